Source: an optimization exercise on an open RTL-to-GDS flow (aim: small area and a short achievable clock period). Production flows keep margins and buffers that such runs may drop.
RTL that was checked went through simulation tests only; none was proved equivalent to the original.
The runs stand in the order in which they began. Some may have run side by side, so a run need not build on the results above it, and the first need not be the original design.
The series may have gaps, and a smaller design here may also do less where the tests do not look.
The RTL of runs 3 to 6, 9 to 12, 20, 21 and 25 was laid out without a check of its function.
The flow treats the clock pin as an ideal source. Dropping or thinning the clock tree relies on that and would not hold on a real chip.

==> flow/run.sh <==
#!/bin/bash
# synth_recipe.tcl (not shown) runs the flow's synth.tcl, then flattens the netlist and writes it again
# the make line also repeats each setting of config.mk as NAME=value (left out here)
make -C /OpenROAD-flow-scripts/flow DESIGN_CONFIG=/design/flow/config.mk WORK_HOME=/design/flow/orfs CLKGATE_MAP_FILE= SYNTH_SCRIPT=/design/flow/synth_recipe.tcl finish
==> flow/config.mk <==
export PLATFORM = sky130hd
export DESIGN_NAME = Master
export DESIGN_NICKNAME = Master
export VERILOG_FILES = /design/flow/design.v
export SDC_FILE = /design/flow/constraint.sdc
export NUM_CORES = 4
export LEC_CHECK = 0
export CAP_MARGIN = 20
export CORE_MARGIN = 2
export CORE_UTILIZATION = 35
export PLACE_DENSITY = 0.6
export SETUP_SLACK_MARGIN = 0.2
export SLEW_MARGIN = 20
==> flow/constraint.sdc <==
create_clock -name core_clock -period 3.7 [get_ports {clk}]
set_input_delay 0.7400 -clock core_clock [delete_from_list [all_inputs] [get_ports {clk}]]
set_output_delay 0.7400 -clock core_clock [all_outputs]
set_load 0.01 [all_outputs]
==> flow/design.v <==
module SPI (clk,rst_n,MOSI,MISO,SS_n,rx_data,rx_valid,tx_data,tx_valid);
parameter IDLE=3'b000;
parameter CHK_CMD=3'b001;
parameter WRITE=3'b010;
parameter READ_ADDRESS=3'b011;
parameter READ_DATA=3'b100;
input MOSI,SS_n,clk,rst_n;
 output reg rx_valid;
output reg [9:0] rx_data;
input [7:0] tx_data;
input tx_valid;
reg  rd_address_first;
output reg MISO;
reg[3:0] count_1;
reg [3:0]count_2;
reg [3:0] count_3;
(* fsm_encoding = "gray" *)
reg [2:0] ns,cs;
always@(*)
begin
ns = cs;
case (cs)
    IDLE:begin
        if(!SS_n)
        ns=CHK_CMD;
        else
        ns= IDLE;
    end
    CHK_CMD:begin
        if(SS_n==0)
        begin
        if(MOSI==0)
        ns=WRITE;
        else
        if(rd_address_first==0)
        begin
        ns=READ_ADDRESS;
        end
        else
        begin
        ns=READ_DATA;
        end
        end
        else
        ns= IDLE;
    end
    WRITE:begin
        if(SS_n)
        ns= IDLE;
        else
        begin
        if(count_1 <10)
        ns= WRITE;
        end
    end
    READ_ADDRESS:begin
        if(SS_n)
        ns=IDLE;
        else
        begin
            if(count_2 < 10)
            ns=READ_ADDRESS;
    end 
    end
    READ_DATA: begin
         if(SS_n)
        ns=IDLE;
        else
        begin
            if(count_3 < 8)
            ns=READ_DATA;
    end 
    end
    default: ns= IDLE;
endcase    
end
always@(posedge clk,negedge rst_n)
begin
  if(!rst_n)
   cs<=IDLE; 
else
cs<= ns;
end
always@(posedge clk,negedge rst_n)
begin
if(!rst_n)
begin
  rx_data<=0;
  rx_valid<=0;
  count_1<=0;
   count_2<=0;
  rd_address_first<=0;
  count_3<=0;
MISO<=0;
end
else
case(cs)
IDLE:begin
  rx_valid<=0;
  count_1<=0;
 count_2<=0;
  count_3<=0;  
end
CHK_CMD:begin
    rx_valid<=0;
    count_1<=0;
   count_2<=0;
    count_3<=0;
end
WRITE: begin
    if(count_1<10)
    begin
        rx_data<={rx_data[8:0],MOSI};
        count_1<=count_1+1;
    end
        else
        rx_valid<=1;
    end
READ_ADDRESS: begin
 rd_address_first<=1;
    if(count_2<10)
    begin
        rx_data<={rx_data[8:0],MOSI };
       count_2<=count_2+1;
    end
        else
        rx_valid<=1;
    end
    READ_DATA: begin
    rd_address_first<=0;
    if(count_2<10)
    begin
        rx_data<={rx_data[8:0],MOSI };
       count_2<=count_2+1;
    end
        else
        begin
        rx_valid<=1;
        if(count_3 < 8 )
        begin
            if(tx_valid==1)
            begin
            MISO <= tx_data[7-count_3];
            count_3<=count_3+1;
            end
        end
        end    
    end
    default:begin
  rx_valid<=0;
  count_1<=0;
 count_2<=0;
  count_3<=7;  
end 
    endcase
end
endmodule
module RAM_pr2(clk,rst_n,din,rx_valid,dout,tx_valid);
parameter MEM_DEPTH = 256;
parameter ADDR_SIZE = 8;
input [9:0] din;
input rx_valid,clk,rst_n;
output reg[7:0] dout;
output reg tx_valid;
reg [ADDR_SIZE-1:0] wr_address;
reg [ADDR_SIZE-1:0] mem_1 [MEM_DEPTH-1:0];
always @(posedge clk,negedge rst_n) begin
    if(!rst_n)
    begin
    dout<=0;
    tx_valid<=0;
    end
    else
    begin
    if(rx_valid==1)
    begin
    case (din[9:8])
    2'b00: begin
      tx_valid<=0;  
    end
    2'b01: begin
        tx_valid<=0;
    end
    2'b10:begin
         tx_valid<=0;
    end
    2'b11: begin
        dout<= mem_1[wr_address];
        tx_valid<=1;
    end
    endcase
    end
end
end 
always @(posedge clk) begin
    if(rst_n && rx_valid==1)
    begin
    case (din[9:8])
    2'b00: wr_address<= din[7:0];
    2'b01: mem_1[wr_address]<= din[7:0];
    2'b10: wr_address<= din[7:0];
    default: ;
    endcase
    end
end
endmodule
module Master(SS_n,MOSI,MISO,clk,rst_n);
input MOSI,SS_n,clk,rst_n;
 output MISO;
 wire rx_valid;
wire [9:0] rx_data;
wire [7:0] tx_data;
wire tx_valid;
 SPI   s1 (clk,rst_n,MOSI,MISO,SS_n,rx_data,rx_valid,tx_data,tx_valid);
RAM_pr2  R1(clk,rst_n,rx_data,rx_valid,tx_data,tx_valid);
endmodule
==> impl_results.md, run 1 <==
- Share of layout cells above drive strength 1: 28.4%
- Setup crit end kind: register
- Top cells by count, synth: edfxtp_1 (2056), mux4_2 (451), nor2_1 (321)
- Synth Area per Inst: 20.4 um^2
- HP Class: primary input to async pin
- Area of the die: 238000 um^2
- Max-slew headroom: 30.7%
- Reg clk slew, reported paths: 70 ps
- Crit-path max FO: 21
- Sequential area share after synthesis: 76.5%
- GP Congestion: 0.877
- TritonCTS buffer count: 210
- Yosys top cell area share: 75.3%
- Adder-cell share of the synthesized area: 0.0458%
- Vias in the first global route: 42.4k
- GR met3 Demand/Resource: 3.42%
- Period utilization: 94.6%
- Die Y: 488 um
- Most frequent cell after synthesis: edfxtp_1
- Fraction of synthesized area in multiplexers: 15.2%
- Final TNS setup: 0 ps
- Initial DRC Count: 5506
- Primary FF master, synth: edfxtp_1
- Syn Nets: 4016
- Floorplan row count: 177
- Vias: 43.0k
- Synth top area cells: edfxtp_1 (75%), mux4_2 (12%), mux2i_1 (2.0%)
- Status: complete, no violations
- # nets final: 4511
- GR Overflow Total: 0
- Skew final: 67.3 ps
- Hold_buf cts: 0
- Compound-gate portion of the synthesized area: 3.04%
- Longest Clk Path Bufs: 3
- Avg WL per Cell: 28.6 um
- Initial core utilization: 35.2%
- Post-Syn Area: 81900 um^2
- Routed WL: 224000 um
- First-pass GRT wire length: 318000 um
- Gr usage total: 18.6%
- Die width: 488 um
- Yosys reg bits: 2093
- Post-Synth XOR/XNOR Area: 0.0321%
- Synth unique cells: 73
- Clk root buf: clkbuf_16
- Port bufs: 4
- CTS H-tree depth: 4
- Post-DP HPWL: 143000 um
- Global routing's busiest layer: met2
- P&R area growth vs syn: 17.1%
- Warnings, synthesis: 2
- Worst Path Arrival: 4240 ps
- Max Transition Viols Final: 0
- Post-Synth Simple-Gate Area: 3.42%
- Fin crit period: 3500 ps
- Via density: 5.51
- GR Util met2: 29.4%
- 1st-pass router iterations: 5
- Min Hold Slack: 119 ps
- Filler cells: 20.4k
- Final setup fails: 0
- CTS Sinks: 2093
- Number of flops mapped to enable cells by yosys: 2056
- Io pins: 5
- Post-synthesis instance total: 4009
- RSZ-0062 raised after global routing: false
- Max Freq: 286 MHz
- Area leader, netlist: edfxtp_1
- Startpoint types: register
- Clock latency on the worst-skew pair: 870 ps
- Synth async-reset ratio: 1.77%
- DRC viols: 0
- TritonCTS clock tree: done
- Grt met1 use: 26.4%
- Measured slew at the worst slew-check pin: 1040 ps
- Core Box Area: 233000 um^2
- Pin count of the biggest net entering global routing: 119
- Crit Path Class: register to register
- Req. time, crit path: 4440 ps
- # Max-Cap Violations: 0
- Final Hold Fails: 0
- Largest family of logic cells by synthesized area: multiplexers
- Initial antenna violation count: 10
- Remaining antenna violation count after routing: 0
[worst paths after layout]
check / startpoint / cells after the start / end / slack (ps)
min: rst_n / 2 / s1.rx_data[1] / 120
max in group asynchronous: rst_n / 2 / s1.rx_data[3] / 3100
max reg2reg: R1.wr_address[3] / 9 / R1.dout[0] / 200
min reg2reg: R1.tx_valid / 1 / R1.tx_valid / 490
min in group core_clock: R1.tx_valid / 1 / R1.tx_valid / 490
max: R1.wr_address[3] / 9 / R1.dout[0] / 200
[worst max-delay path, stage by stage (launching register included)]
cell and delay, ps:
edfxtp_1 460, buf_12 230, buf_4 230, nor2_2 650, a22o_1 250, nor4_1 50, a2111oi_1 720, o21ai_0 370
a31oi_1 280, o22ai_1 130
[sequential cells by signal, summed over array words and instances (netlist names)]
signal and flops:
s1.count_2 4, R1.dout 8, R1.wr_address 8, s1.rx_valid 1, s1.cs 3, s1.count_3 4, R1.mem_1 2048, R1.tx_valid 1
s1.MISO 1, s1.rx_data 10, s1.rd_address_first 1, s1.count_1 4
[layout by cell type (no fill, tap or decap), types with 6 or more instances in the layout]
master / Yosys / routed
nor2_1: 321 / 318
clkbuf_1: 85 / 52
mux4_2: 451 / 451
or4_1: 7 / 7
dfrtp_4: 0 / 8
bufinv_16: 0 / 19
a21oi_1: 54 / 54
buf_12: 2 / 49
mux4_1: 6 / 6
nor3_1: 21 / 21
nand2b_1: 10 / 10
nand4_1: 23 / 23
nor2b_1: 21 / 16
a2111oi_0: 7 / 6
a22o_1: 7 / 7
o221ai_1: 13 / 13
o32ai_1: 6 / 6
mux2i_1: 166 / 166
dfrtp_1: 37 / 29
mux2_2: 41 / 41
nand2_1: 163 / 163
a31oi_1: 10 / 10
a221oi_1: 21 / 21
a211oi_1: 20 / 19
buf_4: 47 / 469
and3_1: 7 / 7
edfxtp_1: 2056 / 2056
o21ai_0: 36 / 35
clkinv_1: 1 / 56
o22ai_1: 36 / 36
clkinv_16: 0 / 6
a32oi_1: 27 / 27
clkbuf_16: 0 / 212
a22oi_1: 68 / 68
clkinv_2: 0 / 30
nand3_1: 47 / 47
[metrics by stage]
step                utilization, %  cells  worst slack [ps]  cell area [um^2]
finish                        41.2   7818               201             95900
global placement              38.3   7421               137             89100
floorplan                        -   4009               817             81900
detailed placement            38.3   7421               141             89100
CTS                           41.2   7812               233             95900
global route                  41.2   7815               248             95900
[metal layers]
layer / routed length (um) / share of wire (%)
met3: 20000 / 8.9
met1: 92100 / 41
met5: 0 / 0
met4: 6440 / 2.9
met2: 105000 / 47
[layout make-up]
class | instances | area [um^2] | area share, %
Antenna cell | 3 | 7.51 | 0.00783
Clock buffer | 264 | 5490 | 5.72
Clock inverter | 127 | 1310 | 1.37
Inverter | 5 | 25.0 | 0.0261
Multi-Input combinational cell | 1668 | 17900 | 18.6
Sequential cell | 2093 | 62700 | 65.4
Tap cell | 3132 | 3920 | 4.09
Timing Repair Buffer | 526 | 4610 | 4.81
[cells by family (layout without fill, tap and decap cells)]
| kind of cell | Yosys count | count (layout) |
|---|---|---|
| fa+ha+maj | 3 | 3 |
| xor+xnor | 3 | 3 |
| flops | 2093 | 2093 |
| mux | 664 | 664 |
| other cells | 0 | 3 |
| compound gates | 349 | 349 |
| buf+inv | 248 | 922 |
| simple gates | 649 | 649 |
[what timing repair did]
item                                    CTS  global route
gates resized for setup                   2             4
endpoints found under the setup margin    2             2
gates cloned                              0             1
buffers inserted                          0             2
Power of run 1 is not shown: the default activity estimate is doubtful for this run.
==> inputs of run 2 (changes only) <==
--- a/flow/design.v
+++ b/flow/design.v
@@ -156,53 +156,56 @@
 end
 endmodule
 module RAM_pr2(clk,rst_n,din,rx_valid,dout,tx_valid);
-parameter MEM_DEPTH = 256;
-parameter ADDR_SIZE = 8;
 input [9:0] din;
 input rx_valid,clk,rst_n;
-output reg[7:0] dout;
+output [7:0] dout;
 output reg tx_valid;
-reg [ADDR_SIZE-1:0] wr_address;
-reg [ADDR_SIZE-1:0] mem_1 [MEM_DEPTH-1:0];
+reg [7:0] wr_address;
+reg [7:0] cw;
+reg valid;
+reg [2:0] ph;
+reg match_r;
+reg [2047:0] st;
+wire ld_addr = rx_valid & ~din[8];
+wire wr = rx_valid & ~din[9] & din[8];
+wire [7:0] addr_nx = ld_addr ? din[7:0] : wr_address;
+assign dout = cw;
 always @(posedge clk,negedge rst_n) begin
     if(!rst_n)
-    begin
-    dout<=0;
-    tx_valid<=0;
-    end
-    else
-    begin
-    if(rx_valid==1)
-    begin
-    case (din[9:8])
-    2'b00: begin
-      tx_valid<=0;  
-    end
-    2'b01: begin
         tx_valid<=0;
-    end
-    2'b10:begin
-         tx_valid<=0;
-    end
-    2'b11: begin
-        dout<= mem_1[wr_address];
-        tx_valid<=1;
-    end
-    endcase
-    end
-end
-end 
+    else if(rx_valid)
+        tx_valid<=din[9]&din[8];
+end
 always @(posedge clk) begin
-    if(rst_n && rx_valid==1)
-    begin
-    case (din[9:8])
-    2'b00: wr_address<= din[7:0];
-    2'b01: mem_1[wr_address]<= din[7:0];
-    2'b10: wr_address<= din[7:0];
-    default: ;
-    endcase
-    end
-end
+    ph <= ph + 3'd1;
+    match_r <= (ph + 3'd1) == addr_nx[2:0];
+    if(ld_addr)
+        wr_address <= din[7:0];
+end
+wire [7:0] rd = st[{wr_address[7:3],6'd56} +: 8];
+always @(posedge clk) begin
+    if(wr) begin
+        cw <= din[7:0];
+        valid <= 1'b1;
+    end else if(ld_addr)
+        valid <= 1'b0;
+    else if(match_r && !valid) begin
+        cw <= rd;
+        valid <= 1'b1;
+    end
+end
+genvar l, i;
+generate
+for (l = 0; l < 32; l = l + 1) begin : g_loop
+    wire sel = match_r & valid & (wr_address[7:3] == l);
+    always @(posedge clk)
+        st[l*64 +: 8] <= sel ? cw : st[l*64+56 +: 8];
+    for (i = 1; i < 8; i = i + 1) begin : g_word
+        always @(posedge clk)
+            st[l*64+i*8 +: 8] <= st[l*64+(i-1)*8 +: 8];
+    end
+end
+endgenerate
 endmodule
 module Master(SS_n,MOSI,MISO,clk,rst_n);
 input MOSI,SS_n,clk,rst_n;
==> run 2 against run 1 <==
- register-to-register slack gained 570 ps
- first-iteration DRC count shrank 81%
- fmax grew 19%
- setup slack gained 570 ps
- critical path depth shrank 3
- clock-buffer cell count grew 13
- sequential share of layout area grew 8.6 points
- final cell count shrank 38%
==> impl_results.md, run 2 <==
- Yosys reg bits: 2098
- Hold_sp: R1.st[1745]
- Synth Area per Inst: 17.6 um^2
- Gr usage total: 10.8%
- Final Hold Fails: 0
- Sequential area share after synthesis: 87.1%
- Port bufs: 4
- Crit Path Class: register to register
- Synth unique cells: 49
- Worst Path Arrival: 3430 ps
- Post-DP HPWL: 44600 um
- Area of the die: 142000 um^2
- TritonCTS clock tree: done
- Initial DRC Count: 1048
- Setup crit end kind: register
- Die Y: 376 um
- Initial antenna violation count: 3
- R2R cell count: 6
- Commonest non-fill, non-tap cell in the layout: dfxtp_1
- CTS resizes: 0
- First-pass GRT wire length: 115000 um
- RSZ-0062 raised after global routing: false
- Vias: 19.4k
- CTS Sinks: 2098
- Final TNS setup: 0 ps
- Floorplan row count: 136
- Register with the most flip-flops: R1.st
- Die width: 376 um
- Post-CTS Setup Inserts: 0
- Initial core utilization: 35.3%
- Flip-flop count of the largest register after layout: 2048
- Period utilization: 79.2%
- Skew final: 29.0 ps
- HP Class: register to register
- Clock latency on the worst-skew pair: 770 ps
- Reg2reg start: R1.wr_address[5]
- Avg WL per Cell: 15.5 um
- Yosys top cell area share: 84.8%
- Max Freq: 341 MHz
- 1st-pass router iterations: 5
- Longest Clk Path Bufs: 3
- Syn Nets: 2772
- Filler cells: 12.2k
- Post-Syn Area: 48500 um^2
- Routed WL: 75600 um
- CTS H-tree depth: 4
- GP Congestion: 0.752
- Synth top area cells: dfxtp_1 (85%), mux2_2 (6.3%), mux4_2 (1.9%)
- Hold_buf cts: 0
- Status: complete, no violations
- Final setup fails: 0
- Top cells by count, synth: dfxtp_1 (2056), mux2_2 (273), mux2i_1 (59)
- Startpoint types: register
- Max-slew headroom: 34.7%
- Number of flops mapped to enable cells by yosys: 13
- R2r setup slk: 770 ps
- Req. time, crit path: 4200 ps
- WHS Path Cells: 0
- Post-synthesis instance total: 2764
- GR Overflow Total: 0
- Via density: 3.98
- Measured slew at the worst slew-check pin: 979 ps
- # Max-Cap Violations: 0
- Synth async-reset ratio: 1.38%
- Top flop regs: R1.st (2048), s1.rx_data (10)
- DRC viols: 0
- Primary FF master, synth: dfxtp_1
- Most frequent cell after synthesis: dfxtp_1
- Area leader, netlist: dfxtp_1
- Warnings, synthesis: 2
- Vias in the first global route: 19.3k
- Pin count of the biggest net entering global routing: 45
- Area after DPL: 50700 um^2
- P&R area growth vs syn: 17.7%
- Clk root buf: clkbuf_16
- Max Transition Viols Final: 0
- Share of layout cells above drive strength 1: 21.7%
- Remaining antenna violation count after routing: 0
- TritonCTS buffer count: 187
- Core Box Area: 137000 um^2
- Fin crit period: 2930 ps
- Io pins: 5
- # nets final: 2928
- Hold EP: R1.st[1753]
- Crit-path max FO: 22
- Reg clk slew, reported paths: 60 ps
- Design Area, Final: 57100 um^2
- FF-to-FF End: R1.cw[0]
- Most frequent cells in the layout: dfxtp_1 (2056), mux2_2 (273), clkbuf_16 (190)
## run 2: cell types whose count changed after synthesis, sizes merged, moves of 28 or more
cell and change:
mux2i -107, mux4 -415, dfxtp +2056, mux2 +236
clkbuf -51, nor2 -262, nand3 -38, o21ai -28
buf -133, a22oi -65, nand2 -137, a21oi -36
edfxtp -2043
## run 2: metrics by stage
stage / hold slack [ps] / utilization [%] / instances / setup WS [ps]
floorplan: 310 / - / 2764 / 1720
global placement: 310 / 36.9 / 4525 / 755
CTS: 295 / 41.6 / 4867 / 765
finish: 304 / 41.6 / 4868 / 770
global route: 302 / 41.6 / 4867 / 711
detailed placement: 312 / 36.9 / 4525 / 772
## run 2: worst max-delay path: stages (launching register included)
cell      delay, ps
edfxtp_1        730
buf_12          290
mux4_2          570
mux2i_1         290
nor2_1           80
nor4_1          560
nor3_1          110
## run 2: logic make-up after synthesis
group	Yosys count	synth area share, %
simple gates	135	1.44
compound gates	78	1.03
mux	378	9.59
xor+xnor	6	0.108
fa+ha+maj	4	0.103
buf+inv	65	0.634
flops	2098	87.1
## run 2: area by class of cell
class,instances,area (um^2),share of cell area [%]
Antenna cell,1,2.50,0.00438
Inverter,6,22.5,0.0394
Tap cell,1794,2240,3.93
Clock inverter,65,852,1.49
Clock buffer,277,5560,9.73
Multi-Input combinational cell,601,5960,10.4
Sequential cell,2098,42300,74.0
Timing Repair Buffer,26,230,0.403
## run 2: layer usage
metal	global-route usage [%]	routed length, um	share of wire, %	vias up
met5	0	0	0	-
met3	2.67	3080	4.1	166
met2	15.4	31400	42	336
met4	4.71	2440	3.2	0
li1	-	-	-	9440
met1	15.4	38700	51	9414
## run 2: worst max-delay path by stage
stage | startpoint | to | slack (ps) | depth (start not counted)
5_1_grt | R1.wr_address[5] | R1.cw[0] | 710 | 6
2_1_floorplan | R1.wr_address[3] | R1.cw[0] | 1720 | 6
4_1_cts | R1.wr_address[5] | R1.cw[0] | 770 | 6
6_report | R1.wr_address[5] | R1.cw[0] | 770 | 6
3_3_place_gp | R1.wr_address[5] | R1.cw[0] | 760 | 6
3_5_place_dp | R1.wr_address[5] | R1.cw[0] | 770 | 6
Power of run 2 is not shown: the default activity estimate is doubtful for this run.
==> inputs of run 3 (changes only) <==
--- a/flow/design.v
+++ b/flow/design.v
@@ -165,10 +165,12 @@
 reg valid;
 reg [2:0] ph;
 reg match_r;
+reg [7:0] rd_r;
+reg rd_ok;
 reg [2047:0] st;
 wire ld_addr = rx_valid & ~din[8];
 wire wr = rx_valid & ~din[9] & din[8];
-wire [7:0] addr_nx = ld_addr ? din[7:0] : wr_address;
+wire [2:0] off_nx = ld_addr ? din[2:0] : wr_address[2:0];
 assign dout = cw;
 always @(posedge clk,negedge rst_n) begin
     if(!rst_n)
@@ -178,19 +180,22 @@
 end
 always @(posedge clk) begin
     ph <= ph + 3'd1;
-    match_r <= (ph + 3'd1) == addr_nx[2:0];
+    match_r <= (ph + 3'd1) == off_nx;
     if(ld_addr)
         wr_address <= din[7:0];
 end
-wire [7:0] rd = st[{wr_address[7:3],6'd56} +: 8];
+always @(posedge clk) begin
+    rd_r <= st[{wr_address[7:3],6'd56} +: 8];
+    rd_ok <= match_r & ~ld_addr;
+end
 always @(posedge clk) begin
     if(wr) begin
         cw <= din[7:0];
         valid <= 1'b1;
     end else if(ld_addr)
         valid <= 1'b0;
-    else if(match_r && !valid) begin
-        cw <= rd;
+    else if(rd_ok && !valid) begin
+        cw <= rd_r;
         valid <= 1'b1;
     end
 end
--- a/flow/config.mk
+++ b/flow/config.mk
@@ -8,6 +8,8 @@
 export CAP_MARGIN = 20
 export CORE_MARGIN = 2
 export CORE_UTILIZATION = 35
+export CTS_CLUSTER_DIAMETER = 100
+export CTS_CLUSTER_SIZE = 30
 export PLACE_DENSITY = 0.6
 export SETUP_SLACK_MARGIN = 0.2
 export SLEW_MARGIN = 20
==> run 3 against run 2 <==
- clock skew increased by 21 ps
- sequential cell count increased by 9
- register-to-register slack improved by 50 ps
- clock-buffer cell count decreased by 185
- fmax increased by 1.6%
- sequential share of layout area increased by 5.6 points
- highest routed layer unchanged
==> impl_results.md, run 3 <==
- P&R area growth vs syn: 9.28%
- HP Class: register to register
- Core Box Area: 139000 um^2
- Synth Area per Inst: 17.6 um^2
- Reg clk slew, reported paths: 110 ps
- Skew final: 49.6 ps
- Post-Synth XOR/XNOR Area: 0.126%
- CTS H-tree depth: 3
- Pin count of the biggest net entering global routing: 36
- Most frequent cell after synthesis: dfxtp_1
- Io pins: 5
- Max Transition Viols Final: 0
- CTS Sinks: 2107
- Crit-path max FO: 22
- CP max-delay cell: edfxtp_1
- Max Freq: 347 MHz
- Post-Syn Area: 48800 um^2
- CTS resizes: 0
- Primary FF master, synth: dfxtp_1
- # Max-Cap Violations: 0
- Commonest non-fill, non-tap cell in the layout: dfxtp_1
- Vias in the first global route: 18.0k
- Initial antenna violation count: 2
- Top delay family on crit path: simple AND/OR/NAND/NOR gates
- Clock latency on the worst-skew pair: 700 ps
- Die Y: 378 um
- Remaining antenna violation count after routing: 0
- Measured slew at the worst slew-check pin: 1040 ps
- # nets final: 2835
- Area of the die: 143000 um^2
- Die width: 378 um
- Clk root buf: clkbuf_16
- Port bufs: 4
- Yosys reg bits: 2107
- Worst Path Arrival: 3430 ps
- Gr usage total: 10.6%
- Critical path's largest stage delay: 1050 ps
- Period utilization: 77.9%
- Flip-flop count of the largest register after layout: 2048
- GR Overflow Total: 0
- Post-CTS Setup Inserts: 0
- Max-slew headroom: 30.4%
- Syn Nets: 2786
- Warnings, synthesis: 2
- Register with the most flip-flops: R1.st
- Final Hold Fails: 0
- 1st-pass router iterations: 4
- Hold_buf cts: 0
- Pre-CTS WS: 870 ps
- Avg WL per Cell: 15.9 um
- Final WS setup: 816 ps
- Crit-path cells: nand3_1 > nor2_2 > mux2_2
- Largest family of logic cells by synthesized area: multiplexers
- Fin crit period: 2880 ps
- Top cells by count, synth: dfxtp_1 (2062), mux2_2 (275), mux2i_1 (70)
- Design Area, Final: 53400 um^2
- Routed WL: 75100 um
- Reg2reg start: R1.wr_address[7]
- Non-Filler Instances: 4722
- Top flop regs: R1.st (2048), s1.rx_data (10)
- TritonCTS clock tree: done
- Synth unique cells: 47
- Area after DPL: 51100 um^2
- Post-synthesis instance total: 2778
- First-pass GRT wire length: 112000 um
- Hold_sp: R1.st[878]
- DP Cell Count: 4620
- Status: complete, no violations
- GP Congestion: 0.755
- Share of layout cells above drive strength 1: 16.2%
- Post-Synth Simple-Gate Area: 1.25%
- Adder-cell share of the synthesized area: 0.102%
- DRC viols: 0
- TritonCTS buffer count: 81
- Crit path launch: R1.wr_address[7]
- Vias: 18.5k
- Yosys top cell area share: 84.5%
- Setup crit end kind: register
- Most frequent cells in the layout: dfxtp_1 (2062), mux2_2 (275), clkbuf_16 (83)
- Synth async-reset ratio: 1.38%
- Startpoint types: register
- Final setup fails: 0
- Crit path buffers/inverters: 0
- Synth top area cells: dfxtp_1 (85%), mux2_2 (6.3%), mux4_2 (1.8%)
- Compound-gate portion of the synthesized area: 1.24%
- Via density: 3.93
- Longest Clk Path Bufs: 3
- Crit Path Class: register to register
- Req. time, crit path: 4250 ps
- Area leader, netlist: dfxtp_1
- RSZ-0062 raised after global routing: false
- Floorplan row count: 137
- Initial core utilization: 35.1%
- Initial DRC Count: 1038
- Fraction of synthesized area in multiplexers: 9.67%
- Final TNS setup: 0 ps
- Post-DP HPWL: 46600 um
- Number of flops mapped to enable cells by yosys: 16
- Sequential area share after synthesis: 87.0%
run 3: changes by cell type after synthesis, sizes merged, moves of 5 or more:
cell	previous run	this run
nor2	59	39
o21a	1	6
a21oi	18	24
o221ai	0	5
dfxtp	2056	2062
a211o	7	0
o22ai	23	18
nor4	9	0
mux2i	59	70
a221oi	0	5
run 3: routing by layer:
layer / GRT usage [%] / vias up / share of wire, %
met5: 0 / - / 0
met4: 3.49 / 0 / 3.1
met3: 2.03 / 118 / 3.2
met2: 15.5 / 197 / 42
met1: 15.5 / 9084 / 52
li1: - / 9141 / -
run 3: path summary, 6_finish.rpt:
path / cells after the start / slack (ps) / endpoint
max: 3 / 820 / R1.st[1410]
min: 0 / 300 / R1.st[886]
max reg2reg: 3 / 820 / R1.st[1410]
min reg2reg: 0 / 300 / R1.st[886]
max in group asynchronous: 2 / 2910 / s1.count_1[0]
min in group asynchronous: 2 / 430 / s1.rx_data[4]
run 3: per-stage QoR:
stage / utilization, % / hold slack (ps)
after floorplan: - / 310
after global placement: 36.8 / 310
after detailed placement: 36.8 / 312
after CTS: 38.4 / 295
after global routing: 38.4 / 309
final: 38.4 / 298
run 3: logic make-up (layout without fill, tap and decap cells):
group	after synthesis	in the layout
AO/OA/AOI/OAI	93	93
XOR/XNOR	7	7
adder cells (fa/ha/maj)	4	4
buffers and inverters	68	135
flip-flops	2107	2107
multiplexers	387	387
other	0	1
AND/OR/NAND/NOR	112	112
run 3: final cells by class:
cell class | count | area, um^2
clock inverters | 9 | 138
multi-input cells | 603 | 6050
inverters | 7 | 26.3
repair buffers | 27 | 213
fillers | 12700 | 85600
clock buffers | 92 | 2110
diodes | 1 | 2.50
flip-flops and latches | 2107 | 42500
well taps | 1876 | 2350
Power of run 3 is not shown: the default activity estimate is doubtful for this run.
==> inputs of run 4 (changes only) <==
--- a/flow/config.mk
+++ b/flow/config.mk
@@ -8,8 +8,8 @@
 export CAP_MARGIN = 20
 export CORE_MARGIN = 2
 export CORE_UTILIZATION = 35
-export CTS_CLUSTER_DIAMETER = 100
-export CTS_CLUSTER_SIZE = 30
+export CTS_CLUSTER_DIAMETER = 50
+export CTS_CLUSTER_SIZE = 40
 export PLACE_DENSITY = 0.6
 export SETUP_SLACK_MARGIN = 0.2
 export SLEW_MARGIN = 20
==> run 4 against run 3 <==
- wire length increased by 1.8%
- first-iteration DRC count decreased by 7.7%
- utilization increased by 1.5 points
- via count increased by 2.2%
- sequential cell count unchanged
- register-to-register slack about the same
- critical path depth unchanged
- sequential share of layout area decreased by 3.0 points
- area after synthesis unchanged
- non-clock buffer count unchanged
- final cell count increased by 2.6%
- critical endpoint unchanged
- highest routed layer unchanged
==> impl_results.md, run 4 <==
- Remaining antenna violation count after routing: 0
- Die width: 378 um
- Most frequent cells in the layout: dfxtp_1 (2062), mux2_2 (275), clkbuf_16 (117)
- Design Area, Final: 55500 um^2
- DRC viols: 0
- Initial antenna violation count: 2
- Yosys top cell area share: 84.5%
- CTS resizes: 0
- Max Transition Viols Final: 0
- Number of flops mapped to enable cells by yosys: 16
- Crit-path max FO: 22
- GP Congestion: 0.755
- Skew final: 37.2 ps
- Post-DP HPWL: 46600 um
- Share of layout cells above drive strength 1: 19.8%
- Startpoint types: register
- Warnings, synthesis: 2
- Longest Clk Path Bufs: 3
- Yosys reg bits: 2107
- GR Overflow Total: 0
- Top cells by count, synth: dfxtp_1 (2062), mux2_2 (275), mux2i_1 (70)
- Commonest non-fill, non-tap cell in the layout: dfxtp_1
- Final Hold Fails: 0
- P&R area growth vs syn: 13.6%
- Area leader, netlist: dfxtp_1
- Clk root buf: clkbuf_16
- # nets final: 2871
- Routed WL: 76400 um
- Core Box Area: 139000 um^2
- Measured slew at the worst slew-check pin: 1050 ps
- Synth unique cells: 47
- Die Y: 378 um
- Clock latency on the worst-skew pair: 740 ps
- Max-slew headroom: 29.8%
- HP Class: register to register
- Pin count of the biggest net entering global routing: 36
- Sequential area share after synthesis: 87.0%
- Post-Syn Area: 48800 um^2
- Synth Area per Inst: 17.6 um^2
- Final setup fails: 0
- Gr usage total: 10.8%
- Status: complete, no violations
- Io pins: 5
- First-pass GRT wire length: 115000 um
- Fin crit period: 2870 ps
- Floorplan row count: 137
- Area after DPL: 51100 um^2
- Initial DRC Count: 958
- CTS Sinks: 2107
- Most frequent cell after synthesis: dfxtp_1
- Flip-flop count of the largest register after layout: 2048
- TritonCTS clock tree: done
- Setup crit end kind: register
- RSZ-0062 raised after global routing: false
- Synth async-reset ratio: 1.38%
- Top flop regs: R1.st (2048), s1.rx_data (10)
- Crit Path Class: register to register
- Syn Nets: 2786
- CTS H-tree depth: 3
- Hold_buf cts: 0
- Avg WL per Cell: 15.8 um
- Req. time, crit path: 4310 ps
- Initial core utilization: 35.1%
- Port bufs: 4
- Primary FF master, synth: dfxtp_1
- # Max-Cap Violations: 0
- Post-CTS Setup Inserts: 0
- Vias: 18.9k
- Worst Path Arrival: 3480 ps
- TritonCTS buffer count: 117
- Reg clk slew, reported paths: 90 ps
- Max Freq: 348 MHz
- Period utilization: 77.6%
- 1st-pass router iterations: 5
- Synth top area cells: dfxtp_1 (85%), mux2_2 (6.3%), mux4_2 (1.8%)
- Via density: 3.91
- Vias in the first global route: 18.6k
- Register with the most flip-flops: R1.st
- Final TNS setup: 0 ps
- Post-synthesis instance total: 2778
- Area of the die: 143000 um^2
==> run 4: cell counts after synthesis <==
Identical to the previous run, type by type.
==> run 4: cell families (layout without fill, tap and decap cells) <==
logic type,after synthesis,in the layout,synth area share [%]
DFF,2107,2107,87.0
muxes,387,387,9.67
and+or+nand+nor,112,112,1.25
AOI/OAI and AO/OA,93,93,1.24
buffers and inverters,68,256,0.623
xor gates and xnor gates,7,7,0.126
adders and majority gates,4,4,0.102
other,0,1,0
==> run 4: cell type report <==
class / instances / area, um^2
fillers: 12500 / 83500
flip-flops and latches: 2107 / 42500
multi-input cells: 603 / 6050
clock buffers: 126 / 3010
well taps: 1876 / 2350
clock inverters: 96 / 1350
repair buffers: 27 / 213
inverters: 7 / 26.3
diodes: 1 / 2.50
==> run 4: path summary, 6_finish.rpt <==
path	cells past startpoint	endpoint	startpoint	slack [ps]
worst max-delay path	3	R1.st[1410]	R1.wr_address[7]	830
worst min-delay path	0	R1.st[955]	R1.st[947]	300
worst max register to register	3	R1.st[1410]	R1.wr_address[7]	830
worst min register to register	0	R1.st[955]	R1.st[947]	300
max in group asynchronous	2	s1.count_1[0]	rst_n	2920
min in group asynchronous	2	s1.rx_data[6]	rst_n	410
==> run 4: worst max-delay path, stage by stage (launching register included) <==
cell and delay [ps]:
edfxtp_1 1050, nand3_1 550, nor2_2 700, mux2_2 420
==> run 4: routing by layer <==
layer / wire length [um] / vias to the layer above / global-route usage, %
met5: 0 / - / 0
met4: 1900 / 0 / 3.33
met3: 2570 / 128 / 1.97
met2: 32600 / 248 / 16.1
met1: 39400 / 9247 / 15.7
li1: - / 9324 / -
==> run 4: stage by stage <==
stage	hold WS [ps]	utilization (%)	std cells	setup slack, ps
floorplan	310	-	2778	1800
global placement	310	36.8	4620	927
detailed placement	312	36.8	4620	870
CTS	307	39.9	4842	816
global route	304	39.9	4842	759
finish	303	39.9	4843	828
Power of run 4 is not shown: the default activity estimate is doubtful for this run.
==> inputs of run 5 (changes only) <==
--- a/flow/config.mk
+++ b/flow/config.mk
@@ -8,8 +8,8 @@
 export CAP_MARGIN = 20
 export CORE_MARGIN = 2
 export CORE_UTILIZATION = 35
-export CTS_CLUSTER_DIAMETER = 50
-export CTS_CLUSTER_SIZE = 40
+export CTS_CLUSTER_DIAMETER = 100
+export CTS_CLUSTER_SIZE = 30
 export PLACE_DENSITY = 0.6
-export SETUP_SLACK_MARGIN = 0.2
+export SETUP_SLACK_MARGIN = 2.0
 export SLEW_MARGIN = 20
==> run 5 against run 4 <==
- critical endpoint is now R1.st[196]
- register-to-register slack better by 700 ps
- setup slack improved by 700 ps
- still clean on timing, DRC and antenna
- area after synthesis unchanged
- first-iteration DRC count down 7.0%
- utilization up 0.55 points
- sequential share of layout area is 1.0 points lower
==> impl_results.md, run 5 <==
- Worst Path Arrival: 2720 ps
- Routed WL: 79000 um
- 1st-pass router iterations: 4
- GR met3 Demand/Resource: 2.11%
- Max Transition Viols Final: 0
- Vias in the first global route: 18.3k
- P&R area growth vs syn: 15.2%
- DRC viols: 0
- GP Congestion: 0.727
- Clock latency on the worst-skew pair: 680 ps
- Grt met1 use: 16.3%
- Reg clk slew, reported paths: 110 ps
- GR Overflow Total: 0
- Synth async-reset ratio: 1.38%
- Initial DRC Count: 891
- Pin count of the biggest net entering global routing: 33
- TritonCTS buffer count: 80
- Startpoint types: register
- Yosys reg bits: 2107
- Top cells by count, synth: dfxtp_1 (2062), mux2_2 (275), mux2i_1 (70)
- Area of the die: 143000 um^2
- Final setup fails: 0
- Commonest non-fill, non-tap cell in the layout: dfxtp_1
- Skew final: 45.6 ps
- HP Class: register to register
- Clk root buf: clkbuf_16
- Avg WL per Cell: 16.3 um
- Top flop regs: R1.st (2048), s1.rx_data (10)
- Most frequent cell after synthesis: dfxtp_1
- GR Util met2: 15.5%
- CTS Sinks: 2107
- Initial antenna violation count: 0
- Max Freq: 461 MHz
- Share of layout cells above drive strength 1: 22.3%
- Period utilization: 58.7%
- Sequential area share after synthesis: 87.0%
- Synth top area cells: dfxtp_1 (85%), mux2_2 (6.3%), mux4_2 (1.8%)
- Crit-path max FO: 8
- Synth unique cells: 47
- Measured slew at the worst slew-check pin: 652 ps
- Setup crit end kind: register
- CTS H-tree depth: 3
- Die Y: 378 um
- Crit Path Class: register to register
- Io pins: 5
- Core Box Area: 139000 um^2
- Remaining antenna violation count after routing: 0
- Final Hold Fails: 0
- Die width: 378 um
- Vias: 19.1k
- Fin crit period: 2170 ps
- Yosys top cell area share: 84.5%
- Max-slew headroom: 56.5%
- FF-to-FF End: R1.st[196]
- Number of flops mapped to enable cells by yosys: 16
- Warnings, synthesis: 2
- Floorplan row count: 137
- Reg2reg start: R1.wr_address[5]
- Post-synthesis instance total: 2778
- Port bufs: 4
- Post-DP HPWL: 45900 um
- Initial core utilization: 35.1%
- RSZ-0062 raised after global routing: true
- Via density: 3.95
- TritonCTS clock tree: done
- Hold EP: R1.st[1597]
- Gr usage total: 10.9%
- Area leader, netlist: dfxtp_1
- WHS Path Cells: 0
- Hold_sp: R1.st[1589]
- R2r setup slk: 1530 ps
- Status: complete, no violations
- Antenna Cells: 0
- Req. time, crit path: 4250 ps
- Global routing's busiest layer: met1
- Longest Clk Path Bufs: 3
- Final TNS setup: 0 ps
- Register with the most flip-flops: R1.st
- Post-Syn Area: 48800 um^2
- R2R cell count: 6
- Flip-flop count of the largest register after layout: 2048
- # Max-Cap Violations: 0
- Primary FF master, synth: dfxtp_1
- Filler cells: 12.4k
- First-pass GRT wire length: 116000 um
- Most frequent cells in the layout: dfxtp_1 (2061), mux2_4 (161), mux2_2 (116)
- Synth Area per Inst: 17.6 um^2
- Syn Nets: 2786
- # nets final: 2956
## run 5: logic make-up after synthesis
family / synth area share, %
DFF: 87.0
muxes: 9.67
and+or+nand+nor: 1.25
AOI/OAI and AO/OA: 1.24
buffers and inverters: 0.623
xor gates and xnor gates: 0.126
adders and majority gates: 0.102
## run 5: critical path, cell delays in order, from the launching register on
cell and delay [ps]:
edfxtp_1 540, buf_12 200, or3b_4 400, nor3b_4 220, buf_12 160, nand3_4 170, mux2_4 340
## run 5: area by class of cell
class,count,area (um^2),share of cell area [%]
Timing Repair Buffer,148,1880,3.34
Clock inverter,4,56.3,0.100
Tap cell,1876,2350,4.17
Multi-Input combinational cell,604,7320,13.0
Clock buffer,93,2110,3.76
Sequential cell,2107,42500,75.5
Inverter,7,37.5,0.0667
## run 5: layer usage
layer | vias up | part of all wire, %
met5 | - | 0
met4 | 0 | 3.3
met3 | 139 | 3.3
met2 | 245 | 41
met1 | 9322 | 52
li1 | 9394 | -
## run 5: worst max path at each step
| stage | from | to | slack [ps] | cells after the start |
|---|---|---|---|---|
| 3_5_place_dp | R1.wr_address[6] | R1.st[1734] | 670 | 4 |
| 4_1_cts | R1.wr_address[5] | R1.st[196] | 1550 | 6 |
| 6_report | R1.wr_address[5] | R1.st[196] | 1530 | 6 |
| 3_3_place_gp | R1.wr_address[6] | R1.st[1734] | 670 | 4 |
| 2_1_floorplan | R1.wr_address[6] | R1.st[0] | 1850 | 5 |
| 5_1_grt | R1.wr_address[4] | R1.rd_r[4] | 1470 | 8 |
## run 5: what timing repair did
action / in CTS / in global routing
buffers inserted: 76 / 35
gates resized for setup: 182 / 142
hold buffers: 0 / 0
setup endpoints to repair: 288 / 293
cloned: 6 / 3
pin swaps: 30 / 33
## run 5: stage by stage
step	cells	hold WS, ps	utilization (%)	setup WS (ps)	area (um^2)
2_1_floorplan	2778	310	-	1850	49100
3_3_place_gp	4620	309	36.9	668	51400
3_5_place_dp	4622	312	37.0	669	51400
4_1_cts	4801	319	39.8	1550	55300
5_1_grt	4839	315	40.5	1470	56300
6_report	4839	316	40.5	1530	56300
Power of run 5 is not shown: the default activity estimate is doubtful for this run.
==> inputs of run 6 (changes only) <==
--- a/flow/config.mk
+++ b/flow/config.mk
@@ -11,5 +11,5 @@
 export CTS_CLUSTER_DIAMETER = 100
 export CTS_CLUSTER_SIZE = 30
 export PLACE_DENSITY = 0.6
-export SETUP_SLACK_MARGIN = 2.0
+export SETUP_SLACK_MARGIN = 1.5
 export SLEW_MARGIN = 20
==> run 6 against run 5 <==
- highest routed layer unchanged
- die area unchanged
- largest cell class unchanged
- setup slack got worse by 79 ps
- critical path depth is 1 higher
- worst hold slack lost 17 ps
- via count shrank 1.8%
- still clean
- utilization down 1.5 points
- clock skew increased by 2.5 ps
- non-clock buffer count decreased by 83
- area after synthesis unchanged
- final cell count decreased by 1.6%
==> impl_results.md, run 6 <==
- Final WS setup: 1450 ps
- Initial antenna violation count: 2
- TritonCTS clock tree: done
- Synth async-reset ratio: 1.38%
- Initial core utilization: 35.1%
- Hold_buf cts: 0
- Min Hold Slack: 299 ps
- Syn Nets: 2786
- Commonest non-fill, non-tap cell in the layout: dfxtp_1
- Floorplan row count: 137
- Period utilization: 60.8%
- Die Y: 378 um
- Vias in the first global route: 18.3k
- Sequential area share after synthesis: 87.0%
- Max Freq: 444 MHz
- Req. time, crit path: 4260 ps
- Clock latency on the worst-skew pair: 700 ps
- Filler cells: 12.6k
- DRC viols: 0
- Core Box Area: 139000 um^2
- Gr usage total: 10.7%
- Vias: 18.8k
- # Max-Cap Violations: 0
- Final TNS setup: 0 ps
- Post-Syn Area: 48800 um^2
- Primary FF master, synth: dfxtp_1
- Pin count of the biggest net entering global routing: 36
- Worst Path Arrival: 2810 ps
- Max-slew headroom: 42.1%
- Post-synthesis instance total: 2778
- Setup crit end kind: register
- Initial DRC Count: 1027
- Top cells by count, synth: dfxtp_1 (2062), mux2_2 (275), mux2i_1 (70)
- Avg WL per Cell: 16.0 um
- Register with the most flip-flops: R1.st
- Longest Clk Path Bufs: 3
- Post-DP HPWL: 46600 um
- Die width: 378 um
- Share of layout cells above drive strength 1: 18.7%
- GP Congestion: 0.755
- Yosys top cell area share: 84.5%
- Startpoint types: register
- Io pins: 5
- Synth top area cells: dfxtp_1 (85%), mux2_2 (6.3%), mux4_2 (1.8%)
- RSZ-0062 raised after global routing: true
- Top flop regs: R1.st (2048), s1.rx_data (10)
- Remaining antenna violation count after routing: 0
- Reg clk slew, reported paths: 110 ps
- Crit Path Class: register to register
- Measured slew at the worst slew-check pin: 868 ps
- TritonCTS buffer count: 81
- Via density: 3.94
- Status: complete, no violations
- CTS Sinks: 2107
- Max Transition Viols Final: 0
- Area of the die: 143000 um^2
- Clk root buf: clkbuf_16
- Yosys reg bits: 2107
- Most frequent cells in the layout: dfxtp_1 (2060), mux2_2 (274), clkbuf_16 (84)
- GR Overflow Total: 0
- Pre-CTS WS: 870 ps
- Number of flops mapped to enable cells by yosys: 16
- Final Hold Fails: 0
- # nets final: 2873
- CTS H-tree depth: 3
- Port bufs: 4
- Flip-flop count of the largest register after layout: 2048
- Synth Area per Inst: 17.6 um^2
- First-pass GRT wire length: 114000 um
- Most frequent cell after synthesis: dfxtp_1
- P&R area growth vs syn: 10.9%
- Area leader, netlist: dfxtp_1
- Fin crit period: 2250 ps
- 1st-pass router iterations: 5
- Skew final: 48.2 ps
- Crit-path max FO: 8
- Routed WL: 76300 um
- HP Class: register to register
- Warnings, synthesis: 2
- Synth unique cells: 47
- Final setup fails: 0
-- run 6: cell counts after synthesis --
Identical to the previous run, type by type.
-- run 6: cells by family after synthesis --
logic type                 Yosys count  share of synthesized area, %
AOI/OAI and AO/OA                   93                          1.24
xor gates and xnor gates             7                         0.126
adders and majority gates            4                         0.102
buffers and inverters               68                         0.623
DFF                               2107                          87.0
muxes                              387                          9.67
and+or+nand+nor                    112                          1.25
-- run 6: cell type report --
class | instances | area, um^2 | share of cell area (%)
inverters | 7 | 26.3 | 0.0485
multi-input cells | 603 | 6360 | 11.7
flip-flops and latches | 2107 | 42500 | 78.4
clock inverters | 9 | 138 | 0.254
repair buffers | 65 | 703 | 1.30
diodes | 1 | 2.50 | 0.00462
clock buffers | 92 | 2110 | 3.90
well taps | 1876 | 2350 | 4.33
-- run 6: repair_timing --
action | in CTS | in global routing
gates cloned | 1 | 1
setup endpoints to repair | 265 | 137
gates resized for setup | 74 | 21
pin swaps | 9 | 4
setup buffers | 30 | 6
-- run 6: worst paths after layout --
path	depth (start not counted)	startpoint	to	slack, ps
worst min-delay path	0	R1.st[980]	R1.st[988]	300
worst min register to register	0	R1.st[980]	R1.st[988]	300
worst max-delay path	7	R1.wr_address[5]	R1.st[196]	1450
max in group asynchronous	2	rst_n	s1.count_1[0]	2910
min in group asynchronous	2	rst_n	s1.rx_data[3]	430
worst max register to register	7	R1.wr_address[5]	R1.st[196]	1450
-- run 6: worst max-delay path, stage by stage (launching register included) --
cell      delay (ps)
edfxtp_1         450
buf_6            170
buf_12           150
or3b_4           410
nor3b_4          220
buf_12           170
nand3_4          170
mux2_4           360
-- run 6: per-layer routing --
metal,vias up,wire length (um),global-route usage (%)
li1,9223,-,-
met1,9195,39500,15.6
met2,215,32100,15.8
met3,120,2480,2.08
met4,0,2310,3.55
met5,-,0,0
-- run 6: through the flow --
step | area, um^2 | instances | util (%)
after floorplan | 48800 | 2778 | -
after global placement | 51100 | 4620 | 36.8
after detailed placement | 51100 | 4620 | 36.8
after CTS | 54000 | 4752 | 38.8
after global routing | 54200 | 4760 | 39.0
final | 54200 | 4760 | 39.0
Power of run 6 is not shown: the default activity estimate is doubtful for this run.
==> inputs of run 7 (changes only) <==
==> flow/design.v (replaced) <==
module SPI (clk,rst_n,MOSI,MISO,SS_n,rx_data,rx_valid,tx_data,tx_valid);
input MOSI,SS_n,clk,rst_n;
output reg rx_valid;
output reg [9:0] rx_data;
input [7:0] tx_data;
input tx_valid;
output reg MISO;
reg chk, act, sh;
reg is_ra, is_rd;
reg rd_address_first;
reg [3:0] cnt;
reg [3:0] count_3;
wire send = act & is_rd & ~sh & tx_valid & ~count_3[3];
always @(posedge clk,negedge rst_n)
begin
    if(!rst_n) begin
        chk <= 1'b0;
        act <= 1'b0;
        sh <= 1'b0;
        rx_valid <= 1'b0;
        rd_address_first <= 1'b0;
        MISO <= 1'b0;
    end else begin
        chk <= ~SS_n & ~chk & ~act;
        act <= ~SS_n & (chk | act);
        sh <= ~SS_n & (chk | (sh & (cnt != 4'd9)));
        rx_valid <= act & ~sh;
        if(act & is_ra)
            rd_address_first <= 1'b1;
        else if(act & is_rd)
            rd_address_first <= 1'b0;
        if(send)
            MISO <= tx_data[~count_3[2:0]];
    end
end
always @(posedge clk)
begin
    if(chk) begin
        is_ra <= MOSI & ~rd_address_first;
        is_rd <= MOSI & rd_address_first;
    end
    if(!act)
        cnt <= 4'd0;
    else if(sh)
        cnt <= cnt + 4'd1;
    if(!act)
        count_3 <= 4'd0;
    else if(send)
        count_3 <= count_3 + 4'd1;
    if(sh)
        rx_data <= {rx_data[8:0],MOSI};
end
endmodule
module RAM_pr2(clk,rst_n,din,rx_valid,dout,tx_valid);
input [9:0] din;
input rx_valid,clk,rst_n;
output [7:0] dout;
output reg tx_valid;
reg [7:0] wr_address;
reg [7:0] cw;
reg valid;
reg [2:0] ph;
reg match_r;
reg [7:0] hi_oh;      
reg [3:0] lo_wb;      
reg [7:0] rd_r;
reg rd_ok;
reg [2047:0] st;
wire ld_addr = rx_valid & ~din[8];
wire wr = rx_valid & ~din[9] & din[8];
wire [7:0] addr_nx = ld_addr ? din[7:0] : wr_address;
wire match_nx = (ph + 3'd1) == addr_nx[2:0];
wire fetch = rd_ok & ~valid;
wire valid_nx = wr | (~ld_addr & (valid | fetch));
assign dout = cw;
always @(posedge clk,negedge rst_n) begin
    if(!rst_n)
        tx_valid<=0;
    else if(rx_valid)
        tx_valid<=din[9]&din[8];
end
integer k;
always @(posedge clk) begin
    ph <= ph + 3'd1;
    wr_address <= addr_nx;
    match_r <= match_nx;
    valid <= valid_nx;
    for (k = 0; k < 8; k = k + 1)
        hi_oh[k] <= addr_nx[7:5] == k;
    for (k = 0; k < 4; k = k + 1)
        lo_wb[k] <= (addr_nx[4:3] == k) & match_nx & valid_nx;
    if(wr)
        cw <= din[7:0];
    else if(fetch)
        cw <= rd_r;
end
reg [7:0] rd;
integer g;
always @(*) begin
    rd = 8'd0;
    for (g = 0; g < 8; g = g + 1)
        rd = rd | ({8{hi_oh[g]}} & st[{g[2:0],wr_address[4:3],6'd56} +: 8]);
end
always @(posedge clk) begin
    rd_r <= rd;
    rd_ok <= match_r & ~ld_addr;
end
genvar l, i;
generate
for (l = 0; l < 32; l = l + 1) begin : g_loop
    wire sel = hi_oh[l/4] & lo_wb[l%4];
    always @(posedge clk)
        st[l*64 +: 8] <= sel ? cw : st[l*64+56 +: 8];
    for (i = 1; i < 8; i = i + 1) begin : g_word
        always @(posedge clk)
            st[l*64+i*8 +: 8] <= st[l*64+(i-1)*8 +: 8];
    end
end
endgenerate
endmodule
module Master(SS_n,MOSI,MISO,clk,rst_n);
input MOSI,SS_n,clk,rst_n;
 output MISO;
 wire rx_valid;
wire [9:0] rx_data;
wire [7:0] tx_data;
wire tx_valid;
 SPI   s1 (clk,rst_n,MOSI,MISO,SS_n,rx_data,rx_valid,tx_data,tx_valid);
RAM_pr2  R1(clk,rst_n,rx_data,rx_valid,tx_data,tx_valid);
endmodule
--- a/flow/config.mk
+++ b/flow/config.mk
@@ -11,5 +11,5 @@
 export CTS_CLUSTER_DIAMETER = 100
 export CTS_CLUSTER_SIZE = 30
 export PLACE_DENSITY = 0.6
-export SETUP_SLACK_MARGIN = 1.5
+export SETUP_SLACK_MARGIN = 2.3
 export SLEW_MARGIN = 20
==> run 7 against run 6 <==
- sequential cell count grew 10
- area after synthesis fell by 0.81%
- register-to-register slack improved by 370 ps
- first-iteration DRC count increased by 4.2%
- utilization up 0.49 points
- setup slack improved by 260 ps
- die area shrank 0.81%
- global-route usage up 0.19 points
- non-clock buffer count rose by 9
- worst hold slack gained 12 ps
- fmax is 13% higher
- critical path depth decreased by 6
- critical endpoint is now MISO
==> impl_results.md, run 7 <==
- # nets final: 2875
- Final Hold Fails: 0
- FF-to-FF End: R1.rd_r[2]
- P&R area growth vs syn: 12.0%
- RSZ-0062 raised after global routing: true
- Fraction of synthesized area in multiplexers: 9.17%
- Initial antenna violation count: 2
- Remaining antenna violation count after routing: 0
- GP Congestion: 0.768
- Req. time, crit path: 2960 ps
- Vias in the first global route: 18.1k
- Initial core utilization: 35.2%
- GR Overflow Total: 0
- WHS Path Cells: 0
- Avg WL per Cell: 16.5 um
- Max-slew headroom: 56.2%
- Clk root buf: clkbuf_16
- R2r setup slk: 1820 ps
- Crit path buffers/inverters: 1
- Routed WL: 77200 um
- Flip-flop count of the largest register after layout: 2048
- Filler cells: 12.4k
- Initial DRC Count: 1070
- Period utilization: 53.7%
- First-pass GRT wire length: 115000 um
- Largest family of logic cells by synthesized area: multiplexers
- Clock latency on the worst-skew pair: 690 ps
- CP max-delay cell: dfrtp_1
- Post-DP HPWL: 47000 um
- Primary FF master, synth: dfxtp_1
- Status: complete, no violations
- Die Y: 376 um
- Vias: 18.7k
- Io pins: 5
- Hold_buf cts: 0
- Warnings, synthesis: 2
- CTS Sinks: 2117
- Top flop regs: R1.st (2048), s1.rx_data (10)
- Floorplan row count: 136
- Synth unique cells: 35
- Post-Synth Simple-Gate Area: 1.11%
- Reg2reg start: R1.wr_address[3]
- HP Class: register to register
- Top cells by count, synth: dfxtp_1 (2090), mux2_2 (264), mux2i_1 (107)
- Post-synthesis instance total: 2770
- Synth Area per Inst: 17.5 um^2
- Most frequent cells in the layout: dfxtp_1 (2080), mux2_2 (264), mux2i_1 (84)
- Adder-cell share of the synthesized area: 0.103%
- Final TNS setup: 0 ps
- Area of the die: 141000 um^2
- Port bufs: 4
- 1st-pass router iterations: 4
- Hold EP: R1.st[1316]
- Sequential area share after synthesis: 88.0%
- # Max-Cap Violations: 0
- Fin crit period: 1990 ps
- Critical path's largest stage delay: 430 ps
- Reg clk slew, reported paths: 110 ps
- Post-Syn Area: 48400 um^2
- Register with the most flip-flops: R1.st
- Most frequent cell after synthesis: dfxtp_1
- TritonCTS clock tree: done
- Syn Nets: 2778
- Core Box Area: 137000 um^2
- Die width: 376 um
- Max Transition Viols Final: 0
- Via density: 3.99
- Startpoint types: register
- CTS H-tree depth: 3
- Skew final: 38.1 ps
- Area leader, netlist: dfxtp_1
- Synth top area cells: dfxtp_1 (86%), mux2_2 (6.1%), mux2i_1 (2.2%)
- Crit-path cells: buf_2
- Pin count of the biggest net entering global routing: 33
- Max Freq: 504 MHz
- Compound-gate portion of the synthesized area: 0.863%
- Share of layout cells above drive strength 1: 19.6%
- Synth async-reset ratio: 0.331%
- TritonCTS buffer count: 81
- Setup crit end kind: output pin
- Antenna Cells: 0
- Top delay family on crit path: flip-flops
- Crit Path Class: register to output pin
- Final setup fails: 0
- Yosys reg bits: 2117
- Hold_sp: R1.st[1308]
- Post-Synth XOR/XNOR Area: 0.163%
- R2R cell count: 5
- Yosys top cell area share: 86.4%
- Longest Clk Path Bufs: 3
- Commonest non-fill, non-tap cell in the layout: dfxtp_1
- DRC viols: 0
- Measured slew at the worst slew-check pin: 658 ps
- Crit-path max FO: 2
- Number of flops mapped to enable cells by yosys: 20
- Gr usage total: 10.9%
- Worst Path Arrival: 1250 ps
[run 7: changes by cell type in the layout (fill, tap and decap cells not counted), moves of 21 or more]
cell,change
nor2_4,-21
mux2i_1,+25
dfrtp_1,-25
o22ai_1,+25
mux4_2,-23
nand2_2,+36
[run 7: what timing repair did]
action                                  in CTS  in global routing
setup buffers                               30                 20
endpoints found under the hold margin        0                  0
gates cloned                                 8                  1
endpoints found under the setup margin     303                156
gates resized for setup                    137                 45
pin swaps                                   25                 18
[run 7: cell families after synthesis]
logic type / Yosys count
xor gates and xnor gates: 9
DFF: 2117
buffers and inverters: 74
and+or+nand+nor: 113
muxes: 389
AOI/OAI and AO/OA: 64
adders and majority gates: 4
[run 7: stage by stage]
step           utilization, %  cells  hold WS, ps  area (um^2)  setup slack [ps]
5_1_grt                  39.5   4677          308        54300              1630
6_report                 39.5   4677          311        54300              1710
4_1_cts                  39.2   4656          312        53900              1660
3_3_place_gp             36.8   4519          310        50600              1340
3_5_place_dp             36.8   4519          312        50600              1390
2_1_floorplan               -   2770          310        48600              1980
[run 7: worst max-delay path by stage]
stage	start	cells after the start	slack, ps	end
floorplan	s1.rx_data[8]	6	1980	R1.lo_wb[1]
finish	s1.MISO	1	1710	MISO
detailed placement	R1.wr_address[3]	4	1390	R1.rd_r[1]
global placement	R1.wr_address[4]	5	1340	R1.rd_r[7]
global route	s1.MISO	1	1630	MISO
CTS	s1.MISO	1	1660	MISO
[run 7: layout make-up]
cell class / count / area [um^2] / share of cell area, %
Clock buffer: 90 / 2080 / 3.84
Clock inverter: 9 / 120 / 0.221
Inverter: 13 / 48.8 / 0.0899
Multi-Input combinational cell: 580 / 6170 / 11.4
Sequential cell: 2117 / 42700 / 78.6
Tap cell: 1794 / 2240 / 4.14
Timing Repair Buffer: 74 / 941 / 1.73
[run 7: metal layers]
layer | up-vias | track usage, % | part of all wire (%)
met2 | 226 | 16.3 | 42
li1 | 9163 | - | -
met3 | 129 | 2.18 | 3.5
met1 | 9151 | 15.6 | 51
met4 | 0 | 3.93 | 3.5
met5 | - | 0 | 0
Power of run 7 is not shown: the default activity estimate is doubtful for this run.
==> inputs of run 8 (changes only) <==
--- a/flow/config.mk
+++ b/flow/config.mk
@@ -11,5 +11,5 @@
 export CTS_CLUSTER_DIAMETER = 100
 export CTS_CLUSTER_SIZE = 30
 export PLACE_DENSITY = 0.6
-export SETUP_SLACK_MARGIN = 2.3
+export SETUP_SLACK_MARGIN = 2.0
 export SLEW_MARGIN = 20
==> run 8 against run 7 <==
- die area did not move
- via count fell by 0.12%
- first-iteration DRC count fell by 2.6%
- area after synthesis did not move
- final area fell by 0.55%
- clock skew fell by 8.9 ps
- still clean
- critical endpoint unchanged
==> impl_results.md, run 8 <==
- Synth unique cells: 35
- Critical path's largest stage delay: 400 ps
- CTS H-tree depth: 3
- Max-slew headroom: 56.1%
- Floorplan row count: 136
- Crit-path cells: buf_2
- Flip-flop count of the largest register after layout: 2048
- R2R cell count: 7
- Primary FF master, synth: dfxtp_1
- Critical path depth: 1
- Clk root buf: clkbuf_16
- Warnings, synthesis: 2
- GR Overflow Total: 0
- CP max-delay cell: dfrtp_1
- Initial core utilization: 35.2%
- Crit Path Class: register to output pin
- Initial antenna violation count: 2
- Pre-CTS WS: 1090 ps
- Startpoint types: register
- Io pins: 5
- Final Hold Fails: 0
- Area of the die: 141000 um^2
- Commonest non-fill, non-tap cell in the layout: dfxtp_1
- Fin crit period: 1960 ps
- Via density: 4.00
- Top flop regs: R1.st (2048), s1.rx_data (10)
- Top cells by count, synth: dfxtp_1 (2090), mux2_2 (264), mux2i_1 (107)
- Vias: 18.6k
- Max Transition Viols Final: 0
- Crit path launch: s1.MISO
- # nets final: 2866
- TritonCTS clock tree: done
- Post-synthesis instance total: 2770
- Non-Filler Instances: 4667
- Remaining antenna violation count after routing: 0
- Reg clk slew, reported paths: 100 ps
- TritonCTS buffer count: 81
- Core Box Area: 137000 um^2
- Measured slew at the worst slew-check pin: 659 ps
- Syn Nets: 2778
- Routed WL: 80500 um
- Yosys reg bits: 2117
- Status: complete, no violations
- Avg WL per Cell: 17.2 um
- Synth Area per Inst: 17.5 um^2
- Most frequent cell after synthesis: dfxtp_1
- Post-DP HPWL: 51700 um
- Reg2reg start: R1.wr_address[3]
- Port bufs: 4
- Max Freq: 510 MHz
- Final TNS setup: 0 ps
- Top delay family on crit path: flip-flops
- Gr usage total: 11.3%
- Most frequent cells in the layout: dfxtp_1 (2084), mux2_2 (264), mux2i_1 (88)
- Area leader, netlist: dfxtp_1
- DP Cell Count: 4520
- Pin count of the biggest net entering global routing: 34
- Sequential area share after synthesis: 88.0%
- Req. time, crit path: 2960 ps
- Setup crit end kind: output pin
- Vias in the first global route: 18.1k
- Period utilization: 53.0%
- DRC viols: 0
- Share of layout cells above drive strength 1: 18.1%
- Crit-path max FO: 2
- Synth async-reset ratio: 0.331%
- Crit path buffers/inverters: 1
- # Max-Cap Violations: 0
- Post-Syn Area: 48400 um^2
- CTS Sinks: 2117
- Die Y: 376 um
- RSZ-0062 raised after global routing: true
- First-pass GRT wire length: 118000 um
- Final setup fails: 0
- Final WS setup: 1740 ps
- Die width: 376 um
- GP Congestion: 0.785
- Yosys top cell area share: 86.4%
- Skew final: 29.2 ps
- Clock latency on the worst-skew pair: 680 ps
- Hold_buf cts: 0
- Worst Path Arrival: 1220 ps
- Initial DRC Count: 1042
- 1st-pass router iterations: 5
- HP Class: primary input to async pin
- Synth top area cells: dfxtp_1 (86%), mux2_2 (6.1%), mux2i_1 (2.2%)
- Number of flops mapped to enable cells by yosys: 20
- Longest Clk Path Bufs: 3
- P&R area growth vs syn: 11.4%
- Register with the most flip-flops: R1.st
## run 8: cell counts after synthesis
No cell type changed its count.
## run 8: cell families (layout without fill, tap and decap cells)
logic type | after synthesis | in the layout | share of synthesized area [%]
DFF | 2117 | 2117 | 88.0
muxes | 389 | 389 | 9.17
and+or+nand+nor | 113 | 113 | 1.11
buffers and inverters | 74 | 175 | 0.620
AOI/OAI and AO/OA | 64 | 64 | 0.863
xor gates and xnor gates | 9 | 9 | 0.163
adders and majority gates | 4 | 4 | 0.103
other | 0 | 2 | 0
## run 8: worst paths after layout
check / endpoint / slack, ps
min in group core_clock: R1.st[948] / 320
worst min-delay path: s1.chk / 310
max in group asynchronous: s1.sh / 3130
worst max register to register: R1.rd_r[5] / 1790
worst max-delay path: MISO / 1740
worst min register to register: R1.st[948] / 320
## run 8: repair_timing
item                       CTS  global route
gates resized for setup     67            64
cloned                       8             1
hold endpoints to repair     0             0
pin swaps                   17            19
setup endpoints to repair  102           146
buffers inserted            29            11
## run 8: routing by layer
metal | global-route usage [%] | vias up | share of wire (%)
li1 | - | 9144 | -
met1 | 15.5 | 9170 | 49
met2 | 18.3 | 203 | 45
met3 | 1.87 | 129 | 2.9
met4 | 3.71 | 0 | 3.1
met5 | 0 | - | 0
## run 8: area by class of cell
type | count | area (um^2)
inverter | 13 | 48.8
sequential | 2117 | 42600
fill | 12400 | 83500
multi-input combinational | 579 | 6010
clock buffer | 89 | 2100
timing repair buffer | 66 | 847
antenna | 2 | 5.00
clock inverter | 7 | 76.3
tap | 1794 | 2240
## run 8: per-stage QoR
step | instance area, um^2 | utilization [%] | hold slack (ps)
2_1_floorplan | 48500 | - | 310
3_3_place_gp | 50600 | 36.8 | 310
3_5_place_dp | 50600 | 36.8 | 312
4_1_cts | 53600 | 38.9 | 263
5_1_grt | 54000 | 39.2 | 288
6_report | 54000 | 39.2 | 309
Power of run 8 is not shown: the default activity estimate is doubtful for this run.
==> inputs of run 9 (changes only) <==
--- a/flow/design.v
+++ b/flow/design.v
@@ -56,20 +56,44 @@
 input rx_valid,clk,rst_n;
 output [7:0] dout;
 output reg tx_valid;
-reg [7:0] wr_address;
+reg [5:0] hi_oh;
+reg [1:0] lo;
+reg [1:0] part;
+reg [1:0] a10;
+reg is21;
 reg [7:0] cw;
 reg valid;
-reg [2:0] ph;
+reg [1:0] p3;         
+reg [1:0] p4;         
 reg match_r;
-reg [7:0] hi_oh;      
 reg [3:0] lo_wb;      
 reg [7:0] rd_r;
 reg rd_ok;
-reg [2047:0] st;
 wire ld_addr = rx_valid & ~din[8];
 wire wr = rx_valid & ~din[9] & din[8];
-wire [7:0] addr_nx = ld_addr ? din[7:0] : wr_address;
-wire match_nx = (ph + 3'd1) == addr_nx[2:0];
+wire [5:0] h = din[7:2];
+reg [2:0] d_hi;
+reg [1:0] d_lo, d_part;
+reg d_is21;
+always @(*) begin
+    d_is21 = 1'b0;
+    if (h[1:0] != 2'd3) begin
+        d_hi = {1'b0, h[5:4]}; d_lo = h[3:2]; d_part = h[1:0];
+    end else if (h[3:2] != 2'd3) begin
+        d_hi = 3'd4; d_lo = h[5:4]; d_part = h[3:2];
+    end else if (h[5:4] != 2'd3) begin
+        d_hi = 3'd5; d_lo = 2'd0; d_part = h[5:4];
+    end else begin
+        d_hi = 3'd5; d_lo = 2'd1; d_part = 2'd0; d_is21 = 1'b1;
+    end
+end
+wire [1:0] lo_nx = ld_addr ? d_lo : lo;
+wire [1:0] part_nx = ld_addr ? d_part : part;
+wire [1:0] a10_nx = ld_addr ? din[1:0] : a10;
+wire is21_nx = ld_addr ? d_is21 : is21;
+wire [1:0] p4_nx = p4 + 2'd1;
+wire [1:0] p3_nx = (p4 == 2'd3) ? ((p3 == 2'd2) ? 2'd0 : p3 + 2'd1) : p3;
+wire match_nx = (p4_nx == a10_nx) & (is21_nx | (p3_nx == part_nx));
 wire fetch = rd_ok & ~valid;
 wire valid_nx = wr | (~ld_addr & (valid | fetch));
 assign dout = cw;
@@ -81,40 +105,48 @@
 end
 integer k;
 always @(posedge clk) begin
-    ph <= ph + 3'd1;
-    wr_address <= addr_nx;
+    p4 <= p4_nx;
+    p3 <= p3_nx;
+    if(ld_addr) begin
+        for (k = 0; k < 6; k = k + 1)
+            hi_oh[k] <= d_hi == k;
+        lo <= d_lo;
+        part <= d_part;
+        a10 <= din[1:0];
+        is21 <= d_is21;
+    end
     match_r <= match_nx;
     valid <= valid_nx;
-    for (k = 0; k < 8; k = k + 1)
-        hi_oh[k] <= addr_nx[7:5] == k;
     for (k = 0; k < 4; k = k + 1)
-        lo_wb[k] <= (addr_nx[4:3] == k) & match_nx & valid_nx;
+        lo_wb[k] <= (lo_nx == k) & match_nx & valid_nx;
     if(wr)
         cw <= din[7:0];
     else if(fetch)
         cw <= rd_r;
 end
+wire [7:0] last [0:23];
+assign last[22] = 8'd0;
+assign last[23] = 8'd0;
 reg [7:0] rd;
 integer g;
 always @(*) begin
     rd = 8'd0;
-    for (g = 0; g < 8; g = g + 1)
-        rd = rd | ({8{hi_oh[g]}} & st[{g[2:0],wr_address[4:3],6'd56} +: 8]);
+    for (g = 0; g < 6; g = g + 1)
+        rd = rd | ({8{hi_oh[g]}} & last[{g[2:0],lo}]);
 end
 always @(posedge clk) begin
     rd_r <= rd;
     rd_ok <= match_r & ~ld_addr;
 end
-genvar l, i;
+genvar l;
 generate
-for (l = 0; l < 32; l = l + 1) begin : g_loop
+for (l = 0; l < 22; l = l + 1) begin : g_loop
+    localparam N = (l == 21) ? 4 : 12;
+    reg [8*N-1:0] w;
     wire sel = hi_oh[l/4] & lo_wb[l%4];
+    assign last[l] = w[8*N-8 +: 8];
     always @(posedge clk)
-        st[l*64 +: 8] <= sel ? cw : st[l*64+56 +: 8];
-    for (i = 1; i < 8; i = i + 1) begin : g_word
-        always @(posedge clk)
-            st[l*64+i*8 +: 8] <= st[l*64+(i-1)*8 +: 8];
-    end
+        w <= {w[8*N-9:0], sel ? cw : w[8*N-8 +: 8]};
 end
 endgenerate
 endmodule
==> run 9 against run 8 <==
- wire length shrank 14%
- fmax increased by 0.71%
- setup slack better by 14 ps
- area after synthesis is 3.2% lower
- synthesized cell count decreased by 6.5%
- worst hold slack improved by 5.2 ps
- sequential cell count fell by 2
- register-to-register slack improved by 60 ps
- final area is 3.4% lower
- first-iteration DRC count up 6.9%
- critical path type unchanged
- largest cell class unchanged
==> impl_results.md, run 9 <==
- Most frequent cells in the layout: dfxtp_1 (2080), mux2_2 (183), clkbuf_16 (81)
- DRC viols: 0
- Share of layout cells above drive strength 1: 16.2%
- Final TNS setup: 0 ps
- Critical Path End: MISO
- Floorplan row count: 134
- Max-slew headroom: 51.5%
- Number of flops mapped to enable cells by yosys: 26
- Req. time, crit path: 2960 ps
- Final setup fails: 0
- Design Area, Final: 52100 um^2
- Measured slew at the worst slew-check pin: 727 ps
- Yosys top cell area share: 88.9%
- Clock latency on the worst-skew pair: 680 ps
- Initial DRC Count: 1114
- Avg WL per Cell: 15.5 um
- TritonCTS clock tree: done
- Initial core utilization: 35.2%
- Top delay family on crit path: flip-flops
- Skew final: 25.7 ps
- Synth top area cells: dfxtp_1 (89%), mux2_2 (4.4%), edfxtp_1 (1.7%)
- Hold_buf cts: 0
- Commonest non-fill, non-tap cell in the layout: dfxtp_1
- Crit Path Class: register to output pin
- GR Overflow Total: 0
- Reg2reg start: s1.rx_data[8]
- Vias: 17.2k
- 1st-pass router iterations: 5
- Port bufs: 4
- R2R cell count: 5
- Longest Clk Path Bufs: 3
- Final WS setup: 1750 ps
- Max Freq: 513 MHz
- Setup crit end kind: output pin
- Flip-flop count of the largest register after layout: 2048
- Filler cells: 12.1k
- Synth unique cells: 43
- Crit path buffers/inverters: 1
- Synth async-reset ratio: 0.331%
- TritonCTS buffer count: 80
- Area after DPL: 49100 um^2
- Pin count of the biggest net entering global routing: 32
- Reg area: 42600 um^2
- Die Y: 370 um
- Post-DP HPWL: 44500 um
- Sequential area share after synthesis: 90.9%
- # nets final: 2705
- Syn Nets: 2597
- Pre-CTS WS: 1340 ps
- FF-to-FF End: R1.lo_wb[2]
- Startpoint types: register
- Top cells by count, synth: dfxtp_1 (2082), mux2_2 (184), nand2_1 (54)
- Crit-path cells: buf_6
- First-pass GRT wire length: 102000 um
- Fin crit period: 1950 ps
- Post-synthesis instance total: 2589
- # Max-Cap Violations: 0
- R2r setup slk: 1850 ps
- Top flop regs: R1.g_loop.w (2048), s1.rx_data (10)
- CTS Sinks: 2115
- Most frequent cell after synthesis: dfxtp_1
- Critical path depth: 1
- Register with the most flip-flops: R1.g_loop.w
- Yosys reg bits: 2115
- Multi-input gate area: 4420 um^2
- Area of the die: 137000 um^2
- Clk root buf: clkbuf_16
- HP Class: register to register
- P&R area growth vs syn: 11.1%
- Routed WL: 69500 um
- Period utilization: 52.6%
- Warnings, synthesis: 2
- Reg clk slew, reported paths: 100 ps
- Final Hold Fails: 0
- Area leader, netlist: dfxtp_1
- Crit-path max FO: 2
- Max Transition Viols Final: 0
- CTS H-tree depth: 3
- Via density: 3.83
- Gr usage total: 10.1%
- Post-Syn Area: 46900 um^2
- GP Congestion: 0.814
- RSZ-0062 raised after global routing: true
- Worst Path Arrival: 1210 ps
- Initial antenna violation count: 2
- Vias in the first global route: 16.1k
- Status: complete, no violations
- Critical path's largest stage delay: 410 ps
- Die width: 370 um
- Core Box Area: 133000 um^2
- Primary FF master, synth: dfxtp_1
- Synth Area per Inst: 18.1 um^2
- Crit path launch: s1.MISO
- Remaining antenna violation count after routing: 0
- Io pins: 5
- WHS Path Cells: 0
- CP max-delay cell: dfrtp_1
-- run 9: cell types whose count changed in the layout (fill, tap and decap cells not counted), sizes merged, moves of 15 or more --
| cell | previous run | this run |
|---|---|---|
| mux2 | 264 | 185 |
| mux2i | 108 | 11 |
| o22ai | 48 | 0 |
| mux4 | 17 | 34 |
| a221oi | 0 | 17 |
| o21ai | 2 | 17 |
| nor2 | 8 | 32 |
-- run 9: kinds of logic (layout without fill, tap and decap cells) --
group | Yosys count | after routing | share of synthesized area, %
flip-flops | 2115 | 2115 | 90.9
multiplexers | 230 | 230 | 6.32
AND/OR/NAND/NOR | 121 | 121 | 1.19
AO/OA/AOI/OAI | 60 | 60 | 0.883
buffers and inverters | 51 | 173 | 0.432
XOR/XNOR | 8 | 8 | 0.149
adder cells (fa/ha/maj) | 4 | 4 | 0.107
other | 0 | 2 | 0
-- run 9: how the worst min path moves through the flow --
stage                             start             endpoint  slack [ps]
floorplan             R1.g_loop[0].w[2]   R1.g_loop[0].w[10]         310
global route                      rst_n              s1.MISO         330
detailed placement   R1.g_loop[0].w[86]   R1.g_loop[0].w[94]         310
finish              R1.g_loop[13].w[57]  R1.g_loop[13].w[65]         310
CTS                               rst_n                s1.sh         310
global placement    R1.g_loop[18].w[26]  R1.g_loop[18].w[34]         310
-- run 9: routing by layer --
layer | global-route usage [%] | part of all wire, % | vias up
li1 | - | - | 8479
met1 | 14.9 | 52 | 8404
met2 | 15.1 | 43 | 212
met3 | 1.70 | 3.5 | 84
met4 | 3.14 | 2.0 | 0
met5 | 0 | 0 | -
-- run 9: layout make-up --
cell class	instances	share of cell area, %
clock buffers	91	3.98
clock inverters	5	0.0984
well taps	1768	4.25
flip-flops and latches	2115	81.8
diodes	2	0.00960
repair buffers	68	1.26
inverters	9	0.0792
multi-input cells	423	8.49
-- run 9: timing repair --
item                       4_1_cts  5_1_grt
setup endpoints to repair      122      118
pin swaps                        7       10
cloned                           1        0
gates resized for setup         71       39
setup buffers                   31       22
-- run 9: worst register-to-register path: cells and delay by family, from the launching register on --
family | cells | cell delay [ps]
mux | 1 | 330
flops | 1 | 410
xor+xnor | 1 | 140
simple gates | 3 | 900
-- run 9: through the flow --
step                util [%]  hold slack [ps]  cells
global placement        36.8              309   4329
CTS                     38.8              305   4457
global route            39.1              325   4479
detailed placement      36.8              312   4329
finish                  39.1              314   4481
floorplan                  -              310   2589
Power of run 9 is not shown: the default activity estimate is doubtful for this run.
==> inputs of run 10 (changes only) <==
--- a/flow/config.mk
+++ b/flow/config.mk
@@ -7,9 +7,9 @@
 export LEC_CHECK = 0
 export CAP_MARGIN = 20
 export CORE_MARGIN = 2
-export CORE_UTILIZATION = 35
+export CORE_UTILIZATION = 60
 export CTS_CLUSTER_DIAMETER = 100
 export CTS_CLUSTER_SIZE = 30
-export PLACE_DENSITY = 0.6
+export PLACE_DENSITY = 0.7
 export SETUP_SLACK_MARGIN = 2.0
 export SLEW_MARGIN = 20
==> run 10 against run 9 <==
- still clean
- critical path depth stayed put
- global-route usage is 7.4 points higher
- register-to-register slack worse by 50 ps
- synthesized cell count stayed put
- clock skew is 0.78 ps lower
- clock-buffer cell count is 2 lower
- final cell count is 17% lower
- wire length is 0.27% higher
==> impl_results.md, run 10 <==
- Status: complete, no violations
- First-pass GRT wire length: 105000 um
- Share of layout cells above drive strength 1: 15.4%
- Final setup fails: 0
- Top flop regs: R1.g_loop.w (2048), s1.rx_data (10)
- Pin count of the biggest net entering global routing: 32
- Io pins: 5
- Max Freq: 518 MHz
- Startpoint types: register
- Area of the die: 80400 um^2
- P&R area growth vs syn: 8.77%
- Initial antenna violation count: 0
- Vias: 17.4k
- HP Class: register to register
- GR Overflow Total: 0
- Max-slew headroom: 55.8%
- Fin crit period: 1930 ps
- GP Congestion: 0.810
- WHS Path Cells: 0
- Filler cells: 5193
- Measured slew at the worst slew-check pin: 663 ps
- Final Hold Fails: 0
- # nets final: 2689
- Number of flops mapped to enable cells by yosys: 26
- # Max-Cap Violations: 0
- Most frequent cells in the layout: dfxtp_1 (2080), mux2_2 (183), clkbuf_16 (83)
- Remaining antenna violation count after routing: 0
- Routed WL: 69700 um
- Hold_sp: R1.g_loop[14].w[82]
- Setup crit end kind: output pin
- Via density: 4.65
- Clock latency on the worst-skew pair: 660 ps
- Register with the most flip-flops: R1.g_loop.w
- Initial DRC Count: 1020
- CP max-delay cell: dfrtp_1
- Syn Nets: 2597
- TritonCTS clock tree: done
- DRC viols: 0
- Vias in the first global route: 17.3k
- Initial core utilization: 60.5%
- Crit-path cells: buf_6
- Final TNS setup: 0 ps
- Yosys top cell area share: 88.9%
- Max Transition Viols Final: 0
- Most frequent cell after synthesis: dfxtp_1
- R2R cell count: 5
- Post-Syn Area: 46900 um^2
- Min Hold Slack: 313 ps
- Core Box Area: 77500 um^2
- Area leader, netlist: dfxtp_1
- Warnings, synthesis: 2
- Reg clk slew, reported paths: 100 ps
- Crit path buffers/inverters: 1
- Avg WL per Cell: 18.7 um
- CTS Sinks: 2115
- TritonCTS buffer count: 80
- Sequential area share after synthesis: 90.9%
- RSZ-0062 raised after global routing: true
- Crit path launch: s1.MISO
- Port bufs: 4
- Skew final: 25.0 ps
- Commonest non-fill, non-tap cell in the layout: dfxtp_1
- Worst Path Arrival: 1190 ps
- Top delay family on crit path: flip-flops
- Period utilization: 52.2%
- CTS H-tree depth: 3
- Crit-path max FO: 2
- Synth Area per Inst: 18.1 um^2
- Multi-input gate area: 4320 um^2
- Floorplan row count: 102
- Reg area: 42600 um^2
- Post-DP HPWL: 43800 um
- Crit Path Class: register to output pin
- Clk root buf: clkbuf_16
- Die Y: 284 um
- Yosys reg bits: 2115
- Synth top area cells: dfxtp_1 (89%), mux2_2 (4.4%), edfxtp_1 (1.7%)
- Primary FF master, synth: dfxtp_1
- Flip-flop count of the largest register after layout: 2048
- Req. time, crit path: 2960 ps
- Hold_buf cts: 0
- 1st-pass router iterations: 5
- Top cells by count, synth: dfxtp_1 (2082), mux2_2 (184), nand2_1 (54)
- Post-synthesis instance total: 2589
- Reg2reg start: s1.rx_data[8]
- Critical path depth: 1
- Die width: 284 um
- Synth async-reset ratio: 0.331%
- Gr usage total: 17.5%
- Critical path's largest stage delay: 420 ps
- Synth unique cells: 43
- Longest Clk Path Bufs: 3
-- run 10: cell count changes in the layout (fill, tap and decap cells not counted), sizes merged --
cell / previous run / this run
clkinv: 1 / 2
bufbuf: 0 / 1
diode: 2 / 1
clkbuf: 91 / 89
inv: 13 / 11
buf: 65 / 48
-- run 10: layer usage --
metal / global-route usage (%) / vias up / share of wire (%)
met4: 6.69 / 0 / 3.5
met2: 26.6 / 285 / 44
met5: 0 / - / 0
met3: 3.25 / 130 / 4.3
met1: 25.1 / 8505 / 49
li1: - / 8454 / -
-- run 10: layout make-up --
class	count	share of cell area (%)
Sequential cell	2115	83.6
Multi-Input combinational cell	423	8.47
Clock buffer	89	4.12
Tap cell	1040	2.55
Timing Repair Buffer	52	1.07
Clock inverter	4	0.0981
Inverter	9	0.0809
Antenna cell	1	0.00491
-- run 10: metrics by stage --
step | setup slack [ps] | area, um^2 | instances | util [%]
after detailed placement | 1370 | 48200 | 3603 | 62.3
after floorplan | 1940 | 46900 | 2589 | -
after global routing | 1720 | 51000 | 3732 | 65.8
final | 1770 | 51000 | 3733 | 65.8
after global placement | 1440 | 48200 | 3599 | 62.2
after CTS | 1720 | 50800 | 3722 | 65.6
-- run 10: cell families after synthesis --
| group | count (synthesis) | share of synthesized area [%] |
|---|---|---|
| flip-flops | 2115 | 90.9 |
| multiplexers | 230 | 6.32 |
| AND/OR/NAND/NOR | 121 | 1.19 |
| AO/OA/AOI/OAI | 60 | 0.883 |
| buffers and inverters | 51 | 0.432 |
| XOR/XNOR | 8 | 0.149 |
| adder cells (fa/ha/maj) | 4 | 0.107 |
-- run 10: worst paths after layout --
kind / to / slack [ps]
min: R1.g_loop[14].w[90] / 310
max: MISO / 1770
max reg2reg: R1.lo_wb[2] / 1800
min reg2reg: R1.g_loop[14].w[90] / 310
min in group asynchronous: s1.rx_valid / 360
max in group asynchronous: s1.act / 3050
-- run 10: repair_timing --
action / 4_1_cts / 5_1_grt
gates resized for setup: 52 / 28
endpoints found under the setup margin: 105 / 103
setup buffers: 24 / 10
pin swaps: 6 / 3
gates cloned: 2 / 0
Power of run 10 is not shown: the default activity estimate is doubtful for this run.
==> inputs of run 11 (changes only) <==
--- a/flow/design.v
+++ b/flow/design.v
@@ -87,13 +87,11 @@
         d_hi = 3'd5; d_lo = 2'd1; d_part = 2'd0; d_is21 = 1'b1;
     end
 end
-wire [1:0] lo_nx = ld_addr ? d_lo : lo;
-wire [1:0] part_nx = ld_addr ? d_part : part;
-wire [1:0] a10_nx = ld_addr ? din[1:0] : a10;
-wire is21_nx = ld_addr ? d_is21 : is21;
 wire [1:0] p4_nx = p4 + 2'd1;
 wire [1:0] p3_nx = (p4 == 2'd3) ? ((p3 == 2'd2) ? 2'd0 : p3 + 2'd1) : p3;
-wire match_nx = (p4_nx == a10_nx) & (is21_nx | (p3_nx == part_nx));
+wire match_old = (p4_nx == a10) & (is21 | (p3_nx == part));
+wire match_new = (p4_nx == din[1:0]) & (d_is21 | (p3_nx == d_part));
+wire match_nx = ld_addr ? match_new : match_old;
 wire fetch = rd_ok & ~valid;
 wire valid_nx = wr | (~ld_addr & (valid | fetch));
 assign dout = cw;
@@ -118,7 +116,7 @@
     match_r <= match_nx;
     valid <= valid_nx;
     for (k = 0; k < 4; k = k + 1)
-        lo_wb[k] <= (lo_nx == k) & match_nx & valid_nx;
+        lo_wb[k] <= (lo == k) & match_old & valid_nx;
     if(wr)
         cw <= din[7:0];
     else if(fetch)
==> run 11 against run 10 <==
- die area grew 0.66%
- final cell count up 0.64%
- synthesized cell count up 0.46%
- utilization increased by 0.26 points
- sequential cell count unchanged
- worst hold slack got worse by 5.0 ps
- register-to-register slack about the same
==> impl_results.md, run 11 <==
- Commonest non-fill, non-tap cell in the layout: dfxtp_1
- Post-Syn Area: 47200 um^2
- Antenna Cells: 0
- 1st-pass router iterations: 5
- Number of flops mapped to enable cells by yosys: 33
- Share of layout cells above drive strength 1: 15.9%
- Final TNS setup: 0 ps
- GP Congestion: 0.866
- HP Class: register to register
- Skew final: 42.5 ps
- Avg WL per Cell: 19.2 um
- RSZ-0062 raised after global routing: true
- Final setup fails: 0
- Yosys top cell area share: 88.0%
- Final WS setup: 1760 ps
- Most frequent cell after synthesis: dfxtp_1
- Grt met1 use: 26.0%
- Period utilization: 52.4%
- Clk root buf: clkbuf_16
- Die width: 285 um
- CP max-delay cell: dfrtp_1
- Initial DRC Count: 1067
- Req. time, crit path: 2960 ps
- Initial antenna violation count: 3
- Reg clk slew, reported paths: 110 ps
- Hold_sp: R1.g_loop[3].w[70]
- CTS H-tree depth: 3
- WHS Path Cells: 0
- Flip-flop count of the largest register after layout: 2048
- First-pass GRT wire length: 108000 um
- Max Transition Viols Final: 0
- # nets final: 2713
- Min Hold Slack: 308 ps
- Area leader, netlist: dfxtp_1
- Top cells by count, synth: dfxtp_1 (2075), mux2_2 (195), nand2_1 (46)
- TritonCTS clock tree: done
- Max-slew headroom: 26.6%
- Startpoint types: register
- R2r setup slk: 1790 ps
- Primary FF master, synth: dfxtp_1
- Post-synthesis instance total: 2601
- Filler cells: 5125
- # Max-Cap Violations: 0
- Critical path's largest stage delay: 410 ps
- GR met3 Demand/Resource: 3.17%
- Pin count of the biggest net entering global routing: 32
- Most frequent cells in the layout: dfxtp_1 (2074), mux2_2 (192), clkbuf_16 (83)
- Synth unique cells: 49
- TritonCTS buffer count: 80
- Global routing's busiest layer: met2
- Crit path buffers/inverters: 1
- Register with the most flip-flops: R1.g_loop.w
- Clock latency on the worst-skew pair: 670 ps
- Measured slew at the worst slew-check pin: 1100 ps
- Yosys reg bits: 2115
- Vias in the first global route: 17.4k
- GR Util met2: 28.7%
- Fin crit period: 1940 ps
- Status: complete, no violations
- Sequential area share after synthesis: 90.5%
- Routed WL: 72300 um
- Port bufs: 4
- Remaining antenna violation count after routing: 0
- Io pins: 5
- Warnings, synthesis: 2
- Pre-CTS WS: 1250 ps
- Syn Nets: 2609
- GR Overflow Total: 0
- Die Y: 285 um
- Top delay family on crit path: flip-flops
- Initial core utilization: 60.7%
- FF-to-FF End: R1.rd_r[7]
- Via density: 4.67
- Worst Path Arrival: 1200 ps
- Synth Area per Inst: 18.2 um^2
- Floorplan row count: 102
- Synth async-reset ratio: 0.331%
- Crit Path Class: register to output pin
- Crit-path max FO: 2
- Setup crit end kind: output pin
- Reg2reg start: R1.lo[0]
- Core Box Area: 77700 um^2
- Gr usage total: 18.0%
- Critical path depth: 1
- R2R cell count: 7
- P&R area growth vs syn: 8.82%
- DRC viols: 0
- Longest Clk Path Bufs: 3
- CTS Sinks: 2115
- Final Hold Fails: 0
- Post-DP HPWL: 46600 um
- Area of the die: 80900 um^2
- Max Freq: 516 MHz
- Hold EP: R1.g_loop[3].w[78]
- Synth top area cells: dfxtp_1 (88%), mux2_2 (4.7%), edfxtp_1 (2.1%)
- Crit-path cells: buf_6
- Vias: 17.5k
- Top flop regs: R1.g_loop.w (2048), s1.rx_data (10)
run 11: cell count changes after synthesis, sizes merged, moves of 6 or more:
cell	before	now
mux2	185	206
nor2	32	18
a21oi	11	20
a221oi	17	8
a22oi	8	0
mux2i	11	19
mux4	34	26
nand2	54	46
o2111ai	0	8
dfxtp	2082	2075
edfxtp	26	33
o21ai	17	23
run 11: kinds of logic (layout without fill, tap and decap cells):
logic type	Yosys count	count (layout)	share of synthesized area [%]
flip-flops	2115	2115	90.5
multiplexers	251	251	6.61
AND/OR/NAND/NOR	100	100	1.04
AO/OA/AOI/OAI	68	68	1.03
buffers and inverters	50	166	0.511
XOR/XNOR	13	13	0.241
adder cells (fa/ha/maj)	4	4	0.106
run 11: worst max-delay path by stage:
| stage | from | endpoint | slack, ps |
|---|---|---|---|
| finish | s1.MISO | MISO | 1760 |
| CTS | s1.MISO | MISO | 1720 |
| floorplan | R1.lo[0] | R1.rd_r[5] | 2060 |
| global route | s1.MISO | MISO | 1700 |
| global placement | R1.lo[0] | R1.rd_r[2] | 1350 |
| detailed placement | R1.lo[0] | R1.rd_r[4] | 1250 |
run 11: final cells by class:
class	instances	area (um^2)	area share, %
Sequential cell	2115	42700	83.1
Multi-Input combinational cell	436	4460	8.69
Clock buffer	87	2050	3.99
Tap cell	1040	1300	2.53
Timing Repair Buffer	65	724	1.41
Clock inverter	7	98.8	0.192
Inverter	7	26.3	0.0511
run 11: layer usage:
layer | vias to the layer above | part of all wire (%) | wire length (um)
li1 | 8531 | - | -
met4 | 0 | 2.1 | 1490
met3 | 88 | 3.8 | 2740
met5 | - | 0 | 0
met2 | 313 | 45 | 32900
met1 | 8605 | 49 | 35200
run 11: timing repair:
item,4_1_cts,5_1_grt
cloned,4,2
resized for setup,66,24
endpoints found under the setup margin,67,79
pin swaps,20,8
hold endpoints to repair,0,0
hold buffers,0,0
buffers inserted,28,13
run 11: metrics by stage:
stage / area (um^2) / instances / utilization (%)
floorplan: 47200 / 2601 / -
global placement: 48500 / 3616 / 62.3
detailed placement: 48500 / 3616 / 62.3
CTS: 51100 / 3742 / 65.8
global route: 51400 / 3757 / 66.1
finish: 51400 / 3757 / 66.1
Power of run 11 is not shown: the default activity estimate is doubtful for this run.
==> inputs of run 12 (changes only) <==
--- a/flow/config.mk
+++ b/flow/config.mk
@@ -7,9 +7,9 @@
 export LEC_CHECK = 0
 export CAP_MARGIN = 20
 export CORE_MARGIN = 2
-export CORE_UTILIZATION = 60
+export CORE_UTILIZATION = 70
 export CTS_CLUSTER_DIAMETER = 100
 export CTS_CLUSTER_SIZE = 30
-export PLACE_DENSITY = 0.7
+export PLACE_DENSITY = 0.8
 export SETUP_SLACK_MARGIN = 2.0
 export SLEW_MARGIN = 20
==> run 12 against run 11 <==
- critical path depth stayed put
- via count is 2.4% higher
- first-iteration DRC count is 15% higher
- non-clock buffer count is 13 lower
- die area is 14% lower
- final area is 0.81% lower
- sequential share of layout area is 0.68 points higher
- worst hold slack better by 14 ps
- critical path type unchanged
- highest routed layer is now met5
==> impl_results.md, run 12 <==
- Status: complete, no violations
- Top delay family on crit path: flip-flops
- Final Hold Fails: 0
- Most frequent cells in the layout: dfxtp_1 (2074), mux2_2 (197), clkbuf_16 (82)
- Top cells by count, synth: dfxtp_1 (2075), mux2_2 (195), nand2_1 (46)
- Initial core utilization: 70.5%
- Via density: 5.02
- P&R area growth vs syn: 7.94%
- CTS H-tree depth: 3
- Share of layout cells above drive strength 1: 15.4%
- Warnings, synthesis: 2
- R2r setup slk: 1790 ps
- Worst Path Arrival: 1210 ps
- Initial DRC Count: 1230
- Adder-cell share of the synthesized area: 0.106%
- Crit-path max FO: 2
- CP max-delay cell: dfrtp_1
- Register with the most flip-flops: R1.g_loop.w
- Antenna Cells: 0
- Flip-flop count of the largest register after layout: 2048
- Non-Filler Instances: 3578
- Post-DP HPWL: 46300 um
- GR Overflow Total: 0
- FF-to-FF End: R1.rd_r[5]
- GP Congestion: 0.865
- First-pass GRT wire length: 118000 um
- Reg clk slew, reported paths: 110 ps
- Clk root buf: clkbuf_16
- Die width: 264 um
- Startpoint types: register
- Crit-path cells: buf_6
- Max Freq: 513 MHz
- Fraction of synthesized area in multiplexers: 6.61%
- Initial antenna violation count: 1
- Sequential area share after synthesis: 90.5%
- Io pins: 5
- Clock latency on the worst-skew pair: 680 ps
- Commonest non-fill, non-tap cell in the layout: dfxtp_1
- Port bufs: 4
- Most frequent cell after synthesis: dfxtp_1
- Top flop regs: R1.g_loop.w (2048), s1.rx_data (10)
- Pin count of the biggest net entering global routing: 32
- Final TNS setup: 0 ps
- Measured slew at the worst slew-check pin: 766 ps
- Syn Nets: 2609
- Synth async-reset ratio: 0.331%
- Floorplan row count: 95
- Remaining antenna violation count after routing: 0
- Fin crit period: 1950 ps
- TritonCTS buffer count: 80
- Area leader, netlist: dfxtp_1
- Longest Clk Path Bufs: 3
- Largest family of logic cells by synthesized area: multiplexers
- R2R cell count: 7
- Yosys top cell area share: 88.0%
- Gr usage total: 23.3%
- Reg2reg start: R1.lo[0]
- Max Transition Viols Final: 0
- Post-Synth Simple-Gate Area: 1.04%
- 1st-pass router iterations: 8
- Synth top area cells: dfxtp_1 (88%), mux2_2 (4.7%), edfxtp_1 (2.1%)
- Routed WL: 80000 um
- Compound-gate portion of the synthesized area: 1.03%
- Req. time, crit path: 2960 ps
- TritonCTS clock tree: done
- Period utilization: 52.7%
- CTS Sinks: 2115
- Synth unique cells: 49
- Primary FF master, synth: dfxtp_1
- Area of the die: 69500 um^2
- Critical path's largest stage delay: 410 ps
- # nets final: 2700
- Critical Path End: MISO
- Critical path depth: 1
- Avg WL per Cell: 22.3 um
- Number of flops mapped to enable cells by yosys: 33
- Final setup fails: 0
- Setup crit end kind: output pin
- DRC viols: 0
- Core Box Area: 66900 um^2
- Post-synthesis instance total: 2601
- Crit Path Class: register to output pin
- Post-Syn Area: 47200 um^2
- Max-slew headroom: 48.8%
- Vias in the first global route: 18.9k
- HP Class: register to register
- Crit path buffers/inverters: 1
- Die Y: 264 um
- Crit path launch: s1.MISO
- RSZ-0062 raised after global routing: true
- # Max-Cap Violations: 0
- Yosys reg bits: 2115
- Post-Synth XOR/XNOR Area: 0.241%
- Skew final: 34.1 ps
- Synth Area per Inst: 18.2 um^2
- Vias: 18.0k
- DP Cell Count: 3444
==> run 12: cell counts after synthesis <==
No cell type changed its count.
==> run 12: metrics by stage <==
step / hold slack, ps / cell area, um^2 / utilization, % / setup WS (ps)
after global routing: 323 / 51000 / 76.2 / 1690
after floorplan: 310 / 47200 / - / 2060
final: 322 / 51000 / 76.2 / 1750
after global placement: 310 / 48200 / 72.0 / 1590
after CTS: 318 / 50800 / 75.9 / 1730
after detailed placement: 312 / 48200 / 72.0 / 1500
==> run 12: what timing repair did <==
action / CTS / global route
setup buffers: 21 / 12
setup endpoints to repair: 97 / 91
pin swaps: 14 / 4
hold buffers: 0 / 0
cloned: 6 / 0
gates resized for setup: 55 / 19
==> run 12: worst min path at each step <==
stage | start | to | depth (start not counted)
floorplan | R1.g_loop[0].w[2] | R1.g_loop[0].w[10] | 0
global placement | R1.g_loop[15].w[68] | R1.g_loop[15].w[76] | 0
detailed placement | R1.g_loop[12].w[77] | R1.g_loop[12].w[85] | 0
CTS | rst_n | s1.MISO | 1
global route | R1.g_loop[14].w[46] | R1.g_loop[14].w[54] | 0
finish | R1.g_loop[14].w[46] | R1.g_loop[14].w[54] | 0
==> run 12: kinds of logic after synthesis <==
group                      count (synthesis)
AOI/OAI and AO/OA                         68
xor gates and xnor gates                  13
adders and majority gates                  4
buffers and inverters                     50
DFF                                     2115
muxes                                    251
and+or+nand+nor                          100
==> run 12: routing by layer <==
layer  vias to the layer above  routed length (um)  global-route usage (%)
li1                       8508                   -                       -
met1                      8866               34600                    30.8
met2                       414               38600                    38.6
met3                       167                3590                    3.80
met4                         2                3110                    9.95
met5                         -                   7                       0
==> run 12: final cells by class <==
class / count / area [um^2]
Tap cell: 873 / 1090
Inverter: 7 / 26.3
Clock buffer: 90 / 2080
Clock inverter: 5 / 51.3
Multi-Input combinational cell: 436 / 4430
Timing Repair Buffer: 52 / 571
Sequential cell: 2115 / 42700
Fill cell: 3374 / 16000
==> run 12: worst reg2reg max path, stage by stage (launching register included) <==
cell and delay (ps):
edfxtp_1 440, buf_6 200, buf_12 150, mux2_2 380, o21ai_4 190, a21oi_2 90, a221oi_2 200, o2111ai_1 130
Power of run 12 is not shown: the default activity estimate is doubtful for this run.
==> inputs of run 13 (changes only) <==
--- a/flow/design.v
+++ b/flow/design.v
@@ -9,8 +9,8 @@
 reg is_ra, is_rd;
 reg rd_address_first;
 reg [3:0] cnt;
-reg [3:0] count_3;
-wire send = act & is_rd & ~sh & tx_valid & ~count_3[3];
+wire send = act & is_rd & ~sh & tx_valid & ~cnt[3];
+wire last_bit = cnt == 4'd9;
 always @(posedge clk,negedge rst_n)
 begin
     if(!rst_n) begin
@@ -23,14 +23,14 @@
     end else begin
         chk <= ~SS_n & ~chk & ~act;
         act <= ~SS_n & (chk | act);
-        sh <= ~SS_n & (chk | (sh & (cnt != 4'd9)));
+        sh <= ~SS_n & (chk | (sh & ~last_bit));
         rx_valid <= act & ~sh;
         if(act & is_ra)
             rd_address_first <= 1'b1;
         else if(act & is_rd)
             rd_address_first <= 1'b0;
         if(send)
-            MISO <= tx_data[~count_3[2:0]];
+            MISO <= tx_data[~cnt[2:0]];
     end
 end
 always @(posedge clk)
@@ -39,14 +39,10 @@
         is_ra <= MOSI & ~rd_address_first;
         is_rd <= MOSI & rd_address_first;
     end
-    if(!act)
+    if(!act || (sh && last_bit))
         cnt <= 4'd0;
-    else if(sh)
+    else if(sh || send)
         cnt <= cnt + 4'd1;
-    if(!act)
-        count_3 <= 4'd0;
-    else if(send)
-        count_3 <= count_3 + 4'd1;
     if(sh)
         rx_data <= {rx_data[8:0],MOSI};
 end
--- a/flow/config.mk
+++ b/flow/config.mk
@@ -7,9 +7,9 @@
 export LEC_CHECK = 0
 export CAP_MARGIN = 20
 export CORE_MARGIN = 2
-export CORE_UTILIZATION = 70
+export CORE_UTILIZATION = 60
 export CTS_CLUSTER_DIAMETER = 100
 export CTS_CLUSTER_SIZE = 30
-export PLACE_DENSITY = 0.8
+export PLACE_DENSITY = 0.7
 export SETUP_SLACK_MARGIN = 2.0
 export SLEW_MARGIN = 20
==> run 13 against run 12 <==
- clock-buffer cell count decreased by 3
- global-route usage fell by 5.1 points
- area after synthesis is 0.37% lower
- wire length shrank 9.5%
- critical path depth did not move
- fmax shrank 1.6%
- clock skew decreased by 7.7 ps
==> impl_results.md, run 13 <==
- Req. time, crit path: 2960 ps
- Area after DPL: 48300 um^2
- Design Area, Final: 50900 um^2
- Worst Path Arrival: 1240 ps
- Avg WL per Cell: 19.4 um
- Final Hold Fails: 0
- Hold_sp: R1.g_loop[15].w[84]
- DRC viols: 0
- Top cells by count, synth: dfxtp_1 (2071), mux2_2 (195), nand2_1 (45)
- Floorplan row count: 102
- Share of layout cells above drive strength 1: 15.0%
- CTS H-tree depth: 3
- Sequential area share after synthesis: 90.6%
- Most frequent cells in the layout: dfxtp_1 (2071), mux2_2 (195), clkbuf_16 (81)
- Die Y: 284 um
- Reg clk slew, reported paths: 110 ps
- GP Congestion: 0.873
- Vias: 17.5k
- FF-to-FF End: R1.rd_r[4]
- R2R cell count: 8
- Warnings, synthesis: 2
- Gr usage total: 18.2%
- Flip-flop count of the largest register after layout: 2048
- Period utilization: 53.6%
- Area of the die: 80600 um^2
- Measured slew at the worst slew-check pin: 660 ps
- Synth top area cells: dfxtp_1 (88%), mux2_2 (4.7%), edfxtp_1 (2.1%)
- Reg2reg start: R1.lo[0]
- Vias in the first global route: 17.4k
- Filler cells: 5253
- Synth async-reset ratio: 0.332%
- Syn Nets: 2596
- RSZ-0062 raised after global routing: true
- Post-layout util: 65.6%
- Max Transition Viols Final: 0
- Via density: 4.68
- Final setup fails: 0
- Post-DP HPWL: 46300 um
- Hold EP: R1.g_loop[15].w[92]
- Synth Area per Inst: 18.2 um^2
- Status: complete, no violations
- TritonCTS clock tree: done
- Clock latency on the worst-skew pair: 660 ps
- Top delay family on crit path: flip-flops
- # Max-Cap Violations: 0
- # nets final: 2688
- Area leader, netlist: dfxtp_1
- Remaining antenna violation count after routing: 0
- CP max-delay cell: dfrtp_1
- First-pass GRT wire length: 108000 um
- Initial core utilization: 60.6%
- Pin count of the biggest net entering global routing: 32
- Skew final: 26.5 ps
- Max Freq: 505 MHz
- Primary FF master, synth: dfxtp_1
- HP Class: register to register
- Top flop regs: R1.g_loop.w (2048), s1.rx_data (10)
- DP Cell Count: 3606
- Final TNS setup: 0 ps
- GR Overflow Total: 0
- TritonCTS buffer count: 80
- Fin crit period: 1980 ps
- Non-Filler Instances: 3734
- Yosys reg bits: 2111
- Yosys top cell area share: 88.1%
- Routed WL: 72400 um
- Io pins: 5
- Synth unique cells: 48
- Crit-path cells: buf_2
- Die width: 284 um
- Longest Clk Path Bufs: 3
- Crit-path max FO: 2
- Initial DRC Count: 923
- Post-Syn Area: 47000 um^2
- Crit path buffers/inverters: 1
- Commonest non-fill, non-tap cell in the layout: dfxtp_1
- Clk root buf: clkbuf_16
- Port bufs: 4
- Most frequent cell after synthesis: dfxtp_1
- Startpoint types: register
- R2r setup slk: 1780 ps
- Number of flops mapped to enable cells by yosys: 33
- CTS Sinks: 2111
- Register with the most flip-flops: R1.g_loop.w
- Core Box Area: 77600 um^2
- Critical path's largest stage delay: 430 ps
- 1st-pass router iterations: 5
- Initial antenna violation count: 2
- Post-synthesis instance total: 2589
- P&R area growth vs syn: 8.26%
- Max-slew headroom: 55.9%
- Setup crit end kind: output pin
- Crit Path Class: register to output pin
- WHS Path Cells: 0
## run 13: changes by cell type after synthesis, sizes merged, moves of 2 or more
cell	before	now
clkbuf	31	29
nor2b	10	8
dfxtp	2075	2071
xnor2	7	5
nor2	18	23
and2	6	1
## run 13: worst max-delay path by stage
stage / startpoint / end / slack, ps / cells after the start
final: s1.MISO / MISO / 1720 / 1
after global routing: s1.MISO / MISO / 1680 / 1
after CTS: s1.MISO / MISO / 1680 / 1
after detailed placement: R1.lo[0] / R1.rd_r[2] / 1160 / 4
after global placement: R1.lo[0] / R1.rd_r[1] / 1300 / 4
after floorplan: R1.lo[0] / R1.rd_r[5] / 2060 / 5
## run 13: layout make-up
cell class,count,area (um^2),area share (%)
inverters,8,30.0,0.0590
diodes,1,2.50,0.00491
clock inverters,7,101,0.199
flip-flops and latches,2111,42600,83.7
well taps,1040,1300,2.56
repair buffers,51,497,0.976
multi-input cells,429,4310,8.47
clock buffers,87,2050,4.02
## run 13: layer usage
| metal | GRT usage [%] | up-vias | part of all wire (%) |
|---|---|---|---|
| li1 | - | 8455 | - |
| met1 | 25.4 | 8585 | 48 |
| met2 | 29.1 | 294 | 45 |
| met3 | 2.78 | 127 | 3.4 |
| met4 | 6.55 | 0 | 3.4 |
| met5 | 0 | - | 0 |
## run 13: cell families (layout without fill, tap and decap cells)
logic type,Yosys count,count (layout),share of synthesized area (%)
AO/OA/AOI/OAI,68,68,1.02
XOR/XNOR,11,11,0.205
adder cells (fa/ha/maj),3,3,0.0798
buffers and inverters,49,153,0.505
flip-flops,2111,2111,90.6
multiplexers,250,250,6.61
other,0,1,0
AND/OR/NAND/NOR,97,97,0.958
## run 13: through the flow
stage	worst slack, ps	hold WS, ps
finish	1720	317
global route	1680	316
CTS	1680	305
detailed placement	1160	312
global placement	1300	310
floorplan	2060	310
## run 13: timing repair
action	in CTS	in global routing
endpoints found under the setup margin	100	90
hold buffers	0	0
pin swaps	18	7
cloned	2	0
buffers inserted	15	16
resized for setup	47	13
hold endpoints to repair	0	0
Power of run 13 is not shown: the default activity estimate is doubtful for this run.
==> inputs of run 14 (changes only) <==
--- a/flow/design.v
+++ b/flow/design.v
@@ -53,7 +53,7 @@
 output [7:0] dout;
 output reg tx_valid;
 reg [5:0] hi_oh;
-reg [1:0] lo;
+reg [3:0] lo_oh;
 reg [1:0] part;
 reg [1:0] a10;
 reg is21;
@@ -104,7 +104,8 @@
     if(ld_addr) begin
         for (k = 0; k < 6; k = k + 1)
             hi_oh[k] <= d_hi == k;
-        lo <= d_lo;
+        for (k = 0; k < 4; k = k + 1)
+            lo_oh[k] <= d_lo == k;
         part <= d_part;
         a10 <= din[1:0];
         is21 <= d_is21;
@@ -112,21 +113,19 @@
     match_r <= match_nx;
     valid <= valid_nx;
     for (k = 0; k < 4; k = k + 1)
-        lo_wb[k] <= (lo == k) & match_old & valid_nx;
+        lo_wb[k] <= lo_oh[k] & match_old & valid_nx;
     if(wr)
         cw <= din[7:0];
     else if(fetch)
         cw <= rd_r;
 end
-wire [7:0] last [0:23];
-assign last[22] = 8'd0;
-assign last[23] = 8'd0;
+wire [7:0] last [0:21];
 reg [7:0] rd;
 integer g;
 always @(*) begin
     rd = 8'd0;
-    for (g = 0; g < 6; g = g + 1)
-        rd = rd | ({8{hi_oh[g]}} & last[{g[2:0],lo}]);
+    for (g = 0; g < 22; g = g + 1)
+        rd = rd | ({8{hi_oh[g/4] & lo_oh[g%4]}} & last[g]);
 end
 always @(posedge clk) begin
     rd_r <= rd;
==> flow/flow/run.sh (new file) <==
#!/bin/bash
# The standard layout, with the clock tree's top rebuilt after CTS
# (flow/post_cts.tcl, run by ORFS's POST_CTS_TCL hook). The ORFS run's
# output goes to standard_flow.log, its logs to orfs/logs.
set -euo pipefail
here=$(pwd)
export POST_CTS_TCL="$here/flow/post_cts.tcl"
bash standard.sh finish > "$here/standard_flow.log" 2>&1
==> flow/flow/post_cts.tcl (new file) <==
# POST_CTS_TCL hook of the ORFS cts step: rebuild the clock tree's top, then
# legalise and repair timing again as the cts step does.
source [file join [file dirname [info script]] retree.tcl]
retree_top
detailed_placement
estimate_parasitics -placement
repair_timing_helper
detailed_placement
check_placement -verbose
estimate_parasitics -placement
report_clock_latency
==> flow/flow/retree.tcl (new file) <==
# Rebuild the top of the clock tree that CTS made: the root buffer and the
# branch buffers under it are replaced by four buffers that the clock port
# drives directly, each driving the leaf buffers (the ones that drive the
# flip-flops) of one quarter of the die. The leaf level is kept as CTS made
# it, so every flip-flop still gets its clock through two buffers, with the
# same latency for all of them. Returns without change unless the tree is
# made of non-inverting clock buffers only.
proc drives_nothing {inst} {
  foreach it [$inst getITerms] {
    if {[$it isOutputSignal] && [$it getNet] ne "NULL"} {
      foreach s [[$it getNet] getITerms] { if {[$s isInputSignal]} { return 0 } }
    }
  }
  return 1
}

proc retree_top {} {
  set block [ord::get_db_block]
  set clk [$block findNet clk]
  set roots {}
  foreach it [$clk getITerms] { lappend roots [$it getInst] }
  if {[llength $roots] != 1} { puts "retree: clk drives [llength $roots] cells, not changed"; return }
  # walk the tree: inner buffers, leaf buffers, dummy loads
  set inner {}; set leaves {}; set dummies {}
  set todo $roots
  while {[llength $todo]} {
    set c [lindex $todo 0]; set todo [lrange $todo 1 end]
    set m [[$c getMaster] getName]
    set out {}
    foreach it [$c getITerms] { if {[$it isOutputSignal]} { set out [$it getNet] } }
    set sinks {}
    if {$out ne "" && $out ne "NULL"} {
      foreach it [$out getITerms] { if {[$it isInputSignal]} { lappend sinks $it } }
    }
    if {![string match "sky130_fd_sc_hd__clkbuf_*" $m]} { puts "retree: $m [$c getName] in the tree, not changed"; return }
    set kids {}; set regs 0
    foreach it $sinks {
      set i [$it getInst]
      if {[drives_nothing $i]} {
        lappend dummies $i
      } elseif {[string match "sky130_fd_sc_hd__clkbuf_*" [[$i getMaster] getName]] && [[$it getMTerm] getName] eq "A"} {
        lappend kids $i
      } else { incr regs }
    }
    if {$regs && [llength $kids]} { puts "retree: [$c getName] drives buffers and flip-flops, not changed"; return }
    if {$regs} { lappend leaves $c } else { lappend inner $c; foreach k $kids { lappend todo $k } }
  }
  if {[llength $leaves] < 8 || ![llength $inner]} { puts "retree: [llength $leaves] leaves, not changed"; return }
  puts "retree: [llength $inner] inner buffers, [llength $leaves] leaf buffers, [llength $dummies] dummy loads"
  # remove the old top
  foreach l $leaves { [$l findITerm A] disconnect }
  set dummies [lsort -unique $dummies]
  foreach d $dummies { foreach it [$d getITerms] { if {[$it getNet] ne "NULL"} { $it disconnect } }; odb::dbInst_destroy $d }
  foreach c $inner {
    set out [[$c findITerm X] getNet]
    foreach it [$c getITerms] { if {[$it getNet] ne "NULL"} { $it disconnect } }
    odb::dbInst_destroy $c
    if {[llength [$out getITerms]] == 0 && [llength [$out getBTerms]] == 0} { odb::dbNet_destroy $out }
  }
  # four groups of leaves: halves by x, then halves by y
  set pts {}
  foreach l $leaves {
    set b [$l getBBox]
    lappend pts [list $l [expr {([$b xMin] + [$b xMax]) / 2}] [expr {([$b yMin] + [$b yMax]) / 2}]]
  }
  set pts [lsort -integer -index 1 $pts]
  set h [expr {[llength $pts] / 2}]
  set groups {}
  foreach half [list [lrange $pts 0 [expr {$h - 1}]] [lrange $pts $h end]] {
    set half [lsort -integer -index 2 $half]
    set q [expr {[llength $half] / 2}]
    lappend groups [lrange $half 0 [expr {$q - 1}]] [lrange $half $q end]
  }
  set master [[ord::get_db] findMaster sky130_fd_sc_hd__clkbuf_16]
  set i 0
  foreach g $groups {
    set sx 0; set sy 0
    foreach p $g { set sx [expr {$sx + [lindex $p 1]}]; set sy [expr {$sy + [lindex $p 2]}] }
    set b [odb::dbInst_create $block $master "clkbuf_top_$i"]
    $b setLocation [expr {$sx / [llength $g]}] [expr {$sy / [llength $g]}]
    $b setPlacementStatus PLACED
    $b setSourceType TIMING
    set n [odb::dbNet_create $block "clknet_top_$i"]
    $n setSigType CLOCK
    [$b findITerm A] connect $clk
    [$b findITerm X] connect $n
    foreach p $g { [[lindex $p 0] findITerm A] connect $n }
    puts "retree: clkbuf_top_$i drives [llength $g] leaf buffers"
    incr i
  }
}
==> flow/standard.sh (new file) <==
#!/bin/bash
# synth_recipe.tcl (not shown) runs the flow's synth.tcl, then flattens the netlist and writes it again
# the make line also repeats each setting of config.mk as NAME=value (left out here)
make -C /OpenROAD-flow-scripts/flow DESIGN_CONFIG=/design/flow/config.mk WORK_HOME=/design/flow/orfs CLKGATE_MAP_FILE= SYNTH_SCRIPT=/design/flow/synth_recipe.tcl "${@:-finish}"
removed: flow/run.sh
==> run 14 against run 13 <==
- final area is 0.57% lower
- still clean on timing, DRC and antenna
- critical path type is now register to register
- area after synthesis is 0.53% lower
- global-route usage is 0.43 points higher
- register-to-register slack better by 30 ps
- first-iteration DRC count is 40% higher
==> impl_results.md, run 14 <==
- CP max-delay cell: or4_1
- Final Hold Fails: 0
- Io pins: 5
- Req. time, crit path: 4110 ps
- Post-synthesis instance total: 2619
- Port bufs: 4
- Period utilization: 51.1%
- Initial DRC Count: 1293
- FF-to-FF End: R1.rd_r[4]
- Synth Area per Inst: 17.9 um^2
- Initial core utilization: 60.5%
- Reg2reg start: R1.hi_oh[1]
- DP Cell Count: 3626
- Area of the die: 80200 um^2
- # nets final: 2736
- DRC viols: 0
- Startpoint types: register
- Grt met1 use: 27.8%
- Worst Path Arrival: 2300 ps
- Measured slew at the worst slew-check pin: 607 ps
- Most frequent cell after synthesis: dfxtp_1
- Core Box Area: 77300 um^2
- Reg area: 42700 um^2
- Floorplan row count: 102
- Gr usage total: 18.6%
- Critical path's largest stage delay: 540 ps
- Most frequent cells in the layout: dfxtp_1 (2070), mux2_2 (182), clkbuf_16 (75)
- Die width: 283 um
- Pin count of the biggest net entering global routing: 31
- Fin crit period: 1890 ps
- Post-DP HPWL: 45800 um
- Crit Path Class: register to register
- Multi-input gate area: 3930 um^2
- Synth async-reset ratio: 0.331%
- Avg WL per Cell: 19.9 um
- P&R area growth vs syn: 8.22%
- Yosys reg bits: 2113
- Register with the most flip-flops: R1.g_loop.w
- Hold EP: R1.g_loop[17].w[78]
- Vias in the first global route: 17.8k
- GP Congestion: 0.891
- Status: complete, no violations
- Remaining antenna violation count after routing: 0
- Crit-path max FO: 20
- WHS Path Cells: 0
- HP Class: register to register
- R2R cell count: 4
- Routed WL: 74800 um
- Synth top area cells: dfxtp_1 (89%), mux2_2 (4.4%), edfxtp_1 (2.2%)
- Setup crit end kind: register
- Synth unique cells: 52
- Die Y: 283 um
- Filler cells: 5244
- Final setup fails: 0
- R2r setup slk: 1810 ps
- Vias: 17.9k
- Top flop regs: R1.g_loop.w (2048), s1.rx_data (10)
- First-pass GRT wire length: 112000 um
- GR Util met2: 28.7%
- Initial antenna violation count: 3
- Hold_sp: R1.g_loop[17].w[70]
- Top cells by count, synth: dfxtp_1 (2071), mux2_2 (182), a22oi_1 (37)
- Commonest non-fill, non-tap cell in the layout: dfxtp_1
- Global routing's busiest layer: met2
- Pre-CTS WS: 1370 ps
- Post-Syn Area: 46800 um^2
- GR Overflow Total: 0
- Area leader, netlist: dfxtp_1
- Final TNS setup: 0 ps
- Skew final: 50.8 ps
- Flip-flop count of the largest register after layout: 2048
- Max Transition Viols Final: 0
- Crit-path cells: buf_4 > a222oi_1 > o211ai_1 > or4_1
- Share of layout cells above drive strength 1: 13.6%
- Clock latency on the worst-skew pair: 520 ps
- Yosys top cell area share: 88.6%
- RSZ-0062 raised after global routing: true
- Final WS setup: 1810 ps
- Max-slew headroom: 59.4%
- Non-Filler Instances: 3767
- Primary FF master, synth: dfxtp_1
- Syn Nets: 2626
- 1st-pass router iterations: 6
- Via density: 4.75
- # Max-Cap Violations: 0
- CTS Sinks: 2113
- Reg clk slew, reported paths: 110 ps
- Max Freq: 529 MHz
- GR met3 Demand/Resource: 2.93%
- Warnings, synthesis: 2
- Number of flops mapped to enable cells by yosys: 35
- Sequential area share after synthesis: 91.2%
==> run 14: changes by cell type after synthesis, moves of 7 or more <==
cell / previous run / this run
o2111ai_1: 8 / 1
a22oi_1: 0 / 37
nand3_1: 2 / 10
buf_2: 6 / 15
a221oi_2: 8 / 0
inv_1: 8 / 15
mux4_2: 25 / 2
mux2i_1: 18 / 3
a22o_1: 2 / 13
nand2_1: 45 / 36
a222oi_1: 0 / 25
mux2_2: 195 / 182
==> run 14: stage by stage <==
stage / hold slack (ps) / instance area (um^2) / util [%]
2_1_floorplan: 310 / 46800 / -
5_1_grt: 313 / 50600 / 65.5
3_3_place_gp: 310 / 48000 / 62.0
6_report: 307 / 50600 / 65.5
3_5_place_dp: 312 / 48000 / 62.0
==> run 14: worst max-delay path: cells and delay by family (launching register included) <==
kind | cells | cell delay [ps]
AND/OR/NAND/NOR | 1 | 540
AO/OA/AOI/OAI | 2 | 530
flip-flops | 1 | 450
buffers and inverters | 1 | 250
==> run 14: cell families after synthesis <==
kind of cell	count (synthesis)	synth area share [%]
compound gates	134	2.18
xor+xnor	11	0.206
fa+ha+maj	4	0.102
buf+inv	66	0.666
flops	2113	91.2
mux	187	4.54
simple gates	104	1.07
==> run 14: routing by layer <==
layer	wire length (um)	vias up	part of all wire, %
li1	-	8633	-
met1	36800	8812	49
met2	33200	339	44
met3	3040	108	4.1
met4	1760	0	2.4
met5	0	-	0
==> run 14: worst max path at each step <==
stage | start | endpoint | cells past startpoint
after floorplan | R1.hi_oh[2] | R1.rd_r[4] | 5
after global placement | R1.hi_oh[2] | R1.rd_r[4] | 5
after detailed placement | R1.hi_oh[2] | R1.rd_r[4] | 5
after global routing | R1.hi_oh[1] | R1.rd_r[4] | 4
final | R1.hi_oh[1] | R1.rd_r[4] | 4
==> run 14: area by class of cell, clock buffers not listed <==
class	instances	area share, %
well taps	1040	2.57
diodes	1	0.00494
inverters	17	0.141
multi-input cells	440	7.75
flip-flops and latches	2113	84.3
repair buffers	81	1.51
Power of run 14 is not shown: the default activity estimate is doubtful for this run.
==> inputs of run 15 (changes only) <==
--- a/flow/design.v
+++ b/flow/design.v
@@ -52,8 +52,7 @@
 input rx_valid,clk,rst_n;
 output [7:0] dout;
 output reg tx_valid;
-reg [5:0] hi_oh;
-reg [3:0] lo_oh;
+reg [21:0] rs;
 reg [1:0] part;
 reg [1:0] a10;
 reg is21;
@@ -62,7 +61,7 @@
 reg [1:0] p3;         
 reg [1:0] p4;         
 reg match_r;
-reg [3:0] lo_wb;      
+reg wbe;              
 reg [7:0] rd_r;
 reg rd_ok;
 wire ld_addr = rx_valid & ~din[8];
@@ -102,18 +101,15 @@
     p4 <= p4_nx;
     p3 <= p3_nx;
     if(ld_addr) begin
-        for (k = 0; k < 6; k = k + 1)
-            hi_oh[k] <= d_hi == k;
-        for (k = 0; k < 4; k = k + 1)
-            lo_oh[k] <= d_lo == k;
+        for (k = 0; k < 22; k = k + 1)
+            rs[k] <= {d_hi, d_lo} == k;
         part <= d_part;
         a10 <= din[1:0];
         is21 <= d_is21;
     end
     match_r <= match_nx;
     valid <= valid_nx;
-    for (k = 0; k < 4; k = k + 1)
-        lo_wb[k] <= lo_oh[k] & match_old & valid_nx;
+    wbe <= match_old & valid_nx;
     if(wr)
         cw <= din[7:0];
     else if(fetch)
@@ -125,7 +121,7 @@
 always @(*) begin
     rd = 8'd0;
     for (g = 0; g < 22; g = g + 1)
-        rd = rd | ({8{hi_oh[g/4] & lo_oh[g%4]}} & last[g]);
+        rd = rd | ({8{rs[g]}} & last[g]);
 end
 always @(posedge clk) begin
     rd_r <= rd;
@@ -136,7 +132,7 @@
 for (l = 0; l < 22; l = l + 1) begin : g_loop
     localparam N = (l == 21) ? 4 : 12;
     reg [8*N-1:0] w;
-    wire sel = hi_oh[l/4] & lo_wb[l%4];
+    wire sel = rs[l] & wbe;
     assign last[l] = w[8*N-8 +: 8];
     always @(posedge clk)
         w <= {w[8*N-9:0], sel ? cw : w[8*N-8 +: 8]};
--- a/flow/config.mk
+++ b/flow/config.mk
@@ -11,5 +11,5 @@
 export CTS_CLUSTER_DIAMETER = 100
 export CTS_CLUSTER_SIZE = 30
 export PLACE_DENSITY = 0.7
-export SETUP_SLACK_MARGIN = 2.0
+export SETUP_SLACK_MARGIN = 1.9
 export SLEW_MARGIN = 20
==> run 15 against run 14 <==
- final cell count fell by 1.2%
- clock skew fell by 8.4 ps
- register-to-register slack improved by 160 ps
- utilization fell by 0.51 points
- die area rose by 0.44%
- fmax rose by 5.8%
- global-route usage barely moved
- area after synthesis rose by 0.45%
- critical path depth fell by 3
- critical path type is now register to output pin
- critical endpoint is now MISO
- highest routed layer is now met5
==> impl_results.md, run 15 <==
- Vias in the first global route: 17.4k
- Crit-path cells: buf_2
- Routed WL: 74700 um
- Setup crit end kind: output pin
- Fin crit period: 1790 ps
- Status: complete, no violations
- # Max-Cap Violations: 0
- Max Freq: 559 MHz
- Top delay family on crit path: flip-flops
- Measured slew at the worst slew-check pin: 630 ps
- Initial DRC Count: 1233
- Floorplan row count: 102
- Top cells by count, synth: dfxtp_1 (2068), mux2_2 (182), a22oi_1 (56)
- Register with the most flip-flops: R1.g_loop.w
- First-pass GRT wire length: 111000 um
- Synth async-reset ratio: 0.330%
- DRC viols: 0
- Warnings, synthesis: 2
- Share of layout cells above drive strength 1: 12.3%
- Die Y: 284 um
- Post-DP HPWL: 47600 um
- Yosys reg bits: 2122
- Max-slew headroom: 58.0%
- WHS Path Cells: 0
- Initial core utilization: 60.7%
- Critical path's largest stage delay: 410 ps
- GR Overflow Total: 0
- Worst Path Arrival: 1050 ps
- Crit-path max FO: 2
- Port bufs: 4
- Die width: 284 um
- P&R area growth vs syn: 7.08%
- Startpoint types: register
- Top flop regs: R1.g_loop.w (2048), R1.rs (22), s1.rx_data (10)
- Yosys top cell area share: 88.1%
- Commonest non-fill, non-tap cell in the layout: dfxtp_1
- Final TNS setup: 0 ps
- R2r setup slk: 1970 ps
- Syn Nets: 2612
- Pre-CTS WS: 1760 ps
- Remaining antenna violation count after routing: 0
- Final setup fails: 0
- Sequential area share after synthesis: 91.5%
- Non-Filler Instances: 3721
- Post-synthesis instance total: 2605
- Most frequent cell after synthesis: dfxtp_1
- Io pins: 5
- Period utilization: 48.3%
- Crit Path Class: register to output pin
- Synth unique cells: 38
- R2R cell count: 6
- Crit path buffers/inverters: 1
- HP Class: register to register
- Reg clk slew, reported paths: 100 ps
- Number of flops mapped to enable cells by yosys: 47
- Post-Syn Area: 47000 um^2
- Final WS setup: 1910 ps
- Critical path depth: 1
- Pin count of the biggest net entering global routing: 32
- Synth Area per Inst: 18.0 um^2
- Vias: 17.6k
- CP max-delay cell: dfrtp_1
- DP Cell Count: 3610
- GP Congestion: 0.861
- Area leader, netlist: dfxtp_1
- Filler cells: 5222
- Area of the die: 80600 um^2
- Initial antenna violation count: 6
- Flip-flop count of the largest register after layout: 2048
- Max Transition Viols Final: 0
- Skew final: 42.4 ps
- Core Box Area: 77500 um^2
- Via density: 4.73
- Req. time, crit path: 2960 ps
- Clock latency on the worst-skew pair: 510 ps
- 1st-pass router iterations: 7
- Most frequent cells in the layout: dfxtp_1 (2068), mux2_2 (182), clkbuf_16 (75)
- Synth top area cells: dfxtp_1 (88%), mux2_2 (4.4%), edfxtp_1 (3.0%)
- # nets final: 2687
- Gr usage total: 18.6%
- Final Hold Fails: 0
- Primary FF master, synth: dfxtp_1
- Avg WL per Cell: 20.1 um
- RSZ-0062 raised after global routing: true
- CTS Sinks: 2122
==> run 15: path summary, 6_finish.rpt <==
kind	end	startpoint
max	MISO	s1.MISO
min	R1.g_loop[20].w[68]	R1.g_loop[20].w[60]
max reg2reg	R1.rd_r[7]	R1.rs[5]
min reg2reg	R1.g_loop[20].w[68]	R1.g_loop[20].w[60]
max in group asynchronous	s1.rd_address_first	rst_n
min in group asynchronous	s1.act	rst_n
==> run 15: cell type report, clock buffers not listed <==
class	instances	area [um^2]	area share, %
well taps	1040	1300	2.59
multi-input cells	429	3760	7.47
diodes	4	10.0	0.0199
flip-flops and latches	2122	43000	85.4
inverters	8	30.0	0.0597
repair buffers	43	359	0.714
==> run 15: cell families after synthesis <==
kind of cell | Yosys count | synth area share [%]
and+or+nand+nor | 125 | 1.38
muxes | 187 | 4.55
AOI/OAI and AO/OA | 104 | 1.76
xor gates and xnor gates | 10 | 0.186
adders and majority gates | 3 | 0.0799
DFF | 2122 | 91.5
buffers and inverters | 54 | 0.572
==> run 15: routing by layer <==
layer / global-route usage [%] / vias to the layer above / part of all wire, %
met5: 0 / - / 0.017
met4: 6.35 / 2 / 3.2
met3: 3.34 / 148 / 5.0
met2: 28.8 / 365 / 44
met1: 26.8 / 8586 / 47
li1: - / 8491 / -
==> run 15: metrics by stage <==
step / instance area [um^2] / util, % / hold slack (ps)
after floorplan: 47000 / - / 310
after global placement: 48100 / 62.2 / 309
after detailed placement: 48100 / 62.2 / 312
after global routing: 50300 / 64.9 / 318
final: 50300 / 65.0 / 309
Power of run 15 is not shown: the default activity estimate is doubtful for this run.
==> inputs of run 16 (changes only) <==
--- a/flow/config.mk
+++ b/flow/config.mk
@@ -8,8 +8,8 @@
 export CAP_MARGIN = 20
 export CORE_MARGIN = 2
 export CORE_UTILIZATION = 60
-export CTS_CLUSTER_DIAMETER = 100
-export CTS_CLUSTER_SIZE = 30
+export CTS_CLUSTER_DIAMETER = 80
+export CTS_CLUSTER_SIZE = 36
 export PLACE_DENSITY = 0.7
-export SETUP_SLACK_MARGIN = 1.9
+export SETUP_SLACK_MARGIN = 2.0
 export SLEW_MARGIN = 20
==> run 16 against run 15 <==
- still clean
- register-to-register slack got worse by 40 ps
- fmax fell by 0.79%
- via count shrank 0.11%
- critical path type unchanged
- highest routed layer is now met4
==> impl_results.md, run 16 <==
- CTS Sinks: 2122
- Status: complete, no violations
- Remaining antenna violation count after routing: 0
- Synth Area per Inst: 18.0 um^2
- Die Y: 284 um
- Yosys top cell area share: 88.1%
- Vias: 17.6k
- Synth top area cells: dfxtp_1 (88%), mux2_2 (4.4%), edfxtp_1 (3.0%)
- Crit-path max FO: 2
- Avg WL per Cell: 20.3 um
- Die width: 284 um
- Period utilization: 48.7%
- Top delay family on crit path: flip-flops
- Most frequent cell after synthesis: dfxtp_1
- RSZ-0062 raised after global routing: true
- Skew final: 50.9 ps
- Most frequent cells in the layout: dfxtp_1 (2067), mux2_2 (182), clkbuf_16 (65)
- Syn Nets: 2612
- Crit-path cells: buf_2
- Clock latency on the worst-skew pair: 490 ps
- Post-Syn Area: 47000 um^2
- Crit Path Class: register to output pin
- First-pass GRT wire length: 112000 um
- Initial antenna violation count: 1
- CP max-delay cell: dfrtp_1
- Post-DP HPWL: 48400 um
- Yosys reg bits: 2122
- Final TNS setup: 0 ps
- Final Hold Fails: 0
- Primary FF master, synth: dfxtp_1
- Crit path buffers/inverters: 1
- # Max-Cap Violations: 0
- Register with the most flip-flops: R1.g_loop.w
- Post-synthesis instance total: 2605
- Top flop regs: R1.g_loop.w (2048), R1.rs (22), s1.rx_data (10)
- WHS Path Cells: 0
- # nets final: 2705
- Gr usage total: 18.8%
- Share of layout cells above drive strength 1: 14.2%
- R2R cell count: 6
- Routed WL: 75800 um
- Number of flops mapped to enable cells by yosys: 47
- Core Box Area: 77500 um^2
- Synth unique cells: 38
- Reg clk slew, reported paths: 120 ps
- Final WS setup: 1900 ps
- Worst Path Arrival: 1060 ps
- DRC viols: 0
- GR Overflow Total: 0
- P&R area growth vs syn: 7.61%
- Pre-CTS WS: 1570 ps
- Initial DRC Count: 1037
- Multi-input gate area: 4010 um^2
- Critical path depth: 1
- Vias in the first global route: 17.7k
- Filler cells: 5231
- Startpoint types: register
- Flip-flop count of the largest register after layout: 2048
- Critical path's largest stage delay: 420 ps
- Port bufs: 4
- Area of the die: 80600 um^2
- 1st-pass router iterations: 5
- HP Class: register to register
- Synth async-reset ratio: 0.330%
- Setup crit end kind: output pin
- Req. time, crit path: 2960 ps
- Area leader, netlist: dfxtp_1
- Fin crit period: 1800 ps
- Warnings, synthesis: 2
- Reg area: 43000 um^2
- Io pins: 5
- Max Freq: 555 MHz
- Pin count of the biggest net entering global routing: 37
- Top cells by count, synth: dfxtp_1 (2068), mux2_2 (182), a22oi_1 (56)
- Floorplan row count: 102
- Measured slew at the worst slew-check pin: 711 ps
- Max Transition Viols Final: 0
- Final setup fails: 0
- Via density: 4.70
- Antenna Cells: 0
- Commonest non-fill, non-tap cell in the layout: dfxtp_1
- Initial core utilization: 60.7%
- GP Congestion: 0.806
- Max-slew headroom: 52.6%
- Sequential area share after synthesis: 91.5%
-- run 16: cell counts after synthesis --
Identical to the previous run, type by type.
-- run 16: layout make-up, clock buffers not listed --
cell class	instances	area share [%]
inverter	8	0.0594
multi-input combinational	430	7.93
sequential	2122	85.0
tap	1040	2.57
timing repair buffer	70	1.21
-- run 16: path summary, 6_finish.rpt --
path                                          start                   to  slack [ps]
max in group asynchronous                     rst_n                s1.sh        2950
worst max register to register             R1.rs[2]           R1.rd_r[6]        1930
worst min register to register  R1.g_loop[13].w[12]  R1.g_loop[13].w[20]         270
min in group asynchronous                     rst_n               s1.chk         500
worst min-delay path            R1.g_loop[13].w[12]  R1.g_loop[13].w[20]         270
worst max-delay path                        s1.MISO                 MISO        1900
-- run 16: per-layer routing --
metal  routed length [um]  GRT usage, %  vias up
met3                 2700          2.27      119
met4                 1970          5.15        0
li1                     -             -     8528
met5                    0             0        -
met1                37100          27.6     8665
met2                34000          29.9      261
-- run 16: logic make-up (layout without fill, tap and decap cells) --
kind of cell | after synthesis | in the layout | share of synthesized area [%]
flip-flops | 2122 | 2122 | 91.5
multiplexers | 187 | 187 | 4.55
AND/OR/NAND/NOR | 125 | 126 | 1.38
AO/OA/AOI/OAI | 104 | 104 | 1.76
buffers and inverters | 54 | 143 | 0.572
XOR/XNOR | 10 | 10 | 0.186
adder cells (fa/ha/maj) | 3 | 3 | 0.0799
-- run 16: metrics by stage --
| step | area, um^2 | instances | hold WS, ps | util, % |
|---|---|---|---|---|
| finish | 50600 | 3735 | 272 | 65.3 |
| global route | 50600 | 3735 | 275 | 65.3 |
| detailed placement | 48200 | 3613 | 312 | 62.2 |
| global placement | 48200 | 3612 | 310 | 62.2 |
| floorplan | 47000 | 2605 | 310 | - |
-- run 16: worst register-to-register path, stage by stage (launching register included) --
cell	delay [ps]
edfxtp_1	450
buf_4	160
a22o_1	260
a221oi_2	260
nand3_1	180
nor2_2	190
nand4_1	110
Power of run 16 is not shown: the default activity estimate is doubtful for this run.
==> inputs of run 17 (changes only) <==
--- a/flow/config.mk
+++ b/flow/config.mk
@@ -8,8 +8,8 @@
 export CAP_MARGIN = 20
 export CORE_MARGIN = 2
 export CORE_UTILIZATION = 60
-export CTS_CLUSTER_DIAMETER = 80
-export CTS_CLUSTER_SIZE = 36
+export CTS_CLUSTER_DIAMETER = 100
+export CTS_CLUSTER_SIZE = 30
 export PLACE_DENSITY = 0.7
 export SETUP_SLACK_MARGIN = 2.0
 export SLEW_MARGIN = 20
==> run 17 against run 16 <==
- synthesized cell count did not move
- clock skew fell by 23 ps
- area after synthesis is the same
- worst hold slack gained 34 ps
- critical path depth is the same
- critical path type unchanged
- critical endpoint unchanged
- largest cell class unchanged
==> impl_results.md, run 17 <==
- 1st-pass router iterations: 4
- Die width: 284 um
- Worst Path Arrival: 1070 ps
- Io pins: 5
- Commonest non-fill, non-tap cell in the layout: dfxtp_1
- Port bufs: 4
- Avg WL per Cell: 20.4 um
- Pin count of the biggest net entering global routing: 31
- Max-slew headroom: 53.1%
- Status: complete, no violations
- CP max-delay cell: dfrtp_1
- Max layer used: met4
- Vias: 17.6k
- RSZ-0062 raised after global routing: true
- Core Box Area: 77500 um^2
- GP Congestion: 0.806
- Post-DP HPWL: 48400 um
- Req. time, crit path: 2960 ps
- Critical path's largest stage delay: 420 ps
- Primary FF master, synth: dfxtp_1
- Final setup fails: 0
- Post-synthesis instance total: 2605
- P&R area growth vs syn: 8.05%
- Period utilization: 48.9%
- Synth Area per Inst: 18.0 um^2
- Skew final: 28.2 ps
- Crit-path max FO: 2
- Top cells by count, synth: dfxtp_1 (2068), mux2_2 (182), a22oi_1 (56)
- Metal3 WL: 2930 um
- Synth unique cells: 38
- Initial core utilization: 60.7%
- Setup crit end kind: output pin
- HP Class: register to register
- Share of layout cells above drive strength 1: 14.4%
- Max Transition Viols Final: 0
- Top flop regs: R1.g_loop.w (2048), R1.rs (22), s1.rx_data (10)
- Syn Nets: 2612
- Post-Syn Area: 47000 um^2
- Area leader, netlist: dfxtp_1
- Vias in the first global route: 17.7k
- Crit Path Class: register to output pin
- CTS Sinks: 2122
- # Max-Cap Violations: 0
- # nets final: 2709
- M1 WL: 36700 um
- Yosys top cell area share: 88.1%
- Non-Filler Instances: 3740
- Flip-flop count of the largest register after layout: 2048
- Gr usage total: 18.9%
- DRC viols: 0
- Most frequent cells in the layout: dfxtp_1 (2067), mux2_2 (182), clkbuf_16 (75)
- Final TNS setup: 0 ps
- Measured slew at the worst slew-check pin: 703 ps
- Reg clk slew, reported paths: 110 ps
- Routed WL: 76200 um
- GR Overflow Total: 0
- Initial antenna violation count: 4
- Crit-path cells: buf_2
- Register with the most flip-flops: R1.g_loop.w
- DP Cell Count: 3613
- Initial DRC Count: 929
- Startpoint types: register
- Synth top area cells: dfxtp_1 (88%), mux2_2 (4.4%), edfxtp_1 (3.0%)
- Top delay family on crit path: flip-flops
- Max Freq: 553 MHz
- Sequential area share after synthesis: 91.5%
- Yosys reg bits: 2122
- Synth async-reset ratio: 0.330%
- Number of flops mapped to enable cells by yosys: 47
- Most frequent cell after synthesis: dfxtp_1
- Clock latency on the worst-skew pair: 500 ps
- Remaining antenna violation count after routing: 0
- Via density: 4.70
- Final Hold Fails: 0
- Warnings, synthesis: 2
- First-pass GRT wire length: 112000 um
- Crit path buffers/inverters: 1
- Routed met2 length: 34900 um
- Area of the die: 80600 um^2
- Fin crit period: 1810 ps
- Die Y: 284 um
- Floorplan row count: 102
-- run 17: changes by cell type in the layout (fill, tap and decap cells not counted), sizes merged --
cell / previous run / this run
diode: 0 / 1
clkbuf: 65 / 75
buf: 67 / 61
-- run 17: cell families after synthesis --
group	count (synthesis)	synth area share, %
flops	2122	91.5
buf+inv	54	0.572
simple gates	125	1.38
compound gates	104	1.76
fa+ha+maj	3	0.0799
mux	187	4.55
xor+xnor	10	0.186
-- run 17: worst paths after layout --
check / start / depth (start not counted) / to / slack [ps]
worst max register to register: R1.rs[5] / 5 / R1.rd_r[1] / 2020
max in group asynchronous: rst_n / 1 / s1.act / 2960
worst min register to register: R1.g_loop[3].w[48] / 0 / R1.g_loop[3].w[56] / 310
worst max-delay path: s1.MISO / 1 / MISO / 1890
worst min-delay path: R1.g_loop[3].w[48] / 0 / R1.g_loop[3].w[56] / 310
min in group asynchronous: rst_n / 1 / R1.tx_valid / 490
-- run 17: cell type report, clock buffers not listed --
cell class | instances | area (um^2)
tap | 1040 | 1300
antenna | 1 | 2.50
sequential | 2122 | 43000
inverter | 8 | 30.0
fill | 5190 | 26700
multi-input combinational | 430 | 4030
timing repair buffer | 64 | 547
-- run 17: routing by layer --
metal,track usage [%],vias to the layer above
met5,0,-
met4,4.92,0
met3,2.28,117
met2,30.5,299
met1,27.5,8628
li1,-,8539
-- run 17: metrics by stage --
| step | cell area, um^2 | setup slack, ps | utilization [%] | hold slack (ps) |
|---|---|---|---|---|
| global placement | 48200 | 1230 | 62.2 | 310 |
| finish | 50800 | 1890 | 65.5 | 306 |
| global route | 50800 | 1850 | 65.5 | 307 |
| floorplan | 47000 | 2270 | - | 310 |
| detailed placement | 48200 | 1570 | 62.2 | 312 |
Power of run 17 is not shown: the default activity estimate is doubtful for this run.
==> inputs of run 18 (changes only) <==
--- a/flow/config.mk
+++ b/flow/config.mk
@@ -5,6 +5,7 @@
 export SDC_FILE = /design/flow/constraint.sdc
 export NUM_CORES = 4
 export LEC_CHECK = 0
+export ABC_AREA = 1
 export CAP_MARGIN = 20
 export CORE_MARGIN = 2
 export CORE_UTILIZATION = 60
==> run 18 against run 17 <==
- sequential cell count is the same
- first-iteration DRC count grew 45%
- still clean on timing, DRC and antenna
- critical path type unchanged
- final cell count grew 8.3%
==> impl_results.md, run 18 <==
- Status: complete, no violations
- Gr usage total: 18.9%
- Top cells by count, synth: dfxtp_1 (2068), nand2_1 (372), o21ai_0 (193)
- Worst Path Arrival: 1050 ps
- Reg clk slew, reported paths: 110 ps
- Vias in the first global route: 18.7k
- Pin count of the biggest net entering global routing: 31
- Post-DP HPWL: 49900 um
- Initial antenna violation count: 2
- Commonest non-fill, non-tap cell in the layout: dfxtp_1
- Max-slew headroom: 59.2%
- Max Freq: 560 MHz
- FF-to-FF End: R1.g_loop[10].w[6]
- 1st-pass router iterations: 6
- P&R area growth vs syn: 7.01%
- Crit-path cells: buf_2
- Yosys top cell area share: 88.4%
- Final TNS setup: 0 ps
- CP max-delay cell: dfrtp_1
- Avg WL per Cell: 18.8 um
- Core Box Area: 77300 um^2
- Setup crit end kind: output pin
- Primary FF master, synth: dfxtp_1
- CTS Sinks: 2122
- HP Class: register to register
- Filler cells: 5362
- Startpoint types: register
- Fin crit period: 1790 ps
- Post-Syn Area: 46800 um^2
- Flip-flop count of the largest register after layout: 2048
- Yosys reg bits: 2122
- First-pass GRT wire length: 114000 um
- Most frequent cells in the layout: dfxtp_1 (2068), nand2_1 (364), o21ai_0 (167)
- Synth async-reset ratio: 0.330%
- Area of the die: 80300 um^2
- Hold EP: R1.g_loop[5].w[54]
- Crit-path max FO: 2
- Antenna Cells: 0
- Remaining antenna violation count after routing: 0
- Share of layout cells above drive strength 1: 4.82%
- DRC viols: 0
- Reg area: 43000 um^2
- Post-synthesis instance total: 2960
- Initial DRC Count: 1347
- Syn Nets: 2967
- Synth unique cells: 33
- Period utilization: 48.3%
- Top flop regs: R1.g_loop.w (2048), R1.rs (22), s1.rx_data (10)
- Synth top area cells: dfxtp_1 (88%), edfxtp_1 (3.0%), nand2_1 (3.0%)
- Skew final: 41.7 ps
- # nets final: 3021
- Reg2reg start: R1.wbe
- Most frequent cell after synthesis: dfxtp_1
- Area leader, netlist: dfxtp_1
- Floorplan row count: 102
- GR Overflow Total: 0
- Synth Area per Inst: 15.8 um^2
- Die Y: 283 um
- Clock latency on the worst-skew pair: 510 ps
- Number of flops mapped to enable cells by yosys: 47
- Crit path buffers/inverters: 1
- Final Hold Fails: 0
- Port bufs: 4
- Critical path depth: 1
- Max Transition Viols Final: 0
- # Max-Cap Violations: 0
- Vias: 19.2k
- Crit Path Class: register to output pin
- Via density: 4.75
- Top delay family on crit path: flip-flops
- Initial core utilization: 60.5%
- Io pins: 5
- Die width: 283 um
- GP Congestion: 0.977
- Final setup fails: 0
- R2R cell count: 3
- Design Area, Final: 50100 um^2
- RSZ-0062 raised after global routing: true
- Area after DPL: 48100 um^2
- Measured slew at the worst slew-check pin: 611 ps
- Sequential area share after synthesis: 91.8%
- DP Cell Count: 3958
- Warnings, synthesis: 2
- Critical path's largest stage delay: 400 ps
- R2r setup slk: 1980 ps
- Hold_sp: R1.g_loop[5].w[46]
- Non-Filler Instances: 4051
- Routed WL: 76200 um
- Req. time, crit path: 2960 ps
- WHS Path Cells: 0
- Register with the most flip-flops: R1.g_loop.w
- Multi-input gate area: 3440 um^2
==> run 18: cell count changes after synthesis, moves of 13 or more <==
cell	change
a22oi_1	-56
buf_2	-13
clkbuf_1	+38
inv_1	+37
mux2_2	-181
nand2_1	+357
nand2_2	-18
nand4_1	+20
o21ai_0	+187
==> run 18: worst max-delay path by stage <==
stage,from,end,slack (ps)
6_report,s1.MISO,MISO,1910
5_1_grt,s1.MISO,MISO,1860
3_5_place_dp,s1.rx_data[8],R1.match_r,1800
3_3_place_gp,s1.rx_data[8],R1.match_r,1790
2_1_floorplan,s1.rx_data[8],R1.match_r,2150
==> run 18: layout make-up, clock buffers not listed <==
cell class,instances,area share [%]
well taps,1040,2.60
repair inverters,1,0.0150
flip-flops and latches,2122,85.8
multi-input cells,724,6.86
repair buffers,39,0.594
inverters,50,0.402
==> run 18: cells by family (layout without fill, tap and decap cells) <==
group                      count (synthesis)  count (layout)  share of synthesized area, %
xor gates and xnor gates                   6               6                         0.112
AOI/OAI and AO/OA                        240             240                          2.90
adders and majority gates                  3               3                        0.0802
and+or+nand+nor                          474             474                          4.14
buffers and inverters                    114             165                         0.941
muxes                                      1               1                        0.0240
DFF                                     2122            2122                          91.8
==> run 18: layer usage <==
metal | up-vias | part of all wire, % | global-route usage (%)
met2 | 496 | 43 | 28.5
met4 | 0 | 4.0 | 7.61
met5 | - | 0 | 0
met3 | 174 | 4.9 | 2.70
met1 | 9187 | 48 | 27.8
li1 | 9377 | - | -
==> run 18: stage by stage <==
stage | hold WS, ps | setup slack [ps] | util, %
6_report | 308 | 1910 | 64.8
5_1_grt | 321 | 1860 | 64.8
3_5_place_dp | 312 | 1800 | 62.1
3_3_place_gp | 310 | 1790 | 62.1
2_1_floorplan | 310 | 2150 | -
Power of run 18 is not shown: the default activity estimate is doubtful for this run.
==> inputs of run 19 (changes only) <==
--- a/flow/config.mk
+++ b/flow/config.mk
@@ -5,12 +5,11 @@
 export SDC_FILE = /design/flow/constraint.sdc
 export NUM_CORES = 4
 export LEC_CHECK = 0
-export ABC_AREA = 1
 export CAP_MARGIN = 20
 export CORE_MARGIN = 2
 export CORE_UTILIZATION = 60
 export CTS_CLUSTER_DIAMETER = 100
 export CTS_CLUSTER_SIZE = 30
 export PLACE_DENSITY = 0.7
-export SETUP_SLACK_MARGIN = 2.0
+export SETUP_SLACK_MARGIN = 1.8
 export SLEW_MARGIN = 20
==> run 19 against run 18 <==
- largest cell class unchanged
- critical path depth grew 2
- via count shrank 8.9%
- final cell count shrank 8.7%
- global-route usage shrank 0.32 points
- setup slack lost 27 ps
- clock skew shrank 2.3 ps
- sequential share of layout area is essentially flat
- still clean on timing, DRC and antenna
- die area grew 0.36%
- critical endpoint is now s1.MISO
- worst hold slack gained 0.81 ps
- sequential cell count is the same
- synthesized cell count shrank 12%
==> impl_results.md, run 19 <==
- Post-Syn Area: 47000 um^2
- Top delay family on crit path: multiplexers
- Vias: 17.5k
- Initial core utilization: 60.7%
- Startpoint types: register
- Io pins: 5
- 1st-pass router iterations: 5
- Routed WL: 74400 um
- Yosys top cell area share: 88.1%
- Synth async-reset ratio: 0.330%
- Avg WL per Cell: 20.1 um
- First-pass GRT wire length: 110000 um
- Top flop regs: R1.g_loop.w (2048), R1.rs (22), s1.rx_data (10)
- Final WS setup: 1890 ps
- # nets final: 2665
- P&R area growth vs syn: 6.67%
- Worst Path Arrival: 2210 ps
- Most frequent cells in the layout: dfxtp_1 (2068), mux2_2 (182), clkbuf_16 (75)
- Reg area: 43000 um^2
- Post-Synth Simple-Gate Area: 1.38%
- Syn Nets: 2612
- Synth top area cells: dfxtp_1 (88%), mux2_2 (4.4%), edfxtp_1 (3.0%)
- Die width: 284 um
- Crit-path max FO: 13
- Remaining antenna violation count after routing: 0
- Measured slew at the worst slew-check pin: 879 ps
- Non-Filler Instances: 3699
- Fraction of synthesized area in multiplexers: 4.55%
- Largest family of logic cells by synthesized area: multiplexers
- Area after DPL: 48100 um^2
- Crit Path Class: register to register
- Share of layout cells above drive strength 1: 11.5%
- Initial DRC Count: 1196
- Final setup fails: 0
- Core Box Area: 77500 um^2
- # Max-Cap Violations: 0
- Warnings, synthesis: 2
- Most frequent cell after synthesis: dfxtp_1
- Vias in the first global route: 17.5k
- Die Y: 284 um
- Multi-input gate area: 3740 um^2
- HP Class: register to register
- Max-slew headroom: 41.4%
- Area of the die: 80600 um^2
- Period utilization: 49.0%
- Filler cells: 5238
- Max Freq: 552 MHz
- Yosys reg bits: 2122
- DRC viols: 0
- Post-synthesis instance total: 2605
- DP Cell Count: 3610
- Initial antenna violation count: 5
- Number of flops mapped to enable cells by yosys: 47
- GR Overflow Total: 0
- Crit-path cells: mux4_2 > mux2i_1 > a21oi_1
- Design Area, Final: 50100 um^2
- Register with the most flip-flops: R1.g_loop.w
- Top cells by count, synth: dfxtp_1 (2068), mux2_2 (182), a22oi_1 (56)
- Setup crit end kind: register
- Reg clk slew, reported paths: 120 ps
- Hold_sp: R1.g_loop[20].w[60]
- Critical path's largest stage delay: 770 ps
- Final TNS setup: 0 ps
- Skew final: 39.4 ps
- CTS Sinks: 2122
- Req. time, crit path: 4090 ps
- RSZ-0062 raised after global routing: false
- Primary FF master, synth: dfxtp_1
- Via density: 4.74
- Floorplan row count: 102
- Port bufs: 4
- CP max-delay cell: edfxtp_1
- Flip-flop count of the largest register after layout: 2048
- Compound-gate portion of the synthesized area: 1.76%
- Max Transition Viols Final: 0
- GP Congestion: 0.861
- Synth unique cells: 38
- Synth Area per Inst: 18.0 um^2
- Commonest non-fill, non-tap cell in the layout: dfxtp_1
- Post-Synth XOR/XNOR Area: 0.186%
- Crit path buffers/inverters: 0
- Pre-CTS WS: 1760 ps
- Crit path launch: R1.cw[3]
- Reg2reg start: R1.cw[3]
- Clock latency on the worst-skew pair: 520 ps
- Pin count of the biggest net entering global routing: 32
- Adder-cell share of the synthesized area: 0.0799%
- Post-DP HPWL: 47600 um
- Sequential area share after synthesis: 91.5%
- Status: complete, no violations
- Gr usage total: 18.6%
- Fin crit period: 1810 ps
- Final Hold Fails: 0
- Area leader, netlist: dfxtp_1
## run 19: kinds of logic after synthesis
family	count (synthesis)
XOR/XNOR	10
adder cells (fa/ha/maj)	3
buffers and inverters	54
flip-flops	2122
AND/OR/NAND/NOR	125
AO/OA/AOI/OAI	104
multiplexers	187
## run 19: cell type report, clock buffers not listed
| cell class | instances | share of cell area [%] |
|---|---|---|
| Antenna cell | 4 | 0.0200 |
| Tap cell | 1040 | 2.60 |
| Timing Repair Buffer | 21 | 0.362 |
| Sequential cell | 2122 | 85.8 |
| Multi-Input combinational cell | 429 | 7.46 |
| Inverter | 8 | 0.0599 |
## run 19: per-layer routing
metal | GRT usage, % | share of wire, % | vias to the layer above
met5 | 0 | 0.017 | -
met4 | 6.98 | 3.6 | 2
met3 | 3.53 | 5.1 | 157
met2 | 28.4 | 44 | 344
met1 | 26.6 | 48 | 8571
li1 | - | - | 8444
## run 19: stage by stage
step / util (%) / hold WS (ps)
floorplan: - / 310
global placement: 62.2 / 309
detailed placement: 62.2 / 312
global route: 64.7 / 318
finish: 64.7 / 308
## run 19: final timing paths
check | end | slack, ps | cells past startpoint
max reg2reg | s1.MISO | 1890 | 3
min | R1.g_loop[20].w[68] | 310 | 0
min in group asynchronous | R1.tx_valid | 490 | 1
max in group asynchronous | s1.rd_address_first | 2960 | 1
max | s1.MISO | 1890 | 3
min reg2reg | R1.g_loop[20].w[68] | 310 | 0
Power of run 19 is not shown: the default activity estimate is doubtful for this run.
==> inputs of run 20 (changes only) <==
--- a/flow/design.v
+++ b/flow/design.v
@@ -62,6 +62,7 @@
 reg [1:0] p4;         
 reg match_r;
 reg wbe;              
+reg wbe_n;            
 reg [7:0] rd_r;
 reg rd_ok;
 wire ld_addr = rx_valid & ~din[8];
@@ -110,6 +111,7 @@
     match_r <= match_nx;
     valid <= valid_nx;
     wbe <= match_old & valid_nx;
+    wbe_n <= ~(match_old & valid_nx);
     if(wr)
         cw <= din[7:0];
     else if(fetch)
@@ -133,9 +135,10 @@
     localparam N = (l == 21) ? 4 : 12;
     reg [8*N-1:0] w;
     wire sel = rs[l] & wbe;
+    wire keep = ~rs[l] | wbe_n;
     assign last[l] = w[8*N-8 +: 8];
     always @(posedge clk)
-        w <= {w[8*N-9:0], sel ? cw : w[8*N-8 +: 8]};
+        w <= {w[8*N-9:0], ({8{sel}} & cw) | ({8{keep}} & w[8*N-8 +: 8])};
 end
 endgenerate
 endmodule
--- a/flow/config.mk
+++ b/flow/config.mk
@@ -5,11 +5,12 @@
 export SDC_FILE = /design/flow/constraint.sdc
 export NUM_CORES = 4
 export LEC_CHECK = 0
+export ABC_AREA = 1
 export CAP_MARGIN = 20
 export CORE_MARGIN = 2
 export CORE_UTILIZATION = 60
 export CTS_CLUSTER_DIAMETER = 100
 export CTS_CLUSTER_SIZE = 30
 export PLACE_DENSITY = 0.7
-export SETUP_SLACK_MARGIN = 1.8
+export SETUP_SLACK_MARGIN = 2.0
 export SLEW_MARGIN = 20
==> run 20 against run 19 <==
- still clean
- wire length rose by 1.3%
- via count rose by 14%
- critical endpoint is now MISO
- largest cell class unchanged
- first-iteration DRC count rose by 45%
- critical path depth fell by 2
- sequential share of layout area fell by 0.66 points
- fmax fell by 1.0%
- critical path type is now register to output pin
==> impl_results.md, run 20 <==
- Vias in the first global route: 19.3k
- Reg clk slew, reported paths: 110 ps
- Routed WL: 75300 um
- FF-to-FF End: R1.rd_r[1]
- Io pins: 5
- Port bufs: 4
- Crit-path cells: buf_6
- GP Congestion: 0.894
- Synth Area per Inst: 15.7 um^2
- Pin count of the biggest net entering global routing: 64
- Most frequent cell after synthesis: dfxtp_1
- Area after DPL: 48400 um^2
- DP Cell Count: 4007
- Final setup fails: 0
- Yosys reg bits: 2123
- RSZ-0062 raised after global routing: true
- Design Area, Final: 50500 um^2
- Req. time, crit path: 2960 ps
- R2R cell count: 6
- Most frequent cells in the layout: dfxtp_1 (2067), o21ai_0 (285), nand2_1 (205)
- DRC viols: 0
- Post-Syn Area: 47200 um^2
- HP Class: register to register
- Top delay family on crit path: flip-flops
- Reg2reg start: R1.rs[9]
- Area of the die: 80900 um^2
- Remaining antenna violation count after routing: 0
- Period utilization: 49.5%
- Core Box Area: 77600 um^2
- Area leader, netlist: dfxtp_1
- Synth async-reset ratio: 0.330%
- Crit-path max FO: 2
- Hold EP: R1.g_loop[11].w[94]
- Synth top area cells: dfxtp_1 (88%), o21ai_0 (3.1%), edfxtp_1 (3.0%)
- Floorplan row count: 102
- Post-DP HPWL: 47400 um
- Syn Nets: 3013
- Non-Filler Instances: 4104
- First-pass GRT wire length: 113000 um
- Critical path's largest stage delay: 440 ps
- Number of flops mapped to enable cells by yosys: 47
- Initial DRC Count: 1736
- Worst Path Arrival: 1090 ps
- CTS Sinks: 2123
- Max Freq: 546 MHz
- Commonest non-fill, non-tap cell in the layout: dfxtp_1
- Via density: 4.89
- Clock latency on the worst-skew pair: 530 ps
- Avg WL per Cell: 18.3 um
- Post-synthesis instance total: 3006
- Register with the most flip-flops: R1.g_loop.w
- Share of layout cells above drive strength 1: 4.64%
- Max-slew headroom: 54.0%
- Flip-flop count of the largest register after layout: 2048
- Initial core utilization: 60.8%
- # nets final: 3069
- Yosys top cell area share: 87.8%
- Top flop regs: R1.g_loop.w (2048), R1.rs (22), s1.rx_data (10)
- Gr usage total: 18.5%
- Vias: 20.1k
- Die Y: 284 um
- Measured slew at the worst slew-check pin: 689 ps
- Final Hold Fails: 0
- # Max-Cap Violations: 0
- Primary FF master, synth: dfxtp_1
- R2r setup slk: 2050 ps
- Sequential area share after synthesis: 91.2%
- 1st-pass router iterations: 8
- Initial antenna violation count: 1
- Startpoint types: register
- WHS Path Cells: 0
- Crit path buffers/inverters: 1
- Die width: 284 um
- Skew final: 50.2 ps
- P&R area growth vs syn: 7.14%
- Final TNS setup: 0 ps
- Status: complete, no violations
- Synth unique cells: 38
- CP max-delay cell: dfrtp_1
- Warnings, synthesis: 2
- Hold_sp: R1.g_loop[11].w[86]
- GR Overflow Total: 0
- Max Transition Viols Final: 0
- Fin crit period: 1830 ps
- Crit Path Class: register to output pin
- Top cells by count, synth: dfxtp_1 (2069), o21ai_0 (294), nand2_1 (206)
- Setup crit end kind: output pin
## run 20: changes by cell type in the layout (fill, tap and decap cells not counted), sizes merged, moves of 23 or more
| cell | before | now |
|---|---|---|
| a22oi | 56 | 1 |
| inv | 8 | 110 |
| mux2 | 182 | 1 |
| nand2 | 35 | 208 |
| nor2 | 34 | 57 |
| o21ai | 7 | 296 |
| o22ai | 1 | 51 |
## run 20: kinds of logic after synthesis
group | after synthesis | share of synthesized area [%]
DFF | 2123 | 91.2
buffers and inverters | 171 | 1.38
and+or+nand+nor | 311 | 2.69
xor gates and xnor gates | 6 | 0.111
AOI/OAI and AO/OA | 391 | 4.56
adders and majority gates | 3 | 0.0796
muxes | 1 | 0.0239
## run 20: worst max-delay path by stage
stage                     slack [ps]  depth (start not counted)                  to     startpoint
after floorplan                 2150                          6          R1.match_r  s1.rx_data[8]
after global placement          1810                          3  R1.g_loop[11].w[5]         R1.wbe
after detailed placement        1790                          3  R1.g_loop[11].w[5]         R1.wbe
after global routing            1820                          1                MISO        s1.MISO
final                           1870                          1                MISO        s1.MISO
## run 20: metal layers
layer  part of all wire [%]  GRT usage (%)
met5                      0              0
met4                    4.9           7.99
met3                    6.8           3.45
met2                     41           26.8
met1                     47           27.3
## run 20: metrics by stage
stage	hold slack (ps)	setup WS, ps	util [%]
2_1_floorplan	310	2150	-
3_3_place_gp	309	1810	62.4
3_5_place_dp	312	1790	62.4
5_1_grt	308	1820	65.1
6_report	304	1870	65.1
## run 20: area by class of cell, clock buffers not listed
type | instances | area (um^2)
flip-flops and latches | 2123 | 43000
fillers | 5373 | 27000
multi-input cells | 712 | 3570
well taps | 1040 | 1300
inverters | 117 | 462
repair buffers | 31 | 302
diodes | 5 | 12.5
repair inverters | 1 | 7.51
Power of run 20 is not shown: the default activity estimate is doubtful for this run.
==> inputs of run 21 (changes only) <==
--- a/flow/config.mk
+++ b/flow/config.mk
@@ -12,5 +12,5 @@
 export CTS_CLUSTER_DIAMETER = 100
 export CTS_CLUSTER_SIZE = 30
 export PLACE_DENSITY = 0.7
-export SETUP_SLACK_MARGIN = 2.0
+export SETUP_SLACK_MARGIN = 1.9
 export SLEW_MARGIN = 20
==> run 21 against run 20 <==
- sequential share of layout area is 0.24 points higher
- first-iteration DRC count fell by 1.8%
- critical path depth unchanged
- register-to-register slack got worse by 110 ps
- final area decreased by 0.28%
- global-route usage down 0.059 points
- wire length down 0.94%
- sequential cell count is the same
- area after synthesis unchanged
- worst hold slack worse by 8.2 ps
==> impl_results.md, run 21 <==
- GR Overflow Total: 0
- Vias: 19.9k
- Reg2reg start: R1.cw[2]
- Primary FF master, synth: dfxtp_1
- Min Hold Slack: 296 ps
- Final setup fails: 0
- WHS Path Cells: 0
- Yosys top cell area share: 87.8%
- Floorplan row count: 102
- Number of flops mapped to enable cells by yosys: 47
- # Max-Cap Violations: 0
- Post-Syn Area: 47200 um^2
- Reg clk slew, reported paths: 110 ps
- Register with the most flip-flops: R1.g_loop.w
- Area of the die: 80900 um^2
- Most frequent cells in the layout: dfxtp_1 (2067), o21ai_0 (290), nand2_1 (206)
- Warnings, synthesis: 2
- Crit-path cells: buf_6
- Vias in the first global route: 19.3k
- Period utilization: 49.7%
- Synth Area per Inst: 15.7 um^2
- Gr usage total: 18.4%
- Max Freq: 544 MHz
- Commonest non-fill, non-tap cell in the layout: dfxtp_1
- Final TNS setup: 0 ps
- Post-synthesis instance total: 3006
- Share of layout cells above drive strength 1: 3.97%
- Avg WL per Cell: 18.2 um
- Startpoint types: register
- Crit path buffers/inverters: 1
- Yosys reg bits: 2123
- Synth top area cells: dfxtp_1 (88%), o21ai_0 (3.1%), edfxtp_1 (3.0%)
- RSZ-0062 raised after global routing: true
- Area leader, netlist: dfxtp_1
- R2R cell count: 3
- Initial antenna violation count: 1
- FF-to-FF End: R1.g_loop[5].w[2]
- Synth async-reset ratio: 0.330%
- R2r setup slk: 1940 ps
- Die width: 284 um
- Critical path's largest stage delay: 440 ps
- Synth unique cells: 38
- Remaining antenna violation count after routing: 0
- Final Hold Fails: 0
- Routed WL: 74600 um
- Max-slew headroom: 37.3%
- Top flop regs: R1.g_loop.w (2048), R1.rs (22), s1.rx_data (10)
- Sequential area share after synthesis: 91.2%
- HP Class: register to register
- Worst Path Arrival: 1100 ps
- Req. time, crit path: 2960 ps
- Initial core utilization: 60.8%
- Crit-path max FO: 2
- Crit Path Class: register to output pin
- Flip-flop count of the largest register after layout: 2048
- CP max-delay cell: dfrtp_1
- DRC viols: 0
- Measured slew at the worst slew-check pin: 939 ps
- Setup crit end kind: output pin
- Initial DRC Count: 1705
- First-pass GRT wire length: 113000 um
- Pin count of the biggest net entering global routing: 64
- Core Box Area: 77600 um^2
- Skew final: 54.6 ps
- Via density: 4.86
- Top delay family on crit path: flip-flops
- Syn Nets: 3013
- 1st-pass router iterations: 7
- P&R area growth vs syn: 6.83%
- Hold EP: R1.g_loop[11].w[90]
- Max Transition Viols Final: 0
- GP Congestion: 0.894
- Top cells by count, synth: dfxtp_1 (2069), o21ai_0 (294), nand2_1 (206)
- Die Y: 284 um
- CTS Sinks: 2123
- Most frequent cell after synthesis: dfxtp_1
- Clock latency on the worst-skew pair: 530 ps
- # nets final: 3061
- Io pins: 5
- Hold_sp: R1.g_loop[11].w[82]
- Post-DP HPWL: 47400 um
- Status: complete, no violations
- Port bufs: 4
- Fin crit period: 1840 ps
[run 21: cell counts after synthesis]
No cell type changed its count.
[run 21: how the worst max path moves through the flow]
stage,startpoint,end,depth (start not counted)
2_1_floorplan,s1.rx_data[8],R1.match_r,6
5_1_grt,s1.MISO,MISO,1
3_5_place_dp,R1.wbe,R1.g_loop[11].w[5],3
3_3_place_gp,R1.wbe,R1.g_loop[11].w[5],3
6_report,s1.MISO,MISO,1
[run 21: layout make-up, clock buffers not listed]
cell class | instances | area [um^2]
repair inverters | 1 | 7.51
fillers | 5382 | 27200
flip-flops and latches | 2123 | 43000
inverters | 117 | 450
multi-input cells | 712 | 3540
diodes | 4 | 10.0
repair buffers | 23 | 204
well taps | 1040 | 1300
[run 21: per-stage QoR]
step           worst slack [ps]  cells  area (um^2)  utilization (%)
2_1_floorplan              2150   3006        47200                -
3_3_place_gp               1810   4007        48400             62.4
3_5_place_dp               1790   4007        48400             62.4
5_1_grt                    1820   4091        50400             64.9
6_report                   1860   4095        50400             65.0
[run 21: cells by family after synthesis]
family / synth area share (%)
DFF: 91.2
adders and majority gates: 0.0796
AOI/OAI and AO/OA: 4.56
and+or+nand+nor: 2.69
xor gates and xnor gates: 0.111
muxes: 0.0239
buffers and inverters: 1.38
[run 21: per-layer routing]
metal  track usage (%)  vias up  part of all wire [%]
met2              26.5      613                    41
met5                 0        -                     0
met3              3.53      199                   6.3
met1              27.1     9473                    48
met4              8.51        0                   4.9
li1                  -     9598                     -
Power of run 21 is not shown: the default activity estimate is doubtful for this run.
==> inputs of run 22 (changes only) <==
--- a/flow/design.v
+++ b/flow/design.v
@@ -62,7 +62,6 @@
 reg [1:0] p4;         
 reg match_r;
 reg wbe;              
-reg wbe_n;            
 reg [7:0] rd_r;
 reg rd_ok;
 wire ld_addr = rx_valid & ~din[8];
@@ -111,7 +110,6 @@
     match_r <= match_nx;
     valid <= valid_nx;
     wbe <= match_old & valid_nx;
-    wbe_n <= ~(match_old & valid_nx);
     if(wr)
         cw <= din[7:0];
     else if(fetch)
@@ -135,10 +133,9 @@
     localparam N = (l == 21) ? 4 : 12;
     reg [8*N-1:0] w;
     wire sel = rs[l] & wbe;
-    wire keep = ~rs[l] | wbe_n;
     assign last[l] = w[8*N-8 +: 8];
     always @(posedge clk)
-        w <= {w[8*N-9:0], ({8{sel}} & cw) | ({8{keep}} & w[8*N-8 +: 8])};
+        w <= {w[8*N-9:0], sel ? cw : w[8*N-8 +: 8]};
 end
 endgenerate
 endmodule
--- a/flow/config.mk
+++ b/flow/config.mk
@@ -8,9 +8,9 @@
 export ABC_AREA = 1
 export CAP_MARGIN = 20
 export CORE_MARGIN = 2
-export CORE_UTILIZATION = 60
+export CORE_UTILIZATION = 70
 export CTS_CLUSTER_DIAMETER = 100
 export CTS_CLUSTER_SIZE = 30
-export PLACE_DENSITY = 0.7
-export SETUP_SLACK_MARGIN = 1.9
+export PLACE_DENSITY = 0.8
+export SETUP_SLACK_MARGIN = 2.0
 export SLEW_MARGIN = 20
==> run 22 against run 21 <==
- sequential share of layout area is 0.86 points higher
- final area is 1.1% lower
- fmax increased by 2.8%
- still clean
- critical path depth unchanged
- synthesized cell count down 1.5%
- final cell count fell by 5.6%
- highest routed layer is now met5
- first-iteration DRC count up 21%
- critical path type unchanged
- via count is 0.76% higher
- largest cell class unchanged
- utilization up 11 points
- wire length up 16%
==> impl_results.md, run 22 <==
- Status: complete, no violations
- Port bufs: 4
- Measured slew at the worst slew-check pin: 637 ps
- Flip-flop count of the largest register after layout: 2048
- Register with the most flip-flops: R1.g_loop.w
- Vias: 20.0k
- Final setup fails: 0
- Yosys top cell area share: 88.4%
- Largest family of logic cells by synthesized area: simple AND/OR/NAND/NOR gates
- CTS Sinks: 2122
- Skew final: 52.7 ps
- Compound-gate portion of the synthesized area: 2.90%
- GP Congestion: 0.992
- Top flop regs: R1.g_loop.w (2048), R1.rs (22), s1.rx_data (10)
- Primary FF master, synth: dfxtp_1
- Post-Synth Simple-Gate Area: 4.14%
- Antenna Cells: 0
- Max-slew headroom: 57.5%
- Die width: 263 um
- CP max-delay cell: dfrtp_1
- Synth async-reset ratio: 0.330%
- Startpoint types: register
- Most frequent cells in the layout: dfxtp_1 (2068), nand2_1 (357), o21ai_0 (157)
- Critical path's largest stage delay: 400 ps
- Final TNS setup: 0 ps
- Most frequent cell after synthesis: dfxtp_1
- Avg WL per Cell: 22.3 um
- Post-synthesis instance total: 2960
- Post-Synth XOR/XNOR Area: 0.112%
- GR Overflow Total: 0
- # nets final: 3010
- Hold_sp: R1.g_loop[19].w[4]
- Yosys reg bits: 2122
- Setup crit end kind: output pin
- Initial antenna violation count: 2
- Max Transition Viols Final: 0
- Clock latency on the worst-skew pair: 500 ps
- Gr usage total: 25.1%
- Initial DRC Count: 2064
- Remaining antenna violation count after routing: 0
- Syn Nets: 2967
- Adder-cell share of the synthesized area: 0.0802%
- Pin count of the biggest net entering global routing: 31
- Core Box Area: 66000 um^2
- # Max-Cap Violations: 0
- Share of layout cells above drive strength 1: 4.73%
- 1st-pass router iterations: 9
- Req. time, crit path: 2960 ps
- Reg clk slew, reported paths: 110 ps
- Number of flops mapped to enable cells by yosys: 47
- Synth Area per Inst: 15.8 um^2
- Max Freq: 559 MHz
- Top cells by count, synth: dfxtp_1 (2068), nand2_1 (372), o21ai_0 (193)
- Commonest non-fill, non-tap cell in the layout: dfxtp_1
- DRC viols: 0
- Sequential area share after synthesis: 91.8%
- Synth unique cells: 33
- Area leader, netlist: dfxtp_1
- Crit path launch: s1.MISO
- Top delay family on crit path: flip-flops
- HP Class: register to register
- Via density: 5.18
- P&R area growth vs syn: 6.51%
- Vias in the first global route: 20.3k
- Io pins: 5
- R2r setup slk: 1980 ps
- Period utilization: 48.3%
- Fin crit period: 1790 ps
- Synth top area cells: dfxtp_1 (88%), edfxtp_1 (3.0%), nand2_1 (3.0%)
- Area of the die: 69000 um^2
- Post-Syn Area: 46800 um^2
- Routed WL: 86200 um
- Reg2reg start: R1.wbe
- Crit path buffers/inverters: 1
- First-pass GRT wire length: 127000 um
- Fraction of synthesized area in multiplexers: 0.0240%
- RSZ-0062 raised after global routing: true
- Crit-path max FO: 2
- Crit-path cells: buf_2
- Die Y: 263 um
- Initial core utilization: 71.0%
- Final Hold Fails: 0
- Floorplan row count: 94
- Post-DP HPWL: 54100 um
- Worst Path Arrival: 1050 ps
- Warnings, synthesis: 2
- Crit Path Class: register to output pin
==> run 22: logic make-up after synthesis <==
logic type / after synthesis
flip-flops: 2122
AND/OR/NAND/NOR: 474
AO/OA/AOI/OAI: 240
buffers and inverters: 114
XOR/XNOR: 6
adder cells (fa/ha/maj): 3
multiplexers: 1
==> run 22: per-stage QoR <==
stage	setup slack [ps]	hold slack, ps	instance area (um^2)	util, %	instances
final	1910	269	49900	75.6	3864
after global routing	1870	268	49900	75.6	3864
after detailed placement	1840	312	47800	72.4	3775
after global placement	1800	309	47800	72.4	3775
after floorplan	2150	310	46800	-	2960
==> run 22: final timing paths <==
path                                  endpoint  cells past startpoint
setup reg to reg             R1.g_loop[8].w[3]                      4
max in group asynchronous                s1.sh                      1
hold reg to reg            R1.g_loop[19].w[12]                      0
setup / recovery                          MISO                      1
min in group asynchronous              s1.MISO                      1
hold / removal             R1.g_loop[19].w[12]                      0
==> run 22: layout make-up, clock buffers not listed <==
| class | count | area (um^2) |
|---|---|---|
| Fill cell | 3500 | 16100 |
| Inverter | 50 | 203 |
| Multi-Input combinational cell | 724 | 3460 |
| Sequential cell | 2122 | 43000 |
| Tap cell | 864 | 1080 |
| Timing Repair Buffer | 27 | 233 |
| Timing Repair inverter | 1 | 7.51 |
==> run 22: layer usage <==
metal  GRT usage, %  vias to the layer above  share of wire [%]
li1               -                     9340                  -
met2           41.4                      768                 47
met3           4.47                      275                6.4
met4           9.60                        2                4.6
met5              0                        -              0.015
met1           33.7                     9649                 42
Power of run 22 is not shown: the default activity estimate is doubtful for this run.
==> inputs of run 23 (changes only) <==
--- a/flow/config.mk
+++ b/flow/config.mk
@@ -8,9 +8,10 @@
 export ABC_AREA = 1
 export CAP_MARGIN = 20
 export CORE_MARGIN = 2
-export CORE_UTILIZATION = 70
-export CTS_CLUSTER_DIAMETER = 100
-export CTS_CLUSTER_SIZE = 30
-export PLACE_DENSITY = 0.8
+export CORE_UTILIZATION = 60
+export CTS_BUF_LIST = sky130_fd_sc_hd__clkbuf_8
+export CTS_CLUSTER_DIAMETER = 60
+export CTS_CLUSTER_SIZE = 20
+export PLACE_DENSITY = 0.7
 export SETUP_SLACK_MARGIN = 2.0
 export SLEW_MARGIN = 20
==> run 23 against run 22 <==
- still clean
- fmax grew 0.44%
- die area grew 16%
- final cell count grew 5.9%
- final area is essentially flat
- wire length shrank 13%
- critical path depth is the same
- critical path type unchanged
- highest routed layer is now met4
==> impl_results.md, run 23 <==
- Area after DPL: 48100 um^2
- Final setup fails: 0
- CP max-delay cell: dfrtp_1
- Final TNS setup: 0 ps
- Design Area, Final: 49800 um^2
- Commonest non-fill, non-tap cell in the layout: dfxtp_1
- Period utilization: 48.1%
- Initial DRC Count: 1447
- FF-to-FF End: R1.g_loop[10].w[6]
- Avg WL per Cell: 18.3 um
- DRC viols: 0
- Crit-path cells: buf_2
- Top cells by count, synth: dfxtp_1 (2068), nand2_1 (372), o21ai_0 (193)
- Crit-path max FO: 2
- Reg clk slew, reported paths: 110 ps
- Top delay family on crit path: flip-flops
- Top flop regs: R1.g_loop.w (2048), R1.rs (22), s1.rx_data (10)
- Io pins: 5
- Primary FF master, synth: dfxtp_1
- Grt met1 use: 27.5%
- Number of flops mapped to enable cells by yosys: 47
- Final Hold Fails: 0
- Yosys top cell area share: 88.4%
- Synth top area cells: dfxtp_1 (88%), edfxtp_1 (3.0%), nand2_1 (3.0%)
- GR met3 Demand/Resource: 2.76%
- CTS Sinks: 2122
- Setup crit end kind: output pin
- Initial antenna violation count: 3
- 1st-pass router iterations: 7
- Post-layout util: 64.5%
- Hold_sp: R1.g_loop[19].w[75]
- Most frequent cell after synthesis: dfxtp_1
- Share of layout cells above drive strength 1: 6.03%
- Port bufs: 4
- P&R area growth vs syn: 6.46%
- Warnings, synthesis: 2
- Vias: 19.3k
- Most frequent cells in the layout: dfxtp_1 (2068), nand2_1 (363), o21ai_0 (169)
- Global routing's busiest layer: met2
- Clock latency on the worst-skew pair: 500 ps
- Area of the die: 80300 um^2
- Crit path buffers/inverters: 1
- Reg2reg start: R1.wbe
- Syn Nets: 2967
- RSZ-0062 raised after global routing: true
- Post-Syn Area: 46800 um^2
- Yosys reg bits: 2122
- First-pass GRT wire length: 112000 um
- Vias in the first global route: 18.8k
- WHS Path Cells: 0
- Gr usage total: 18.6%
- Pin count of the biggest net entering global routing: 28
- Worst Path Arrival: 1040 ps
- Synth Area per Inst: 15.8 um^2
- Sequential area share after synthesis: 91.8%
- Routed WL: 74900 um
- Startpoint types: register
- GR Util met2: 27.8%
- Status: complete, no violations
- Max Freq: 562 MHz
- Synth unique cells: 33
- Req. time, crit path: 2960 ps
- Measured slew at the worst slew-check pin: 603 ps
- Max-slew headroom: 59.7%
- # Max-Cap Violations: 0
- Synth async-reset ratio: 0.330%
- R2R cell count: 3
- HP Class: register to register
- Die Y: 283 um
- Crit Path Class: register to output pin
- # nets final: 3059
- Post-DP HPWL: 49900 um
- GP Congestion: 0.977
- Critical path's largest stage delay: 400 ps
- Post-synthesis instance total: 2960
- Area leader, netlist: dfxtp_1
- Skew final: 38.4 ps
- Floorplan row count: 102
- Register with the most flip-flops: R1.g_loop.w
- Hold EP: R1.g_loop[19].w[83]
- Fin crit period: 1780 ps
- Via density: 4.73
- Die width: 283 um
- Core Box Area: 77300 um^2
- Remaining antenna violation count after routing: 0
- GR Overflow Total: 0
- R2r setup slk: 2010 ps
- Flip-flop count of the largest register after layout: 2048
- Max Transition Viols Final: 0
- Initial core utilization: 60.5%
run 23: cell count changes in the layout (fill, tap and decap cells not counted), sizes merged:
cell      previous run  this run
buf                 24        37
clkbuf              76       112
clkinv               0         3
clkinvlp             5         4
diode                0         3
inv                 46        44
run 23: worst max-delay path by stage:
stage / slack (ps) / cells after the start / end / start
after floorplan: 2150 / 6 / R1.match_r / s1.rx_data[8]
after global routing: 1870 / 1 / MISO / s1.MISO
after detailed placement: 1800 / 6 / R1.match_r / s1.rx_data[8]
after global placement: 1790 / 6 / R1.match_r / s1.rx_data[8]
final: 1920 / 1 / MISO / s1.MISO
run 23: cell families (layout without fill, tap and decap cells):
family / Yosys count / count (layout) / synth area share, %
other: 0 / 3 / 0
AO/OA/AOI/OAI: 240 / 240 / 2.90
AND/OR/NAND/NOR: 474 / 474 / 4.14
buffers and inverters: 114 / 203 / 0.941
flip-flops: 2122 / 2122 / 91.8
multiplexers: 1 / 1 / 0.0240
XOR/XNOR: 6 / 6 / 0.112
adder cells (fa/ha/maj): 3 / 3 / 0.0802
run 23: layout make-up, clock buffers not listed:
class	instances	area, um^2
multi-input combinational	724	3440
tap	1040	1300
fill	5414	27500
timing repair inverter	1	7.51
sequential	2122	43000
timing repair buffer	40	318
antenna	3	7.51
inverter	50	201
run 23: per-layer routing:
layer / share of wire, % / up-vias / routed length (um)
li1: - / 9426 / -
met1: 49 / 9201 / 36300
met2: 42 / 534 / 31800
met3: 5.3 / 174 / 3970
met4: 3.7 / 0 / 2800
met5: 0 / - / 0
run 23: through the flow:
stage / worst slack [ps] / std cells / hold slack (ps)
after global placement: 1790 / 3958 / 310
after floorplan: 2150 / 2960 / 310
final: 1920 / 4092 / 308
after detailed placement: 1800 / 3958 / 312
after global routing: 1870 / 4089 / 308
Power of run 23 is not shown: the default activity estimate is doubtful for this run.
==> inputs of run 24 (changes only) <==
--- a/flow/config.mk
+++ b/flow/config.mk
@@ -13,5 +13,5 @@
 export CTS_CLUSTER_DIAMETER = 60
 export CTS_CLUSTER_SIZE = 20
 export PLACE_DENSITY = 0.7
-export SETUP_SLACK_MARGIN = 2.0
+export SETUP_SLACK_MARGIN = 1.95
 export SLEW_MARGIN = 20
==> run 24 against run 23 <==
- still clean
- worst hold slack better by 0.82 ps
- register-to-register slack worse by 70 ps
- utilization down 0.13 points
- fmax about the same
- sequential share of layout area up 0.17 points
- final area down 0.20%
- critical path depth unchanged
- wire length down 0.35%
- die area unchanged
- via count down 0.40%
- clock skew down 2.6 ps
- critical path type unchanged
- largest cell class unchanged
==> impl_results.md, run 24 <==
- Sequential area share after synthesis: 91.8%
- Setup crit end kind: output pin
- Crit path buffers/inverters: 1
- Critical path depth: 1
- 1st-pass router iterations: 5
- Initial DRC Count: 1349
- Synth unique cells: 33
- Crit Path Class: register to output pin
- CP max-delay cell: dfrtp_1
- Port bufs: 4
- Period utilization: 48.1%
- Core Box Area: 77300 um^2
- Post-DP HPWL: 49900 um
- RSZ-0062 raised after global routing: true
- Die width: 283 um
- Synth async-reset ratio: 0.330%
- Worst Path Arrival: 1040 ps
- Pin count of the biggest net entering global routing: 28
- Final setup fails: 0
- Share of layout cells above drive strength 1: 5.46%
- Final TNS setup: 0 ps
- HP Class: register to register
- Gr usage total: 18.6%
- Flip-flop count of the largest register after layout: 2048
- R2R cell count: 3
- Final Hold Fails: 0
- Die Y: 283 um
- Clock latency on the worst-skew pair: 500 ps
- Hold_sp: R1.g_loop[19].w[8]
- Via density: 4.72
- Crit-path max FO: 2
- Primary FF master, synth: dfxtp_1
- Initial antenna violation count: 3
- Yosys top cell area share: 88.4%
- GP Congestion: 0.977
- Floorplan row count: 102
- Max Freq: 562 MHz
- Reg clk slew, reported paths: 110 ps
- Skew final: 35.8 ps
- GR Overflow Total: 0
- Synth Area per Inst: 15.8 um^2
- Synth top area cells: dfxtp_1 (88%), edfxtp_1 (3.0%), nand2_1 (3.0%)
- Register with the most flip-flops: R1.g_loop.w
- Yosys reg bits: 2122
- Warnings, synthesis: 2
- Crit-path cells: buf_2
- Area leader, netlist: dfxtp_1
- Routed WL: 74600 um
- Area of the die: 80300 um^2
- Top cells by count, synth: dfxtp_1 (2068), nand2_1 (372), o21ai_0 (193)
- Io pins: 5
- CTS Sinks: 2122
- # nets final: 3049
- Reg2reg start: R1.wbe
- Number of flops mapped to enable cells by yosys: 47
- Critical path's largest stage delay: 400 ps
- Area after DPL: 48100 um^2
- Measured slew at the worst slew-check pin: 891 ps
- Status: complete, no violations
- Req. time, crit path: 2960 ps
- Post-synthesis instance total: 2960
- # Max-Cap Violations: 0
- Top flop regs: R1.g_loop.w (2048), R1.rs (22), s1.rx_data (10)
- First-pass GRT wire length: 112000 um
- Most frequent cells in the layout: dfxtp_1 (2068), nand2_1 (368), o21ai_0 (174)
- WHS Path Cells: 0
- Initial core utilization: 60.5%
- Max-slew headroom: 40.5%
- Syn Nets: 2967
- Vias in the first global route: 18.8k
- Fin crit period: 1780 ps
- Avg WL per Cell: 18.3 um
- Startpoint types: register
- Crit path launch: s1.MISO
- Most frequent cell after synthesis: dfxtp_1
- Remaining antenna violation count after routing: 0
- Post-Syn Area: 46800 um^2
- DRC viols: 0
- Post-layout util: 64.3%
- Design Area, Final: 49700 um^2
- Top delay family on crit path: flip-flops
- Commonest non-fill, non-tap cell in the layout: dfxtp_1
- Vias: 19.3k
- Max Transition Viols Final: 0
- P&R area growth vs syn: 6.25%
[run 24: cell counts after synthesis]
No cell type changed its count.
[run 24: path summary, 6_finish.rpt]
path	to	slack (ps)
max in group asynchronous	s1.rx_valid	2950
worst max register to register	R1.g_loop[6].w[7]	1940
worst min register to register	R1.g_loop[19].w[16]	310
worst min-delay path	R1.g_loop[19].w[16]	310
worst max-delay path	MISO	1920
min in group asynchronous	s1.MISO	500
[run 24: final cells by class, clock buffers not listed]
| class | instances | area (um^2) |
|---|---|---|
| Sequential cell | 2122 | 43000 |
| Fill cell | 5422 | 27600 |
| Multi-Input combinational cell | 724 | 3430 |
| Tap cell | 1040 | 1300 |
| Timing Repair Buffer | 30 | 243 |
| Inverter | 50 | 193 |
| Timing Repair inverter | 1 | 7.51 |
| Antenna cell | 2 | 5.00 |
[run 24: cell families after synthesis]
logic type      after synthesis  share of synthesized area (%)
fa+ha+maj                     3                         0.0802
compound gates              240                           2.90
flops                      2122                           91.8
mux                           1                         0.0240
buf+inv                     114                          0.941
simple gates                474                           4.14
xor+xnor                      6                          0.112
[run 24: through the flow]
step | hold slack, ps | setup WS (ps) | instances
global placement | 310 | 1790 | 3958
detailed placement | 312 | 1800 | 3958
floorplan | 310 | 2150 | 2960
global route | 308 | 1870 | 4079
finish | 308 | 1920 | 4081
[run 24: routing by layer]
| metal | part of all wire (%) | vias to the layer above | wire [um] | track usage, % |
|---|---|---|---|---|
| li1 | - | 9405 | - | - |
| met1 | 49 | 9197 | 36600 | 27.6 |
| met2 | 42 | 485 | 31600 | 27.8 |
| met3 | 4.8 | 170 | 3590 | 2.65 |
| met4 | 3.8 | 0 | 2860 | 7.28 |
| met5 | 0 | - | 0 | 0 |
Power of run 24 is not shown: the default activity estimate is doubtful for this run.
==> inputs of run 25 (changes only) <==
--- a/flow/design.v
+++ b/flow/design.v
@@ -62,8 +62,6 @@
 reg [1:0] p4;         
 reg match_r;
 reg wbe;              
-reg [7:0] rd_r;
-reg rd_ok;
 wire ld_addr = rx_valid & ~din[8];
 wire wr = rx_valid & ~din[9] & din[8];
 wire [5:0] h = din[7:2];
@@ -87,8 +85,16 @@
 wire match_old = (p4_nx == a10) & (is21 | (p3_nx == part));
 wire match_new = (p4_nx == din[1:0]) & (d_is21 | (p3_nx == d_part));
 wire match_nx = ld_addr ? match_new : match_old;
-wire fetch = rd_ok & ~valid;
+wire fetch = match_r & ~valid & ~ld_addr;
 wire valid_nx = wr | (~ld_addr & (valid | fetch));
+wire [7:0] last [0:21];
+reg [7:0] rd;
+integer g;
+always @(*) begin
+    rd = 8'd0;
+    for (g = 0; g < 22; g = g + 1)
+        rd = rd | ({8{rs[g]}} & last[g]);
+end
 assign dout = cw;
 always @(posedge clk,negedge rst_n) begin
     if(!rst_n)
@@ -113,19 +119,7 @@
     if(wr)
         cw <= din[7:0];
     else if(fetch)
-        cw <= rd_r;
-end
-wire [7:0] last [0:21];
-reg [7:0] rd;
-integer g;
-always @(*) begin
-    rd = 8'd0;
-    for (g = 0; g < 22; g = g + 1)
-        rd = rd | ({8{rs[g]}} & last[g]);
-end
-always @(posedge clk) begin
-    rd_r <= rd;
-    rd_ok <= match_r & ~ld_addr;
+        cw <= rd;
 end
 genvar l;
 generate
--- a/flow/config.mk
+++ b/flow/config.mk
@@ -13,5 +13,5 @@
 export CTS_CLUSTER_DIAMETER = 60
 export CTS_CLUSTER_SIZE = 20
 export PLACE_DENSITY = 0.7
-export SETUP_SLACK_MARGIN = 1.95
+export SETUP_SLACK_MARGIN = 2.0
 export SLEW_MARGIN = 20
==> run 25 against run 24 <==
- largest cell class unchanged
- final cell count increased by 1.7%
- wire length down 3.8%
- clock skew increased by 44 ps
- synthesized cell count rose by 1.5%
- sequential cell count decreased by 9
- setup slack worse by 23 ps
- die area shrank 0.24%
==> impl_results.md, run 25 <==
- Critical path depth: 1
- Warnings, synthesis: 2
- # Max-Cap Violations: 0
- Flip-flop count of the largest register after layout: 2048
- Non-Filler Instances: 4151
- Compound-gate portion of the synthesized area: 2.51%
- P&R area growth vs syn: 6.90%
- Floorplan row count: 102
- GP Congestion: 0.863
- 1st-pass router iterations: 5
- Crit Path Class: register to output pin
- Final setup fails: 0
- Core Box Area: 77200 um^2
- Vias: 19.3k
- Remaining antenna violation count after routing: 0
- Yosys reg bits: 2113
- Synth async-reset ratio: 0.331%
- Antenna Cells: 0
- HP Class: register to register
- Pin count of the biggest net entering global routing: 29
- Top delay family on crit path: flip-flops
- Global routing's busiest layer: met1
- Max-slew headroom: 43.2%
- Post-synthesis instance total: 3003
- Max Transition Viols Final: 0
- Sequential area share after synthesis: 91.6%
- Gr usage total: 17.8%
- Syn Nets: 3010
- Synth Area per Inst: 15.6 um^2
- Initial antenna violation count: 0
- DP Cell Count: 3986
- Filler cells: 5349
- Post-Syn Area: 46700 um^2
- Primary FF master, synth: dfxtp_1
- Die width: 283 um
- CTS Sinks: 2113
- Yosys top cell area share: 88.2%
- GR Overflow Total: 0
- Fin crit period: 1800 ps
- FF-to-FF End: R1.cw[4]
- Fraction of synthesized area in multiplexers: 0%
- Req. time, crit path: 2960 ps
- DRC viols: 0
- Clock latency on the worst-skew pair: 510 ps
- Io pins: 5
- Final Hold Fails: 0
- Area leader, netlist: dfxtp_1
- Vias in the first global route: 18.7k
- RSZ-0062 raised after global routing: true
- Status: complete, no violations
- Critical path's largest stage delay: 430 ps
- Port bufs: 4
- Final TNS setup: 0 ps
- Crit-path max FO: 2
- Worst Path Arrival: 1060 ps
- Adder-cell share of the synthesized area: 0.0804%
- Most frequent cell after synthesis: dfxtp_1
- Synth top area cells: dfxtp_1 (88%), nand2_1 (3.4%), edfxtp_1 (3.0%)
- Post-DP HPWL: 44200 um
- Period utilization: 48.7%
- GR Util met2: 26.2%
- Hold_sp: R1.g_loop[10].w[25]
- Initial DRC Count: 1543
- Pre-CTS WS: 1600 ps
- R2r setup slk: 2020 ps
- Final WS setup: 1900 ps
- Grt met1 use: 27.2%
- Measured slew at the worst slew-check pin: 851 ps
- First-pass GRT wire length: 110000 um
- Reg clk slew, reported paths: 110 ps
- Register with the most flip-flops: R1.g_loop.w
- Commonest non-fill, non-tap cell in the layout: dfxtp_1
- R2R cell count: 5
- Die Y: 283 um
- Skew final: 80.1 ps
- Area of the die: 80100 um^2
- Top cells by count, synth: dfxtp_1 (2059), nand2_1 (420), o21ai_0 (184)
- Synth unique cells: 32
- # nets final: 3121
- Number of flops mapped to enable cells by yosys: 47
- CP max-delay cell: dfrtp_1
- Reg2reg start: R1.rs[19]
- Crit path buffers/inverters: 1
- Routed WL: 71700 um
- Setup crit end kind: output pin
- Post-Synth XOR/XNOR Area: 0.0938%
- Avg WL per Cell: 17.3 um
- Share of layout cells above drive strength 1: 6.91%
- WHS Path Cells: 0
- Min Hold Slack: 259 ps
- Post-Synth Simple-Gate Area: 4.74%
- Hold EP: R1.g_loop[10].w[33]
- Most frequent cells in the layout: dfxtp_1 (2058), nand2_1 (408), o21ai_0 (182)
- Via density: 4.65
- GR met3 Demand/Resource: 3.08%
- Max Freq: 555 MHz
- Startpoint types: register
- Top flop regs: R1.g_loop.w (2048), R1.rs (22), s1.rx_data (10)
- Crit-path cells: buf_6
- Largest family of logic cells by synthesized area: simple AND/OR/NAND/NOR gates
- Initial core utilization: 60.5%
[run 25: changes by cell type in the layout (fill, tap and decap cells not counted), sizes merged, moves of 6 or more]
cell	previous run	this run
a221oi	8	0
a22o	24	8
a31oi	0	7
buf	27	54
dfxtp	2068	2059
nand2	374	422
nand3	19	34
nand4	29	23
nor2	30	52
o21ai	195	186
[run 25: kinds of logic (layout without fill, tap and decap cells)]
| family | count (synthesis) | count (layout) |
|---|---|---|
| flops | 2113 | 2113 |
| simple gates | 551 | 552 |
| compound gates | 218 | 218 |
| buf+inv | 113 | 220 |
| xor+xnor | 5 | 5 |
| fa+ha+maj | 3 | 3 |
[run 25: worst max path at each step]
| stage | start | to | slack (ps) |
|---|---|---|---|
| global route | s1.MISO | MISO | 1850 |
| global placement | R1.rs[5] | R1.cw[6] | 1630 |
| floorplan | s1.rx_data[8] | R1.cw[0] | 2070 |
| finish | s1.MISO | MISO | 1900 |
| detailed placement | R1.rs[5] | R1.cw[6] | 1600 |
[run 25: cell type report, clock buffers not listed]
class,instances,area [um^2],share of cell area [%]
sequential,2113,42800,85.7
timing repair buffer,58,462,0.925
tap,1040,1300,2.61
inverter,49,195,0.391
multi-input combinational,778,3560,7.13
[run 25: metrics by stage]
stage,cell area [um^2],utilization [%]
final,49900,64.7
after global routing,49900,64.7
after detailed placement,47800,61.9
after global placement,47800,61.9
after floorplan,46700,-
[run 25: per-layer routing]
metal / up-vias / part of all wire [%]
met1: 9274 / 50
met5: - / 0
met4: 0 / 2.9
met3: 131 / 4.7
met2: 365 / 42
li1: 9538 / -
Power of run 25 is not shown: the default activity estimate is doubtful for this run.
==> inputs of run 26 (changes only) <==
--- a/flow/design.v
+++ b/flow/design.v
@@ -52,47 +52,37 @@
 input rx_valid,clk,rst_n;
 output [7:0] dout;
 output reg tx_valid;
-reg [21:0] rs;
-reg [1:0] part;
-reg [1:0] a10;
-reg is21;
+reg [19:0] rs;
+reg [3:0] al;
+reg [1:0] ah;
 reg [7:0] cw;
 reg valid;
+reg [3:0] q;          
 reg [1:0] p3;         
 reg [1:0] p4;         
 reg match_r;
 reg wbe;              
 wire ld_addr = rx_valid & ~din[8];
 wire wr = rx_valid & ~din[9] & din[8];
-wire [5:0] h = din[7:2];
-reg [2:0] d_hi;
-reg [1:0] d_lo, d_part;
-reg d_is21;
-always @(*) begin
-    d_is21 = 1'b0;
-    if (h[1:0] != 2'd3) begin
-        d_hi = {1'b0, h[5:4]}; d_lo = h[3:2]; d_part = h[1:0];
-    end else if (h[3:2] != 2'd3) begin
-        d_hi = 3'd4; d_lo = h[5:4]; d_part = h[3:2];
-    end else if (h[5:4] != 2'd3) begin
-        d_hi = 3'd5; d_lo = 2'd0; d_part = h[5:4];
-    end else begin
-        d_hi = 3'd5; d_lo = 2'd1; d_part = 2'd0; d_is21 = 1'b1;
-    end
-end
+wire [3:0] dl = din[3:0];
+wire [3:0] dh = din[7:4];
+wire d_is13 = ~(dl[3] & dl[2] & (dl[1] | dl[0]));
+wire [4:0] d_loop = d_is13 ? {1'b0, dh} : {3'b100, dh[3:2]};
+wire a_is13 = ~(al[3] & al[2] & (al[1] | al[0]));
+wire [3:0] q_nx = (q == 4'd12) ? 4'd0 : q + 4'd1;
 wire [1:0] p4_nx = p4 + 2'd1;
-wire [1:0] p3_nx = (p4 == 2'd3) ? ((p3 == 2'd2) ? 2'd0 : p3 + 2'd1) : p3;
-wire match_old = (p4_nx == a10) & (is21 | (p3_nx == part));
-wire match_new = (p4_nx == din[1:0]) & (d_is21 | (p3_nx == d_part));
+wire [1:0] p3_nx = (p4 == 2'd3) ? ((p3 == 2'd3) ? 2'd1 : p3 + 2'd1) : p3;
+wire match_old = a_is13 ? (q_nx == al) : ((p3_nx == al[1:0]) & (p4_nx == ah));
+wire match_new = d_is13 ? (q_nx == dl) : ((p3_nx == dl[1:0]) & (p4_nx == dh[1:0]));
 wire match_nx = ld_addr ? match_new : match_old;
 wire fetch = match_r & ~valid & ~ld_addr;
 wire valid_nx = wr | (~ld_addr & (valid | fetch));
-wire [7:0] last [0:21];
+wire [7:0] last [0:19];
 reg [7:0] rd;
 integer g;
 always @(*) begin
     rd = 8'd0;
-    for (g = 0; g < 22; g = g + 1)
+    for (g = 0; g < 20; g = g + 1)
         rd = rd | ({8{rs[g]}} & last[g]);
 end
 assign dout = cw;
@@ -104,14 +94,14 @@
 end
 integer k;
 always @(posedge clk) begin
+    q <= q_nx;
     p4 <= p4_nx;
     p3 <= p3_nx;
     if(ld_addr) begin
-        for (k = 0; k < 22; k = k + 1)
-            rs[k] <= {d_hi, d_lo} == k;
-        part <= d_part;
-        a10 <= din[1:0];
-        is21 <= d_is21;
+        for (k = 0; k < 20; k = k + 1)
+            rs[k] <= d_loop == k;
+        al <= dl;
+        ah <= dh[1:0];
     end
     match_r <= match_nx;
     valid <= valid_nx;
@@ -123,8 +113,8 @@
 end
 genvar l;
 generate
-for (l = 0; l < 22; l = l + 1) begin : g_loop
-    localparam N = (l == 21) ? 4 : 12;
+for (l = 0; l < 20; l = l + 1) begin : g_loop
+    localparam N = (l < 16) ? 13 : 12;
     reg [8*N-1:0] w;
     wire sel = rs[l] & wbe;
     assign last[l] = w[8*N-8 +: 8];
--- a/flow/config.mk
+++ b/flow/config.mk
@@ -10,8 +10,8 @@
 export CORE_MARGIN = 2
 export CORE_UTILIZATION = 60
 export CTS_BUF_LIST = sky130_fd_sc_hd__clkbuf_8
-export CTS_CLUSTER_DIAMETER = 60
-export CTS_CLUSTER_SIZE = 20
+export CTS_CLUSTER_DIAMETER = 50
+export CTS_CLUSTER_SIZE = 18
 export PLACE_DENSITY = 0.7
 export SETUP_SLACK_MARGIN = 2.0
 export SLEW_MARGIN = 20
==> run 26 against run 25 <==
- die area decreased by 0.11%
- largest cell class unchanged
- final area increased by 0.22%
- still clean
- highest routed layer unchanged
- clock skew decreased by 22 ps
==> impl_results.md, run 26 <==
- First-pass GRT wire length: 107000 um
- Final WS setup: 1910 ps
- Req. time, crit path: 2960 ps
- DRC viols: 0
- Global routing's busiest layer: met2
- Synth top area cells: dfxtp_1 (89%), nand2_1 (3.3%), edfxtp_1 (3.0%)
- Filler cells: 5335
- Crit path buffers/inverters: 1
- Post-Synth XOR/XNOR Area: 0.150%
- Setup crit end kind: output pin
- Reg clk slew, reported paths: 100 ps
- Largest family of logic cells by synthesized area: simple AND/OR/NAND/NOR gates
- Core Box Area: 77200 um^2
- RSZ-0062 raised after global routing: true
- Vias in the first global route: 18.7k
- Remaining antenna violation count after routing: 0
- Area leader, netlist: dfxtp_1
- Yosys top cell area share: 88.5%
- # nets final: 3116
- Grt met1 use: 25.8%
- Most frequent cells in the layout: dfxtp_1 (2061), nand2_1 (398), o21ai_0 (156)
- Crit-path cells: buf_2
- Warnings, synthesis: 2
- Non-Filler Instances: 4144
- Register with the most flip-flops: R1.g_loop.w
- Synth unique cells: 31
- Max-slew headroom: 63.9%
- Die width: 283 um
- Port bufs: 4
- GR Overflow Total: 0
- Vias: 19.2k
- Measured slew at the worst slew-check pin: 536 ps
- Worst Path Arrival: 1050 ps
- Yosys reg bits: 2116
- Post-synthesis instance total: 2985
- Avg WL per Cell: 17.1 um
- Clock latency on the worst-skew pair: 530 ps
- Syn Nets: 2995
- Area of the die: 80000 um^2
- Via density: 4.62
- Min Hold Slack: 278 ps
- Initial DRC Count: 1229
- Status: complete, no violations
- 1st-pass router iterations: 5
- CP max-delay cell: dfrtp_1
- Synth async-reset ratio: 0.331%
- Adder-cell share of the synthesized area: 0.161%
- Top cells by count, synth: dfxtp_1 (2063), nand2_1 (406), o21ai_0 (171)
- Startpoint types: register
- Routed WL: 71100 um
- Initial antenna violation count: 1
- GR met3 Demand/Resource: 3.06%
- Post-Synth Simple-Gate Area: 4.65%
- Post-DP HPWL: 46600 um
- Max Freq: 558 MHz
- Floorplan row count: 102
- DP Cell Count: 3982
- Post-Syn Area: 46700 um^2
- Pre-CTS WS: 1660 ps
- Final setup fails: 0
- Period utilization: 48.4%
- Top flop regs: R1.g_loop.w (2048), R1.rs (20), s1.rx_data (10)
- Die Y: 283 um
- Final Hold Fails: 0
- Share of layout cells above drive strength 1: 6.61%
- P&R area growth vs syn: 7.25%
- Crit-path max FO: 2
- Sequential area share after synthesis: 91.9%
- Fraction of synthesized area in multiplexers: 0%
- Top delay family on crit path: flip-flops
- CTS Sinks: 2116
- Commonest non-fill, non-tap cell in the layout: dfxtp_1
- Critical path's largest stage delay: 420 ps
- Final TNS setup: 0 ps
- Number of flops mapped to enable cells by yosys: 46
- Initial core utilization: 60.4%
- Synth Area per Inst: 15.6 um^2
- Skew final: 58.1 ps
- Most frequent cell after synthesis: dfxtp_1
- Crit Path Class: register to output pin
- Max Transition Viols Final: 0
- Pin count of the biggest net entering global routing: 33
- GP Congestion: 0.920
- Primary FF master, synth: dfxtp_1
- # Max-Cap Violations: 0
- Fin crit period: 1790 ps
- Compound-gate portion of the synthesized area: 2.28%
- Io pins: 5
- GR Util met2: 27.6%
- HP Class: register to register
- Gr usage total: 18.0%
- Flip-flop count of the largest register after layout: 2048
==> run 26: path summary, 6_finish.rpt <==
kind / from / endpoint / slack [ps] / cells past startpoint
setup / recovery: s1.MISO / MISO / 1910 / 1
hold / removal: R1.g_loop[14].w[17] / R1.g_loop[14].w[25] / 280 / 0
setup reg to reg: R1.cw[3] / R1.g_loop[13].w[3] / 2060 / 3
hold reg to reg: R1.g_loop[14].w[17] / R1.g_loop[14].w[25] / 280 / 0
max in group asynchronous: rst_n / s1.sh / 2890 / 1
min in group asynchronous: rst_n / s1.chk / 490 / 1
==> run 26: stage by stage <==
step	util (%)	cell area [um^2]
5_1_grt	64.8	50000
3_5_place_dp	62.0	47900
2_1_floorplan	-	46700
6_report	64.8	50000
3_3_place_gp	62.0	47900
==> run 26: per-layer routing <==
metal	routed length, um	part of all wire, %	vias up
li1	-	-	9471
met1	34400	48	9106
met2	30800	43	431
met3	3580	5.0	152
met4	2280	3.2	0
met5	0	0	-
==> run 26: final cells by class, clock buffers not listed <==
cell class | count | area [um^2] | share of cell area (%)
Antenna cell | 1 | 2.50 | 0.00500
Inverter | 54 | 215 | 0.430
Multi-Input combinational cell | 758 | 3470 | 6.93
Sequential cell | 2116 | 42900 | 85.7
Tap cell | 1040 | 1300 | 2.60
Timing Repair Buffer | 45 | 355 | 0.710
==> run 26: kinds of logic (layout without fill, tap and decap cells) <==
group                    count (synthesis)  after routing
adder cells (fa/ha/maj)                  6              6
flip-flops                            2116           2116
XOR/XNOR                                 8              8
other                                    0              1
AND/OR/NAND/NOR                        541            542
buffers and inverters                  112            229
AO/OA/AOI/OAI                          202            202
Power of run 26 is not shown: the default activity estimate is doubtful for this run.
==> inputs of run 27 (changes only) <==
==> flow/design.v: back to that of run 15 <==
==> run 27 against run 26 <==
- critical path depth stayed put
- clock skew shrank 21 ps
- largest cell class unchanged
- fmax is 0.41% higher
- wire length is 5.6% higher
- sequential share of layout area grew 0.27 points
- die area is 0.36% higher
- first-iteration DRC count increased by 16%
- utilization decreased by 0.12 points
- final area barely moved
- sequential cell count increased by 6
==> impl_results.md, run 27 <==
- Synth top area cells: dfxtp_1 (88%), edfxtp_1 (3.0%), nand2_1 (3.0%)
- Io pins: 5
- GR Overflow Total: 0
- Floorplan row count: 102
- Status: complete, no violations
- Vias: 19.4k
- Yosys top cell area share: 88.4%
- Warnings, synthesis: 2
- 1st-pass router iterations: 5
- Initial antenna violation count: 2
- Clock latency on the worst-skew pair: 520 ps
- Crit-path cells: buf_2
- CTS Sinks: 2122
- Max Freq: 561 MHz
- Vias in the first global route: 19.0k
- Measured slew at the worst slew-check pin: 906 ps
- Avg WL per Cell: 18.3 um
- Skew final: 36.8 ps
- Crit path buffers/inverters: 1
- Area leader, netlist: dfxtp_1
- Crit-path max FO: 2
- Pin count of the biggest net entering global routing: 33
- Most frequent cells in the layout: dfxtp_1 (2068), nand2_1 (364), o21ai_0 (168)
- Top flop regs: R1.g_loop.w (2048), R1.rs (22), s1.rx_data (10)
- Initial DRC Count: 1424
- Req. time, crit path: 2960 ps
- Most frequent cell after synthesis: dfxtp_1
- Post-synthesis instance total: 2960
- Synth Area per Inst: 15.8 um^2
- Max-slew headroom: 39.5%
- Via density: 4.74
- Synth async-reset ratio: 0.330%
- Period utilization: 48.2%
- Final WS setup: 1920 ps
- Gr usage total: 18.6%
- Critical path's largest stage delay: 390 ps
- RSZ-0062 raised after global routing: true
- Die width: 283 um
- Worst Path Arrival: 1040 ps
- DRC viols: 0
- CP max-delay cell: dfrtp_1
- Synth unique cells: 33
- Port bufs: 4
- First-pass GRT wire length: 113000 um
- Setup crit end kind: output pin
- Max Transition Viols Final: 0
- Flip-flop count of the largest register after layout: 2048
- Top delay family on crit path: flip-flops
- Core Box Area: 77300 um^2
- GP Congestion: 0.977
- Post-Syn Area: 46800 um^2
- Pre-CTS WS: 1800 ps
- Sequential area share after synthesis: 91.8%
- Remaining antenna violation count after routing: 0
- Routed WL: 75000 um
- HP Class: register to register
- Final setup fails: 0
- Final TNS setup: 0 ps
- P&R area growth vs syn: 6.84%
- Initial core utilization: 60.5%
- Syn Nets: 2967
- Share of layout cells above drive strength 1: 6.34%
- Final Hold Fails: 0
- Reg clk slew, reported paths: 100 ps
- Min Hold Slack: 294 ps
- Yosys reg bits: 2122
- Primary FF master, synth: dfxtp_1
- Commonest non-fill, non-tap cell in the layout: dfxtp_1
- Fin crit period: 1780 ps
- Number of flops mapped to enable cells by yosys: 47
- Post-DP HPWL: 49900 um
- # Max-Cap Violations: 0
- Crit Path Class: register to output pin
- Area of the die: 80300 um^2
- Startpoint types: register
- Top cells by count, synth: dfxtp_1 (2068), nand2_1 (372), o21ai_0 (193)
- # nets final: 3070
- Register with the most flip-flops: R1.g_loop.w
- Die Y: 283 um
==> run 27: cell types whose count changed after synthesis, sizes merged, moves of 6 or more <==
cell | before | now
a22o | 9 | 24
o21ai | 173 | 195
nor2 | 75 | 30
nand2 | 407 | 374
a221oi | 2 | 8
nand4 | 22 | 29
==> run 27: cells by family after synthesis <==
group | synth area share, %
XOR/XNOR | 0.112
flip-flops | 91.8
adder cells (fa/ha/maj) | 0.0802
buffers and inverters | 0.941
multiplexers | 0.0240
AND/OR/NAND/NOR | 4.14
AO/OA/AOI/OAI | 2.90
==> run 27: area by class of cell, clock buffers not listed <==
type                    count  area, um^2
flip-flops and latches   2122       43000
fillers                  5400       27300
multi-input cells         724        3440
well taps                1040        1300
repair buffers             34         273
inverters                  50         198
repair inverters            1        7.51
diodes                      1        2.50
==> run 27: final timing paths <==
kind                                      from             endpoint  slack (ps)  depth (start not counted)
max                                    s1.MISO                 MISO        1920                          1
min                        R1.g_loop[21].w[20]  R1.g_loop[21].w[28]         290                          0
max reg2reg                           R1.cw[4]   R1.g_loop[18].w[4]        2020                          3
min reg2reg                R1.g_loop[21].w[20]  R1.g_loop[21].w[28]         290                          0
max in group asynchronous                rst_n  s1.rd_address_first        2950                          1
min in group asynchronous                rst_n                s1.sh         490                          1
==> run 27: metal layers <==
| metal | vias up | GRT usage [%] | share of wire [%] |
|---|---|---|---|
| met1 | 9262 | 27.4 | 48 |
| met3 | 190 | 3.30 | 5.6 |
| met2 | 530 | 27.6 | 42 |
| li1 | 9438 | - | - |
| met5 | - | 0 | 0 |
| met4 | 0 | 7.65 | 3.9 |
==> run 27: stage by stage <==
| stage | util (%) | instance area [um^2] | instances |
|---|---|---|---|
| 6_report | 64.7 | 50000 | 4101 |
| 3_3_place_gp | 62.1 | 48100 | 3958 |
| 2_1_floorplan | - | 46800 | 2960 |
| 5_1_grt | 64.7 | 50000 | 4100 |
| 3_5_place_dp | 62.1 | 48100 | 3958 |
==> run 27: worst reg2reg max path, cell delays in order, from the launching register on <==
cell	delay, ps
edfxtp_1	420
inv_1	680
buf_4	330
o21ai_0	120
Power of run 27 is not shown: the default activity estimate is doubtful for this run.

port drivers added, routing unchanged:
The results above use ideal ports. As a check the final layouts listed here were re-extracted and re-timed, cells and wires unchanged.
Step 1: set_driving_cell puts a clkbuf_16 on clk and a buf_2 on each other input, an assumption about the parent block.
Step 2, shift: input delay + t, output delay - t, t = (earliest + latest rising clock arrival at the registers) / 2. This alone moves slack from input paths to output paths.
Three values: ideal ports, drivers, drivers and shift; two values: the first two.
run | t (ns) | setup WS [ns] | worst setup path after step 2 | worst slew at a driven data input, ns
run 1 | 0.930 | 0.201 / 0.201 / 0.201 | register to register | 0.10
run 2 | 0.835 | 0.770 / 0.770 / 0.770 | register to register | 0.03
run 3 | 0.745 | 0.816 / 0.816 / 0.816 | register to register | 0.04
run 4 | 0.788 | 0.828 / 0.828 / 0.828 | register to register | 0.04
run 5 | 0.730 | 1.529 / 1.529 / 1.529 | register to register | 0.03
run 6 | 0.744 | 1.450 / 1.450 / 1.450 | register to register | 0.04
run 7 | 0.736 | 1.714 / 1.651 / 1.820 | register to register | 0.04
run 8 | 0.750 | 1.738 / 1.654 / 1.788 | register to register | 0.03
run 9 | 0.737 | 1.752 / 1.685 / 1.849 | register to register | 0.04
run 10 | 0.711 | 1.769 / 1.701 / 1.800 | register to register | 0.03
run 11 | 0.714 | 1.762 / 1.695 / 1.789 | register to register | 0.03
run 12 | 0.728 | 1.750 / 1.684 / 1.788 | register to register | 0.03
run 13 | 0.718 | 1.718 / 1.648 / 1.778 | register to register | 0.03
run 14 | 0.635 | 1.809 / 1.803 / 1.809 | register to register | 0.03
run 15 | 0.626 | 1.913 / 1.779 / 1.965 | register to register | 0.04
run 16 | 0.614 | 1.898 / 1.761 / 1.927 | register to register | 0.03
run 17 | 0.627 | 1.892 / 1.756 / 2.022 | register to register | 0.03
run 18 | 0.625 | 1.913 / 1.780 / 1.983 | register to register | 0.03
run 19 | 0.630 | 1.887 / 1.773 / 1.887 | register to register | 0.04
run 20 | 0.635 | 1.868 / 1.733 / 2.028 | input to register | 0.05
run 21 | 0.634 | 1.861 / 1.727 / 1.939 | register to register | 0.05
run 22 | 0.617 | 1.912 / 1.778 / 1.984 | register to register | 0.04
run 23 | 0.617 | 1.919 / 1.785 / 2.012 | register to register | 0.03
run 24 | 0.617 | 1.920 / 1.785 / 1.942 | register to register | 0.03
run 25 | 0.605 | 1.897 / 1.760 / 2.015 | register to register | 0.04
run 26 | 0.627 | 1.909 / 1.774 / 2.059 | register to register | 0.03
run 27 | 0.634 | 1.916 / 1.783 / 2.019 | register to register | 0.03
After both steps every run listed still meets setup and hold.
